This design comes from an exercise in tuning for small area on the open sky130 flow, not from production work. At most, simulation tests tie the RTL to the original design; equivalence was not proved. Runs are listed by start time; runs that overlapped did not see each other's results, and the first one shown may already differ from the original design. Some runs may be left out. An edit can pass the tests and still lose a function that they never use. Only the layout flow was run in runs 2 to 4, 12 and 17; the RTL was not checked for function there. Power and IR drop assume default switching activity.

## config.mk

```make
export PLATFORM = sky130hd
export DESIGN_NAME = lab1_chip
export DESIGN_NICKNAME = lab1_chip
export VERILOG_FILES = /design/flow/design.v
export SDC_FILE = /design/flow/constraint.sdc
export NUM_CORES = 4
export LEC_CHECK = 0
export CAP_MARGIN = 20
export CORE_MARGIN = 2
export CORE_UTILIZATION = 40
export SLEW_MARGIN = 20
```

## constraint.sdc

```tcl
create_clock -name core_clock -period 7.0 [get_ports {clk}]
set_input_delay 1.4000 -clock core_clock [delete_from_list [all_inputs] [get_ports {clk}]]
set_output_delay 1.4000 -clock core_clock [all_outputs]
set_load 0.01 [all_outputs]
```

## design.v

```verilog
module SevenHexDecoder(
	input [3:0] i_hex,
  input i_on,
	output logic [6:0] o_seven_ten,
	output logic [6:0] o_seven_one
);
	parameter D0 = 7'b1000000;
	parameter D1 = 7'b1111001;
	parameter D2 = 7'b0100100;
	parameter D3 = 7'b0110000;
	parameter D4 = 7'b0011001;
	parameter D5 = 7'b0010010;
	parameter D6 = 7'b0000010;
	parameter D7 = 7'b1011000;
	parameter D8 = 7'b0000000;
	parameter D9 = 7'b0010000;
	always_comb begin
    if (i_on) begin
      case(i_hex)
        4'h0: begin o_seven_ten = D0; o_seven_one = D0; end
        4'h1: begin o_seven_ten = D0; o_seven_one = D1; end
        4'h2: begin o_seven_ten = D0; o_seven_one = D2; end
        4'h3: begin o_seven_ten = D0; o_seven_one = D3; end
        4'h4: begin o_seven_ten = D0; o_seven_one = D4; end
        4'h5: begin o_seven_ten = D0; o_seven_one = D5; end
        4'h6: begin o_seven_ten = D0; o_seven_one = D6; end
        4'h7: begin o_seven_ten = D0; o_seven_one = D7; end
        4'h8: begin o_seven_ten = D0; o_seven_one = D8; end
        4'h9: begin o_seven_ten = D0; o_seven_one = D9; end
        4'ha: begin o_seven_ten = D1; o_seven_one = D0; end
        4'hb: begin o_seven_ten = D1; o_seven_one = D1; end
        4'hc: begin o_seven_ten = D1; o_seven_one = D2; end
        4'hd: begin o_seven_ten = D1; o_seven_one = D3; end
        4'he: begin o_seven_ten = D1; o_seven_one = D4; end
        4'hf: begin o_seven_ten = D1; o_seven_one = D5; end
      endcase
    end
    else begin
      o_seven_ten = '1;
      o_seven_one = '1;
    end
	end
endmodule
module Debounce(
	input i_in,
	input i_clk,
	input i_rst,
	output o_debounced,
	output o_neg,
	output o_pos
);
	parameter CNT_N = 7;
	localparam CNT_BIT = $clog2(CNT_N+1);
	logic o_debounced_r, o_debounced_w;
	logic [CNT_BIT-1:0] counter_r, counter_w;
	logic neg_r, neg_w, pos_r, pos_w;
	assign o_debounced = o_debounced_r;
	assign o_pos = pos_r;
	assign o_neg = neg_r;
	always_comb begin
		pos_w = ~o_debounced_r &  o_debounced_w;
		neg_w =  o_debounced_r & ~o_debounced_w;
		if (i_in != o_debounced_r) begin
			counter_w = counter_r - 1;
		end else begin
			counter_w = CNT_N;
		end
		if (counter_r == 0) begin
			o_debounced_w = ~o_debounced_r;
		end else begin
			o_debounced_w = o_debounced_r;
		end
	end
	always_ff @(posedge i_clk) begin
		if (i_rst) begin
			o_debounced_r <= 1'b1;
			counter_r <= CNT_N;
			neg_r <= 1'b0;
			pos_r <= 1'b0;
		end else begin
			o_debounced_r <= o_debounced_w;
			counter_r <= counter_w;
			neg_r <= neg_w;
			pos_r <= pos_w;
		end
	end
endmodule
module RngGen(
    input i_clk,
    input i_rst,
    output [3:0] o_rnd
);
parameter a = 32'd22695477;
parameter b = 32'd1; 
parameter period = 32'd9;
reg [15:0] counter;
reg [31:0] state;
always @(posedge i_clk) begin
    if (i_rst) begin
        state <= '0;
        counter <= '0;
    end
    else if (counter == period) begin
        state <= (a * state + b);
        counter <= 0;
    end
    else 
        counter <= counter + 1;
end
assign o_rnd = state[19:16];
endmodule
module Top(
    input i_clk,
    input i_rst,
    input i_start,
    output [3:0] o_random_out,
    output o_led_on
);
reg [31:0] s_clock;
reg [3:0] cur_number;
reg [3:0] final_number;
reg [3:0] ticks_cnt;
reg [31:0] cur_tick_clocks;
wire [3:0] random;
parameter IDLE = 2'b00;
parameter START = 2'b01;
parameter BLINK = 2'b11;
parameter total_ticks_cnt = 4'd15;
parameter init_tick_clocks = (1 << 13);
parameter blink_tick_clocks = (32'd1 << 15);
wire tick_ended, process_ended;
assign tick_ended = (s_clock == cur_tick_clocks);
assign process_ended = (tick_ended && ticks_cnt == total_ticks_cnt);
reg is_on;
reg [1:0] cur_state;
RngGen rngGen(
    .i_clk(i_clk),
    .i_rst(i_rst),
    .o_rnd(random)
);
always @(posedge i_clk) begin
    if (i_rst) begin
        cur_state <= IDLE;
        s_clock <= '0;
        ticks_cnt <= '0;
        cur_tick_clocks <= '0;
        cur_number <= '0;
        final_number <= '0;
        is_on <= 1;
    end
    else if (i_start == 1) begin 
        cur_state <= START;
        s_clock <= '0;
        ticks_cnt <= '0;
        cur_tick_clocks <= init_tick_clocks;
        is_on <= 1;
    end
    else begin
        s_clock <= s_clock + 1;
        if (cur_state == START) begin
            if (tick_ended) begin
                cur_number <= random;
                ticks_cnt <= ticks_cnt + 1;
                s_clock <= 0;
                cur_tick_clocks <= (cur_tick_clocks >> 3) * 9;
            end 
            if (process_ended) begin
                cur_state <= BLINK;
                final_number <= random;
                s_clock <= 0;
                ticks_cnt <= 6;
                cur_tick_clocks <= blink_tick_clocks;
                is_on <= 1;
            end
        end
        else if (cur_state == BLINK) begin
            if (tick_ended) begin
                is_on <= ~is_on;
                ticks_cnt <= ticks_cnt + 1;
                s_clock <= 0;
            end
            if (process_ended) begin
                cur_state <= IDLE;
            end
        end
    end
end
assign o_random_out = cur_number;
assign o_led_on = is_on;
endmodule
module lab1_chip(
	input        clk,
	input        rst,
	input        key0,
	output [6:0] hex0,
	output [6:0] hex1
);
	logic keydown;
	logic [3:0] random_value;
	wire led_on;
	Debounce deb0(
		.i_in(key0),
		.i_clk(clk),
		.i_rst(rst),
		.o_debounced(),
		.o_neg(keydown),
		.o_pos()
	);
	Top top0(
		.i_clk(clk),
		.i_rst(rst),
		.i_start(keydown),
		.o_random_out(random_value),
		.o_led_on(led_on)
	);
	SevenHexDecoder seven_dec0(
		.i_hex(random_value),
		.i_on(led_on),
		.o_seven_ten(hex1),
		.o_seven_one(hex0)
	);
endmodule
```

## run.sh

```bash
#!/bin/bash
# synth_recipe.tcl (not shown) runs the flow's synth.tcl, then flattens the netlist and writes it again
# the make line also repeats each setting of config.mk as NAME=value (left out here)
make -C /OpenROAD-flow-scripts/flow DESIGN_CONFIG=/design/flow/config.mk WORK_HOME=/design/flow/orfs CLKGATE_MAP_FILE= SYNTH_SCRIPT=/design/flow/synth_recipe.tcl finish
```

==> flow_summary_export.csv, run 1 <==
group,metric,value,unit
status,status,"no timing/DRC/antenna violations",
logic_synthesis,async_flop_share,0,
setup_path,crit_fanout,6,
clock_tree,cts.path.max_buffers,2,
logic_synthesis,syn-cell-area,10400,sq um
timing,finalMaxSlewViolations,0,
setup_path,path_class,"reg2reg",
finish,area_growth,9.67,%
grt,antenna_found_initial,0,
timing,rsz0062_at_grt,"no",
clock_tree,post_cts_buffers,0,
grt,grt_max_degree,38,
finish,nNetsFinal,1410,
finish,drive_gt1_frac,0.0424,
setup_path,endpoint,"top0.rngGen.state[18]",
clock_tree,clock_sinks,124,
clock_tree,h-tree-depth,4,
clock_tree,cts.hold.buffers_added,0,
setup_path,r2r_start,"top0.rngGen.state[9]",
finish,diodes,0,
timing,tightest_slew,840,ps
timing,setup_viol,0,
routing,drtPass1Iterations,4,
logic_synthesis,synth_top_family_by_area,"adder cells",
setup_path,end_kind,"flop",
setup_path,startpoint,"top0.rngGen.state[9]",
placed_design,place.gp.congestion,0.872,
routing,drt_wl_total,22300,um
grt,grt_pass1_vias,7691,
logic_synthesis,synth_xor_area_frac,0.112,
logic_synthesis,synth.net_count,1405,
clock_tree,worstSkewPairLatency,420,ps
setup_path,start_kind,"flop",
die,fp.dieW,165,um
timing,maxSlewHeadroom,0.438,
routing,ant_nets,0,
clock_tree,root_buffer,"clkbuf_16",
logic_synthesis,synth-seq-cells,124,
setup_path,crit_required,7360,ps
routing,avgViaCountPerCell,5.11,
clock_tree,cts_tree,"yes",
setup_path,crit_path_max_incr_delay,540,ps
logic_synthesis,ys_seq_area_frac,0.239,
grt,grtUsageTotal,0.174,
clock_tree,clk_pin_slew,70,ps
timing,hold_viol,0,
die,coreArea,25300,sq um
setup_path,r2r-end,"top0.rngGen.state[18]",
setup_path,ff2ff_path_depth,18,
logic_synthesis,synth_fa_ha_area_frac,0.298,
logic_synthesis,yosysWarnings,4,
die,row_count,58,
setup_path,critPathArrivalTime,5630,ps
placed_design,port_buffers,15,
logic_synthesis,synth_edf_count,0,
clock_tree,cts_resized,0,
logic_synthesis,synth_compound_area_frac,0.108,
logic_synthesis,synth_cells,1185,
logic_synthesis,avgSynthCellArea,8.75,sq um
routing,num_vias,7839,
grt,grt_pass1_wl,37800,um
setup_path,critical-path-slowest-cell,"fa_1",
routing,drt-initial-drc-count,413,
setup_path,path_cells,"ha_1 > fa_1 > fa_1 > ha_1 > inv_1 > fa_1 > inv_1 > fa_1 > inv_1 > fa_1 > inv_1 > ha_1 > o21a_1 > o21ai_0 > o21ai_0 > nand2_1 > nor4b_1 > o31a_1",
setup_path,r2r_slack,1730,ps
timing,tns,0,ps
hold_path,holdCritPathClass,"reg2reg",
placed_design,dp_hpwl,17200,um
clock_tree,cts_buffers,17,
die,dieArea,27200,sq um
die,die_h,165,um
timing,fin_crit_sh,0.753,
grt,grt_overflow_total,0,
routing,wl_per_cell,14.5,um
job,drv_cap,0,
routing,drc,0,
setup_path,crit_top_cell,"fa_1",
timing,min_period,5270,ps
die,start_util,0.409,
timing,finClkSkew,13.2,ps
logic_synthesis,synth.distinct_cells,65,
die,boundaryPins,17,
logic_synthesis,synthFlopType,"dfxtp_1",
timing,fmax,190,MHz
logic_synthesis,synthSimpleGateAreaFrac,0.161,
logic_synthesis,synth_mux_area_frac,0.0162,
-- Yosys cell counts, drive strengths merged, types with 11 or more instances --
library cell,n,area share
nand4,21,0.013
mux2i,16,0.016
nand3,40,0.019
clkbuf,16,0.0058
nor2,117,0.042
a21oi,66,0.032
dfxtp,124,0.24
nand2b,16,0.0097
inv,131,0.047
nand2,76,0.028
nor2b,11,0.0066
a21o,12,0.0087
xnor2,86,0.073
buf,18,0.011
xor2,47,0.040
fa,50,0.097
ha,167,0.20
nor3,12,0.0063
o21ai,44,0.021
and3,14,0.0084
-- worst min-delay path by stage --
stage | depth (start not counted) | start | to
global placement | 1 | deb0.counter_r[0] | deb0.counter_r[0]
detailed placement | 1 | deb0.counter_r[0] | deb0.counter_r[0]
global route | 1 | deb0.counter_r[0] | deb0.counter_r[0]
floorplan | 1 | deb0.counter_r[0] | deb0.counter_r[0]
CTS | 1 | deb0.counter_r[0] | deb0.counter_r[0]
finish | 1 | deb0.counter_r[0] | deb0.counter_r[0]
-- routing by layer --
layer  vias to the layer above  share of wire  routed length (um)  global-route usage
li1                       4017              -                   -                   -
met4                         0          0.017                 390              0.0478
met3                        19          0.023                 517              0.0254
met5                         -              0                   0                   0
met1                      3716           0.50               11000               0.235
met2                        87           0.46               10300               0.291
-- registers in the layout, summed over array words and instances, names as in the netlist, named ones only --
register and count:
top0.cur_tick_clocks 32, top0.s_clock 32, top0.rngGen.state 20, top0.rngGen.counter 16, top0.cur_number 4, top0.ticks_cnt 4
deb0.counter_r 3, top0.cur_state 2, deb0.neg_r 1, deb0.o_debounced_r 1, top0.is_on 1
-- metrics by stage --
stage | setup WS, ps | std cells | util | hold slack, ps | cell area (sq um)
floorplan | 2130 | 1185 | - | 358 | 10400
global placement | 1840 | 1501 | 0.426 | 366 | 10800
CTS | 1720 | 1533 | 0.449 | 388 | 11400
detailed placement | 1810 | 1501 | 0.426 | 373 | 10800
finish | 1730 | 1533 | 0.449 | 384 | 11400
global route | 1410 | 1533 | 0.449 | 397 | 11400
-- cells by family (layout without fill, tap and decap cells) --
group                      after synthesis  in the layout
and+or+nand+nor                        349            349
adders and majority gates              217            217
xor gates and xnor gates               133            133
buffers and inverters                  166            184
AOI/OAI and AO/OA                      179            179
muxes                                   16             16
other                                    1              1
DFF                                    124            124
-- critical path: cells and delay by family (launching register included) --
| kind | cells | cell delay [ps] |
|---|---|---|
| AOI/OAI and AO/OA | 4 | 710 |
| adders and majority gates | 8 | 3330 |
| buffers and inverters | 4 | 220 |
| DFF | 1 | 500 |
| and+or+nand+nor | 2 | 440 |
-- area by class of cell --
type / instances / area (sq um)
Inverter: 132 / 495
Tap cell: 330 / 413
Fill cell: 2478 / 14000
Clock inverter: 15 / 148
Clock buffer: 17 / 425
Timing Repair Buffer: 20 / 188
Multi-Input combinational cell: 895 / 7220
Sequential cell: 124 / 2480
-- cells in the final DEF (no fill, tap or decap), types with 9 or more instances in the layout --
cell	instances
xnor2_1	86
and3_1	14
clkbuf_16	17
or3_1	9
mux2i_1	14
nor2b_1	11
inv_6	10
inv_1	130
nor2_1	117
clkdlybuf4s50_1	15
nand2_1	76
a21oi_1	66
xor2_1	47
a21o_1	12
ha_1	167
fa_1	50
nand4_1	21
nor3_1	11
o21ai_0	25
dfxtp_1	124
nand2b_1	16
nand3_1	40
o21ai_1	19
Power of run 1 is not shown: the default activity estimate is doubtful for this run.
==> inputs of run 2 (changes only) <==
==> design.v (replaced) <==
module SevenHexDecoder(
	input [3:0] i_hex,
	input i_on,
	output logic [6:0] o_seven_ten,
	output logic [6:0] o_seven_one
);
	parameter D0 = 7'b1000000;
	parameter D1 = 7'b1111001;
	parameter D2 = 7'b0100100;
	parameter D3 = 7'b0110000;
	parameter D4 = 7'b0011001;
	parameter D5 = 7'b0010010;
	parameter D6 = 7'b0000010;
	parameter D7 = 7'b1011000;
	parameter D8 = 7'b0000000;
	parameter D9 = 7'b0010000;
	always_comb begin
		if (i_on) begin
			case (i_hex)
				4'h0: begin o_seven_ten = D0; o_seven_one = D0; end
				4'h1: begin o_seven_ten = D0; o_seven_one = D1; end
				4'h2: begin o_seven_ten = D0; o_seven_one = D2; end
				4'h3: begin o_seven_ten = D0; o_seven_one = D3; end
				4'h4: begin o_seven_ten = D0; o_seven_one = D4; end
				4'h5: begin o_seven_ten = D0; o_seven_one = D5; end
				4'h6: begin o_seven_ten = D0; o_seven_one = D6; end
				4'h7: begin o_seven_ten = D0; o_seven_one = D7; end
				4'h8: begin o_seven_ten = D0; o_seven_one = D8; end
				4'h9: begin o_seven_ten = D0; o_seven_one = D9; end
				4'ha: begin o_seven_ten = D1; o_seven_one = D0; end
				4'hb: begin o_seven_ten = D1; o_seven_one = D1; end
				4'hc: begin o_seven_ten = D1; o_seven_one = D2; end
				4'hd: begin o_seven_ten = D1; o_seven_one = D3; end
				4'he: begin o_seven_ten = D1; o_seven_one = D4; end
				default: begin o_seven_ten = D1; o_seven_one = D5; end
			endcase
		end else begin
			o_seven_ten = '1;
			o_seven_one = '1;
		end
	end
endmodule
module Debounce(
	input i_in,
	input i_clk,
	input i_rst,
	output o_neg
);
	logic       deb_r;
	logic [2:0] cnt_r;
	logic       neg_r;
	wire        flip = (cnt_r == 3'd0);
	assign o_neg = neg_r;
	always_ff @(posedge i_clk) begin
		if (i_rst) begin
			deb_r <= 1'b1;
			cnt_r <= 3'd7;
			neg_r <= 1'b0;
		end else begin
			deb_r <= deb_r ^ flip;
			cnt_r <= (i_in != deb_r) ? cnt_r - 3'd1 : 3'd7;
			neg_r <= deb_r & flip;
		end
	end
endmodule
module RngGen(
    input i_clk,
    input i_rst,
    output [3:0] o_rnd
);
    reg [3:0]  counter;
    reg [19:0] state;
    wire [19:0] nxt;
    RngMul mul(.x(state), .y(nxt));
    always @(posedge i_clk) begin
        if (i_rst) begin
            state <= '0;
            counter <= '0;
        end else if (counter == 4'd9) begin
            state <= nxt;
            counter <= '0;
        end else
            counter <= counter + 4'd1;
    end
    assign o_rnd = state[19:16];
endmodule
module RngMul(
    input  [19:0] x,
    output [19:0] y
);
    wire [19:0] r1, r2, s;
    wire [20:0] c1, c2, c3, c4, c5;
    genvar i;
    assign r1[3:0] = x[3:0];
    assign c1[4] = 1'b0;
    for (i = 4; i < 20; i = i + 1) begin : g_r1
        assign r1[i]   = x[i] ^ x[i-4] ^ c1[i];
        assign c1[i+1] = (x[i] & x[i-4]) | (c1[i] & (x[i] ^ x[i-4]));
    end
    assign r2[11:0] = r1[11:0];
    assign c2[12] = 1'b0;
    for (i = 12; i < 20; i = i + 1) begin : g_r2
        assign r2[i]   = r1[i] ^ x[i-12] ^ c2[i];
        assign c2[i+1] = (r1[i] & x[i-12]) | (c2[i] & (r1[i] ^ x[i-12]));
    end
    assign s[17:0] = r2[17:0];
    assign c3[18] = 1'b1;
    for (i = 18; i < 20; i = i + 1) begin : g_s
        assign s[i]    = r2[i] ^ ~x[i-18] ^ c3[i];
        assign c3[i+1] = (r2[i] & ~x[i-18]) | (c3[i] & (r2[i] ^ ~x[i-18]));
    end
    wire [19:0] t1;
    assign t1[0] = ~s[0];
    assign c4[1] = s[0];
    assign t1[1] = s[1] ^ c4[1];
    assign c4[2] = s[1] & c4[1];
    for (i = 2; i < 20; i = i + 1) begin : g_t1
        assign t1[i]   = s[i] ^ s[i-2] ^ c4[i];
        assign c4[i+1] = (s[i] & s[i-2]) | (c4[i] & (s[i] ^ s[i-2]));
    end
    assign y[4:0] = t1[4:0];
    assign c5[5] = 1'b1;
    for (i = 5; i < 20; i = i + 1) begin : g_y
        assign y[i]    = t1[i] ^ ~s[i-5] ^ c5[i];
        assign c5[i+1] = (t1[i] & ~s[i-5]) | (c5[i] & (t1[i] ^ ~s[i-5]));
    end
endmodule
module Top(
    input i_clk,
    input i_rst,
    input i_start,
    output [3:0] o_random_out,
    output o_led_on
);
    reg        run, blink;
    reg [3:0]  ticks;
    reg [15:0] s_clock;
    reg [3:0]  cur_number;
    wire [3:0] random;
    RngGen rngGen(
        .i_clk(i_clk),
        .i_rst(i_rst),
        .o_rnd(random)
    );
    reg [15:0] tick_len;
    always_comb begin
        if (blink) tick_len = 16'd32768;
        else case (ticks)
            4'd0:  tick_len = 16'd8192;
            4'd1:  tick_len = 16'd9216;
            4'd2:  tick_len = 16'd10368;
            4'd3:  tick_len = 16'd11664;
            4'd4:  tick_len = 16'd13122;
            4'd5:  tick_len = 16'd14760;
            4'd6:  tick_len = 16'd16605;
            4'd7:  tick_len = 16'd18675;
            4'd8:  tick_len = 16'd21006;
            4'd9:  tick_len = 16'd23625;
            4'd10: tick_len = 16'd26577;
            4'd11: tick_len = 16'd29898;
            4'd12: tick_len = 16'd33633;
            4'd13: tick_len = 16'd37836;
            4'd14: tick_len = 16'd42561;
            default: tick_len = 16'd47880;
        endcase
    end
    wire tick_ended = &(s_clock | ~tick_len);
    wire last_tick  = blink ? (ticks == 4'd9) : (ticks == 4'd15);
    always @(posedge i_clk) begin
        if (i_rst) begin
            run <= 1'b0;
            blink <= 1'b0;
            s_clock <= '0;
            ticks <= '0;
            cur_number <= '0;
        end else if (i_start) begin
            run <= 1'b1;
            blink <= 1'b0;
            s_clock <= '0;
            ticks <= '0;
        end else begin
            s_clock <= s_clock + 16'd1;
            if (run && tick_ended) begin
                s_clock <= '0;
                ticks <= ticks + 4'd1;
                if (!blink)
                    cur_number <= random;
                if (last_tick) begin
                    if (blink) run <= 1'b0;
                    blink <= ~blink;
                end
            end
        end
    end
    assign o_random_out = cur_number;
    assign o_led_on = ~(blink & ticks[0]);
endmodule
module lab1_chip(
	input        clk,
	input        rst,
	input        key0,
	output [6:0] hex0,
	output [6:0] hex1
);
	logic keydown;
	logic [3:0] random_value;
	wire led_on;
	Debounce deb0(
		.i_in(key0),
		.i_clk(clk),
		.i_rst(rst),
		.o_neg(keydown)
	);
	Top top0(
		.i_clk(clk),
		.i_rst(rst),
		.i_start(keydown),
		.o_random_out(random_value),
		.o_led_on(led_on)
	);
	SevenHexDecoder seven_dec0(
		.i_hex(random_value),
		.i_on(led_on),
		.o_seven_ten(hex1),
		.o_seven_one(hex0)
	);
endmodule
==> run 2 against run 1 <==
  * Now fails the layout checks on setup timing
  * Clock-buffer cell count is 6 lower
  * Via count is 51% lower
  * Register-to-register slack worse by 3000 ps
  * Synthesized area is 50% lower
  * Fmax is 36% lower
  * Clock skew is 5.6 ps lower
  * Critical endpoint is now top0.rngGen.state[19]
  * Highest routed layer unchanged
==> flow_summary_export.csv, run 2 <==
group,metric,value,unit
finish,multi_input_area,3330,sq um
setup_path,crit_path_max_incr_delay,530,ps
logic_synthesis,yosysTopAreaCellShare,0.306,
logic_synthesis,avgSynthCellArea,9.45,sq um
grt,grt_max_degree,37,
pwr,ir_worst_vdd,0.0987,mV
timing,hold_viol,0,
pwr,combPwrFrac,0.041,
die,row_count,41,
hold_path,whs_path_depth,1,
logic_synthesis,synth_most_common_cell,"dfxtp_1",
placed_design,place.gp.congestion,0.822,
setup_path,start_kind,"flop",
clock_tree,clk_pin_slew,60,ps
timing,finClkSkew,7.61,ps
clock_tree,h-tree-depth,3,
finish,final_common_cell,"dfxtp_1",
setup_path,r2r_start,"top0.rngGen.state[0]",
setup_path,crit_fanout,2,
logic_synthesis,netlist_top_cells_count,"dfxtp_1 (79), inv_1 (66), fa_1 (50), nor2_1 (50), nand2_1 (47)",
grt,grt_pass1_wl,18800,um
clock_tree,post_cts_buffers,0,
clock_tree,cts_buffers,9,
setup_path,ff2ff_path_depth,28,
logic_synthesis,synth.area.top_cells,"dfxtp_1 (31%), fa_1 (19%), ha_1 (5.8%)",
clock_tree,cts.hold.buffers_added,0,
clock_tree,worstSkewPairLatency,340,ps
clock_tree,clock_sinks,79,
die,start_util,0.409,
clock_tree,cts.path.max_buffers,2,
logic_synthesis,yosysWarnings,4,
routing,drt-initial-drc-count,286,
logic_synthesis,synth_cells,546,
pwr,total_power,946,uW
setup_path,path_class,"reg2reg",
routing,num_vias,3840,
setup_path,critical-path-slowest-cell,"fa_2",
logic_synthesis,synth_edf_count,0,
pwr,switching_share,0.236,
finish,final_cell_mix,"dfxtp_1 (77), inv_1 (63), nor2_1 (49)",
setup_path,end_kind,"flop",
logic_synthesis,synth-seq-cells,79,
logic_synthesis,async_flop_share,0,
timing,setup_viol,3,
timing,maxSlewHeadroom,0.392,
placed_design,dp.cells,751,
timing,tightest_slew,912,ps
hold_path,hold_path_end,"deb0.cnt_r[0]",
routing,drt_wl_total,10800,um
logic_synthesis,yosysTopAreaCell,"dfxtp_1",
finish,drive_gt1_frac,0.203,
die,fp.dieW,118,um
pwr,intPower,722,uW
status,so.violations,"setup timing",
routing,drc,0,
job,drv_cap,0,
timing,timing.hold.ws,385,ps
pwr,leakagePower,0.00240,uW
pwr,power.density,155,nW/um^2
setup_path,r2r-end,"top0.rngGen.state[19]",
logic_synthesis,syn-cell-area,5160,sq um
finish,nNetsFinal,667,
setup_path,crit_required,7280,ps
routing,ant_nets,0,
finish,final_util,0.484,
setup_path,crit_top_cell,"fa_2",
die,boundaryPins,17,
clock_tree,root_buffer,"clkbuf_16",
placed_design,port_buffers,15,
setup_path,r2r_slack,-1300,ps
finish,seq_area,1590,sq um
timing,min_period,8300,ps
die,coreArea,12600,sq um
routing,wl_per_cell,14.0,um
grt,grt_overflow_total,0,
timing,rsz0062_at_grt,"yes",
clock_tree,cts_tree,"yes",
routing,drtPass1Iterations,4,
timing,setup_slack,-1300,ps
die,die_h,118,um
finish,diodes,0,
logic_synthesis,ys_seq_area_frac,0.306,
hold_path,min_from,"deb0.cnt_r[0]",
timing,fmax,120,MHz
pwr,seq_power_share,0.485,
placed_design,dp_hpwl,8400,um
die,dieArea,13800,sq um
grt,grt_pass1_vias,3853,
timing,tns,-2390,ps
finish,layoutNonFillerInstCount,767,
pwr,power.switching,224,uW
timing,fin_crit_sh,1.19,
routing,avgViaCountPerCell,5.01,
logic_synthesis,synth.distinct_cells,62,
finish,area_growth,18.3,%
hold_path,holdCritPathClass,"reg2reg",
setup_path,critPathArrivalTime,8580,ps
status,status,"finished with violations",
pwr,p_clk_frac,0.474,
grt,antenna_found_initial,0,
timing,finalMaxSlewViolations,0,
logic_synthesis,synth.net_count,623,
finish,n_fill_cell,1173,
logic_synthesis,synthFlopType,"dfxtp_1",
grt,grtUsageTotal,0.169,
[run 2: cells by family after synthesis]
group | share of synthesized area
AND/OR/NAND/NOR | 0.193
AO/OA/AOI/OAI | 0.0870
flip-flops | 0.306
buffers and inverters | 0.0703
multiplexers | 0.0373
adder cells (fa/ha/maj) | 0.252
XOR/XNOR | 0.0526
other | 0.000727
[run 2: final cells by class]
cell class,count,area share
Clock buffer,11,0.0398
Clock inverter,5,0.00656
Inverter,67,0.0412
Multi-Input combinational cell,380,0.546
Sequential cell,79,0.260
Tap cell,172,0.0353
Timing Repair Buffer,53,0.0713
[run 2: power groups by stage]
| stage | clock (uW) | sequential [uW] | combinational (uW) |
|---|---|---|---|
| 6_report | 449 | 459 | 38.3 |
| 5_1_grt | 478 | 460 | 43.6 |
| 4_1_cts | 460 | 459 | 38.5 |
| 3_5_place_dp | 0 | 469 | 38.1 |
| 3_3_place_gp | 0 | 469 | 37.2 |
| 2_1_floorplan | 0 | 468 | 29.2 |
[run 2: worst max-delay path: cells and delay by family, from the launching register on]
family	cells	cell delay, ps
adder cells (fa/ha/maj)	19	6910
XOR/XNOR	4	650
flip-flops	1	360
buffers and inverters	3	110
AO/OA/AOI/OAI	1	140
AND/OR/NAND/NOR	1	70
[run 2: through the flow]
step	setup slack [ps]	instance area, sq um
after floorplan	-1110	5250
after global placement	-1180	5800
after detailed placement	-1300	5800
after CTS	-1310	6090
after global routing	-1570	6100
final	-1300	6100
[run 2: routing by layer]
layer | global-route usage | wire [um] | vias to the layer above
met5 | 0 | 0 | -
met4 | 0.0625 | 176 | 0
met3 | 0.0310 | 475 | 14
met2 | 0.267 | 4930 | 76
met1 | 0.232 | 5180 | 1879
li1 | - | - | 1871
[run 2: worst max path at each step]
stage | end | depth (start not counted) | startpoint
6_report | top0.rngGen.state[19] | 28 | top0.rngGen.state[0]
5_1_grt | top0.rngGen.state[19] | 28 | top0.rngGen.state[0]
4_1_cts | top0.rngGen.state[19] | 28 | top0.rngGen.state[0]
3_5_place_dp | top0.rngGen.state[19] | 28 | top0.rngGen.state[0]
3_3_place_gp | top0.rngGen.state[19] | 28 | top0.rngGen.state[0]
2_1_floorplan | top0.rngGen.state[19] | 28 | top0.rngGen.state[0]
[run 2: what timing repair did]
item | 4_1_cts | 5_1_grt
gates resized for setup | 3 | 8
endpoints found under the setup margin | 4 | 4
pin swaps | 2 | 1
hold endpoints to repair | 0 | 0
==> inputs of run 3 (changes only) <==
--- a/design.v
+++ b/design.v
@@ -70,9 +70,12 @@
 );
     reg [3:0]  counter;
     reg [19:0] state;
+    reg [2:0]  carry;
     wire [19:0] nxt;
-    RngMul mul(.x(state), .y(nxt));
+    wire [2:0]  carry_nxt;
+    RngMul mul(.x(state), .ci(carry), .y(nxt), .co(carry_nxt));
     always @(posedge i_clk) begin
+        carry <= carry_nxt;
         if (i_rst) begin
             state <= '0;
             counter <= '0;
@@ -86,16 +89,20 @@
 endmodule
 module RngMul(
     input  [19:0] x,
-    output [19:0] y
-);
+    input  [2:0]  ci,
+    output [19:0] y,
+    output [2:0]  co
+);
+    localparam SPLIT = 10;
     wire [19:0] r1, r2, s;
     wire [20:0] c1, c2, c3, c4, c5;
     genvar i;
     assign r1[3:0] = x[3:0];
     assign c1[4] = 1'b0;
     for (i = 4; i < 20; i = i + 1) begin : g_r1
-        assign r1[i]   = x[i] ^ x[i-4] ^ c1[i];
-        assign c1[i+1] = (x[i] & x[i-4]) | (c1[i] & (x[i] ^ x[i-4]));
+        wire cin = (i == SPLIT) ? ci[0] : c1[i];
+        assign r1[i]   = x[i] ^ x[i-4] ^ cin;
+        assign c1[i+1] = (x[i] & x[i-4]) | (cin & (x[i] ^ x[i-4]));
     end
     assign r2[11:0] = r1[11:0];
     assign c2[12] = 1'b0;
@@ -115,15 +122,18 @@
     assign t1[1] = s[1] ^ c4[1];
     assign c4[2] = s[1] & c4[1];
     for (i = 2; i < 20; i = i + 1) begin : g_t1
-        assign t1[i]   = s[i] ^ s[i-2] ^ c4[i];
-        assign c4[i+1] = (s[i] & s[i-2]) | (c4[i] & (s[i] ^ s[i-2]));
+        wire cin = (i == SPLIT) ? ci[1] : c4[i];
+        assign t1[i]   = s[i] ^ s[i-2] ^ cin;
+        assign c4[i+1] = (s[i] & s[i-2]) | (cin & (s[i] ^ s[i-2]));
     end
     assign y[4:0] = t1[4:0];
     assign c5[5] = 1'b1;
     for (i = 5; i < 20; i = i + 1) begin : g_y
-        assign y[i]    = t1[i] ^ ~s[i-5] ^ c5[i];
-        assign c5[i+1] = (t1[i] & ~s[i-5]) | (c5[i] & (t1[i] ^ ~s[i-5]));
-    end
+        wire cin = (i == SPLIT) ? ci[2] : c5[i];
+        assign y[i]    = t1[i] ^ ~s[i-5] ^ cin;
+        assign c5[i+1] = (t1[i] & ~s[i-5]) | (cin & (t1[i] ^ ~s[i-5]));
+    end
+    assign co = {c5[SPLIT], c4[SPLIT], c1[SPLIT]};
 endmodule
 module Top(
     input i_clk,
@@ -142,36 +152,31 @@
         .i_rst(i_rst),
         .o_rnd(random)
     );
-    reg [15:0] tick_len;
-    always_comb begin
-        if (blink) tick_len = 16'd32768;
-        else case (ticks)
-            4'd0:  tick_len = 16'd8192;
-            4'd1:  tick_len = 16'd9216;
-            4'd2:  tick_len = 16'd10368;
-            4'd3:  tick_len = 16'd11664;
-            4'd4:  tick_len = 16'd13122;
-            4'd5:  tick_len = 16'd14760;
-            4'd6:  tick_len = 16'd16605;
-            4'd7:  tick_len = 16'd18675;
-            4'd8:  tick_len = 16'd21006;
-            4'd9:  tick_len = 16'd23625;
-            4'd10: tick_len = 16'd26577;
-            4'd11: tick_len = 16'd29898;
-            4'd12: tick_len = 16'd33633;
-            4'd13: tick_len = 16'd37836;
-            4'd14: tick_len = 16'd42561;
-            default: tick_len = 16'd47880;
-        endcase
-    end
+    localparam [255:0] ROLL_END = {
+        16'd47880,
+        16'd42561,
+        16'd37836,
+        16'd33633,
+        16'd29898,
+        16'd26577,
+        16'd23625,
+        16'd21006,
+        16'd18675,
+        16'd16605,
+        16'd14760,
+        16'd13122,
+        16'd11664,
+        16'd10368,
+        16'd9216,
+        16'd8192
+    };
+    wire [15:0] tick_len = blink ? 16'd32768 : ROLL_END[{ticks, 4'd0} +: 16];
     wire tick_ended = &(s_clock | ~tick_len);
     wire last_tick  = blink ? (ticks == 4'd9) : (ticks == 4'd15);
     always @(posedge i_clk) begin
         if (i_rst) begin
             run <= 1'b0;
             blink <= 1'b0;
-            s_clock <= '0;
-            ticks <= '0;
             cur_number <= '0;
         end else if (i_start) begin
             run <= 1'b1;
==> run 3 against run 2 <==
  * Now clean on timing, DRC and antenna
  * Critical path depth shrank 4
  * Setup slack improved by 1500 ps
  * Largest cell class unchanged
  * First-iteration DRC count is 39% lower
  * Global-route usage shrank 1.2 points
  * Clock power shrank 3%
  * Cell count down 14%
  * Flip-flop and latch count decreased by 13
  * Non-clock buffer count is 26 lower
  * Combinational power grew 4%
  * Highest routed layer unchanged
  * Synthesized cell count decreased by 9.9%
==> flow_summary_export.csv, run 3 <==
group,metric,value,unit
die,row_count,40,
hold_path,holdCritPathClass,"reg2reg",
clock_tree,cts_buffers,9,
grt,grtUsageTotal,0.157,
logic_synthesis,synth_most_common_cell,"inv_1",
timing,min_period,6830,ps
finish,diodes,0,
clock_tree,clk_pin_slew,60,ps
timing,hold_viol,0,
timing,setup_slack,173,ps
die,die_h,114,um
clock_tree,h-tree-depth,3,
pwr,power.switching,209,uW
setup_path,crit_fanout,2,
setup_path,crit_buf_inv,3,
die,fp.dieW,114,um
finish,area_growth,13.9,%
logic_synthesis,yosysTopAreaCellShare,0.208,
setup_path,path_cells,"ha_4 > fa_2 > inv_2 > fa_2 > fa_2 > inv_2 > fa_1 > inv_2 > fa_2 > fa_2 > fa_2 > fa_2 > fa_2 > fa_2 > fa_2 > fa_2 > fa_1 > fa_2 > xnor2_2 > xnor2_1 > xnor2_1 > xnor2_1 > or3_1 > a21oi_2",
finish,final_util,0.462,
timing,fmax,146,MHz
clock_tree,cts.path.max_buffers,2,
die,coreArea,11900,sq um
grt,antenna_found_initial,0,
logic_synthesis,syn-cell-area,4820,sq um
finish,seq_area,1530,sq um
routing,drt-initial-drc-count,174,
routing,drc,0,
finish,drive_gt1_frac,0.146,
pwr,intPower,684,uW
grt,grt_pass1_vias,3245,
timing,tightest_slew,1040,ps
pwr,seq_power_share,0.467,
logic_synthesis,synth.net_count,569,
setup_path,crit_required,7260,ps
logic_synthesis,synth_edf_count,20,
timing,setup_viol,0,
logic_synthesis,async_flop_share,0,
placed_design,dpl_worst_slack,-225,ps
pwr,leakagePower,0.00216,uW
setup_path,start_kind,"flop",
clock_tree,worstSkewPairLatency,330,ps
pwr,ir_worst_vdd,0.135,mV
grt,grt_pass1_wl,15800,um
logic_synthesis,ys_seq_area_frac,0.316,
logic_synthesis,avgSynthCellArea,9.79,sq um
pwr,p_clk_frac,0.489,
setup_path,crit_top_cell,"fa_2",
finish,stdcell_area,5480,sq um
placed_design,place_area,5120,sq um
finish,final_cell_mix,"inv_1 (75), nor2_1 (50), dfxtp_1 (43)",
setup_path,end_kind,"flop",
logic_synthesis,synth_cells,492,
placed_design,place.gp.congestion,0.868,
routing,drtPass1Iterations,4,
die,dieArea,12900,sq um
setup_path,critical-path-slowest-cell,"fa_1",
routing,ant_nets,0,
setup_path,crit_family,"adder cells",
logic_synthesis,yosysWarnings,4,
timing,finClkSkew,6.67,ps
clock_tree,cts_tree,"yes",
finish,n_fill_cell,1110,
clock_tree,clock_sinks,66,
routing,num_vias,3252,
pwr,switching_share,0.234,
setup_path,path_class,"reg2reg",
logic_synthesis,yosysTopAreaCell,"fa_1",
die,start_util,0.406,
logic_synthesis,synth.area.top_cells,"fa_1 (21%), dfxtp_1 (19%), edfxtp_1 (12%)",
timing,rsz0062_at_grt,"yes",
finish,nNetsFinal,584,
placed_design,port_buffers,15,
status,status,"no timing/DRC/antenna violations",
setup_path,crit_path_max_incr_delay,520,ps
finish,multi_input_area,2950,sq um
die,boundaryPins,17,
routing,wl_per_cell,14.1,um
timing,fin_crit_sh,0.975,
logic_synthesis,synth-seq-cells,66,
job,drv_cap,0,
timing,maxSlewHeadroom,0.310,
grt,grt_max_degree,24,
logic_synthesis,synthFlopType,"dfxtp_1",
grt,grt_overflow_total,0,
pwr,combPwrFrac,0.045,
finish,final_common_cell,"inv_1",
clock_tree,root_buffer,"clkbuf_16",
setup_path,critPathArrivalTime,7080,ps
pwr,power.density,163,nW/um^2
routing,drt_wl_total,9290,um
routing,avgViaCountPerCell,4.93,
clock_tree,cts.hold.buffers_added,0,
placed_design,dp_hpwl,7010,um
logic_synthesis,netlist_top_cells_count,"inv_1 (78), nor2_1 (51), fa_1 (50)",
timing,finalMaxSlewViolations,0,
logic_synthesis,synth.distinct_cells,59,
[run 3: per-stage QoR]
| stage | TNS, ps | power [uW] | hold slack (ps) | cells |
|---|---|---|---|---|
| floorplan | 0 | 453 | 358 | 492 |
| global placement | -101 | 463 | 365 | 642 |
| detailed placement | -225 | 464 | 373 | 642 |
| CTS | 0 | 907 | 386 | 659 |
| global route | -66.8 | 931 | 410 | 659 |
| finish | 0 | 893 | 380 | 659 |
[run 3: layout make-up]
type                       count  share of cell area
tap                          147              0.0335
inverter                      79              0.0541
multi-input combinational    324               0.538
sequential                    66               0.278
clock inverter                 6             0.00684
timing repair buffer          27              0.0438
clock buffer                  10              0.0456
[run 3: final timing paths]
kind	slack, ps	from	endpoint	cells after the start
worst min-delay path	380	deb0.cnt_r[0]	deb0.cnt_r[0]	1
worst min register to register	380	deb0.cnt_r[0]	deb0.cnt_r[0]	1
worst max register to register	170	top0.rngGen.state[0]	top0.rngGen.state[19]	24
worst max-delay path	170	top0.rngGen.state[0]	top0.rngGen.state[19]	24
[run 3: power by group through the flow]
stage,Clock (uW),Combinational (uW),Sequential [uW]
final,436,39.8,417
after global routing,468,45.5,418
after CTS,450,40.2,417
after detailed placement,0,39.5,425
after global placement,0,38.2,425
after floorplan,0,31.8,421
[run 3: cell families after synthesis]
| group | share of synthesized area |
|---|---|
| other | 0.000779 |
| muxes | 0.0359 |
| adders and majority gates | 0.270 |
| buffers and inverters | 0.0883 |
| AOI/OAI and AO/OA | 0.0852 |
| and+or+nand+nor | 0.147 |
| DFF | 0.316 |
| xor gates and xnor gates | 0.0564 |
[run 3: metal layers]
layer  wire length, um  part of all wire  up-vias  track usage
met2              4310              0.46       41        0.246
li1                  -                 -     1611            -
met1              4580              0.49     1587        0.213
met3               223             0.024       13       0.0340
met5                 0                 0        -            0
met4               174             0.019        0       0.0650
[run 3: repair_timing]
| item | CTS | global route |
|---|---|---|
| resized for setup | 9 | 16 |
| buffers inserted | 1 | 0 |
| endpoints found under the setup margin | 1 | 1 |
| pin swaps | 5 | 10 |
==> inputs of run 4 (changes only) <==
--- a/config.mk
+++ b/config.mk
@@ -5,6 +5,7 @@
 export SDC_FILE = /design/flow/constraint.sdc
 export NUM_CORES = 4
 export LEC_CHECK = 0
+export ABC_AREA = 1
 export CAP_MARGIN = 20
 export CORE_MARGIN = 2
 export CORE_UTILIZATION = 40
==> run 4 against run 3 <==
  * Via count up 7.3%
  * Fmax up 1.1%
  * Global-route usage up 1.2 points
  * Total power down 2.3%
  * Sequential power down 1%
  * Setup slack better by 77 ps
  * Still clean on timing, DRC and antenna
  * Clock power down 4%
  * Sequential share of layout area up 0.31 points
  * Wire length up 7.4%
==> flow_summary_export.csv, run 4 <==
group,metric,value,unit
hold_path,hold_path_end,"deb0.cnt_r[0]",
setup_path,crit_top_cell,"fa_1",
status,status,"no timing/DRC/antenna violations",
timing,finalMaxSlewViolations,0,
timing,finClkSkew,6.10,ps
setup_path,ff2ff_path_depth,23,
setup_path,startpoint,"top0.rngGen.state[0]",
finish,final_cell_mix,"inv_1 (114), nand2_1 (88), dfxtp_1 (45)",
logic_synthesis,syn-cell-area,4830,sq um
finish,drive_gt1_frac,0.113,
timing,fin_crit_sh,0.964,
grt,grt_overflow_total,0,
setup_path,crit_fanout,2,
hold_path,min_from,"deb0.cnt_r[0]",
logic_synthesis,synthFlopType,"dfxtp_1",
logic_synthesis,synth_cells,555,
finish,nNetsFinal,649,
routing,drt_wl_total,9970,um
grt,grtUsageTotal,0.169,
clock_tree,cts.hold.buffers_added,0,
setup_path,path_cells,"ha_1 > fa_1 > inv_1 > fa_2 > fa_1 > inv_1 > fa_1 > inv_2 > fa_1 > fa_2 > fa_1 > fa_1 > fa_1 > fa_2 > fa_1 > fa_2 > fa_1 > fa_1 > xor2_1 > xor2_1 > xnor2_1 > o21ai_1 > inv_1",
setup_path,end_kind,"flop",
finish,multi_input_area,2790,sq um
clock_tree,cts_tree,"yes",
pwr,power.density,161,nW/um^2
grt,antenna_found_initial,0,
timing,tns,0,ps
placed_design,dpl_worst_slack,16.2,ps
grt,met3_usage,0.0430,
hold_path,holdCritPathClass,"reg2reg",
setup_path,crit_required,7230,ps
setup_path,critPathArrivalTime,6980,ps
clock_tree,cts.path.max_buffers,2,
grt,grt_pass1_vias,3532,
setup_path,crit_path_max_incr_delay,530,ps
finish,final_common_cell,"inv_1",
logic_synthesis,synth.distinct_cells,35,
logic_synthesis,avgSynthCellArea,8.70,sq um
grt,busiest_layer,"met2",
die,coreArea,11900,sq um
setup_path,path_class,"reg2reg",
routing,drt-initial-drc-count,204,
clock_tree,cts_buffers,9,
clock_tree,root_buffer,"clkbuf_16",
finish,n_fill_cell,1165,
logic_synthesis,synth-seq-cells,66,
setup_path,r2r_slack,250,ps
routing,ant_nets,0,
finish,diodes,0,
die,die_h,114,um
logic_synthesis,async_flop_share,0,
routing,drc,0,
logic_synthesis,ys_seq_area_frac,0.315,
timing,fmax,148,MHz
die,row_count,40,
routing,drtPass1Iterations,4,
hold_path,whs_path_depth,1,
placed_design,port_buffers,15,
die,start_util,0.405,
timing,hold_viol,0,
logic_synthesis,synth_most_common_cell,"inv_1",
timing,min_period,6750,ps
job,drv_cap,0,
timing,maxSlewHeadroom,0.568,
logic_synthesis,yosysTopAreaCell,"fa_1",
placed_design,dp_hpwl,7660,um
grt,grt_pass1_wl,17100,um
routing,num_vias,3488,
finish,seq_area,1520,sq um
clock_tree,clock_sinks,66,
routing,avgViaCountPerCell,4.82,
clock_tree,worstSkewPairLatency,330,ps
logic_synthesis,synth.area.top_cells,"fa_1 (21%), dfxtp_1 (19%), edfxtp_1 (12%)",
die,dieArea,13000,sq um
logic_synthesis,yosysWarnings,4,
clock_tree,h-tree-depth,3,
pwr,ir_worst_vdd,0.115,mV
timing,timing.hold.ws,396,ps
die,fp.dieW,114,um
routing,wl_per_cell,13.8,um
timing,setup_viol,0,
clock_tree,clk_pin_slew,60,ps
grt,grt.met2_usage,0.283,
setup_path,r2r-end,"top0.rngGen.state[19]",
setup_path,start_kind,"flop",
logic_synthesis,synth.net_count,632,
logic_synthesis,synth_edf_count,20,
die,boundaryPins,17,
setup_path,r2r_start,"top0.rngGen.state[0]",
grt,met1_usage,0.220,
timing,rsz0062_at_grt,"no",
logic_synthesis,yosysTopAreaCellShare,0.207,
setup_path,critical-path-slowest-cell,"fa_1",
placed_design,place.gp.congestion,0.873,
grt,grt_max_degree,49,
pwr,leakagePower,0.00244,uW
timing,setup_slack,250,ps
logic_synthesis,netlist_top_cells_count,"inv_1 (115), nand2_1 (88), fa_1 (50)",
finish,area_growth,12.1,%
timing,tightest_slew,647,ps
==> run 4: cell count changes in the layout (fill, tap and decap cells not counted), moves of 13 or more <==
| cell | previous run | this run |
|---|---|---|
| nand2b_1 | 13 | 0 |
| o21ai_0 | 4 | 28 |
| inv_1 | 75 | 114 |
| nand3_1 | 11 | 34 |
| fa_2 | 22 | 6 |
| fa_1 | 28 | 44 |
| xnor2_1 | 22 | 9 |
| nand2_1 | 29 | 88 |
| a21oi_1 | 16 | 38 |
| nor2_1 | 50 | 26 |
==> run 4: cell type report <==
| cell class | count | area share |
|---|---|---|
| tap | 147 | 0.0340 |
| sequential | 66 | 0.281 |
| clock buffer | 11 | 0.0448 |
| inverter | 118 | 0.0818 |
| clock inverter | 5 | 0.00555 |
| multi-input combinational | 355 | 0.515 |
| timing repair buffer | 22 | 0.0374 |
==> run 4: routing by layer <==
layer | share of wire | up-vias
met5 | 0 | -
met4 | 0.0099 | 0
met3 | 0.029 | 9
met2 | 0.49 | 45
met1 | 0.47 | 1680
li1 | - | 1754
==> run 4: worst max-delay path by stage <==
| stage | endpoint | slack, ps | cells past startpoint |
|---|---|---|---|
| after floorplan | top0.rngGen.state[19] | 180 | 23 |
| after global placement | top0.rngGen.state[19] | 150 | 23 |
| after detailed placement | top0.rngGen.state[19] | 20 | 23 |
| after CTS | top0.rngGen.state[19] | 20 | 23 |
| after global routing | top0.rngGen.state[19] | 6 | 23 |
| final | top0.rngGen.state[19] | 250 | 23 |
==> run 4: cell families after synthesis <==
family	after synthesis	share of synthesized area
AO/OA/AOI/OAI	72	0.0770
XOR/XNOR	15	0.0272
adder cells (fa/ha/maj)	74	0.270
buffers and inverters	134	0.110
flip-flops	66	0.315
other	1	0.000777
AND/OR/NAND/NOR	193	0.200
==> run 4: repair_timing <==
item                                    in CTS  in global routing
cloned                                       0                  0
endpoints found under the setup margin       1                  1
pin swaps                                    0                  2
buffers inserted                             0                  1
resized for setup                            1                  8
==> run 4: metrics by stage <==
step                      total power [uW]   util  cells  cell area, sq um
after global placement                 462  0.430    707              5120
after detailed placement               464  0.430    707              5120
after global routing                   909  0.455    724              5410
after CTS                              886  0.453    723              5390
final                                  873  0.455    724              5410
after floorplan                        451      -    555              4830
==> run 4: report_power, final <==
group | internal, uW | switching [uW] | total, uW
logic | 16.7 | 27.2 | 43.9
registers | 404 | 7.91 | 412
clock network | 248 | 168 | 417
==> run 4: worst max-delay path: cells and delay by family (launching register included) <==
kind,cells,cell delay (ps)
flops,1,320
fa+ha+maj,15,5470
xor+xnor,3,470
buf+inv,4,260
compound gates,1,120
==> inputs of run 5 (changes only) <==
--- a/design.v
+++ b/design.v
@@ -1,44 +1,18 @@
 module SevenHexDecoder(
 	input [3:0] i_hex,
 	input i_on,
-	output logic [6:0] o_seven_ten,
-	output logic [6:0] o_seven_one
+	output [6:0] o_seven_ten,
+	output [6:0] o_seven_one
 );
-	parameter D0 = 7'b1000000;
-	parameter D1 = 7'b1111001;
-	parameter D2 = 7'b0100100;
-	parameter D3 = 7'b0110000;
-	parameter D4 = 7'b0011001;
-	parameter D5 = 7'b0010010;
-	parameter D6 = 7'b0000010;
-	parameter D7 = 7'b1011000;
-	parameter D8 = 7'b0000000;
-	parameter D9 = 7'b0010000;
-	always_comb begin
-		if (i_on) begin
-			case (i_hex)
-				4'h0: begin o_seven_ten = D0; o_seven_one = D0; end
-				4'h1: begin o_seven_ten = D0; o_seven_one = D1; end
-				4'h2: begin o_seven_ten = D0; o_seven_one = D2; end
-				4'h3: begin o_seven_ten = D0; o_seven_one = D3; end
-				4'h4: begin o_seven_ten = D0; o_seven_one = D4; end
-				4'h5: begin o_seven_ten = D0; o_seven_one = D5; end
-				4'h6: begin o_seven_ten = D0; o_seven_one = D6; end
-				4'h7: begin o_seven_ten = D0; o_seven_one = D7; end
-				4'h8: begin o_seven_ten = D0; o_seven_one = D8; end
-				4'h9: begin o_seven_ten = D0; o_seven_one = D9; end
-				4'ha: begin o_seven_ten = D1; o_seven_one = D0; end
-				4'hb: begin o_seven_ten = D1; o_seven_one = D1; end
-				4'hc: begin o_seven_ten = D1; o_seven_one = D2; end
-				4'hd: begin o_seven_ten = D1; o_seven_one = D3; end
-				4'he: begin o_seven_ten = D1; o_seven_one = D4; end
-				default: begin o_seven_ten = D1; o_seven_one = D5; end
-			endcase
-		end else begin
-			o_seven_ten = '1;
-			o_seven_one = '1;
-		end
-	end
+	localparam [111:0] ONES = {
+		7'b0010010, 7'b0011001, 7'b0110000, 7'b0100100, 7'b1111001, 7'b1000000,
+		7'b0010000, 7'b0000000, 7'b1011000, 7'b0000010, 7'b0010010, 7'b0011001,
+		7'b0110000, 7'b0100100, 7'b1111001, 7'b1000000
+	};
+	wire ten = i_hex[3] & (i_hex[2] | i_hex[1]);
+	wire [6:0] one = ONES[i_hex * 7 +: 7];
+	assign o_seven_ten = i_on ? {1'b1, ten, ten, ten, 1'b0, 1'b0, ten} : 7'h7f;
+	assign o_seven_one = i_on ? one : 7'h7f;
 endmodule
 module Debounce(
 	input i_in,
@@ -153,26 +127,19 @@
         .o_rnd(random)
     );
     localparam [255:0] ROLL_END = {
-        16'd47880,
-        16'd42561,
-        16'd37836,
-        16'd33633,
-        16'd29898,
-        16'd26577,
-        16'd23625,
-        16'd21006,
-        16'd18675,
-        16'd16605,
-        16'd14760,
-        16'd13122,
-        16'd11664,
-        16'd10368,
-        16'd9216,
-        16'd8192
+        16'd47880, 16'd42561, 16'd37836, 16'd33633,
+        16'd29898, 16'd26577, 16'd23625, 16'd21006,
+        16'd18675, 16'd16605, 16'd14760, 16'd13122,
+        16'd11664, 16'd10368, 16'd9216,  16'd8192
     };
     wire [15:0] tick_len = blink ? 16'd32768 : ROLL_END[{ticks, 4'd0} +: 16];
     wire tick_ended = &(s_clock | ~tick_len);
     wire last_tick  = blink ? (ticks == 4'd9) : (ticks == 4'd15);
+    wire tick_done  = run & tick_ended;
+    always @(posedge i_clk) begin
+        s_clock <= (i_start | tick_done) ? 16'd0 : s_clock + 16'd1;
+        ticks   <= i_start ? 4'd0 : ticks + {3'd0, tick_done};
+    end
     always @(posedge i_clk) begin
         if (i_rst) begin
             run <= 1'b0;
@@ -181,19 +148,12 @@
         end else if (i_start) begin
             run <= 1'b1;
             blink <= 1'b0;
-            s_clock <= '0;
-            ticks <= '0;
-        end else begin
-            s_clock <= s_clock + 16'd1;
-            if (run && tick_ended) begin
-                s_clock <= '0;
-                ticks <= ticks + 4'd1;
-                if (!blink)
-                    cur_number <= random;
-                if (last_tick) begin
-                    if (blink) run <= 1'b0;
-                    blink <= ~blink;
-                end
+        end else if (tick_done) begin
+            if (!blink)
+                cur_number <= random;
+            if (last_tick) begin
+                if (blink) run <= 1'b0;
+                blink <= ~blink;
             end
         end
     end
--- a/config.mk
+++ b/config.mk
@@ -9,4 +9,5 @@
 export CAP_MARGIN = 20
 export CORE_MARGIN = 2
 export CORE_UTILIZATION = 40
+export CTS_BUF_LIST = sky130_fd_sc_hd__clkbuf_2 sky130_fd_sc_hd__clkbuf_4 sky130_fd_sc_hd__clkbuf_8
 export SLEW_MARGIN = 20
==> run 5 against run 4 <==
  * Cell area fell by 12%
  * First-iteration DRC count is 16% lower
  * Still clean
  * Cell count down 7.6%
  * Critical path type unchanged
  * Synthesized cell count fell by 7.7%
  * Highest routed layer unchanged
  * Total power fell by 3.7%
==> flow_summary_export.csv, run 5 <==
group,metric,value,unit
logic_synthesis,yosysTopAreaCell,"dfxtp_1",
setup_path,startpoint,"top0.rngGen.state[4]",
timing,hold_viol,0,
logic_synthesis,synth-seq-cells,58,
finish,n_fill_cell,1021,
die,boundaryPins,17,
setup_path,critPathArrivalTime,7020,ps
status,status,"no timing/DRC/antenna violations",
finish,final_common_cell,"inv_1",
finish,layoutNonFillerInstCount,669,
setup_path,critical-path-slowest-cell,"fa_1",
logic_synthesis,synth.distinct_cells,35,
logic_synthesis,netlist_top_cells_count,"inv_1 (98), nand2_1 (75), dfxtp_1 (58)",
logic_synthesis,synth_cells,512,
logic_synthesis,synth_fa_ha_area_frac,0.304,
routing,avgViaCountPerCell,4.71,
logic_synthesis,synth_most_common_cell,"inv_1",
placed_design,dp_hpwl,6750,um
clock_tree,cts.path.max_buffers,2,
finish,drive_gt1_frac,0.103,
placed_design,place_area,4570,sq um
timing,maxSlewHeadroom,0.509,
logic_synthesis,synth_compound_area_frac,0.0930,
setup_path,r2r_start,"top0.rngGen.state[4]",
setup_path,crit_required,7260,ps
logic_synthesis,synthFlopType,"dfxtp_1",
placed_design,place.gp.congestion,0.858,
die,start_util,0.415,
logic_synthesis,syn-cell-area,4320,sq um
die,coreArea,10400,sq um
setup_path,crit_family,"adder cells",
die,fp.dieW,108,um
clock_tree,h-tree-depth,3,
die,dieArea,11600,sq um
routing,top_layer,"met4",
clock_tree,cts_buffers,9,
grt,grt_pass1_vias,3148,
finish,largest_registers,"top0.rngGen.state (20), top0.s_clock (16)",
finish,seq_area,1160,sq um
logic_synthesis,synth_top_family_by_area,"adder cells",
setup_path,crit_path_max_incr_delay,530,ps
setup_path,crit_fanout,2,
setup_path,crit_top_cell,"fa_1",
grt,antenna_found_initial,0,
setup_path,crit_buf_inv,2,
pwr,ir_worst_vdd,0.0712,mV
setup_path,r2r_slack,240,ps
finish,final_cell_mix,"inv_1 (97), nand2_1 (75), dfxtp_1 (57)",
routing,met2_length,3820,um
grt,grtUsageTotal,0.170,
finish,final_util,0.460,
logic_synthesis,synthSimpleGateAreaFrac,0.177,
routing,num_vias,3154,
timing,setup_viol,0,
pwr,leakagePower,0.00204,uW
finish,stdcell_area,4790,sq um
finish,multi_input_area,2680,sq um
pwr,power.density,175,nW/um^2
clock_tree,clk_pin_slew,70,ps
grt,grt_pass1_wl,15100,um
die,row_count,37,
grt,grt_overflow_total,0,
timing,fmax,148,MHz
timing,tightest_slew,732,ps
logic_synthesis,yosysWarnings,3,
logic_synthesis,synth.area.top_cells,"dfxtp_1 (27%), fa_1 (23%), inv_1 (8.5%)",
logic_synthesis,async_flop_share,0,
setup_path,start_kind,"flop",
logic_synthesis,synth_xor_area_frac,0.0406,
placed_design,dp.cells,654,
placed_design,port_buffers,15,
timing,fin_crit_sh,0.966,
clock_tree,worstSkewPairLatency,360,ps
routing,drc,0,
clock_tree,cts_tree,"yes",
finish,nNetsFinal,607,
logic_synthesis,ys_seq_area_frac,0.269,
logic_synthesis,yosysTopAreaCellShare,0.269,
routing,drt_wl_total,8660,um
pwr,total_power,840,uW
timing,finalMaxSlewViolations,0,
grt,grt_max_degree,29,
clock_tree,clock_sinks,58,
routing,wl_met1,4290,um
finish,largest-register,"top0.rngGen.state",
routing,dr_wl_met3,419,um
job,drv_cap,0,
finish,area_growth,10.9,%
die,die_h,108,um
timing,timing.hold.ws,392,ps
finish,diodes,0,
logic_synthesis,synth.net_count,590,
timing,finClkSkew,15.3,ps
finish,largest_reg_flops,20,
logic_synthesis,synth_edf_count,0,
setup_path,path_class,"reg2reg",
setup_path,path_cells,"ha_2 > fa_1 > inv_1 > fa_2 > fa_2 > fa_1 > fa_2 > fa_1 > fa_2 > fa_1 > fa_1 > fa_2 > fa_1 > fa_2 > fa_1 > fa_1 > xnor2_1 > xor2_1 > xnor2_1 > nand2_1 > nand2_1 > inv_1",
timing,min_period,6760,ps
routing,drt-initial-drc-count,171,
routing,drtPass1Iterations,4,
logic_synthesis,synth_mux_area_frac,0,
setup_path,end_kind,"flop",
timing,rsz0062_at_grt,"no",
routing,wl_per_cell,12.9,um
hold_path,min_from,"deb0.cnt_r[0]",
hold_path,holdCritPathClass,"reg2reg",
routing,ant_nets,0,
logic_synthesis,avgSynthCellArea,8.43,sq um
clock_tree,root_buffer,"clkbuf_8",
## run 5: layer usage
| metal | up-vias | global-route usage |
|---|---|---|
| met4 | 0 | 0.0540 |
| met2 | 60 | 0.259 |
| met1 | 1486 | 0.233 |
| met5 | - | 0 |
| li1 | 1596 | - |
| met3 | 12 | 0.0484 |
## run 5: cell families after synthesis
group,Yosys count
XOR/XNOR,20
flip-flops,58
buffers and inverters,117
adder cells (fa/ha/maj),75
AND/OR/NAND/NOR,167
AO/OA/AOI/OAI,74
other,1
## run 5: final cells by class
type | instances | area share
clock buffer | 9 | 0.0259
clock inverter | 6 | 0.0144
inverter | 101 | 0.0792
multi-input combinational | 337 | 0.560
sequential | 58 | 0.243
tap | 136 | 0.0355
timing repair buffer | 22 | 0.0423
## run 5: metrics by stage
stage	setup slack [ps]	TNS [ps]
2_1_floorplan	81.0	0
3_3_place_gp	81.6	0
5_1_grt	0.947	0
4_1_cts	22.1	0
3_5_place_dp	-24.4	-24.4
6_report	241	0
## run 5: final timing paths
kind,end,cells after the start
max,top0.rngGen.state[19],22
min,deb0.cnt_r[0],1
max reg2reg,top0.rngGen.state[19],22
min reg2reg,deb0.cnt_r[0],1
## run 5: power by group
part / switching, uW / internal [uW] / total, uW
clock: 145 / 162 / 308
combinational: 71.9 / 58.3 / 130
sequential: 34.8 / 367 / 402
total: 252 / 588 / 840
## run 5: timing repair
item	CTS	global route
endpoints found under the setup margin	1	1
gates resized for setup	1	9
setup buffers	0	0
pin swaps	3	3
hold buffers	0	0
hold endpoints to repair	0	0
==> inputs of run 6 (changes only) <==
--- a/config.mk
+++ b/config.mk
@@ -9,5 +9,7 @@
 export CAP_MARGIN = 20
 export CORE_MARGIN = 2
 export CORE_UTILIZATION = 40
-export CTS_BUF_LIST = sky130_fd_sc_hd__clkbuf_2 sky130_fd_sc_hd__clkbuf_4 sky130_fd_sc_hd__clkbuf_8
+export CTS_BUF_LIST = sky130_fd_sc_hd__clkbuf_4
+export CTS_CLUSTER_DIAMETER = 100
+export CTS_CLUSTER_SIZE = 30
 export SLEW_MARGIN = 20
==> run 6 against run 5 <==
  * Clock power down 21%
  * Flip-flop and latch count is the same
  * Setup slack got worse by 10 ps
  * Die area did not move
  * Register-to-register slack about the same
  * Non-clock buffer count unchanged
  * Critical endpoint unchanged
==> flow_summary_export.csv, run 6 <==
group,metric,value,unit
timing,finClkSkew,22.1,ps
finish,final_cell_mix,"inv_1 (98), nand2_1 (75), dfxtp_1 (56)",
finish,nNetsFinal,607,
timing,finalMaxSlewViolations,0,
clock_tree,clk_pin_slew,110,ps
pwr,leakagePower,0.00202,uW
setup_path,crit_required,7340,ps
clock_tree,worstSkewPairLatency,430,ps
finish,diodes,0,
placed_design,dp_hpwl,6750,um
routing,wl_per_cell,12.9,um
clock_tree,h-tree-depth,3,
logic_synthesis,synth.distinct_cells,35,
finish,final_util,0.454,
placed_design,dp.cells,654,
routing,wl_met1,4230,um
logic_synthesis,synth_xor_area_frac,0.0406,
clock_tree,cts.path.max_buffers,2,
finish,seq_area,1160,sq um
finish,multi_input_area,2680,sq um
grt,grt_pass1_wl,15000,um
logic_synthesis,synthFlopType,"dfxtp_1",
clock_tree,cts.hold.buffers_added,0,
timing,setup_viol,0,
grt,grt_overflow_total,0,
placed_design,place.gp.congestion,0.858,
routing,num_vias,3159,
logic_synthesis,synth_cells,512,
setup_path,crit_top_cell,"fa_1",
finish,n_fill_cell,1027,
logic_synthesis,synth.net_count,590,
logic_synthesis,synth_edf_count,0,
logic_synthesis,synth-seq-cells,58,
die,fp.dieW,108,um
routing,drt-initial-drc-count,153,
finish,area_growth,9.53,%
finish,largest-register,"top0.rngGen.state",
setup_path,crit_fanout,3,
pwr,power.density,164,nW/um^2
die,start_util,0.415,
finish,drive_gt1_frac,0.101,
setup_path,crit_path_max_incr_delay,530,ps
die,boundaryPins,17,
routing,dr_wl_met3,411,um
setup_path,critPathArrivalTime,7110,ps
logic_synthesis,avgSynthCellArea,8.43,sq um
clock_tree,root_buffer,"clkbuf_4",
logic_synthesis,syn-cell-area,4320,sq um
timing,rsz0062_at_grt,"no",
finish,final_common_cell,"inv_1",
finish,largest_registers,"top0.rngGen.state (20), top0.s_clock (16)",
grt,grtUsageTotal,0.167,
timing,setup_slack,230,ps
finish,layoutNonFillerInstCount,669,
logic_synthesis,ys_seq_area_frac,0.269,
pwr,total_power,777,uW
logic_synthesis,yosysTopAreaCell,"dfxtp_1",
job,drv_cap,0,
routing,avgViaCountPerCell,4.72,
grt,grt_max_degree,29,
setup_path,path_cells,"fa_1 > inv_1 > fa_1 > fa_1 > fa_1 > fa_1 > fa_1 > inv_1 > fa_1 > fa_1 > fa_1 > fa_1 > inv_1 > ha_1 > fa_1 > fa_1 > xnor2_1 > xor2_1 > xnor2_1 > nand2_1 > nand2_1 > inv_1",
logic_synthesis,netlist_top_cells_count,"inv_1 (98), nand2_1 (75), dfxtp_1 (58)",
routing,ant_nets,0,
hold_path,holdCritPathClass,"reg2reg",
routing,drc,0,
logic_synthesis,synth_compound_area_frac,0.0930,
clock_tree,cts_tree,"yes",
die,row_count,37,
routing,top_layer,"met4",
placed_design,port_buffers,15,
grt,antenna_found_initial,0,
routing,met2_length,3800,um
timing,tightest_slew,731,ps
clock_tree,clock_sinks,58,
logic_synthesis,synth.area.top_cells,"dfxtp_1 (27%), fa_1 (23%), inv_1 (8.5%)",
setup_path,critical-path-slowest-cell,"fa_1",
setup_path,start_kind,"flop",
logic_synthesis,synthSimpleGateAreaFrac,0.177,
timing,fin_crit_sh,0.967,
clock_tree,cts_buffers,9,
setup_path,end_kind,"flop",
timing,min_period,6770,ps
logic_synthesis,yosysWarnings,3,
routing,drt_wl_total,8600,um
timing,timing.hold.ws,401,ps
logic_synthesis,async_flop_share,0,
timing,fmax,148,MHz
timing,maxSlewHeadroom,0.510,
status,status,"no timing/DRC/antenna violations",
die,dieArea,11600,sq um
routing,drtPass1Iterations,7,
die,die_h,108,um
setup_path,path_class,"reg2reg",
timing,hold_viol,0,
grt,grt_pass1_vias,3148,
logic_synthesis,synth_most_common_cell,"inv_1",
placed_design,dpl_worst_slack,-24.4,ps
logic_synthesis,synth_top_family_by_area,"adder cells",
logic_synthesis,synth_mux_area_frac,0,
logic_synthesis,synth_fa_ha_area_frac,0.304,
die,coreArea,10400,sq um
pwr,ir_worst_vdd,0.0709,mV
logic_synthesis,yosysTopAreaCellShare,0.269,
finish,largest_reg_flops,20,
run 6: power breakdown:
| group | switching, uW | leakage [uW] | total [uW] | internal [uW] |
|---|---|---|---|---|
| registers | 35.6 | 0.000475 | 403 | 367 |
| logic | 71.6 | 0.00149 | 130 | 58.2 |
| clock network | 137 | 0.0000602 | 244 | 107 |
run 6: worst max-delay path: cells and delay by family (launching register included):
kind | cells | cell delay (ps)
flip-flops | 1 | 430
XOR/XNOR | 3 | 510
buffers and inverters | 4 | 200
AND/OR/NAND/NOR | 2 | 110
adder cells (fa/ha/maj) | 13 | 5440
run 6: worst paths after layout:
| path | slack, ps | cells past startpoint | from | endpoint |
|---|---|---|---|---|
| max | 230 | 22 | top0.rngGen.state[6] | top0.rngGen.state[19] |
| min | 400 | 1 | deb0.cnt_r[0] | deb0.cnt_r[0] |
| max reg2reg | 230 | 22 | top0.rngGen.state[6] | top0.rngGen.state[19] |
| min reg2reg | 400 | 1 | deb0.cnt_r[0] | deb0.cnt_r[0] |
run 6: metrics by stage:
| stage | setup TNS (ps) | instance area [sq um] |
|---|---|---|
| 5_1_grt | 0 | 4730 |
| 6_report | 0 | 4730 |
| 4_1_cts | 0 | 4710 |
| 3_3_place_gp | 0 | 4570 |
| 3_5_place_dp | -24.4 | 4570 |
| 2_1_floorplan | 0 | 4320 |
run 6: layer usage:
metal  vias up  global-route usage
li1       1599                   -
met1      1489               0.228
met2        60               0.256
met3        11              0.0381
met4         0              0.0687
met5         -                   0
run 6: what timing repair did:
item / CTS / global route
gates resized for setup: 1 / 8
pin swaps: 3 / 3
buffers inserted: 0 / 0
endpoints found under the setup margin: 1 / 1
run 6: logic make-up after synthesis:
group	Yosys count
simple gates	167
buf+inv	117
xor+xnor	20
other cells	1
fa+ha+maj	75
compound gates	74
flops	58
run 6: cell type report:
type                            count  share of cell area
Clock inverter                      6              0.0146
Clock buffer                        9              0.0143
Timing Repair Buffer               22              0.0429
Sequential cell                    58               0.246
Multi-Input combinational cell    337               0.566
Tap cell                          136              0.0360
Inverter                          101              0.0802
==> inputs of run 7 (changes only) <==
==> flow/run.sh (new file) <==
#!/bin/bash
# Own layout flow: the standard synthesis, then its combinational logic re-optimised for
# area (full adders in the polarity that needs the fewest inverters, then ABC with the
# flip-flops, adders and tie cells kept as they are), then the standard flow from the
# floorplan on, with smaller clock-tree and port buffers.
set -euo pipefail
W=$PWD
F=$W/flow
R=$W/orfs/results/$FLOW_PLATFORM/lab1_chip/base
LIB=$FLOW_HOME/platforms/sky130hd/lib/sky130_fd_sc_hd__tt_025C_1v80.lib
YOSYS=$FLOW_HOME/../tools/install/yosys/bin/yosys
[ -x "$YOSYS" ] || YOSYS=yosys

bash standard.sh synth > $W/run_synth.log 2>&1
cp $R/1_2_yosys.v $W/std_1_2_yosys.v

mkdir -p $W/reopt
python3 $F/libsplit.py $LIB $W/reopt > $W/run_libsplit.log 2>&1
python3 $F/fapol.py $W/std_1_2_yosys.v $W/reopt/pol.v > $W/run_fapol.log 2>&1

DU=$(grep -o -- "-dont_use [A-Za-z0-9_]*" $W/orfs/logs/$FLOW_PLATFORM/lab1_chip/base/1_2_yosys.log | sort -u | tr '\n' ' ')
cat > $W/reopt/reopt.ys <<EOF
read_liberty -lib $W/reopt/box.lib
read_liberty -ignore_miss_func $W/reopt/logic.lib
read_verilog $W/reopt/pol.v
hierarchy -top $FLOW_TOP
flatten
opt_clean -purge
abc -liberty $LIB $DU -script "+strash;&get,-n;&deepsyn,-T,30;&put;&get,-n;&dch,-f;&nf,-R,1000,-a;&put"
opt_clean -purge
hilomap -singleton -hicell sky130_fd_sc_hd__conb_1 HI -locell sky130_fd_sc_hd__conb_1 LO
splitnets
opt_clean -purge
stat -liberty $LIB
write_verilog -noattr -nohex -nodec $W/reopt/reopt.v
EOF
$YOSYS -s $W/reopt/reopt.ys > $W/run_reopt.log 2>&1
cp $W/reopt/reopt.v $R/1_2_yosys.v
rm -f $R/1_synth.odb $R/1_synth.sdc

bash standard.sh finish \
  "CTS_ARGS=-sink_clustering_enable -repair_clock_nets -dont_use_dummy_load -buf_list sky130_fd_sc_hd__clkbuf_4" \
  "BUFFER_PORTS_ARGS=-buffer_cell sky130_fd_sc_hd__buf_1" > $W/run_finish.log 2>&1
==> flow/fapol.py (new file) <==
#!/usr/bin/env python3
"""Choose, for each full adder (sky130 fa cell), whether to build it in inverted form.
A full adder is self-dual: FA(~a, ~b, ~c) = (~sum, ~cout). Inverting one moves the
inverters from some of its pins to the others; this picks the forms that leave the
fewest inverters between adders, half adders and flip-flops, where logic cannot absorb
them. A flipped adder gets an inverter on each of its five pins; the logic
re-optimisation that follows cancels the inverter pairs.
usage: fapol.py IN.v OUT.v"""
import re, sys, random

src = open(sys.argv[1]).read()
inst_re = re.compile(r'^(\s*)(sky130_fd_sc_hd__\w+)\s+(\S+)\s*\((.*?)\);', re.S | re.M)
pin_re = re.compile(r'\.(\w+)\(([^()]*)\)')

cells = []
for m in inst_re.finditer(src):
    pins = {p: n.strip() for p, n in pin_re.findall(m.group(4))}
    cells.append(dict(span=m.span(), indent=m.group(1), typ=m.group(2)[17:], name=m.group(3), pins=pins))

OUTS = ('X', 'Y', 'Q', 'Q_N', 'SUM', 'COUT', 'HI', 'LO')
drv = {}
for i, c in enumerate(cells):
    for p, n in c['pins'].items():
        if p in OUTS:
            drv[n] = (i, p)

def is_inv(c):
    return re.match(r'(clk)?inv_\d+$', c['typ']) is not None

def root(n):
    par = 0
    seen = 0
    while n in drv and is_inv(cells[drv[n][0]]) and seen < 50:
        n = cells[drv[n][0]]['pins']['A']
        par ^= 1
        seen += 1
    return n, par

fas = [i for i, c in enumerate(cells) if re.match(r'fa_\d+$', c['typ'])]
fa_idx = {i: k for k, i in enumerate(fas)}
# box input pins: (owner fa index or None, root net, parity)
box_pins = []
for i, c in enumerate(cells):
    if is_inv(c):
        continue
    t = c['typ']
    if re.match(r'fa_\d+$', t):
        names = ('A', 'B', 'CIN')
    elif re.match(r'ha_\d+$', t):
        names = ('A', 'B')
    elif 'df' in t:
        names = tuple(p for p in c['pins'] if p not in OUTS and p != 'CLK')
    else:
        continue
    for p in names:
        r, par = root(c['pins'][p])
        box_pins.append((fa_idx.get(i), r, par))

def root_flip(r, flip):
    if r in drv and drv[r][0] in fa_idx:
        return flip[fa_idx[drv[r][0]]]
    return 0

def cost(flip):
    need = set()
    for owner, r, par in box_pins:
        f = flip[owner] if owner is not None else 0
        if par ^ f ^ root_flip(r, flip):
            need.add(r)
    return len(need)

n = len(fas)
best = [0] * n
best_c = cost(best)
print('adders', n, 'inverters between boxes before', best_c)
rng = random.Random(1)
for restart in range(20):
    flip = [0] * n if restart == 0 else [rng.randint(0, 1) for _ in range(n)]
    c = cost(flip)
    improved = True
    while improved:
        improved = False
        for k in rng.sample(range(n), n):
            flip[k] ^= 1
            c2 = cost(flip)
            if c2 < c:
                c = c2
                improved = True
            else:
                flip[k] ^= 1
    if c < best_c:
        best, best_c = flip[:], c
print('after', best_c, 'flipped', sum(best))

# emit: flipped adders drive new nets, with an inverter back to the old net for
# any other load; every adder, half adder and flip-flop input is rewired to the
# root of its inverter chain, or to one shared inverter of it.
cnt = [0]
extra_wires = []
extra_invs = []
def fmt(n):
    return n + ' ' if n.startswith('\\') else n
def newnet():
    cnt[0] += 1
    w = '_fapol_%d_' % cnt[0]
    extra_wires.append(w)
    return w
avail = {}      # root net -> net carrying the root's value as the adders now give it
inv_of = {}     # net -> net carrying its inverse
for i in fas:
    if best[fa_idx[i]]:
        c = cells[i]
        for p in ('SUM', 'COUT'):
            n = c['pins'].get(p)
            if n:
                w = newnet()
                c['pins'][p] = w
                extra_invs.append((w, n))
                avail[n] = w
                inv_of[w] = n
def inv_net(n):
    if n not in inv_of:
        w = newnet()
        extra_invs.append((n, w))
        inv_of[n] = w
    return inv_of[n]
for i, c in enumerate(cells):
    if is_inv(c):
        continue
    t = c['typ']
    if re.match(r'fa_\d+$', t):
        names = ('A', 'B', 'CIN')
    elif re.match(r'ha_\d+$', t):
        names = ('A', 'B')
    elif 'df' in t:
        names = tuple(p for p in c['pins'] if p not in OUTS and p != 'CLK')
    else:
        continue
    pg = best[fa_idx[i]] if i in fa_idx else 0
    for p in names:
        r, par = root(c['pins'][p])
        pr = 1 if r in avail else 0
        base = avail.get(r, r)
        c['pins'][p] = inv_net(base) if (par ^ pg ^ pr) else base

out = []
pos = 0
for i, c in enumerate(cells):
    s, e = c['span']
    out.append(src[pos:s])
    pos = e
    body = ',\n'.join('    .%s(%s)' % (p, fmt(v)) for p, v in c['pins'].items())
    out.append('%ssky130_fd_sc_hd__%s %s (\n%s\n  );' % (c['indent'], c['typ'], c['name'], body))
rest = src[pos:]
k = rest.rfind('endmodule')
add = ''.join('  wire %s;\n' % w for w in extra_wires)
for j, (a, y) in enumerate(extra_invs):
    add += '  sky130_fd_sc_hd__inv_1 _fapol_inv_%d_ (\n    .A(%s),\n    .Y(%s)\n  );\n' % (j, fmt(a), fmt(y))
out.append(rest[:k] + add + rest[k:])
open(sys.argv[2], 'w').write(''.join(out))
==> flow/libsplit.py (new file) <==
#!/usr/bin/env python3
"""Split the platform's liberty file for re-optimising a mapped netlist in Yosys:
box.lib holds the cells kept as they are (flip-flops, latches, adders, tie cells),
logic.lib the other cells, read as logic.
usage: libsplit.py LIB OUTDIR"""
import re, sys
src = open(sys.argv[1]).read()
hdr_end = re.search(r'\n\s*cell\s*\(', src).start()
hdr = src[:hdr_end]
cells = []
pos = hdr_end
pat = re.compile(r'\n\s*cell\s*\(')
while True:
    m = pat.search(src, pos)
    if not m:
        break
    j = src.index('{', m.start())
    depth, k = 1, j + 1
    while depth:
        ch = src[k]
        if ch == '{':
            depth += 1
        elif ch == '}':
            depth -= 1
        k += 1
    name = re.search(r'cell\s*\(\s*"?(\w+)"?', src[m.start():j]).group(1)
    cells.append((name, src[m.start():k]))
    pos = k
def boxed(n, body):
    return (re.search(r'__(fa|ha|conb)_', n) is not None
            or re.search(r'\b(ff|latch|statetable)\s*\(', body) is not None)
open(sys.argv[2] + '/box.lib', 'w').write(hdr + ''.join(b for n, b in cells if boxed(n, b)) + '\n}\n')
open(sys.argv[2] + '/logic.lib', 'w').write(hdr + ''.join(b for n, b in cells if not boxed(n, b)) + '\n}\n')
print(len(cells), 'cells,', sum(1 for n, b in cells if boxed(n, b)), 'boxed')
==> standard.sh (new file) <==
#!/bin/bash
# synth_recipe.tcl (not shown) runs the flow's synth.tcl, then flattens the netlist and writes it again
# the make line also repeats each setting of config.mk as NAME=value (left out here)
make -C /OpenROAD-flow-scripts/flow DESIGN_CONFIG=/design/flow/config.mk WORK_HOME=/design/flow/orfs CLKGATE_MAP_FILE= SYNTH_SCRIPT=/design/flow/synth_recipe.tcl "${@:-finish}"
--- a/config.mk
+++ b/config.mk
@@ -9,7 +9,4 @@
 export CAP_MARGIN = 20
 export CORE_MARGIN = 2
 export CORE_UTILIZATION = 40
-export CTS_BUF_LIST = sky130_fd_sc_hd__clkbuf_4
-export CTS_CLUSTER_DIAMETER = 100
-export CTS_CLUSTER_SIZE = 30
 export SLEW_MARGIN = 20
removed: run.sh
==> run 7 against run 6 <==
  * First-iteration DRC count fell by 73%
  * Hold slack worse by 9.4 ps
  * Sequential share of layout area increased by 3.5 points
  * Combinational power grew 18%
  * Flip-flop and latch count did not move
  * Clock power shrank 32%
  * Wire length decreased by 15%
  * Critical path type unchanged
==> flow_summary_export.csv, run 7 <==
group,metric,value,unit
routing,num_vias,2660,
clock_tree,post_cts_buffers,0,
placed_design,dp_hpwl,5800,um
clock_tree,cts_buffers,9,
setup_path,crit_required,7270,ps
timing,tightest_slew,935,ps
setup_path,crit_fanout,2,
grt,grt_overflow_total,0,
finish,area_growth,10.6,%
grt,grt_pass1_wl,12700,um
logic_synthesis,synth.net_count,437,
finish,nNetsFinal,471,
timing,hold_viol,0,
placed_design,place_area,4010,sq um
timing,min_period,6750,ps
pwr,power.density,180,nW/um^2
setup_path,end_kind,"flop",
job,drv_cap,0,
setup_path,path_class,"reg2reg",
die,fp.dieW,101,um
finish,largest-register,"top0.rngGen.state",
grt,grt_pass1_vias,2633,
clock_tree,cts.hold.buffers_added,0,
finish,layoutNonFillerInstCount,502,
placed_design,place.gp.congestion,0.832,
clock_tree,clock_sinks,58,
timing,rsz0062_at_grt,"no",
finish,drive_gt1_frac,0.120,
clock_tree,worstSkewPairLatency,400,ps
timing,fin_crit_sh,0.964,
timing,finalMaxSlewViolations,0,
setup_path,start_kind,"flop",
finish,final_cell_mix,"dfxtp_1 (56), clkinv_1 (29), fa_2 (27)",
clock_tree,h-tree-depth,3,
logic_synthesis,avgSynthCellArea,10.4,sq um
finish,final_util,0.452,
logic_synthesis,syn-cell-area,3740,sq um
routing,ant_nets,0,
finish,stdcell_area,4140,sq um
grt,grtUsageTotal,0.162,
clock_tree,root_buffer,"clkbuf_4",
timing,fmax,148,MHz
timing,setup_viol,0,
clock_tree,clk_pin_slew,80,ps
logic_synthesis,yosysWarnings,3,
timing,tns,0,ps
clock_tree,cts_tree,"yes",
grt,grt_max_degree,17,
die,die_h,101,um
setup_path,critPathArrivalTime,7020,ps
die,start_util,0.409,
routing,drt_wl_total,7340,um
die,row_count,35,
routing,drc,0,
routing,drt-initial-drc-count,41,
finish,largest_reg_flops,20,
placed_design,dp.cells,493,
timing,finClkSkew,34.8,ps
grt,antenna_found_initial,0,
pwr,total_power,745,uW
die,coreArea,9150,sq um
die,dieArea,10100,sq um
timing,maxSlewHeadroom,0.375,
clock_tree,cts.path.max_buffers,2,
finish,largest_registers,"top0.rngGen.state (20), top0.s_clock (16)",
logic_synthesis,synth_cells,359,
routing,drtPass1Iterations,4,
pwr,ir_worst_vdd,0.0848,mV
placed_design,port_buffers,15,
finish,diodes,0,
finish,final_common_cell,"dfxtp_1",
die,boundaryPins,17,
routing,wl_per_cell,14.6,um
routing,avgViaCountPerCell,5.30,
status,status,"no timing/DRC/antenna violations",
pwr,leakagePower,0.00173,uW
hold_path,holdCritPathClass,"reg2reg",
==> run 7: worst max-delay path, cell delays in order, from the launching register on <==
cell     delay (ps)
dfxtp_2         330
ha_2            180
fa_2            380
fa_2            360
fa_2            420
fa_2            370
fa_2            450
fa_2            410
fa_2            350
fa_2            360
fa_2            360
fa_2            350
fa_2            350
fa_2            350
fa_1            490
fa_2            370
xor2_1          150
xnor2_1         190
xnor2_1          90
nor2_1          120
a21oi_1          80
o21a_1          120
==> run 7: area by class of cell <==
cell class	instances	area, sq um
fillers	854	5010
multi-input cells	272	2540
flip-flops and latches	58	1160
well taps	111	139
repair buffers	23	116
inverters	29	109
clock buffers	9	67.6
==> run 7: path summary, 6_finish.rpt <==
path	from	endpoint	slack, ps	depth (start not counted)
worst max register to register	top0.rngGen.state[0]	top0.rngGen.state[19]	250	21
worst max-delay path	top0.rngGen.state[0]	top0.rngGen.state[19]	250	21
worst min register to register	deb0.cnt_r[0]	deb0.cnt_r[0]	390	1
worst min-delay path	deb0.cnt_r[0]	deb0.cnt_r[0]	390	1
==> run 7: power by group <==
group	internal [uW]	leakage, uW	switching (uW)
clock	59.6	0.0000414	105
combinational	77.1	0.00121	76.3
sequential	375	0.000476	52.4
total	511	0.00173	234
==> run 7: repair_timing <==
| item | in CTS | in global routing |
|---|---|---|
| endpoints found under the hold margin | 0 | 0 |
| pin swaps | 3 | 8 |
| endpoints found under the setup margin | 1 | 1 |
| gates resized for setup | 8 | 15 |
==> run 7: stage by stage <==
step                      hold slack (ps)  setup WS, ps
after floorplan                       362          1.55
after global placement                370          -103
after detailed placement              373          -177
after CTS                             394          2.28
after global routing                  436          17.8
final                                 392           251
==> run 7: layer usage <==
metal	vias up	track usage	part of all wire
li1	1308	-	-
met4	0	0.0601	0.0086
met2	53	0.234	0.44
met1	1293	0.236	0.50
met3	6	0.0361	0.045
met5	-	0	0
==> inputs of run 8 (changes only) <==
--- a/design.v
+++ b/design.v
@@ -67,14 +67,14 @@
     output [19:0] y,
     output [2:0]  co
 );
-    localparam SPLIT = 10;
+    localparam SPLIT_R1 = 12, SPLIT_T1 = 14, SPLIT_Y = 14;
     wire [19:0] r1, r2, s;
     wire [20:0] c1, c2, c3, c4, c5;
     genvar i;
     assign r1[3:0] = x[3:0];
     assign c1[4] = 1'b0;
     for (i = 4; i < 20; i = i + 1) begin : g_r1
-        wire cin = (i == SPLIT) ? ci[0] : c1[i];
+        wire cin = (i == SPLIT_R1) ? ci[0] : c1[i];
         assign r1[i]   = x[i] ^ x[i-4] ^ cin;
         assign c1[i+1] = (x[i] & x[i-4]) | (cin & (x[i] ^ x[i-4]));
     end
@@ -96,18 +96,18 @@
     assign t1[1] = s[1] ^ c4[1];
     assign c4[2] = s[1] & c4[1];
     for (i = 2; i < 20; i = i + 1) begin : g_t1
-        wire cin = (i == SPLIT) ? ci[1] : c4[i];
+        wire cin = (i == SPLIT_T1) ? ci[1] : c4[i];
         assign t1[i]   = s[i] ^ s[i-2] ^ cin;
         assign c4[i+1] = (s[i] & s[i-2]) | (cin & (s[i] ^ s[i-2]));
     end
     assign y[4:0] = t1[4:0];
     assign c5[5] = 1'b1;
     for (i = 5; i < 20; i = i + 1) begin : g_y
-        wire cin = (i == SPLIT) ? ci[2] : c5[i];
+        wire cin = (i == SPLIT_Y) ? ci[2] : c5[i];
         assign y[i]    = t1[i] ^ ~s[i-5] ^ cin;
         assign c5[i+1] = (t1[i] & ~s[i-5]) | (cin & (t1[i] ^ ~s[i-5]));
     end
-    assign co = {c5[SPLIT], c4[SPLIT], c1[SPLIT]};
+    assign co = {c5[SPLIT_Y], c4[SPLIT_T1], c1[SPLIT_R1]};
 endmodule
 module Top(
     input i_clk,
--- a/flow/run.sh
+++ b/flow/run.sh
@@ -1,8 +1,9 @@
 #!/bin/bash
 # Own layout flow: the standard synthesis, then its combinational logic re-optimised for
 # area (full adders in the polarity that needs the fewest inverters, then ABC with the
-# flip-flops, adders and tie cells kept as they are), then the standard flow from the
-# floorplan on, with smaller clock-tree and port buffers.
+# flip-flops, full adders and tie cells kept as they are and the rest, half adders too,
+# remapped), then the standard flow from the floorplan on, with smaller clock-tree and
+# port buffers.
 set -euo pipefail
 W=$PWD
 F=$W/flow
@@ -15,7 +16,7 @@
 cp $R/1_2_yosys.v $W/std_1_2_yosys.v
 
 mkdir -p $W/reopt
-python3 $F/libsplit.py $LIB $W/reopt > $W/run_libsplit.log 2>&1
+python3 $F/libsplit.py $LIB $W/reopt "fa|conb" > $W/run_libsplit.log 2>&1
 python3 $F/fapol.py $W/std_1_2_yosys.v $W/reopt/pol.v > $W/run_fapol.log 2>&1
 
 DU=$(grep -o -- "-dont_use [A-Za-z0-9_]*" $W/orfs/logs/$FLOW_PLATFORM/lab1_chip/base/1_2_yosys.log | sort -u | tr '\n' ' ')
--- a/flow/fapol.py
+++ b/flow/fapol.py
@@ -2,13 +2,14 @@
 """Choose, for each full adder (sky130 fa cell), whether to build it in inverted form.
 A full adder is self-dual: FA(~a, ~b, ~c) = (~sum, ~cout). Inverting one moves the
 inverters from some of its pins to the others; this picks the forms that leave the
-fewest inverters between adders, half adders and flip-flops, where logic cannot absorb
+fewest inverters between adders and flip-flops, where logic cannot absorb
 them. A flipped adder gets an inverter on each of its five pins; the logic
 re-optimisation that follows cancels the inverter pairs.
 usage: fapol.py IN.v OUT.v"""
 import re, sys, random
 
 src = open(sys.argv[1]).read()
+KEEP_HA = False  # half adders are re-optimised as logic
 inst_re = re.compile(r'^(\s*)(sky130_fd_sc_hd__\w+)\s+(\S+)\s*\((.*?)\);', re.S | re.M)
 pin_re = re.compile(r'\.(\w+)\(([^()]*)\)')
 
@@ -46,7 +47,7 @@
     t = c['typ']
     if re.match(r'fa_\d+$', t):
         names = ('A', 'B', 'CIN')
-    elif re.match(r'ha_\d+$', t):
+    elif re.match(r'ha_\d+$', t) and KEEP_HA:
         names = ('A', 'B')
     elif 'df' in t:
         names = tuple(p for p in c['pins'] if p not in OUTS and p != 'CLK')
@@ -93,7 +94,7 @@
 print('after', best_c, 'flipped', sum(best))
 
 # emit: flipped adders drive new nets, with an inverter back to the old net for
-# any other load; every adder, half adder and flip-flop input is rewired to the
+# any other load; every adder and flip-flop input is rewired to the
 # root of its inverter chain, or to one shared inverter of it.
 cnt = [0]
 extra_wires = []
@@ -130,7 +131,7 @@
     t = c['typ']
     if re.match(r'fa_\d+$', t):
         names = ('A', 'B', 'CIN')
-    elif re.match(r'ha_\d+$', t):
+    elif re.match(r'ha_\d+$', t) and KEEP_HA:
         names = ('A', 'B')
     elif 'df' in t:
         names = tuple(p for p in c['pins'] if p not in OUTS and p != 'CLK')
--- a/flow/libsplit.py
+++ b/flow/libsplit.py
@@ -5,6 +5,7 @@
 usage: libsplit.py LIB OUTDIR"""
 import re, sys
 src = open(sys.argv[1]).read()
+BOXED = sys.argv[3] if len(sys.argv) > 3 else 'fa|ha|conb'
 hdr_end = re.search(r'\n\s*cell\s*\(', src).start()
 hdr = src[:hdr_end]
 cells = []
@@ -27,7 +28,7 @@
     cells.append((name, src[m.start():k]))
     pos = k
 def boxed(n, body):
-    return (re.search(r'__(fa|ha|conb)_', n) is not None
+    return (re.search(r'__(%s)_' % BOXED, n) is not None
             or re.search(r'\b(ff|latch|statetable)\s*\(', body) is not None)
 open(sys.argv[2] + '/box.lib', 'w').write(hdr + ''.join(b for n, b in cells if boxed(n, b)) + '\n}\n')
 open(sys.argv[2] + '/logic.lib', 'w').write(hdr + ''.join(b for n, b in cells if not boxed(n, b)) + '\n}\n')
==> run 8 against run 7 <==
  * Non-clock buffer count decreased by 6
  * Via count shrank 7.9%
  * Still clean on timing, DRC and antenna
  * Synthesized cell count is 7.2% lower
  * Largest cell class unchanged
==> flow_summary_export.csv, run 8 <==
group,metric,value,unit
die,dieArea,9320,sq um
finish,final_cell_mix,"dfxtp_1 (58), fa_1 (50), nor2_1 (30)",
routing,drt_wl_total,6820,um
pwr,leakagePower,0.00150,uW
setup_path,r2r_slack,420,ps
clock_tree,h-tree-depth,3,
clock_tree,clk_pin_slew,80,ps
timing,hold_viol,0,
clock_tree,cts_buffers,9,
status,status,"no timing/DRC/antenna violations",
die,fp.dieW,96.5,um
logic_synthesis,avgSynthCellArea,10.3,sq um
finish,largest_registers,"top0.rngGen.state (20), top0.s_clock (16)",
setup_path,start_kind,"flop",
setup_path,end_kind,"flop",
placed_design,place.gp.congestion,0.838,
grt,grt_pass1_wl,11800,um
grt,grt_max_degree,20,
clock_tree,worstSkewPairLatency,400,ps
finish,diodes,0,
clock_tree,post_cts_buffers,0,
logic_synthesis,yosysWarnings,3,
timing,finClkSkew,33.8,ps
routing,drtPass1Iterations,4,
timing,maxSlewHeadroom,0.401,
logic_synthesis,synth_cells,333,
routing,avgViaCountPerCell,5.28,
clock_tree,clock_sinks,58,
timing,fin_crit_sh,0.940,
finish,largest_reg_flops,20,
finish,drive_gt1_frac,0.0306,
timing,min_period,6580,ps
timing,rsz0062_at_grt,"no",
setup_path,crit_required,7280,ps
clock_tree,cts_tree,"yes",
pwr,total_power,672,uW
pwr,power.density,182,nW/um^2
routing,drc,0,
timing,timing.hold.ws,417,ps
finish,final_common_cell,"dfxtp_1",
die,die_h,96.5,um
finish,seq_area,1160,sq um
grt,grtUsageTotal,0.168,
clock_tree,root_buffer,"clkbuf_4",
clock_tree,cts_resized,0,
die,row_count,33,
finish,multi_input_area,2200,sq um
finish,nNetsFinal,414,
timing,finalMaxSlewViolations,0,
grt,grt_overflow_total,0,
timing,tns,0,ps
setup_path,crit_fanout,12,
routing,wl_per_cell,14.7,um
placed_design,dp.cells,455,
grt,grt_pass1_vias,2468,
die,start_util,0.415,
timing,tightest_slew,898,ps
die,boundaryPins,17,
setup_path,critPathArrivalTime,6860,ps
hold_path,holdCritPathClass,"reg2reg",
timing,fmax,152,MHz
placed_design,dp_hpwl,5260,um
logic_synthesis,syn-cell-area,3430,sq um
finish,area_growth,7.89,%
job,drv_cap,0,
setup_path,path_class,"reg2reg",
routing,ant_nets,0,
grt,antenna_found_initial,0,
logic_synthesis,synth.net_count,386,
pwr,ir_worst_vdd,0.0744,mV
finish,n_fill_cell,830,
timing,setup_viol,0,
placed_design,port_buffers,15,
routing,num_vias,2451,
clock_tree,cts.path.max_buffers,2,
finish,largest-register,"top0.rngGen.state",
finish,layoutNonFillerInstCount,464,
clock_tree,cts.hold.buffers_added,0,
die,coreArea,8260,sq um
routing,drt-initial-drc-count,151,
[run 8: power by group]
group	leakage, uW	switching [uW]	internal [uW]
Clock	0.0000414	109	59.7
Sequential	0.000474	41.3	370
Combinational	0.000989	46.0	46.8
Total	0.00150	196	476
[run 8: path summary, 6_finish.rpt]
check	start	to	depth (start not counted)
setup / recovery	top0.rngGen.state[0]	top0.rngGen.state[13]	17
hold / removal	deb0.cnt_r[0]	deb0.cnt_r[0]	1
setup reg to reg	top0.rngGen.state[0]	top0.rngGen.state[13]	17
hold reg to reg	deb0.cnt_r[0]	deb0.cnt_r[0]	1
[run 8: critical path, cell delays in order (launching register included)]
cell	delay [ps]
dfxtp_1	450
and2_0	270
fa_1	460
fa_1	460
fa_1	430
fa_1	410
fa_1	380
fa_1	500
clkinv_1	90
fa_1	440
fa_1	390
fa_1	390
fa_1	390
fa_1	380
fa_1	380
clkinv_1	70
fa_1	400
a22o_1	200
[run 8: metrics by stage]
step	cell area, sq um	worst slack [ps]	util
2_1_floorplan	3430	654	-
3_3_place_gp	3630	551	0.439
3_5_place_dp	3630	389	0.439
4_1_cts	3700	397	0.448
5_1_grt	3700	81.1	0.448
6_report	3700	423	0.448
[run 8: area by class of cell]
class | count | share of cell area
Sequential cell | 58 | 0.314
Tap cell | 105 | 0.0355
Timing Repair Buffer | 17 | 0.0193
Clock buffer | 9 | 0.0183
Multi-Input combinational cell | 259 | 0.596
Inverter | 16 | 0.0162
[run 8: routing by layer]
metal  global-route usage  up-vias  routed length, um
met5                    0        -                  0
met4               0.0775        0                148
met3               0.0334       12                250
met2                0.269       47               3180
met1                0.221     1208               3240
li1                     -     1184                  -
==> inputs of run 9 (changes only) <==
--- a/design.v
+++ b/design.v
@@ -116,8 +116,7 @@
     output [3:0] o_random_out,
     output o_led_on
 );
-    reg        run, blink;
-    reg [3:0]  ticks;
+    reg [4:0]  phase;
     reg [15:0] s_clock;
     reg [3:0]  cur_number;
     wire [3:0] random;
@@ -126,39 +125,33 @@
         .i_rst(i_rst),
         .o_rnd(random)
     );
+    wire idle  = phase[4] & phase[3] & (phase[2] | phase[1]);
+    wire blink = phase[4] & ~idle;
     localparam [255:0] ROLL_END = {
         16'd47880, 16'd42561, 16'd37836, 16'd33633,
         16'd29898, 16'd26577, 16'd23625, 16'd21006,
         16'd18675, 16'd16605, 16'd14760, 16'd13122,
         16'd11664, 16'd10368, 16'd9216,  16'd8192
     };
-    wire [15:0] tick_len = blink ? 16'd32768 : ROLL_END[{ticks, 4'd0} +: 16];
+    wire [15:0] tick_len = phase[4] ? 16'd32768 : ROLL_END[{phase[3:0], 4'd0} +: 16];
     wire tick_ended = &(s_clock | ~tick_len);
-    wire last_tick  = blink ? (ticks == 4'd9) : (ticks == 4'd15);
-    wire tick_done  = run & tick_ended;
-    always @(posedge i_clk) begin
+    wire tick_done  = ~idle & tick_ended;
+    always @(posedge i_clk)
         s_clock <= (i_start | tick_done) ? 16'd0 : s_clock + 16'd1;
-        ticks   <= i_start ? 4'd0 : ticks + {3'd0, tick_done};
-    end
     always @(posedge i_clk) begin
         if (i_rst) begin
-            run <= 1'b0;
-            blink <= 1'b0;
+            phase <= 5'd26;
             cur_number <= '0;
         end else if (i_start) begin
-            run <= 1'b1;
-            blink <= 1'b0;
+            phase <= 5'd0;
         end else if (tick_done) begin
-            if (!blink)
+            phase <= phase + 5'd1;
+            if (!phase[4])
                 cur_number <= random;
-            if (last_tick) begin
-                if (blink) run <= 1'b0;
-                blink <= ~blink;
-            end
         end
     end
     assign o_random_out = cur_number;
-    assign o_led_on = ~(blink & ticks[0]);
+    assign o_led_on = ~(blink & phase[0]);
 endmodule
 module lab1_chip(
 	input        clk,
==> run 9 against run 8 <==
  * Still clean on timing, DRC and antenna
  * Register-to-register slack gained 170 ps
  * Sequential share of layout area shrank 0.31 points
  * Wire length shrank 0.67%
  * Clock power is essentially flat
  * Cell count grew 0.22%
  * Flip-flop and latch count shrank 1
  * Sequential power shrank 11%
  * First-iteration DRC count shrank 35%
  * Synthesized area shrank 1.0%
  * Total power shrank 13%
  * Global-route usage is essentially flat
  * Combinational power shrank about 40%
  * Critical path type unchanged
  * Largest cell class unchanged
==> flow_summary_export.csv, run 9 <==
group,metric,value,unit
logic_synthesis,avgSynthCellArea,10.2,sq um
finish,largest_reg_flops,20,
clock_tree,root_buffer,"clkbuf_4",
timing,setup_slack,593,ps
placed_design,port_buffers,15,
logic_synthesis,syn-cell-area,3390,sq um
grt,grt_pass1_wl,11700,um
timing,min_period,6410,ps
pwr,intPower,431,uW
grt,grt_overflow_total,0,
routing,num_vias,2401,
placed_design,dpl_worst_slack,546,ps
finish,drive_gt1_frac,0.0333,
die,row_count,33,
grt,antenna_found_initial,0,
pwr,combPwrFrac,0.094,
hold_path,whs_path_depth,1,
routing,drt-initial-drc-count,98,
clock_tree,clk_pin_slew,90,ps
finish,area_growth,8.19,%
clock_tree,cts_resized,0,
pwr,switching_share,0.266,
grt,grt_max_degree,17,
timing,tns,0,ps
setup_path,crit_fanout,2,
setup_path,r2r_slack,590,ps
die,dieArea,9230,sq um
routing,drc,0,
setup_path,ff2ff_path_depth,17,
routing,drt_wl_total,6770,um
timing,fin_crit_sh,0.915,
finish,n_fill_cell,807,
clock_tree,cts.path.max_buffers,2,
routing,wl_per_cell,14.6,um
timing,hold_viol,0,
pwr,power.switching,156,uW
grt,grt_pass1_vias,2396,
timing,fmax,156,MHz
logic_synthesis,synth.net_count,386,
pwr,p_clk_frac,0.284,
job,drv_cap,0,
finish,final_cell_mix,"dfxtp_1 (57), fa_1 (50), nand2_1 (31)",
timing,rsz0062_at_grt,"no",
logic_synthesis,yosysWarnings,3,
die,fp.dieW,96.1,um
clock_tree,post_cts_buffers,0,
setup_path,end_kind,"flop",
finish,nNetsFinal,415,
timing,setup_viol,0,
pwr,leakagePower,0.00148,uW
finish,largest-register,"top0.rngGen.state",
setup_path,path_class,"reg2reg",
placed_design,dp_hpwl,5270,um
die,boundaryPins,17,
finish,final_common_cell,"dfxtp_1",
status,status,"no timing/DRC/antenna violations",
logic_synthesis,synth_cells,333,
clock_tree,worstSkewPairLatency,400,ps
clock_tree,h-tree-depth,3,
timing,finClkSkew,31.5,ps
routing,avgViaCountPerCell,5.16,
routing,drtPass1Iterations,4,
pwr,seq_power_share,0.622,
clock_tree,cts_tree,"yes",
setup_path,crit_required,7290,ps
finish,largest_registers,"top0.rngGen.state (20), top0.s_clock (16), top0.phase (5)",
pwr,power.density,160,nW/um^2
clock_tree,cts_buffers,9,
timing,finalMaxSlewViolations,0,
pwr,ir_worst_vdd,0.0852,mV
timing,maxSlewHeadroom,0.411,
placed_design,place.gp.congestion,0.869,
routing,ant_nets,0,
setup_path,start_kind,"flop",
hold_path,holdCritPathClass,"reg2reg",
clock_tree,cts.hold.buffers_added,0,
timing,tightest_slew,884,ps
die,die_h,96.1,um
setup_path,critPathArrivalTime,6690,ps
finish,diodes,0,
grt,grtUsageTotal,0.168,
die,start_util,0.413,
clock_tree,clock_sinks,57,
die,coreArea,8220,sq um
[run 9: per-stage QoR]
stage          total power, uW  hold WS (ps)  cell area [sq um]  utilization  instances
3_3_place_gp               427           398               3600        0.438        456
3_5_place_dp               428           406               3600        0.438        456
2_1_floorplan              413           388               3390            -        333
5_1_grt                    618           470               3670        0.446        465
4_1_cts                    597           428               3670        0.446        465
6_report                   588           423               3670        0.446        465
[run 9: worst paths after layout]
check,start,endpoint
max,top0.rngGen.state[1],top0.rngGen.state[13]
max reg2reg,top0.rngGen.state[1],top0.rngGen.state[13]
min reg2reg,deb0.cnt_r[0],deb0.cnt_r[0]
min,deb0.cnt_r[0],deb0.cnt_r[0]
[run 9: layout make-up]
type | count | area (sq um) | share of cell area
Clock buffer | 9 | 67.6 | 0.0184
Inverter | 18 | 67.6 | 0.0184
Multi-Input combinational cell | 258 | 2180 | 0.595
Sequential cell | 57 | 1140 | 0.311
Tap cell | 105 | 131 | 0.0358
Timing Repair Buffer | 18 | 78.8 | 0.0215
[run 9: layer usage]
metal  vias up  part of all wire  GRT usage
li1       1199                 -          -
met1      1160              0.47      0.225
met2        36              0.49      0.273
met3         6             0.035     0.0446
met4         0            0.0097     0.0405
met5         -                 0          0
[run 9: critical path: stages (launching register included)]
cell	delay (ps)
dfxtp_1	320
and2_0	150
fa_1	450
fa_1	450
fa_1	420
fa_1	420
fa_1	500
clkinv_1	90
fa_1	450
fa_1	430
fa_1	430
fa_1	400
fa_1	380
fa_1	380
fa_1	370
clkinv_1	60
fa_1	390
a22o_1	190
[run 9: power groups by stage]
stage / Clock, uW / Combinational (uW) / Sequential (uW)
floorplan: 0 / 47.3 / 365
global placement: 0 / 53.9 / 373
detailed placement: 0 / 55.9 / 372
CTS: 176 / 55.8 / 365
global route: 185 / 64.0 / 369
finish: 167 / 55.4 / 365
==> inputs of run 10 (changes only) <==
--- a/config.mk
+++ b/config.mk
@@ -8,5 +8,6 @@
 export ABC_AREA = 1
 export CAP_MARGIN = 20
 export CORE_MARGIN = 2
-export CORE_UTILIZATION = 40
+export CORE_UTILIZATION = 65
+export PLACE_DENSITY = 0.75
 export SLEW_MARGIN = 20
==> run 10 against run 9 <==
  * Critical endpoint unchanged
  * Setup slack got worse by 21 ps
  * Still clean
  * Non-clock buffer count did not move
  * Flip-flop and latch count did not move
  * Largest power group unchanged
  * Combinational power rose by 1%
  * Cell area fell by 1.2%
==> flow_summary_export.csv, run 10 <==
group,metric,value,unit
status,status,"no timing/DRC/antenna violations",
logic_synthesis,yosysWarnings,3,
finish,final_common_cell,"dfxtp_1",
setup_path,crit_path_max_incr_delay,490,ps
die,dieArea,5810,sq um
die,row_count,26,
setup_path,crit_buf_inv,2,
grt,grt_max_degree,17,
routing,drt_wl_total,7060,um
die,boundaryPins,17,
clock_tree,cts.path.max_buffers,2,
timing,maxSlewHeadroom,0.405,
setup_path,end_kind,"flop",
timing,setup_viol,0,
pwr,total_power,583,uW
die,fp.dieW,76.2,um
job,drv_cap,0,
clock_tree,cts_tree,"yes",
timing,finalMaxSlewViolations,0,
die,start_util,0.668,
setup_path,r2r_slack,570,ps
timing,tightest_slew,892,ps
timing,min_period,6430,ps
finish,nNetsFinal,415,
setup_path,path_cells,"and2_0 > fa_1 > fa_1 > fa_1 > fa_1 > fa_1 > clkinv_1 > fa_1 > fa_1 > fa_1 > fa_1 > fa_1 > fa_1 > fa_1 > clkinv_1 > fa_1 > a22o_1",
routing,drtPass1Iterations,5,
setup_path,endpoint,"top0.rngGen.state[13]",
setup_path,cp.depth,17,
hold_path,holdCritPathClass,"reg2reg",
pwr,ir_worst_vdd,0.122,mV
grt,antenna_found_initial,0,
routing,ant_nets,0,
logic_synthesis,avgSynthCellArea,10.2,sq um
finish,area_growth,6.90,%
logic_synthesis,synth.net_count,386,
setup_path,start_kind,"flop",
timing,rsz0062_at_grt,"no",
setup_path,ff2ff_path_depth,17,
timing,fin_crit_sh,0.918,
timing,fmax,156,MHz
timing,tns,0,ps
setup_path,startpoint,"top0.rngGen.state[0]",
logic_synthesis,synth_cells,333,
grt,grt_pass1_wl,12000,um
setup_path,r2r_start,"top0.rngGen.state[0]",
finish,drive_gt1_frac,0.0333,
routing,num_vias,2494,
grt,grtUsageTotal,0.271,
setup_path,r2r-end,"top0.rngGen.state[13]",
setup_path,path_class,"reg2reg",
clock_tree,worstSkewPairLatency,390,ps
logic_synthesis,syn-cell-area,3390,sq um
grt,grt_pass1_vias,2490,
timing,hold_viol,0,
die,die_h,76.2,um
grt,grt_overflow_total,0,
setup_path,critPathArrivalTime,6720,ps
setup_path,crit_required,7290,ps
pwr,leakagePower,0.00148,uW
finish,final_cell_mix,"dfxtp_1 (57), fa_1 (50), nand2_1 (31)",
clock_tree,post_cts_buffers,0,
clock_tree,cts_buffers,9,
finish,largest_reg_flops,20,
clock_tree,cts.hold.buffers_added,0,
routing,drt-initial-drc-count,125,
setup_path,crit_top_cell,"fa_1",
routing,avgViaCountPerCell,5.80,
clock_tree,root_buffer,"clkbuf_4",
clock_tree,clk_pin_slew,90,ps
routing,drc,0,
finish,largest-register,"top0.rngGen.state",
clock_tree,cts_resized,0,
finish,diodes,0,
clock_tree,clock_sinks,57,
timing,setup_slack,572,ps
finish,final_util,0.714,
placed_design,place.gp.congestion,0.883,
timing,finClkSkew,16.0,ps
pwr,power.density,161,nW/um^2
die,coreArea,5070,sq um
setup_path,critical-path-slowest-cell,"fa_1",
placed_design,dpl_worst_slack,555,ps
placed_design,port_buffers,15,
setup_path,crit_family,"adder cells",
finish,largest_registers,"top0.rngGen.state (20), top0.s_clock (16), top0.phase (5)",
setup_path,crit_fanout,2,
routing,wl_per_cell,16.4,um
clock_tree,h-tree-depth,3,
placed_design,dp_hpwl,5490,um
run 10: power breakdown:
group / internal, uW / leakage (uW) / total (uW) / switching (uW)
logic: 28.0 / 0.000975 / 56.0 / 28.1
registers: 344 / 0.000463 / 364 / 20.5
clock network: 59.6 / 0.0000414 / 163 / 104
run 10: cell type report:
| class | instances | area, sq um |
|---|---|---|
| multi-input combinational | 258 | 2180 |
| fill | 405 | 1450 |
| sequential | 57 | 1140 |
| tap | 70 | 87.6 |
| timing repair buffer | 18 | 78.8 |
| clock buffer | 9 | 67.6 |
| inverter | 18 | 67.6 |
run 10: worst min path at each step:
stage                        startpoint       endpoint  slack (ps)  cells past startpoint
after floorplan           deb0.cnt_r[0]  deb0.cnt_r[0]         390                      1
after global placement    deb0.cnt_r[0]  deb0.cnt_r[0]         400                      1
after detailed placement  deb0.cnt_r[0]  deb0.cnt_r[0]         410                      1
after CTS                 deb0.cnt_r[0]  deb0.cnt_r[0]         430                      1
after global routing      deb0.cnt_r[0]  deb0.cnt_r[0]         450                      1
final                     deb0.cnt_r[0]  deb0.cnt_r[0]         430                      1
run 10: metrics by stage:
| stage | std cells | hold WS, ps | cell area [sq um] |
|---|---|---|---|
| 6_report | 430 | 427 | 3620 |
| 5_1_grt | 430 | 455 | 3620 |
| 4_1_cts | 430 | 432 | 3620 |
| 3_5_place_dp | 421 | 412 | 3560 |
| 3_3_place_gp | 421 | 401 | 3560 |
| 2_1_floorplan | 333 | 388 | 3390 |
run 10: per-layer routing:
layer / up-vias / global-route usage / share of wire
li1: 1196 / - / -
met1: 1219 / 0.316 / 0.40
met2: 69 / 0.476 / 0.54
met3: 10 / 0.0770 / 0.041
met4: 0 / 0.102 / 0.018
met5: - / 0 / 0
==> inputs of run 11 (changes only) <==
--- a/design.v
+++ b/design.v
@@ -44,70 +44,69 @@
 );
     reg [3:0]  counter;
     reg [19:0] state;
-    reg [2:0]  carry;
+    reg [3:0]  held;
+    reg [1:0]  carry;
     wire [19:0] nxt;
-    wire [2:0]  carry_nxt;
-    RngMul mul(.x(state), .ci(carry), .y(nxt), .co(carry_nxt));
+    wire [1:0]  carry_nxt;
+    wire last = (counter == 4'd9);
+    RngMulW mul(.x(state), .inc(counter[3]), .ci(carry), .y(nxt), .co(carry_nxt));
     always @(posedge i_clk) begin
         carry <= carry_nxt;
         if (i_rst) begin
             state <= '0;
             counter <= '0;
-        end else if (counter == 4'd9) begin
-            state <= nxt;
-            counter <= '0;
-        end else
-            counter <= counter + 4'd1;
+            held <= '0;
+        end else begin
+            counter <= last ? 4'd0 : counter + 4'd1;
+            if (counter[0])
+                state <= nxt;
+            if (last)
+                held <= nxt[19:16];
+        end
     end
-    assign o_rnd = state[19:16];
+    assign o_rnd = held;
 endmodule
-module RngMul(
+module RngMulW(
     input  [19:0] x,
-    input  [2:0]  ci,
+    input         inc,
+    input  [1:0]  ci,
     output [19:0] y,
-    output [2:0]  co
+    output [1:0]  co
 );
-    localparam SPLIT_R1 = 12, SPLIT_T1 = 14, SPLIT_Y = 14;
-    wire [19:0] r1, r2, s;
-    wire [20:0] c1, c2, c3, c4, c5;
+    localparam SPLIT = 12;
     genvar i;
-    assign r1[3:0] = x[3:0];
-    assign c1[4] = 1'b0;
-    for (i = 4; i < 20; i = i + 1) begin : g_r1
-        wire cin = (i == SPLIT_R1) ? ci[0] : c1[i];
-        assign r1[i]   = x[i] ^ x[i-4] ^ cin;
-        assign c1[i+1] = (x[i] & x[i-4]) | (cin & (x[i] ^ x[i-4]));
+    wire [19:0] t1, t;
+    wire [20:0] c1, c2, c3, c4;
+    assign t1[8:0] = x[8:0];
+    assign c1[9] = 1'b0;
+    for (i = 9; i < 20; i = i + 1) begin : g_t1
+        wire cin = (i == SPLIT) ? ci[0] : c1[i];
+        assign t1[i]   = x[i] ^ x[i-9] ^ cin;
+        assign c1[i+1] = (x[i] & x[i-9]) | (cin & (x[i] ^ x[i-9]));
     end
-    assign r2[11:0] = r1[11:0];
-    assign c2[12] = 1'b0;
-    for (i = 12; i < 20; i = i + 1) begin : g_r2
-        assign r2[i]   = r1[i] ^ x[i-12] ^ c2[i];
-        assign c2[i+1] = (r1[i] & x[i-12]) | (c2[i] & (r1[i] ^ x[i-12]));
+    assign t[14:0] = t1[14:0];
+    assign c2[15] = 1'b1;
+    for (i = 15; i < 20; i = i + 1) begin : g_t
+        assign t[i]    = t1[i] ^ ~x[i-15] ^ c2[i];
+        assign c2[i+1] = (t1[i] & ~x[i-15]) | (c2[i] & (t1[i] ^ ~x[i-15]));
     end
-    assign s[17:0] = r2[17:0];
-    assign c3[18] = 1'b1;
-    for (i = 18; i < 20; i = i + 1) begin : g_s
-        assign s[i]    = r2[i] ^ ~x[i-18] ^ c3[i];
-        assign c3[i+1] = (r2[i] & ~x[i-18]) | (c3[i] & (r2[i] ^ ~x[i-18]));
+    wire [19:0] y1;
+    assign y1[0] = t[0] ^ inc;
+    assign c3[1] = t[0] & inc;
+    assign y1[1] = t[1] ^ c3[1];
+    assign c3[2] = t[1] & c3[1];
+    for (i = 2; i < 20; i = i + 1) begin : g_y1
+        wire cin = (i == SPLIT) ? ci[1] : c3[i];
+        assign y1[i]   = t[i] ^ t[i-2] ^ cin;
+        assign c3[i+1] = (t[i] & t[i-2]) | (cin & (t[i] ^ t[i-2]));
     end
-    wire [19:0] t1;
-    assign t1[0] = ~s[0];
-    assign c4[1] = s[0];
-    assign t1[1] = s[1] ^ c4[1];
-    assign c4[2] = s[1] & c4[1];
-    for (i = 2; i < 20; i = i + 1) begin : g_t1
-        wire cin = (i == SPLIT_T1) ? ci[1] : c4[i];
-        assign t1[i]   = s[i] ^ s[i-2] ^ cin;
-        assign c4[i+1] = (s[i] & s[i-2]) | (cin & (s[i] ^ s[i-2]));
+    assign y[11:0] = y1[11:0];
+    assign c4[12] = 1'b1;
+    for (i = 12; i < 20; i = i + 1) begin : g_y
+        assign y[i]    = y1[i] ^ ~t[i-12] ^ c4[i];
+        assign c4[i+1] = (y1[i] & ~t[i-12]) | (c4[i] & (y1[i] ^ ~t[i-12]));
     end
-    assign y[4:0] = t1[4:0];
-    assign c5[5] = 1'b1;
-    for (i = 5; i < 20; i = i + 1) begin : g_y
-        wire cin = (i == SPLIT_Y) ? ci[2] : c5[i];
-        assign y[i]    = t1[i] ^ ~s[i-5] ^ cin;
-        assign c5[i+1] = (t1[i] & ~s[i-5]) | (cin & (t1[i] ^ ~s[i-5]));
-    end
-    assign co = {c5[SPLIT_Y], c4[SPLIT_T1], c1[SPLIT_R1]};
+    assign co = {c3[SPLIT], c1[SPLIT]};
 endmodule
 module Top(
     input i_clk,
--- a/config.mk
+++ b/config.mk
@@ -8,6 +8,5 @@
 export ABC_AREA = 1
 export CAP_MARGIN = 20
 export CORE_MARGIN = 2
-export CORE_UTILIZATION = 65
-export PLACE_DENSITY = 0.75
+export CORE_UTILIZATION = 40
 export SLEW_MARGIN = 20
==> run 11 against run 10 <==
  * Still clean
  * Fmax rose by 8.5%
  * Wire length fell by 14%
  * Clock power rose by 6%
  * Via count fell by 7.4%
  * Flip-flop and latch count rose by 3
  * Synthesized area fell by 7.6%
  * Cell area fell by 6.2%
  * Hold slack got worse by 8.8 ps
  * Sequential share of layout area rose by 3.8 points
  * Non-clock buffer count fell by 1
  * Synthesized cell count fell by 4.5%
  * Sequential power rose by 12%
  * Critical path type unchanged
==> flow_summary_export.csv, run 11 <==
group,metric,value,unit
status,status,"no timing/DRC/antenna violations",
finish,stdcell_area,3400,sq um
hold_path,holdCritPathClass,"reg2reg",
setup_path,end_kind,"flop",
timing,fin_crit_sh,0.846,
finish,largest_registers,"top0.rngGen.state (20), top0.s_clock (16), top0.phase (5)",
setup_path,crit_buf_inv,1,
routing,drt-initial-drc-count,111,
timing,fmax,169,MHz
clock_tree,clock_sinks,60,
setup_path,crit_fanout,6,
routing,drc,0,
job,drv_cap,0,
routing,drt_wl_total,6090,um
timing,finClkSkew,40.8,ps
die,boundaryPins,17,
pwr,ir_worst_vdd,0.0761,mV
clock_tree,cts.hold.buffers_added,0,
pwr,leakagePower,0.00135,uW
die,coreArea,7650,sq um
finish,nNetsFinal,384,
timing,tns,0,ps
grt,antenna_found_initial,0,
routing,drtPass1Iterations,4,
setup_path,critPathArrivalTime,6210,ps
clock_tree,cts_buffers,9,
logic_synthesis,synth.net_count,356,
logic_synthesis,yosysWarnings,3,
die,dieArea,8560,sq um
clock_tree,worstSkewPairLatency,410,ps
timing,min_period,5920,ps
logic_synthesis,synth_cells,318,
placed_design,port_buffers,15,
timing,rsz0062_at_grt,"no",
clock_tree,post_cts_buffers,0,
grt,grt_overflow_total,0,
timing,hold_viol,0,
die,start_util,0.410,
setup_path,crit_path_max_incr_delay,590,ps
setup_path,crit_family,"adder cells",
setup_path,critical-path-slowest-cell,"fa_1",
clock_tree,root_buffer,"clkbuf_4",
setup_path,crit_required,7280,ps
clock_tree,cts_tree,"yes",
setup_path,path_cells,"fa_1 > fa_1 > fa_1 > fa_1 > fa_1 > clkinv_1 > fa_1 > fa_1 > fa_1 > fa_1 > fa_1 > xor2_1 > xnor2_1 > xnor2_1 > nand2_1 > xor2_1 > o21ai_0",
clock_tree,clk_pin_slew,90,ps
routing,ant_nets,0,
die,row_count,32,
finish,diodes,0,
routing,avgViaCountPerCell,5.18,
pwr,power.density,193,nW/um^2
finish,final_common_cell,"dfxtp_1",
timing,setup_viol,0,
setup_path,path_class,"reg2reg",
clock_tree,cts.path.max_buffers,2,
timing,tightest_slew,704,ps
timing,finalMaxSlewViolations,0,
finish,seq_area,1200,sq um
die,fp.dieW,92.5,um
setup_path,start_kind,"flop",
die,die_h,92.5,um
clock_tree,h-tree-depth,3,
setup_path,crit_top_cell,"fa_1",
finish,multi_input_area,1880,sq um
finish,largest_reg_flops,20,
finish,area_growth,8.50,%
finish,largest-register,"top0.rngGen.state",
routing,num_vias,2310,
clock_tree,cts_resized,0,
placed_design,place_area,3330,sq um
logic_synthesis,avgSynthCellArea,9.86,sq um
finish,drive_gt1_frac,0.0320,
logic_synthesis,syn-cell-area,3130,sq um
finish,final_cell_mix,"dfxtp_1 (60), nand2_1 (39), fa_1 (35)",
placed_design,dp_hpwl,4580,um
grt,grt_max_degree,19,
routing,wl_per_cell,13.7,um
grt,grtUsageTotal,0.165,
timing,maxSlewHeadroom,0.530,
placed_design,place.gp.congestion,0.831,
grt,grt_pass1_vias,2319,
grt,grt_pass1_wl,11000,um
finish,n_fill_cell,756,
-- run 11: cell type report --
| cell class | instances | area share |
|---|---|---|
| clock buffers | 9 | 0.0199 |
| inverters | 14 | 0.0155 |
| multi-input cells | 244 | 0.553 |
| flip-flops and latches | 60 | 0.353 |
| well taps | 102 | 0.0375 |
| repair buffers | 17 | 0.0210 |
-- run 11: metal layers --
metal  up-vias  track usage  part of all wire
met3        13       0.0350             0.039
li1       1159            -                 -
met1      1092        0.218              0.50
met5         -            0                 0
met2        46        0.259              0.44
met4         0       0.0746             0.022
-- run 11: worst paths after layout --
kind | startpoint | endpoint | slack (ps) | depth (start not counted)
worst max-delay path | top0.rngGen.state[3] | top0.rngGen.held[3] | 1080 | 17
worst min-delay path | deb0.cnt_r[0] | deb0.cnt_r[0] | 420 | 1
worst min register to register | deb0.cnt_r[0] | deb0.cnt_r[0] | 420 | 1
worst max register to register | top0.rngGen.state[3] | top0.rngGen.held[3] | 1080 | 17
-- run 11: power by group --
group	leakage [uW]	internal (uW)	switching, uW
logic	0.000821	35.6	39.1
registers	0.000490	370	38.2
clock network	0.0000414	59.7	112
-- run 11: stage by stage --
step	setup slack, ps	std cells	power (uW)	hold slack [ps]	util
floorplan	1400	318	465	388	-
global placement	1270	437	487	400	0.436
CTS	1070	446	662	421	0.445
finish	1080	446	655	418	0.445
global route	813	446	695	454	0.445
detailed placement	1110	437	490	406	0.436
==> inputs of run 12 (changes only) <==
--- a/design.v
+++ b/design.v
@@ -45,9 +45,9 @@
     reg [3:0]  counter;
     reg [19:0] state;
     reg [3:0]  held;
-    reg [1:0]  carry;
+    reg        carry;
     wire [19:0] nxt;
-    wire [1:0]  carry_nxt;
+    wire        carry_nxt;
     wire last = (counter == 4'd9);
     RngMulW mul(.x(state), .inc(counter[3]), .ci(carry), .y(nxt), .co(carry_nxt));
     always @(posedge i_clk) begin
@@ -69,9 +69,9 @@
 module RngMulW(
     input  [19:0] x,
     input         inc,
-    input  [1:0]  ci,
+    input         ci,
     output [19:0] y,
-    output [1:0]  co
+    output        co
 );
     localparam SPLIT = 12;
     genvar i;
@@ -80,9 +80,8 @@
     assign t1[8:0] = x[8:0];
     assign c1[9] = 1'b0;
     for (i = 9; i < 20; i = i + 1) begin : g_t1
-        wire cin = (i == SPLIT) ? ci[0] : c1[i];
-        assign t1[i]   = x[i] ^ x[i-9] ^ cin;
-        assign c1[i+1] = (x[i] & x[i-9]) | (cin & (x[i] ^ x[i-9]));
+        assign t1[i]   = x[i] ^ x[i-9] ^ c1[i];
+        assign c1[i+1] = (x[i] & x[i-9]) | (c1[i] & (x[i] ^ x[i-9]));
     end
     assign t[14:0] = t1[14:0];
     assign c2[15] = 1'b1;
@@ -96,7 +95,7 @@
     assign y1[1] = t[1] ^ c3[1];
     assign c3[2] = t[1] & c3[1];
     for (i = 2; i < 20; i = i + 1) begin : g_y1
-        wire cin = (i == SPLIT) ? ci[1] : c3[i];
+        wire cin = (i == SPLIT) ? ci : c3[i];
         assign y1[i]   = t[i] ^ t[i-2] ^ cin;
         assign c3[i+1] = (t[i] & t[i-2]) | (cin & (t[i] ^ t[i-2]));
     end
@@ -106,7 +105,7 @@
         assign y[i]    = y1[i] ^ ~t[i-12] ^ c4[i];
         assign c4[i+1] = (y1[i] & ~t[i-12]) | (c4[i] & (y1[i] ^ ~t[i-12]));
     end
-    assign co = {c3[SPLIT], c1[SPLIT]};
+    assign co = c3[SPLIT];
 endmodule
 module Top(
     input i_clk,
--- a/config.mk
+++ b/config.mk
@@ -8,5 +8,6 @@
 export ABC_AREA = 1
 export CAP_MARGIN = 20
 export CORE_MARGIN = 2
-export CORE_UTILIZATION = 40
+export CORE_UTILIZATION = 65
+export PLACE_DENSITY = 0.75
 export SLEW_MARGIN = 20
==> run 12 against run 11 <==
  * Global-route usage is 8.2 points higher
  * Critical path type unchanged
  * Still clean
  * Via count is 3.2% higher
  * Register-to-register slack got worse by 850 ps
  * Clock skew down 25 ps
  * Sequential share of layout area is 0.51 points lower
  * Hold slack improved by 10 ps
  * Setup slack got worse by 850 ps
==> flow_summary_export.csv, run 12 <==
group,metric,value,unit
status,status,"no timing/DRC/antenna violations",
routing,num_vias,2385,
die,die_h,73.6,um
timing,finalMaxSlewViolations,0,
setup_path,crit_required,7280,ps
pwr,seq_power_share,0.624,
setup_path,crit_family,"adder cells",
finish,layoutNonFillerInstCount,412,
setup_path,critPathArrivalTime,7050,ps
finish,nNetsFinal,398,
clock_tree,cts.path.max_buffers,2,
logic_synthesis,syn-cell-area,3150,sq um
die,coreArea,4690,sq um
routing,top_layer,"met4",
setup_path,critical-path-slowest-cell,"fa_2",
setup_path,start_kind,"flop",
routing,drtPass1Iterations,4,
pwr,switching_share,0.270,
routing,dr_wl_met3,275,um
setup_path,crit_path_max_incr_delay,600,ps
routing,wl_met1,2710,um
grt,grt_max_degree,18,
pwr,leakagePower,0.00133,uW
timing,finClkSkew,15.4,ps
routing,ant_nets,0,
placed_design,port_buffers,15,
logic_synthesis,synth.net_count,367,
finish,drive_gt1_frac,0.0503,
grt,grt_overflow_total,0,
logic_synthesis,avgSynthCellArea,9.57,sq um
routing,drt_wl_total,6050,um
timing,fin_crit_sh,0.968,
routing,drc,0,
logic_synthesis,yosysWarnings,3,
clock_tree,root_buffer,"clkbuf_4",
clock_tree,cts_tree,"yes",
setup_path,crit_buf_inv,1,
setup_path,path_class,"reg2reg",
pwr,p_clk_frac,0.281,
timing,fmax,148,MHz
timing,maxSlewHeadroom,0.420,
timing,hold_viol,0,
die,start_util,0.671,
placed_design,place.gp.congestion,0.831,
pwr,power.density,178,nW/um^2
finish,n_fill_cell,383,
clock_tree,worstSkewPairLatency,400,ps
placed_design,dp.cells,402,
placed_design,dp_hpwl,4490,um
routing,avgViaCountPerCell,5.79,
clock_tree,clk_pin_slew,90,ps
timing,setup_viol,0,
clock_tree,cts_buffers,9,
clock_tree,clock_sinks,59,
clock_tree,h-tree-depth,3,
setup_path,path_cells,"and2_1 > fa_1 > fa_2 > fa_1 > fa_1 > fa_1 > fa_1 > fa_1 > clkinv_1 > fa_2 > fa_1 > fa_1 > fa_1 > fa_2 > xnor2_2 > xnor2_1 > xnor2_1 > nand2_1 > xor2_1 > o21ai_0",
finish,diodes,0,
setup_path,crit_top_cell,"fa_1",
pwr,ir_worst_vdd,0.126,mV
finish,largest-register,"top0.rngGen.state",
routing,wl_per_cell,14.7,um
die,boundaryPins,17,
pwr,power.switching,163,uW
job,drv_cap,0,
finish,final_cell_mix,"dfxtp_1 (59), nand2_1 (35), fa_1 (32)",
finish,area_growth,7.75,%
finish,largest_reg_flops,20,
timing,setup_slack,224,ps
routing,drt-initial-drc-count,138,
timing,min_period,6780,ps
routing,met2_length,2910,um
finish,final_common_cell,"dfxtp_1",
grt,grtUsageTotal,0.247,
logic_synthesis,synth_cells,329,
timing,tightest_slew,870,ps
pwr,intPower,441,uW
hold_path,holdCritPathClass,"reg2reg",
pwr,total_power,604,uW
die,row_count,25,
grt,grt_pass1_wl,9940,um
grt,grt_pass1_vias,2133,
grt,antenna_found_initial,0,
die,dieArea,5420,sq um
setup_path,end_kind,"flop",
finish,largest_registers,"top0.rngGen.state (20), top0.s_clock (16), top0.phase (5)",
die,fp.dieW,73.6,um
setup_path,crit_fanout,4,
placed_design,dpl_worst_slack,151,ps
pwr,combPwrFrac,0.095,
-- run 12: final cells by class --
class                   count  area, sq um  area share
multi-input cells         251         1910       0.563
inverters                  19         71.3      0.0210
repair buffers             20         93.8      0.0277
clock buffers               9         67.6      0.0199
well taps                  54         67.6      0.0199
flip-flops and latches     59         1180       0.348
-- run 12: worst paths after layout --
path                        startpoint                   to  slack [ps]  cells past startpoint
setup / recovery  top0.rngGen.state[9]  top0.rngGen.held[3]         220                     20
hold / removal           deb0.cnt_r[0]        deb0.cnt_r[0]         430                      1
setup reg to reg  top0.rngGen.state[9]  top0.rngGen.held[3]         220                     20
hold reg to reg          deb0.cnt_r[0]        deb0.cnt_r[0]         430                      1
-- run 12: power groups by stage --
stage | sequential (uW) | combinational (uW) | clock, uW
final | 377 | 57.6 | 169
after global routing | 380 | 67.2 | 187
after CTS | 376 | 57.9 | 172
after detailed placement | 384 | 57.3 | 0
after global placement | 383 | 54.3 | 0
after floorplan | 377 | 46.1 | 0
-- run 12: what timing repair did --
item	CTS	global route
endpoints found under the setup margin	0	2
resized for setup	0	5
hold buffers	0	0
setup buffers	0	1
-- run 12: routing by layer --
layer	up-vias	track usage
met4	0	0.117
met1	1116	0.330
met5	-	0
met2	60	0.380
li1	1193	-
met3	16	0.0576
-- run 12: through the flow --
stage | utilization | TNS [ps] | area [sq um] | hold WS, ps
CTS | 0.718 | 0 | 3370 | 430
global route | 0.723 | -7.49 | 3390 | 448
finish | 0.723 | 0 | 3390 | 428
global placement | 0.704 | 0 | 3300 | 398
detailed placement | 0.704 | 0 | 3300 | 406
floorplan | - | 0 | 3150 | 388
==> inputs of run 13 (changes only) <==
--- a/design.v
+++ b/design.v
@@ -45,9 +45,9 @@
     reg [3:0]  counter;
     reg [19:0] state;
     reg [3:0]  held;
-    reg        carry;
+    reg [1:0]  carry;
     wire [19:0] nxt;
-    wire        carry_nxt;
+    wire [1:0]  carry_nxt;
     wire last = (counter == 4'd9);
     RngMulW mul(.x(state), .inc(counter[3]), .ci(carry), .y(nxt), .co(carry_nxt));
     always @(posedge i_clk) begin
@@ -69,9 +69,9 @@
 module RngMulW(
     input  [19:0] x,
     input         inc,
-    input         ci,
+    input  [1:0]  ci,
     output [19:0] y,
-    output        co
+    output [1:0]  co
 );
     localparam SPLIT = 12;
     genvar i;
@@ -80,8 +80,9 @@
     assign t1[8:0] = x[8:0];
     assign c1[9] = 1'b0;
     for (i = 9; i < 20; i = i + 1) begin : g_t1
-        assign t1[i]   = x[i] ^ x[i-9] ^ c1[i];
-        assign c1[i+1] = (x[i] & x[i-9]) | (c1[i] & (x[i] ^ x[i-9]));
+        wire cin = (i == SPLIT) ? ci[0] : c1[i];
+        assign t1[i]   = x[i] ^ x[i-9] ^ cin;
+        assign c1[i+1] = (x[i] & x[i-9]) | (cin & (x[i] ^ x[i-9]));
     end
     assign t[14:0] = t1[14:0];
     assign c2[15] = 1'b1;
@@ -95,7 +96,7 @@
     assign y1[1] = t[1] ^ c3[1];
     assign c3[2] = t[1] & c3[1];
     for (i = 2; i < 20; i = i + 1) begin : g_y1
-        wire cin = (i == SPLIT) ? ci : c3[i];
+        wire cin = (i == SPLIT) ? ci[1] : c3[i];
         assign y1[i]   = t[i] ^ t[i-2] ^ cin;
         assign c3[i+1] = (t[i] & t[i-2]) | (cin & (t[i] ^ t[i-2]));
     end
@@ -105,7 +106,7 @@
         assign y[i]    = y1[i] ^ ~t[i-12] ^ c4[i];
         assign c4[i+1] = (y1[i] & ~t[i-12]) | (c4[i] & (y1[i] ^ ~t[i-12]));
     end
-    assign co = c3[SPLIT];
+    assign co = {c3[SPLIT], c1[SPLIT]};
 endmodule
 module Top(
     input i_clk,
@@ -125,17 +126,30 @@
     );
     wire idle  = phase[4] & phase[3] & (phase[2] | phase[1]);
     wire blink = phase[4] & ~idle;
-    localparam [255:0] ROLL_END = {
-        16'd47880, 16'd42561, 16'd37836, 16'd33633,
-        16'd29898, 16'd26577, 16'd23625, 16'd21006,
-        16'd18675, 16'd16605, 16'd14760, 16'd13122,
-        16'd11664, 16'd10368, 16'd9216,  16'd8192
+    localparam [255:0] NEXT_START = {
+        16'hd715,
+        16'h2794,
+        16'h7c79,
+        16'h2623,
+        16'h77ee,
+        16'haf4d,
+        16'he2fb,
+        16'h10dc,
+        16'h4589,
+        16'hd0dc,
+        16'h593d,
+        16'hf630,
+        16'h5d19,
+        16'hc456,
+        16'hf3da,
+        16'h7f6d
     };
-    wire [15:0] tick_len = phase[4] ? 16'd32768 : ROLL_END[{phase[3:0], 4'd0} +: 16];
-    wire tick_ended = &(s_clock | ~tick_len);
+    wire [15:0] next_start = phase[4] ? 16'hd715 : NEXT_START[{phase[3:0], 4'd0} +: 16];
+    wire [15:0] lfsr_next = {1'b0, s_clock[15:1]} ^ (s_clock[0] ? 16'hb400 : 16'h0000);
+    wire tick_ended = &s_clock;
     wire tick_done  = ~idle & tick_ended;
     always @(posedge i_clk)
-        s_clock <= (i_start | tick_done) ? 16'd0 : s_clock + 16'd1;
+        s_clock <= i_start ? 16'h553f : tick_done ? next_start : lfsr_next;
     always @(posedge i_clk) begin
         if (i_rst) begin
             phase <= 5'd26;
==> run 13 against run 12 <==
  * Hold slack worse by 15 ps
  * Cell count decreased by 5.6%
  * Core utilization down 1.6 points
  * Wire length shrank 1.3%
  * Fmax is 8.3% higher
  * Clock-buffer cell count unchanged
  * Global-route usage up 1.7 points
  * First-iteration DRC count up 5.8%
  * Critical path depth decreased by 2
==> flow_summary_export.csv, run 13 <==
group,metric,value,unit
clock_tree,cts.path.max_buffers,2,
routing,drt-initial-drc-count,146,
placed_design,place.gp.congestion,0.914,
pwr,intPower,417,uW
clock_tree,cts_resized,0,
grt,grt_pass1_vias,2106,
clock_tree,post_cts_buffers,0,
hold_path,holdCritPathClass,"reg2reg",
die,boundaryPins,17,
setup_path,crit_family,"adder cells",
setup_path,crit_path_max_incr_delay,600,ps
finish,nNetsFinal,375,
grt,grt_overflow_total,0,
timing,hold_viol,0,
timing,setup_viol,0,
logic_synthesis,avgSynthCellArea,10.0,sq um
clock_tree,cts.hold.buffers_added,0,
timing,timing.hold.ws,413,ps
setup_path,end_kind,"flop",
pwr,ir_worst_vdd,0.117,mV
clock_tree,cts_buffers,9,
routing,drtPass1Iterations,4,
setup_path,start_kind,"flop",
setup_path,crit_buf_inv,1,
timing,tightest_slew,816,ps
clock_tree,worstSkewPairLatency,400,ps
finish,largest-register,"top0.rngGen.state",
placed_design,place_area,3230,sq um
pwr,power.density,164,nW/um^2
finish,largest_registers,"top0.rngGen.state (20), top0.s_clock (16), top0.phase (5)",
clock_tree,clock_sinks,60,
grt,grtUsageTotal,0.264,
finish,area_growth,6.68,%
timing,rsz0062_at_grt,"no",
pwr,total_power,541,uW
pwr,p_clk_frac,0.307,
routing,num_vias,2277,
finish,final_common_cell,"dfxtp_1",
finish,drive_gt1_frac,0.0328,
grt,grt.met2_usage,0.402,
timing,min_period,6260,ps
logic_synthesis,yosysWarnings,3,
clock_tree,clk_pin_slew,80,ps
timing,fmax,160,MHz
timing,finalMaxSlewViolations,0,
timing,maxSlewHeadroom,0.455,
grt,met3_usage,0.0718,
pwr,combPwrFrac,0.039,
finish,stdcell_area,3300,sq um
timing,finClkSkew,32.2,ps
job,drv_cap,0,
setup_path,critical-path-slowest-cell,"fa_1",
placed_design,port_buffers,15,
die,coreArea,4660,sq um
routing,drc,0,
grt,met1_usage,0.363,
setup_path,crit_fanout,6,
die,dieArea,5320,sq um
clock_tree,h-tree-depth,3,
setup_path,critPathArrivalTime,6590,ps
logic_synthesis,syn-cell-area,3090,sq um
setup_path,path_class,"reg2reg",
die,start_util,0.663,
routing,ant_nets,0,
timing,fin_crit_sh,0.894,
setup_path,path_cells,"fa_1 > fa_1 > fa_1 > fa_1 > fa_1 > fa_1 > clkinv_1 > fa_1 > fa_1 > fa_1 > fa_1 > xor2_1 > xnor2_1 > o21ai_0 > a21oi_1 > o21ai_0 > a21oi_1 > a22o_1",
logic_synthesis,synth.net_count,347,
routing,drt_wl_total,5970,um
routing,wl_per_cell,15.4,um
placed_design,dp_hpwl,4590,um
die,row_count,25,
grt,grt_max_degree,21,
grt,busiest_layer,"met2",
grt,grt_pass1_wl,10300,um
status,status,"no timing/DRC/antenna violations",
finish,diodes,0,
clock_tree,cts_tree,"yes",
clock_tree,root_buffer,"clkbuf_4",
setup_path,crit_top_cell,"fa_1",
grt,antenna_found_initial,0,
logic_synthesis,synth_cells,309,
finish,largest_reg_flops,20,
pwr,leakagePower,0.00133,uW
finish,final_cell_mix,"dfxtp_1 (60), fa_1 (35), nand2_1 (32)",
setup_path,crit_required,7330,ps
pwr,power.switching,125,uW
timing,tns,0,ps
pwr,switching_share,0.230,
routing,avgViaCountPerCell,5.85,
die,fp.dieW,73.0,um
pwr,seq_power_share,0.655,
die,die_h,73.0,um
-- run 13: final cells by class --
class                           instances  area [sq um]
Clock buffer                            9          67.6
Fill cell                             367          1360
Inverter                               14          52.6
Multi-Input combinational cell        235          1840
Sequential cell                        60          1200
Tap cell                               54          67.6
Timing Repair Buffer                   17          71.3
-- run 13: power by group through the flow --
stage / clock, uW / combinational, uW / sequential (uW)
global route: 182 / 23.8 / 356
floorplan: 0 / 14.8 / 361
global placement: 0 / 20.5 / 362
detailed placement: 0 / 21.1 / 363
CTS: 168 / 21.2 / 355
finish: 166 / 20.9 / 355
-- run 13: worst paths after layout --
check,start,end,slack [ps],cells after the start
worst min-delay path,deb0.cnt_r[0],deb0.cnt_r[0],410,1
worst min register to register,deb0.cnt_r[0],deb0.cnt_r[0],410,1
worst max register to register,top0.rngGen.state[3],top0.rngGen.held[3],740,18
worst max-delay path,top0.rngGen.state[3],top0.rngGen.held[3],740,18
-- run 13: per-stage QoR --
| step | std cells | setup slack, ps | utilization |
|---|---|---|---|
| after floorplan | 309 | 960 | - |
| after global placement | 380 | 839 | 0.693 |
| after detailed placement | 380 | 722 | 0.693 |
| after CTS | 389 | 710 | 0.707 |
| after global routing | 389 | 334 | 0.707 |
| final | 389 | 742 | 0.707 |
-- run 13: worst reg2reg max path, stage by stage (launching register included) --
cell	delay, ps
dfxtp_1	430
fa_1	460
fa_1	460
fa_1	450
fa_1	460
fa_1	460
fa_1	550
clkinv_1	80
fa_1	600
fa_1	460
fa_1	420
fa_1	400
xor2_1	160
xnor2_1	170
o21ai_0	100
a21oi_1	170
o21ai_0	90
a21oi_1	160
a22o_1	140
-- run 13: layer usage --
metal,up-vias,part of all wire
met1,1088,0.46
li1,1123,-
met3,13,0.039
met5,-,0
met2,53,0.48
met4,0,0.020
==> inputs of run 14 (changes only) <==
--- a/config.mk
+++ b/config.mk
@@ -9,5 +9,6 @@
 export CAP_MARGIN = 20
 export CORE_MARGIN = 2
 export CORE_UTILIZATION = 65
+export GPL_TIMING_DRIVEN = 0
 export PLACE_DENSITY = 0.75
 export SLEW_MARGIN = 20
==> run 14 against run 13 <==
  * Still clean
  * Core utilization fell by 0.27 points
  * Synthesized area did not move
  * Via count fell by 0.13%
  * Sequential share of layout area rose by 0.14 points
  * Total power rose by 0.64%
  * Sequential power barely moved
  * First-iteration DRC count fell by 4.8%
  * Clock skew fell by 6.8 ps
==> flow_summary_export.csv, run 14 <==
group,metric,value,unit
setup_path,crit_required,7350,ps
pwr,switching_share,0.236,
routing,drt-initial-drc-count,139,
routing,drc,0,
routing,ant_nets,0,
pwr,seq_power_share,0.652,
clock_tree,cts_tree,"yes",
setup_path,crit_buf_inv,1,
timing,setup_viol,0,
grt,grt_pass1_wl,10600,um
logic_synthesis,syn-cell-area,3090,sq um
setup_path,end_kind,"flop",
timing,tns,0,ps
hold_path,min_from,"deb0.cnt_r[0]",
setup_path,path_cells,"fa_1 > fa_1 > fa_1 > fa_1 > fa_1 > fa_1 > clkinv_1 > fa_1 > fa_1 > fa_1 > fa_1 > xor2_1 > xnor2_1 > o21ai_0 > a21oi_1 > o21ai_0 > a21oi_1 > a22o_1",
finish,largest_registers,"top0.rngGen.state (20), top0.s_clock (16), top0.phase (5)",
clock_tree,cts.path.max_buffers,2,
grt,grtUsageTotal,0.268,
grt,grt_max_degree,21,
placed_design,place_area,3220,sq um
setup_path,r2r-end,"top0.rngGen.held[3]",
routing,num_vias,2274,
logic_synthesis,synth_cells,309,
job,drv_cap,0,
die,die_h,73.0,um
finish,largest-register,"top0.rngGen.state",
pwr,p_clk_frac,0.311,
finish,area_growth,6.28,%
setup_path,crit_path_max_incr_delay,600,ps
routing,avgViaCountPerCell,5.88,
finish,stdcell_area,3280,sq um
placed_design,place.gp.congestion,0.884,
setup_path,critPathArrivalTime,6670,ps
pwr,ir_worst_vdd,0.135,mV
timing,tightest_slew,771,ps
die,fp.dieW,73.0,um
finish,largest_reg_flops,20,
setup_path,ff2ff_path_depth,18,
logic_synthesis,yosysWarnings,3,
placed_design,port_buffers,15,
pwr,leakagePower,0.00132,uW
die,start_util,0.663,
timing,fmax,158,MHz
timing,maxSlewHeadroom,0.486,
status,status,"no timing/DRC/antenna violations",
setup_path,start_kind,"flop",
setup_path,r2r_slack,680,ps
clock_tree,cts.hold.buffers_added,0,
setup_path,critical-path-slowest-cell,"fa_1",
timing,setup_slack,685,ps
setup_path,crit_top_cell,"fa_1",
finish,nNetsFinal,373,
clock_tree,root_buffer,"clkbuf_4",
logic_synthesis,avgSynthCellArea,10.0,sq um
timing,rsz0062_at_grt,"no",
die,dieArea,5320,sq um
routing,drt_wl_total,5950,um
hold_path,hold_path_end,"deb0.cnt_r[0]",
die,boundaryPins,17,
clock_tree,h-tree-depth,3,
finish,diodes,0,
timing,finClkSkew,25.4,ps
clock_tree,clock_sinks,60,
grt,grt_pass1_vias,2325,
placed_design,dp_hpwl,4480,um
placed_design,dpl_worst_slack,631,ps
logic_synthesis,synth.net_count,347,
clock_tree,post_cts_buffers,0,
grt,grt_overflow_total,0,
clock_tree,cts_resized,0,
setup_path,path_class,"reg2reg",
setup_path,crit_family,"adder cells",
die,coreArea,4660,sq um
hold_path,holdCritPathClass,"reg2reg",
pwr,total_power,545,uW
finish,final_common_cell,"dfxtp_1",
clock_tree,clk_pin_slew,90,ps
setup_path,crit_fanout,6,
setup_path,r2r_start,"top0.rngGen.state[3]",
clock_tree,worstSkewPairLatency,400,ps
finish,final_cell_mix,"dfxtp_1 (60), fa_1 (35), nand2_1 (32)",
hold_path,whs_path_depth,1,
routing,wl_per_cell,15.4,um
routing,drtPass1Iterations,5,
timing,timing.hold.ws,427,ps
finish,drive_gt1_frac,0.0300,
pwr,power.switching,129,uW
timing,fin_crit_sh,0.902,
die,row_count,25,
pwr,power.density,166,nW/um^2
pwr,combPwrFrac,0.037,
clock_tree,cts_buffers,9,
grt,antenna_found_initial,0,
pwr,intPower,416,uW
timing,finalMaxSlewViolations,0,
timing,min_period,6320,ps
timing,hold_viol,0,
==> run 14: how the worst max path moves through the flow <==
stage | from | to | slack [ps] | depth (start not counted)
3_5_place_dp | top0.rngGen.state[3] | top0.rngGen.held[3] | 630 | 18
4_1_cts | top0.rngGen.state[3] | top0.rngGen.held[3] | 620 | 18
2_1_floorplan | top0.rngGen.state[3] | top0.rngGen.held[3] | 960 | 18
3_3_place_gp | top0.rngGen.state[3] | top0.rngGen.held[3] | 710 | 18
5_1_grt | top0.rngGen.state[3] | top0.rngGen.held[3] | 270 | 18
6_report | top0.rngGen.state[3] | top0.rngGen.held[3] | 680 | 18
==> run 14: power by group through the flow <==
stage               Sequential (uW)  Combinational, uW  Clock [uW]
finish                          355               20.2         170
global route                    356               23.3         188
CTS                             355               20.5         172
detailed placement              363               20.3           0
global placement                363               19.5           0
floorplan                       361               14.8           0
==> run 14: cell type report <==
class	count	area, sq um
Timing Repair Buffer	15	56.3
Multi-Input combinational cell	235	1840
Clock buffer	9	67.6
Sequential cell	60	1200
Inverter	14	52.6
Tap cell	54	67.6
Fill cell	362	1380
==> run 14: per-layer routing <==
metal,vias up,part of all wire,track usage,routed length [um]
li1,1118,-,-,-
met2,62,0.50,0.461,2950
met5,-,0,0,0
met1,1077,0.44,0.319,2600
met3,17,0.041,0.0539,245
met4,0,0.025,0.134,149
==> run 14: metrics by stage <==
stage,util,std cells
after floorplan,-,309
after global placement,0.690,378
after detailed placement,0.690,378
after CTS,0.705,387
after global routing,0.705,387
final,0.705,387
==> inputs of run 15 (changes only) <==
--- a/flow/run.sh
+++ b/flow/run.sh
@@ -2,8 +2,8 @@
 # Own layout flow: the standard synthesis, then its combinational logic re-optimised for
 # area (full adders in the polarity that needs the fewest inverters, then ABC with the
 # flip-flops, full adders and tie cells kept as they are and the rest, half adders too,
-# remapped), then the standard flow from the floorplan on, with smaller clock-tree and
-# port buffers.
+# remapped; ABC runs from several random seeds and the smallest netlist is kept), then
+# the standard flow from the floorplan on, with smaller clock-tree and port buffers.
 set -euo pipefail
 W=$PWD
 F=$W/flow
@@ -20,23 +20,31 @@
 python3 $F/fapol.py $W/std_1_2_yosys.v $W/reopt/pol.v > $W/run_fapol.log 2>&1
 
 DU=$(grep -o -- "-dont_use [A-Za-z0-9_]*" $W/orfs/logs/$FLOW_PLATFORM/lab1_chip/base/1_2_yosys.log | sort -u | tr '\n' ' ')
-cat > $W/reopt/reopt.ys <<EOF
+for S in 1 2 3 4 5 6 7 8; do
+  cat > $W/reopt/reopt_$S.ys <<EOF
 read_liberty -lib $W/reopt/box.lib
 read_liberty -ignore_miss_func $W/reopt/logic.lib
 read_verilog $W/reopt/pol.v
 hierarchy -top $FLOW_TOP
 flatten
 opt_clean -purge
-abc -liberty $LIB $DU -script "+strash;&get,-n;&deepsyn,-T,30;&put;&get,-n;&dch,-f;&nf,-R,1000,-a;&put"
+abc -liberty $LIB $DU -script "+strash;&get,-n;&deepsyn,-T,20,-S,$S;&put;&get,-n;&dch,-f;&nf,-R,1000,-a;&put"
 opt_clean -purge
 hilomap -singleton -hicell sky130_fd_sc_hd__conb_1 HI -locell sky130_fd_sc_hd__conb_1 LO
 splitnets
 opt_clean -purge
 stat -liberty $LIB
-write_verilog -noattr -nohex -nodec $W/reopt/reopt.v
+write_verilog -noattr -nohex -nodec $W/reopt/reopt_$S.v
 EOF
-$YOSYS -s $W/reopt/reopt.ys > $W/run_reopt.log 2>&1
-cp $W/reopt/reopt.v $R/1_2_yosys.v
+done
+for S in 1 2 3 4; do $YOSYS -s $W/reopt/reopt_$S.ys > $W/run_reopt_$S.log 2>&1 & done; wait
+for S in 5 6 7 8; do $YOSYS -s $W/reopt/reopt_$S.ys > $W/run_reopt_$S.log 2>&1 & done; wait
+BEST=$(for S in 1 2 3 4 5 6 7 8; do
+  a=$(sed -n "s/.*Chip area for module .*: \([0-9.]*\).*/\1/p" $W/run_reopt_$S.log | tail -1)
+  [ -n "$a" ] && [ -s $W/reopt/reopt_$S.v ] && echo "$a $S"
+done | sort -g | head -1 | cut -d' ' -f2)
+echo "kept seed $BEST" > $W/run_pick.log
+cp $W/reopt/reopt_$BEST.v $R/1_2_yosys.v
 rm -f $R/1_synth.odb $R/1_synth.sdc
 
 bash standard.sh finish \
==> run 15 against run 14 <==
  * Highest routed layer unchanged
  * Core utilization increased by 0.51 points
  * Global-route usage decreased by 1.3 points
  * Setup slack worse by 76 ps
==> flow_summary_export.csv, run 15 <==
group,metric,value,unit
clock_tree,root_buffer,"clkbuf_4",
routing,avgViaCountPerCell,5.91,
logic_synthesis,avgSynthCellArea,9.93,sq um
timing,maxSlewHeadroom,0.446,
grt,grt_overflow_total,0,
clock_tree,worstSkewPairLatency,390,ps
finish,drive_gt1_frac,0.0296,
logic_synthesis,syn-cell-area,3110,sq um
timing,tns,0,ps
setup_path,r2r-end,"top0.rngGen.held[3]",
routing,drt-initial-drc-count,154,
clock_tree,clock_sinks,60,
timing,rsz0062_at_grt,"no",
clock_tree,clk_pin_slew,80,ps
die,coreArea,4660,sq um
setup_path,crit_required,7270,ps
hold_path,whs_path_depth,1,
timing,fin_crit_sh,0.913,
timing,setup_viol,0,
placed_design,place.gp.congestion,0.923,
die,boundaryPins,17,
die,die_h,73.2,um
die,fp.dieW,73.2,um
setup_path,path_class,"reg2reg",
pwr,total_power,597,uW
timing,finClkSkew,34.3,ps
timing,finalMaxSlewViolations,0,
setup_path,ff2ff_path_depth,17,
routing,ant_nets,0,
clock_tree,cts_resized,0,
routing,wl_per_cell,15.3,um
logic_synthesis,synth_cells,313,
grt,grt_max_degree,21,
status,status,"no timing/DRC/antenna violations",
setup_path,r2r_start,"top0.rngGen.state[3]",
hold_path,hold_path_end,"deb0.cnt_r[0]",
placed_design,port_buffers,15,
die,row_count,25,
timing,fmax,156,MHz
grt,grt_pass1_vias,2167,
finish,largest-register,"top0.rngGen.state",
logic_synthesis,synth.net_count,351,
die,dieArea,5350,sq um
setup_path,crit_fanout,6,
timing,min_period,6390,ps
pwr,ir_worst_vdd,0.128,mV
finish,area_growth,6.40,%
clock_tree,h-tree-depth,3,
pwr,power.density,180,nW/um^2
finish,largest_reg_flops,20,
setup_path,end_kind,"flop",
placed_design,dp_hpwl,4610,um
clock_tree,cts_buffers,9,
clock_tree,cts.path.max_buffers,2,
hold_path,holdCritPathClass,"reg2reg",
grt,antenna_found_initial,0,
hold_path,min_from,"deb0.cnt_r[0]",
clock_tree,cts_tree,"yes",
setup_path,critPathArrivalTime,6670,ps
finish,n_fill_cell,369,
routing,drtPass1Iterations,5,
routing,num_vias,2318,
job,drv_cap,0,
finish,final_common_cell,"dfxtp_1",
routing,drc,0,
die,start_util,0.667,
timing,tightest_slew,831,ps
grt,grt_pass1_wl,10200,um
clock_tree,cts.hold.buffers_added,0,
finish,final_cell_mix,"dfxtp_1 (60), nand2_1 (36), fa_1 (35)",
finish,largest_registers,"top0.rngGen.state (20), top0.s_clock (16), top0.phase (5)",
timing,hold_viol,0,
setup_path,r2r_slack,610,ps
logic_synthesis,yosysWarnings,3,
finish,nNetsFinal,378,
grt,grtUsageTotal,0.255,
setup_path,start_kind,"flop",
routing,drt_wl_total,6010,um
pwr,leakagePower,0.00130,uW
finish,diodes,0,
clock_tree,post_cts_buffers,0,
## run 15: cell types whose count changed in the layout (fill, tap and decap cells not counted), sizes merged, moves of 2 or more
cell    delta
a21oi      +3
and2       -3
and3       -3
nand2      +4
nand2b     +3
nand3      +3
nor4       -2
o21a       -3
o21ai      -5
o21bai     -2
## run 15: worst max path at each step
stage / startpoint / to / cells past startpoint
detailed placement: top0.rngGen.state[3] / top0.rngGen.held[3] / 17
finish: top0.rngGen.state[3] / top0.rngGen.held[3] / 17
CTS: top0.rngGen.state[3] / top0.rngGen.held[3] / 17
global placement: top0.rngGen.state[3] / top0.rngGen.held[3] / 17
global route: top0.rngGen.state[3] / top0.rngGen.held[3] / 17
floorplan: top0.rngGen.state[3] / top0.rngGen.held[3] / 17
## run 15: layer usage
layer	track usage	wire, um	up-vias
met5	0	0	-
met4	0.0885	70	0
met3	0.0732	316	8
met2	0.402	2920	59
met1	0.337	2700	1106
li1	-	-	1145
## run 15: power breakdown
| part | switching, uW | total (uW) | internal, uW |
|---|---|---|---|
| Clock | 102 | 162 | 59.6 |
| Combinational | 24.1 | 45.7 | 21.6 |
| Sequential | 18.6 | 390 | 371 |
| Total | 145 | 597 | 452 |
## run 15: cell type report
| cell class | count | area, sq um | area share |
|---|---|---|---|
| clock buffers | 9 | 67.6 | 0.0204 |
| inverters | 14 | 52.6 | 0.0159 |
| multi-input cells | 239 | 1860 | 0.561 |
| flip-flops and latches | 60 | 1200 | 0.363 |
| well taps | 54 | 67.6 | 0.0204 |
| repair buffers | 16 | 63.8 | 0.0193 |
## run 15: per-stage QoR
| stage | setup slack [ps] | util | hold WS [ps] | area [sq um] | std cells |
|---|---|---|---|---|---|
| floorplan | 941 | - | 388 | 3110 | 313 |
| global placement | 653 | 0.694 | 399 | 3230 | 382 |
| detailed placement | 571 | 0.695 | 405 | 3240 | 383 |
| CTS | 585 | 0.710 | 425 | 3310 | 392 |
| global route | 297 | 0.710 | 446 | 3310 | 392 |
| finish | 609 | 0.710 | 422 | 3310 | 392 |
## run 15: worst max-delay path, stage by stage (launching register included)
cell and delay, ps:
dfxtp_1 430, fa_1 470, fa_1 460, fa_1 460, fa_1 460, fa_1 550
clkinv_1 80, fa_1 630, fa_1 470, fa_1 460, fa_1 400, fa_1 400
xnor2_1 190, xnor2_1 170, xnor2_1 190, a31oi_1 120, nor2b_1 180, a22o_1 170
==> inputs of run 16 (changes only) <==
--- a/flow/run.sh
+++ b/flow/run.sh
@@ -20,7 +20,7 @@
 python3 $F/fapol.py $W/std_1_2_yosys.v $W/reopt/pol.v > $W/run_fapol.log 2>&1
 
 DU=$(grep -o -- "-dont_use [A-Za-z0-9_]*" $W/orfs/logs/$FLOW_PLATFORM/lab1_chip/base/1_2_yosys.log | sort -u | tr '\n' ' ')
-for S in 1 2 3 4 5 6 7 8; do
+for S in 0 1 2 3 4 5 6 7; do
   cat > $W/reopt/reopt_$S.ys <<EOF
 read_liberty -lib $W/reopt/box.lib
 read_liberty -ignore_miss_func $W/reopt/logic.lib
@@ -37,14 +37,19 @@
 write_verilog -noattr -nohex -nodec $W/reopt/reopt_$S.v
 EOF
 done
-for S in 1 2 3 4; do $YOSYS -s $W/reopt/reopt_$S.ys > $W/run_reopt_$S.log 2>&1 & done; wait
-for S in 5 6 7 8; do $YOSYS -s $W/reopt/reopt_$S.ys > $W/run_reopt_$S.log 2>&1 & done; wait
-BEST=$(for S in 1 2 3 4 5 6 7 8; do
+for S in 0 1 2 3; do $YOSYS -s $W/reopt/reopt_$S.ys > $W/run_reopt_$S.log 2>&1 & done; wait
+for S in 4 5 6 7; do $YOSYS -s $W/reopt/reopt_$S.ys > $W/run_reopt_$S.log 2>&1 & done; wait
+BEST=$(for S in 0 1 2 3 4 5 6 7; do
   a=$(sed -n "s/.*Chip area for module .*: \([0-9.]*\).*/\1/p" $W/run_reopt_$S.log | tail -1)
   [ -n "$a" ] && [ -s $W/reopt/reopt_$S.v ] && echo "$a $S"
 done | sort -g | head -1 | cut -d' ' -f2)
-echo "kept seed $BEST" > $W/run_pick.log
-cp $W/reopt/reopt_$BEST.v $R/1_2_yosys.v
+if [ -n "$BEST" ]; then
+  echo "kept seed $BEST" > $W/run_pick.log
+  cp $W/reopt/reopt_$BEST.v $R/1_2_yosys.v
+else
+  echo "no re-optimised netlist; kept the standard one" > $W/run_pick.log
+  cp $W/std_1_2_yosys.v $R/1_2_yosys.v
+fi
 rm -f $R/1_synth.odb $R/1_synth.sdc
 
 bash standard.sh finish \
==> run 16 against run 15 <==
  * Cell count fell by 1.3%
  * Sequential share of layout area rose by 0.26 points
  * Non-clock buffer count fell by 1
  * First-iteration DRC count fell by 9.7%
  * Register-to-register slack improved by 80 ps
  * Setup slack improved by 76 ps
  * Synthesized cell count fell by 1.3%
  * Fmax rose by 1.2%
  * Global-route usage rose by 1.3 points
  * Largest cell class unchanged
  * Largest power group unchanged
==> flow_summary_export.csv, run 16 <==
group,metric,value,unit
clock_tree,post_cts_buffers,0,
finish,largest_registers,"top0.rngGen.state (20), top0.s_clock (16), top0.phase (5)",
routing,drt-initial-drc-count,139,
timing,fin_crit_sh,0.902,
pwr,power.density,166,nW/um^2
pwr,leakagePower,0.00132,uW
finish,n_fill_cell,362,
finish,final_util,0.705,
grt,grt_pass1_vias,2325,
die,fp.dieW,73.0,um
setup_path,crit_buf_inv,1,
pwr,switching_share,0.236,
grt,grtUsageTotal,0.268,
logic_synthesis,synth.net_count,347,
timing,setup_viol,0,
clock_tree,root_buffer,"clkbuf_4",
setup_path,path_class,"reg2reg",
clock_tree,clk_pin_slew,90,ps
job,drv_cap,0,
logic_synthesis,avgSynthCellArea,10.0,sq um
pwr,power.switching,129,uW
hold_path,holdCritPathClass,"reg2reg",
finish,final_cell_mix,"dfxtp_1 (60), fa_1 (35), nand2_1 (32)",
die,dieArea,5320,sq um
timing,rsz0062_at_grt,"no",
setup_path,path_cells,"fa_1 > fa_1 > fa_1 > fa_1 > fa_1 > fa_1 > clkinv_1 > fa_1 > fa_1 > fa_1 > fa_1 > xor2_1 > xnor2_1 > o21ai_0 > a21oi_1 > o21ai_0 > a21oi_1 > a22o_1",
timing,fmax,158,MHz
setup_path,end_kind,"flop",
routing,avgViaCountPerCell,5.88,
routing,drc,0,
timing,min_period,6320,ps
setup_path,crit_top_cell,"fa_1",
finish,largest-register,"top0.rngGen.state",
clock_tree,cts.hold.buffers_added,0,
clock_tree,cts.path.max_buffers,2,
routing,wl_per_cell,15.4,um
clock_tree,cts_buffers,9,
pwr,intPower,416,uW
finish,nNetsFinal,373,
setup_path,crit_fanout,6,
die,start_util,0.663,
routing,drtPass1Iterations,5,
clock_tree,h-tree-depth,3,
logic_synthesis,synth_cells,309,
setup_path,critPathArrivalTime,6670,ps
setup_path,critical-path-slowest-cell,"fa_1",
clock_tree,cts_resized,0,
clock_tree,cts_tree,"yes",
setup_path,crit_path_max_incr_delay,600,ps
timing,tns,0,ps
grt,grt_overflow_total,0,
logic_synthesis,yosysWarnings,3,
setup_path,crit_family,"adder cells",
finish,diodes,0,
grt,grt_max_degree,21,
routing,ant_nets,0,
placed_design,dp_hpwl,4480,um
placed_design,port_buffers,15,
timing,finalMaxSlewViolations,0,
status,status,"no timing/DRC/antenna violations",
routing,drt_wl_total,5950,um
finish,drive_gt1_frac,0.0300,
timing,hold_viol,0,
logic_synthesis,syn-cell-area,3090,sq um
die,coreArea,4660,sq um
die,die_h,73.0,um
clock_tree,clock_sinks,60,
pwr,combPwrFrac,0.037,
setup_path,crit_required,7350,ps
die,row_count,25,
pwr,p_clk_frac,0.311,
grt,grt_pass1_wl,10600,um
timing,tightest_slew,771,ps
routing,num_vias,2274,
placed_design,place.gp.congestion,0.884,
timing,finClkSkew,25.4,ps
finish,area_growth,6.28,%
die,boundaryPins,17,
pwr,seq_power_share,0.652,
finish,final_common_cell,"dfxtp_1",
pwr,ir_worst_vdd,0.135,mV
timing,maxSlewHeadroom,0.486,
setup_path,start_kind,"flop",
finish,largest_reg_flops,20,
clock_tree,worstSkewPairLatency,400,ps
grt,antenna_found_initial,0,
run 16: cell types whose count changed in the layout (fill, tap and decap cells not counted), sizes merged, moves of 3 or more:
cell	before	now
nand2	36	32
nand3	8	5
o21ai	22	27
o21a	1	4
a21oi	19	16
and3	4	7
and2	1	4
nand2b	7	4
run 16: through the flow:
step / hold slack (ps) / area, sq um / setup slack (ps) / instances / total power (uW)
floorplan: 388 / 3090 / 960 / 309 / 376
global placement: 402 / 3210 / 711 / 378 / 382
detailed placement: 405 / 3220 / 631 / 378 / 383
CTS: 428 / 3280 / 622 / 387 / 548
global route: 445 / 3280 / 269 / 387 / 568
finish: 427 / 3280 / 685 / 387 / 545
run 16: worst paths after layout:
| check | startpoint | to | slack, ps | depth (start not counted) |
|---|---|---|---|---|
| max | top0.rngGen.state[3] | top0.rngGen.held[3] | 680 | 18 |
| max reg2reg | top0.rngGen.state[3] | top0.rngGen.held[3] | 680 | 18 |
| min reg2reg | deb0.cnt_r[0] | deb0.cnt_r[0] | 430 | 1 |
| min | deb0.cnt_r[0] | deb0.cnt_r[0] | 430 | 1 |
run 16: cell type report:
type                    instances  area, sq um  area share
multi-input cells             235         1840       0.560
flip-flops and latches         60         1200       0.366
clock buffers                   9         67.6      0.0206
well taps                      54         67.6      0.0206
repair buffers                 15         56.3      0.0171
inverters                      14         52.6      0.0160
run 16: metal layers:
metal,part of all wire,vias up,track usage,routed length (um)
met5,0,-,0,0
met4,0.025,0,0.134,149
met3,0.041,17,0.0539,245
met2,0.50,62,0.461,2950
met1,0.44,1077,0.319,2600
li1,-,1118,-,-
run 16: power by group through the flow:
stage / clock [uW] / sequential, uW / combinational [uW]
final: 170 / 355 / 20.2
after global routing: 188 / 356 / 23.3
after CTS: 172 / 355 / 20.5
after detailed placement: 0 / 363 / 20.3
after global placement: 0 / 363 / 19.5
after floorplan: 0 / 361 / 14.8
run 16: worst register-to-register path: cells and delay by family, from the launching register on:
kind / cells / cell delay, ps
AO/OA/AOI/OAI: 5 / 700
buffers and inverters: 1 / 80
adder cells (fa/ha/maj): 10 / 4730
XOR/XNOR: 2 / 330
flip-flops: 1 / 440
==> inputs of run 17 (changes only) <==
--- a/design.v
+++ b/design.v
@@ -45,9 +45,9 @@
     reg [3:0]  counter;
     reg [19:0] state;
     reg [3:0]  held;
-    reg [1:0]  carry;
+    reg        carry;
     wire [19:0] nxt;
-    wire [1:0]  carry_nxt;
+    wire        carry_nxt;
     wire last = (counter == 4'd9);
     RngMulW mul(.x(state), .inc(counter[3]), .ci(carry), .y(nxt), .co(carry_nxt));
     always @(posedge i_clk) begin
@@ -69,9 +69,9 @@
 module RngMulW(
     input  [19:0] x,
     input         inc,
-    input  [1:0]  ci,
+    input         ci,
     output [19:0] y,
-    output [1:0]  co
+    output        co
 );
     localparam SPLIT = 12;
     genvar i;
@@ -80,9 +80,8 @@
     assign t1[8:0] = x[8:0];
     assign c1[9] = 1'b0;
     for (i = 9; i < 20; i = i + 1) begin : g_t1
-        wire cin = (i == SPLIT) ? ci[0] : c1[i];
-        assign t1[i]   = x[i] ^ x[i-9] ^ cin;
-        assign c1[i+1] = (x[i] & x[i-9]) | (cin & (x[i] ^ x[i-9]));
+        assign t1[i]   = x[i] ^ x[i-9] ^ c1[i];
+        assign c1[i+1] = (x[i] & x[i-9]) | (c1[i] & (x[i] ^ x[i-9]));
     end
     assign t[14:0] = t1[14:0];
     assign c2[15] = 1'b1;
@@ -96,7 +95,7 @@
     assign y1[1] = t[1] ^ c3[1];
     assign c3[2] = t[1] & c3[1];
     for (i = 2; i < 20; i = i + 1) begin : g_y1
-        wire cin = (i == SPLIT) ? ci[1] : c3[i];
+        wire cin = (i == SPLIT) ? ci : c3[i];
         assign y1[i]   = t[i] ^ t[i-2] ^ cin;
         assign c3[i+1] = (t[i] & t[i-2]) | (cin & (t[i] ^ t[i-2]));
     end
@@ -106,7 +105,7 @@
         assign y[i]    = y1[i] ^ ~t[i-12] ^ c4[i];
         assign c4[i+1] = (y1[i] & ~t[i-12]) | (c4[i] & (y1[i] ^ ~t[i-12]));
     end
-    assign co = {c3[SPLIT], c1[SPLIT]};
+    assign co = c3[SPLIT];
 endmodule
 module Top(
     input i_clk,
==> run 17 against run 16 <==
  * Combinational power rose by 29%
  * Largest cell class unchanged
  * Clock skew fell by 9.8 ps
  * Critical endpoint unchanged
  * Still clean on timing, DRC and antenna
  * Total power decreased by 0.54%
  * Flip-flop and latch count is 1 lower
  * Sequential share of layout area is 1.0 points lower
  * Hold slack about the same
  * Via count rose by 0.35%
  * Sequential power decreased by 1%
==> flow_summary_export.csv, run 17 <==
group,metric,value,unit
routing,dr_wl_met3,281,um
routing,met2_length,2890,um
pwr,power.density,162,nW/um^2
finish,final_cell_mix,"dfxtp_1 (57), nand2_1 (29), nor2_1 (24)",
grt,grt_pass1_vias,2295,
grt,antenna_found_initial,0,
die,row_count,24,
finish,drive_gt1_frac,0.100,
timing,tightest_slew,919,ps
die,coreArea,4440,sq um
setup_path,crit_fanout,4,
pwr,p_clk_frac,0.306,
grt,grtUsageTotal,0.283,
logic_synthesis,synth.net_count,340,
clock_tree,h-tree-depth,3,
routing,drt-initial-drc-count,180,
placed_design,port_buffers,15,
setup_path,start_kind,"flop",
grt,grt_max_degree,22,
finish,largest_registers,"top0.rngGen.state (20), top0.s_clock (16), top0.phase (5)",
clock_tree,cts.path.max_buffers,2,
timing,fin_crit_sh,0.958,
die,start_util,0.690,
pwr,power.switching,128,uW
grt,grt_overflow_total,0,
clock_tree,clk_pin_slew,90,ps
timing,finClkSkew,15.7,ps
setup_path,startpoint,"top0.rngGen.state[9]",
die,boundaryPins,17,
routing,top_layer,"met4",
grt,grt_pass1_wl,11100,um
hold_path,holdCritPathClass,"reg2reg",
pwr,leakagePower,0.00135,uW
finish,nNetsFinal,370,
routing,num_vias,2282,
timing,hold_viol,0,
finish,area_growth,8.93,%
routing,drc,0,
clock_tree,cts.hold.buffers_added,0,
setup_path,crit_required,7350,ps
finish,diodes,0,
pwr,ir_worst_vdd,0.124,mV
setup_path,critPathArrivalTime,7060,ps
job,drv_cap,0,
routing,ant_nets,0,
setup_path,end_kind,"flop",
die,dieArea,5290,sq um
logic_synthesis,syn-cell-area,3070,sq um
timing,finalMaxSlewViolations,0,
timing,fmax,149,MHz
finish,largest-register,"top0.rngGen.state",
pwr,total_power,542,uW
routing,drtPass1Iterations,4,
finish,final_common_cell,"dfxtp_1",
clock_tree,worstSkewPairLatency,400,ps
clock_tree,cts_buffers,9,
die,fp.dieW,72.7,um
clock_tree,clock_sinks,59,
routing,wl_per_cell,16.7,um
logic_synthesis,yosysWarnings,3,
placed_design,place.gp.congestion,0.935,
pwr,switching_share,0.236,
timing,setup_viol,0,
pwr,intPower,414,uW
die,die_h,72.7,um
routing,wl_met1,3090,um
hold_path,min_from,"deb0.cnt_r[0]",
finish,final_util,0.752,
timing,rsz0062_at_grt,"no",
routing,drt_wl_total,6390,um
finish,n_fill_cell,324,
logic_synthesis,avgSynthCellArea,10.2,sq um
finish,largest_reg_flops,20,
clock_tree,cts_tree,"yes",
routing,avgViaCountPerCell,5.97,
pwr,seq_power_share,0.646,
clock_tree,root_buffer,"clkbuf_4",
timing,min_period,6710,ps
placed_design,dp_hpwl,4770,um
setup_path,r2r_start,"top0.rngGen.state[9]",
logic_synthesis,synth_cells,302,
timing,maxSlewHeadroom,0.381,
setup_path,path_class,"reg2reg",
status,status,"no timing/DRC/antenna violations",
pwr,combPwrFrac,0.048,
## run 17: per-layer routing
layer / GRT usage / up-vias
met2: 0.425 / 51
met5: 0 / -
met1: 0.410 / 1105
li1: - / 1111
met3: 0.0552 / 15
met4: 0.105 / 0
## run 17: worst max-delay path: stages (launching register included)
cell and delay [ps]:
dfxtp_4 370, and2_1 180, fa_2 360, fa_2 350
fa_2 350, fa_2 350, fa_2 360, fa_2 410
fa_2 570, clkinv_1 80, fa_2 380, fa_2 400
fa_1 490, fa_1 540, fa_2 370, xor2_1 180
xnor2_1 260, o21ai_1 110, a21oi_2 180, o21ai_1 100
a21oi_2 140, a22o_1 150
## run 17: worst paths after layout
check	endpoint	slack, ps	depth (start not counted)
setup / recovery	top0.rngGen.held[3]	290	21
hold / removal	deb0.cnt_r[0]	430	1
setup reg to reg	top0.rngGen.held[3]	290	21
hold reg to reg	deb0.cnt_r[0]	430	1
## run 17: layout make-up
type                    instances  area, sq um  share of cell area
multi-input cells             231         1890               0.565
well taps                      52         65.1              0.0195
repair buffers                 19         86.3              0.0258
flip-flops and latches         59         1190               0.356
clock buffers                   9         67.6              0.0202
inverters                      12         45.0              0.0135
## run 17: metrics by stage
stage / hold WS (ps) / area [sq um] / TNS [ps] / std cells / setup WS, ps
floorplan: 388 / 3080 / 0 / 302 / 36.4
finish: 428 / 3340 / 0 / 382 / 292
CTS: 430 / 3320 / 0 / 381 / 48.0
global route: 447 / 3340 / 0 / 382 / 31.5
detailed placement: 408 / 3200 / -544 / 369 / -345
global placement: 400 / 3200 / -350 / 369 / -247
## run 17: what timing repair did
item                                    in CTS  in global routing
gates resized for setup                     11                  7
pin swaps                                    7                 11
setup buffers                                3                  1
endpoints found under the hold margin        0                  0
endpoints found under the setup margin       2                  2
## run 17: power groups by stage
stage          clock network [uW]  registers [uW]  logic [uW]
6_report                      166             350        26.0
5_1_grt                       183             351        29.7
4_1_cts                       167             350        25.6
3_5_place_dp                    0             359        24.6
3_3_place_gp                    0             359        23.7
2_1_floorplan                   0             357        18.5
==> inputs of run 18 (changes only) <==
--- a/design.v
+++ b/design.v
@@ -45,9 +45,9 @@
     reg [3:0]  counter;
     reg [19:0] state;
     reg [3:0]  held;
-    reg        carry;
+    reg [1:0]  carry;
     wire [19:0] nxt;
-    wire        carry_nxt;
+    wire [1:0]  carry_nxt;
     wire last = (counter == 4'd9);
     RngMulW mul(.x(state), .inc(counter[3]), .ci(carry), .y(nxt), .co(carry_nxt));
     always @(posedge i_clk) begin
@@ -69,9 +69,9 @@
 module RngMulW(
     input  [19:0] x,
     input         inc,
-    input         ci,
+    input  [1:0]  ci,
     output [19:0] y,
-    output        co
+    output [1:0]  co
 );
     localparam SPLIT = 12;
     genvar i;
@@ -80,8 +80,9 @@
     assign t1[8:0] = x[8:0];
     assign c1[9] = 1'b0;
     for (i = 9; i < 20; i = i + 1) begin : g_t1
-        assign t1[i]   = x[i] ^ x[i-9] ^ c1[i];
-        assign c1[i+1] = (x[i] & x[i-9]) | (c1[i] & (x[i] ^ x[i-9]));
+        wire cin = (i == SPLIT) ? ci[0] : c1[i];
+        assign t1[i]   = x[i] ^ x[i-9] ^ cin;
+        assign c1[i+1] = (x[i] & x[i-9]) | (cin & (x[i] ^ x[i-9]));
     end
     assign t[14:0] = t1[14:0];
     assign c2[15] = 1'b1;
@@ -95,7 +96,7 @@
     assign y1[1] = t[1] ^ c3[1];
     assign c3[2] = t[1] & c3[1];
     for (i = 2; i < 20; i = i + 1) begin : g_y1
-        wire cin = (i == SPLIT) ? ci : c3[i];
+        wire cin = (i == SPLIT) ? ci[1] : c3[i];
         assign y1[i]   = t[i] ^ t[i-2] ^ cin;
         assign c3[i+1] = (t[i] & t[i-2]) | (cin & (t[i] ^ t[i-2]));
     end
@@ -105,7 +106,7 @@
         assign y[i]    = y1[i] ^ ~t[i-12] ^ c4[i];
         assign c4[i+1] = (y1[i] & ~t[i-12]) | (c4[i] & (y1[i] ^ ~t[i-12]));
     end
-    assign co = c3[SPLIT];
+    assign co = {c3[SPLIT], c1[SPLIT]};
 endmodule
 module Top(
     input i_clk,
--- a/flow/run.sh
+++ b/flow/run.sh
@@ -20,7 +20,7 @@
 python3 $F/fapol.py $W/std_1_2_yosys.v $W/reopt/pol.v > $W/run_fapol.log 2>&1
 
 DU=$(grep -o -- "-dont_use [A-Za-z0-9_]*" $W/orfs/logs/$FLOW_PLATFORM/lab1_chip/base/1_2_yosys.log | sort -u | tr '\n' ' ')
-for S in 0 1 2 3 4 5 6 7; do
+for S in $(seq 0 15); do
   cat > $W/reopt/reopt_$S.ys <<EOF
 read_liberty -lib $W/reopt/box.lib
 read_liberty -ignore_miss_func $W/reopt/logic.lib
@@ -37,9 +37,10 @@
 write_verilog -noattr -nohex -nodec $W/reopt/reopt_$S.v
 EOF
 done
-for S in 0 1 2 3; do $YOSYS -s $W/reopt/reopt_$S.ys > $W/run_reopt_$S.log 2>&1 & done; wait
-for S in 4 5 6 7; do $YOSYS -s $W/reopt/reopt_$S.ys > $W/run_reopt_$S.log 2>&1 & done; wait
-BEST=$(for S in 0 1 2 3 4 5 6 7; do
+for B in 0 4 8 12; do
+  for S in $(seq $B $((B + 3))); do $YOSYS -s $W/reopt/reopt_$S.ys > $W/run_reopt_$S.log 2>&1 & done; wait
+done
+BEST=$(for S in $(seq 0 15); do
   a=$(sed -n "s/.*Chip area for module .*: \([0-9.]*\).*/\1/p" $W/run_reopt_$S.log | tail -1)
   [ -n "$a" ] && [ -s $W/reopt/reopt_$S.v ] && echo "$a $S"
 done | sort -g | head -1 | cut -d' ' -f2)
==> run 18 against run 17 <==
  * Flip-flop and latch count rose by 1
  * Synthesized cell count rose by 2.3%
  * Sequential share of layout area rose by 1.0 points
  * Hold slack barely moved
  * Non-clock buffer count fell by 4
  * Global-route usage fell by 1.5 points
  * Via count fell by 0.35%
  * Core utilization fell by 4.7 points
  * Clock power rose by 2%
  * Wire length fell by 6.9%
  * Clock skew rose by 9.8 ps
  * Cell count rose by 1.3%
==> flow_summary_export.csv, run 18 <==
group,metric,value,unit
grt,grtUsageTotal,0.268,
routing,drt_wl_total,5950,um
clock_tree,worstSkewPairLatency,400,ps
placed_design,place.gp.congestion,0.884,
pwr,ir_worst_vdd,0.135,mV
routing,drc,0,
clock_tree,cts_buffers,9,
finish,stdcell_area,3280,sq um
finish,largest-register,"top0.rngGen.state",
grt,grt_overflow_total,0,
finish,largest_registers,"top0.rngGen.state (20), top0.s_clock (16), top0.phase (5)",
clock_tree,root_buffer,"clkbuf_4",
grt,grt_pass1_wl,10600,um
timing,min_period,6320,ps
clock_tree,h-tree-depth,3,
die,boundaryPins,17,
die,dieArea,5320,sq um
timing,fmax,158,MHz
clock_tree,cts_resized,0,
placed_design,place_area,3220,sq um
finish,final_cell_mix,"dfxtp_1 (60), fa_1 (35), nand2_1 (32)",
finish,drive_gt1_frac,0.0300,
die,coreArea,4660,sq um
clock_tree,cts_tree,"yes",
clock_tree,clk_pin_slew,90,ps
finish,final_common_cell,"dfxtp_1",
clock_tree,cts.hold.buffers_added,0,
setup_path,end_kind,"flop",
routing,ant_nets,0,
logic_synthesis,yosysWarnings,3,
routing,drtPass1Iterations,5,
logic_synthesis,avgSynthCellArea,10.0,sq um
timing,finClkSkew,25.4,ps
grt,grt_max_degree,21,
timing,tightest_slew,771,ps
finish,nNetsFinal,373,
grt,met3_usage,0.0539,
clock_tree,clock_sinks,60,
timing,tns,0,ps
placed_design,dp_hpwl,4480,um
die,die_h,73.0,um
die,start_util,0.663,
grt,busiest_layer,"met2",
pwr,power.density,166,nW/um^2
finish,largest_reg_flops,20,
finish,multi_input_area,1840,sq um
routing,num_vias,2274,
setup_path,path_class,"reg2reg",
timing,maxSlewHeadroom,0.486,
grt,met1_usage,0.319,
timing,finalMaxSlewViolations,0,
placed_design,port_buffers,15,
timing,fin_crit_sh,0.902,
grt,antenna_found_initial,0,
finish,seq_area,1200,sq um
logic_synthesis,synth_cells,309,
finish,n_fill_cell,362,
timing,setup_viol,0,
die,row_count,25,
routing,avgViaCountPerCell,5.88,
finish,diodes,0,
timing,hold_viol,0,
setup_path,crit_required,7350,ps
hold_path,holdCritPathClass,"reg2reg",
grt,grt_pass1_vias,2325,
setup_path,critPathArrivalTime,6670,ps
routing,drt-initial-drc-count,139,
timing,rsz0062_at_grt,"no",
pwr,leakagePower,0.00132,uW
logic_synthesis,syn-cell-area,3090,sq um
setup_path,crit_fanout,6,
clock_tree,post_cts_buffers,0,
die,fp.dieW,73.0,um
logic_synthesis,synth.net_count,347,
setup_path,start_kind,"flop",
status,status,"no timing/DRC/antenna violations",
job,drv_cap,0,
finish,area_growth,6.28,%
grt,grt.met2_usage,0.461,
routing,wl_per_cell,15.4,um
clock_tree,cts.path.max_buffers,2,
## run 18: cell count changes in the layout (fill, tap and decap cells not counted), moves of 4 or more
cell / previous run / this run
buf_4: 4 / 0
o21ai_0: 21 / 27
fa_2: 15 / 0
nand3_1: 13 / 5
a21o_1: 8 / 3
and3_1: 3 / 7
fa_1: 20 / 35
## run 18: worst paths after layout
check / cells past startpoint / end / slack (ps) / startpoint
setup reg to reg: 18 / top0.rngGen.held[3] / 680 / top0.rngGen.state[3]
hold reg to reg: 1 / deb0.cnt_r[0] / 430 / deb0.cnt_r[0]
setup / recovery: 18 / top0.rngGen.held[3] / 680 / top0.rngGen.state[3]
hold / removal: 1 / deb0.cnt_r[0] / 430 / deb0.cnt_r[0]
## run 18: worst max-delay path: stages, from the launching register on
cell      delay (ps)
dfxtp_1          440
fa_1             490
fa_1             460
fa_1             460
fa_1             460
fa_1             460
fa_1             550
clkinv_1          80
fa_1             600
fa_1             450
fa_1             420
fa_1             380
xor2_1           180
xnor2_1          150
o21ai_0          100
a21oi_1          190
o21ai_0           90
a21oi_1          180
a22o_1           140
## run 18: report_power, final
group	switching (uW)	internal, uW
combinational	12.4	7.83
clock	110	59.6
sequential	6.23	349
total	129	416
## run 18: final cells by class
class | instances | share of cell area
inverters | 14 | 0.0160
clock buffers | 9 | 0.0206
well taps | 54 | 0.0206
flip-flops and latches | 60 | 0.366
multi-input cells | 235 | 0.560
repair buffers | 15 | 0.0171
## run 18: stage by stage
stage / utilization / setup WS (ps) / total power [uW] / cells / hold WS [ps]
global placement: 0.690 / 711 / 382 / 378 / 402
global route: 0.705 / 269 / 568 / 387 / 445
CTS: 0.705 / 622 / 548 / 387 / 428
finish: 0.705 / 685 / 545 / 387 / 427
detailed placement: 0.690 / 631 / 383 / 378 / 405
floorplan: - / 960 / 376 / 309 / 388
## run 18: layer usage
metal	wire length (um)	share of wire	vias up
met5	0	0	-
met4	149	0.025	0
met3	245	0.041	17
met2	2950	0.50	62
met1	2600	0.44	1077
li1	-	-	1118

what the ideal ports hide:
How much do the figures lean on ideal ports? The routed layouts below were timed once more, with nothing changed but the port constraints. Step 1 (the two cells are an assumption about what drives the block):
set clk [get_ports {clk}]
set_driving_cell -lib_cell sky130_fd_sc_hd__clkbuf_16 $clk
set_driving_cell -lib_cell sky130_fd_sc_hd__buf_2 [delete_from_list [all_inputs] $clk]
Step 2 adds t to the input delays and takes it off the output delays; t is the mean of the earliest and latest rising clock arrival at the registers after step 1. Input paths then give back, and output paths get back, about the clock's delay inside the block. a / b / c = ideal / step 1 / step 2; a / b = the first two.
| run | shift t [ns] | slack for setup (ns) | worst setup path at the end |
|---|---|---|---|
| run 1 | 0.462 | 1.728 / 1.728 / 1.728 | register to register |
| run 2 | 0.382 | -1.301 / -1.301 / -1.301 | register to register |
| run 3 | 0.371 | 0.173 / 0.173 / 0.173 | register to register |
| run 4 | 0.369 | 0.250 / 0.250 / 0.250 | register to register |
| run 5 | 0.384 | 0.241 / 0.241 / 0.241 | register to register |
| run 6 | 0.451 | 0.230 / 0.230 / 0.230 | register to register |
| run 7 | 0.416 | 0.251 / 0.251 / 0.251 | register to register |
| run 8 | 0.414 | 0.423 / 0.423 / 0.423 | register to register |
| run 9 | 0.413 | 0.593 / 0.593 / 0.593 | register to register |
| run 10 | 0.411 | 0.572 / 0.572 / 0.572 | register to register |
| run 11 | 0.418 | 1.076 / 1.076 / 1.076 | register to register |
| run 12 | 0.416 | 0.224 / 0.224 / 0.224 | register to register |
| run 13 | 0.414 | 0.742 / 0.742 / 0.742 | register to register |
| run 14 | 0.418 | 0.685 / 0.685 / 0.685 | register to register |
| run 15 | 0.393 | 0.609 / 0.609 / 0.609 | register to register |
| run 16 | 0.418 | 0.685 / 0.685 / 0.685 | register to register |
| run 17 | 0.416 | 0.292 / 0.292 / 0.292 | register to register |
| run 18 | 0.418 | 0.685 / 0.685 / 0.685 | register to register |
